This is an optimization exercise on Yosys and OpenROAD, whose aim is small area and a short achievable clock period, not a production implementation.
Only simulation tests tie the RTL to the original design; equivalence was not proved.
Runs are listed by start time; runs that overlapped did not see each other's results, and the first one shown may already differ from the original design.
Not every run is shown, and edits may drop behaviour that the tests do not exercise.
Power and IR drop assume default switching activity.

===== flow/design.v =====
module Decoder (
input  wire [1:0] IN ,
output reg  [3:0] OUT
);
always @(*)
  begin
  OUT = 4'b0000 ;
    case (IN)
     2'b00 : OUT = 4'b0001 ;
     2'b01 : OUT = 4'b0010 ;          
     2'b10 : OUT = 4'b0100 ;     
     2'b11 : OUT = 4'b1000 ;     
   endcase
 end 
 endmodule
module ARITHMATIC_UNIT
  #(parameter IN_DATA_WIDTH= 16,
              OUT_DATA_WIDTH=16
  )
  (
  input wire      [IN_DATA_WIDTH-1:0]        A,
  input wire      [IN_DATA_WIDTH-1:0]        B,
  input wire      [1:0]                      ALU_FUN,
  input wire                                 Clk,
  input wire                                 RST,
  input wire                                 Arithmaitc_Enable,
  output reg     [OUT_DATA_WIDTH-1:0]       Arith_out,
  output reg                                Arith_Flag,
  output reg                                Carry_out
  );
   reg     [OUT_DATA_WIDTH-1:0]       Arith_out_signal;
   reg     [1:0]                      Arith_Flag_signal;
   wire                              Carry_out_signal;
always@(posedge Clk or negedge RST)
begin
  if(!RST)
    begin
      Arith_out<=0;
      Arith_Flag<=0;
      Carry_out<=0;
    end
  else 
    begin
     Arith_out<=Arith_out_signal;
     Arith_Flag<=Arith_Flag_signal;
     Carry_out<=Carry_out_signal;
    end
end
always@(*)
begin
  Arith_out_signal=16'b0;
  Arith_Flag_signal=1'b0;
  if(Arithmaitc_Enable)
    begin
      case(ALU_FUN)
        2'b00:begin
          Arith_out_signal=A+B;
            Arith_Flag_signal=1'b1;
        end
        2'b01:begin
          Arith_out_signal=A-B;
            Arith_Flag_signal=1'b1;
        end
        2'b10:begin
          Arith_out_signal=A*B;
            Arith_Flag_signal=1'b1;
        end
        2'b11:begin
          Arith_out_signal=(B==0)?32'h0000FFFF:A/B;
            Arith_Flag_signal=1'b1;
        end   
    endcase
    end
    else
      begin
        Arith_out_signal=16'b0;
        Arith_Flag_signal=1'b0;
      end
end
assign  Carry_out_signal= Arith_out_signal[IN_DATA_WIDTH];
endmodule
module LOGIC_UNIT
   #(parameter IN_DATA_WIDTH= 16,
              OUT_DATA_WIDTH=16
  )
  (
  input wire      [IN_DATA_WIDTH-1:0]        A,
  input wire      [IN_DATA_WIDTH-1:0]        B,
  input wire      [1:0]                      ALU_FUN,
  input wire                                 Clk,
  input wire                                 RST,
  input wire                                 LOGIC_Enable,
  output reg     [OUT_DATA_WIDTH-1:0]        LOGICAL_out,
  output reg                                 LOGICAL_Flag
  );
  reg [OUT_DATA_WIDTH-1:0]        LOGICAL_out_signal;
  reg                             LOGICAL_Flag_siganl;
  always@(posedge Clk or negedge RST)
  begin
    if(!RST)
      begin
      LOGICAL_out<=16'b0;
      LOGICAL_Flag<=1'b0;
      end
    else
      begin
      LOGICAL_out<=LOGICAL_out_signal;
      LOGICAL_Flag<=LOGICAL_Flag_siganl;
      end
  end
  always@(*)
  begin
    LOGICAL_Flag_siganl=1'b0;
    LOGICAL_out_signal=16'b0;
    if(LOGIC_Enable)
      begin
        case(ALU_FUN)
           2'b00 : begin
              LOGICAL_out_signal = A & B ;
              LOGICAL_Flag_siganl = 1'b1 ;              
		      end
          2'b01 : begin
              LOGICAL_out_signal = A | B ;
              LOGICAL_Flag_siganl = 1'b1 ;           
		      end
         2'b10 : begin
              LOGICAL_out_signal = ~(A & B) ;
              LOGICAL_Flag_siganl = 1'b1 ;           
		      end
         2'b11 : begin
              LOGICAL_out_signal = ~(A | B) ;
              LOGICAL_Flag_siganl = 1'b1 ;           
		      end
		    endcase
		   end
		   else
		     begin
		        LOGICAL_Flag_siganl=1'b0;
            LOGICAL_out_signal=16'b0;
		       end
		end
		endmodule
module SHIFT_UNIT  
   #(parameter IN_DATA_WIDTH= 16,
              OUT_DATA_WIDTH=16
  )
  (
  input wire      [IN_DATA_WIDTH-1:0]        A,
  input wire      [IN_DATA_WIDTH-1:0]        B,
  input wire      [1:0]                      ALU_FUN,
  input wire                                 Clk,
  input wire                                 RST,
  input wire                                 SHIFT_Enable,
  output reg     [OUT_DATA_WIDTH-1:0]        SHIFT_OUT,
  output reg                                 SHIFT_FLAG
  );
  reg [OUT_DATA_WIDTH-1:0]        SHIFT_OUT_SIGNAL;
  reg                             SHIFT_FLAG_SIGNAL;
  always@(posedge Clk or negedge RST)
  begin
    if(!RST)
      begin
        SHIFT_OUT<=16'b0;
        SHIFT_FLAG<=1'b0;
      end
    else
      begin
      SHIFT_OUT<=SHIFT_OUT_SIGNAL;
      SHIFT_FLAG<=SHIFT_FLAG_SIGNAL;
      end
  end
  always@(*)
  begin 
    SHIFT_OUT_SIGNAL = 1'b0 ;
    SHIFT_FLAG_SIGNAL = 1'b0 ;
	if(SHIFT_Enable)
      case (ALU_FUN)
      2'b00 : begin
              SHIFT_OUT_SIGNAL = A >> 1  ;
              SHIFT_FLAG_SIGNAL = 1'b1 ;              
		      end
      2'b01 : begin
              SHIFT_OUT_SIGNAL = A << 1 ;
              SHIFT_FLAG_SIGNAL = 1'b1 ;           
		      end
      2'b10 : begin
              SHIFT_OUT_SIGNAL = B >> 1 ;
              SHIFT_FLAG_SIGNAL = 1'b1 ;           
		      end
      2'b11 : begin
              SHIFT_OUT_SIGNAL = B << 1 ;
              SHIFT_FLAG_SIGNAL = 1'b1 ;           
		      end
      endcase
	else
	 begin
      SHIFT_OUT_SIGNAL = 1'b0 ;
      SHIFT_FLAG_SIGNAL = 1'b0 ;
     end
 end
 endmodule
module CMP_UNIT 
  #(parameter IN_DATA_WIDTH= 16,
              OUT_DATA_WIDTH=16
  )
    (
  input wire      [IN_DATA_WIDTH-1:0]        A,
  input wire      [IN_DATA_WIDTH-1:0]        B,
  input wire      [1:0]                      ALU_FUN,
  input wire                                 Clk,
  input wire                                 RST,
  input wire                                 CMP_Enable,
  output reg     [OUT_DATA_WIDTH-1:0]        CMP_out,
  output reg                                 CMP_Flag
  );
  reg [OUT_DATA_WIDTH-1:0]        CMP_out_signal;
  reg                             CMP_Flag_siganl;
  always@(posedge Clk or negedge RST)
  begin
    if(!RST)
      begin
        CMP_out<=16'b0;
        CMP_Flag<=1'b0; 
      end
    else
      begin
      CMP_out<=CMP_out_signal;
      CMP_Flag<=CMP_Flag_siganl;
      end
  end
  always@(*)
  begin
    CMP_Flag_siganl=1'b0;
    CMP_out_signal=16'b0;
    if(CMP_Enable)
      begin
        case(ALU_FUN)
           2'b00 : begin
              CMP_out_signal = 16'b0  ;
              CMP_Flag_siganl = 1'b1 ;              
		               end
           2'b01 : begin
              CMP_Flag_siganl = 1'b1 ;  
              if (A==B)
                CMP_out_signal = 16'b1;
              else
                CMP_out_signal = 16'b0;			  
		               end
          2'b10 : begin
              CMP_Flag_siganl = 1'b1 ;  
              if (A>B)
                CMP_out_signal = 16'b10;
              else
                CMP_out_signal = 16'b0;			  
		              end
          2'b11 : begin
              CMP_Flag_siganl = 1'b1 ; 
              if (A<B)
                CMP_out_signal = 16'b11;
              else
                CMP_out_signal = 16'b0;			  
		              end
		         endcase
		     end
		   else
		     begin
		        CMP_Flag_siganl=1'b0;
            CMP_out_signal=16'b0;
		       end
		end
		endmodule
module ALU_TOP 
  #(parameter INDATA_WIDTH=16,
              Arithmatic_width=INDATA_WIDTH+INDATA_WIDTH,
              Logic_Width= INDATA_WIDTH,
              Shift_Width=INDATA_WIDTH,
              CMP_Width=3
  )
(
input wire [INDATA_WIDTH-1:0]           A,
input wire [INDATA_WIDTH-1:0]           B,
input wire [3:0]                        ALU_FUN,
input wire                              CLK,
input wire                              RST,
output wire [Arithmatic_width-1:0]      Arith_OUT,
output wire [Logic_Width-1:0]           Logic_OUT,
output wire [Shift_Width-1:0]           Shift_OUT,
output wire [CMP_Width-1:0]             CMP_OUT,
output wire                             Arith_FLAG,
output wire                             Carry_OUT,
output wire                             Logic_FLAG,
output wire                             Shift_FLAG,
output wire                             CMP_FLAG
);
wire                  Arith_enable ;
wire                  Logic_enable ;
wire                  Shift_enable ;
wire                  CMP_enable ;
Decoder mapping_Decoder(
.IN(ALU_FUN[3:2]),
.OUT({Shift_enable,CMP_enable,Logic_enable,Arith_enable})
);
ARITHMATIC_UNIT #(.IN_DATA_WIDTH(INDATA_WIDTH),.OUT_DATA_WIDTH(Arithmatic_width))mapping_Arith
(
.A(A),
.B(B),
.ALU_FUN(ALU_FUN[1:0]),
.Clk(CLK),
.RST(RST),
.Arithmaitc_Enable(Arith_enable),
.Arith_out(Arith_OUT),
.Arith_Flag(Arith_FLAG),
.Carry_out(Carry_OUT)
);
LOGIC_UNIT #(.IN_DATA_WIDTH(INDATA_WIDTH),.OUT_DATA_WIDTH(Logic_Width))mapping_Logic
(
.A(A),
.B(B),
.ALU_FUN(ALU_FUN[1:0]),
.Clk(CLK),
.RST(RST),
.LOGIC_Enable(Logic_enable),
.LOGICAL_out(Logic_OUT),
.LOGICAL_Flag(Logic_FLAG)
);
SHIFT_UNIT  #(.IN_DATA_WIDTH(INDATA_WIDTH),.OUT_DATA_WIDTH(Shift_Width))mapping_Shift
(
.A(A),
.B(B),
.ALU_FUN(ALU_FUN[1:0]),
.Clk(CLK),
.RST(RST),
.SHIFT_Enable(Shift_enable),
.SHIFT_OUT(Shift_OUT),
.SHIFT_FLAG(Shift_FLAG)
);
CMP_UNIT #(.IN_DATA_WIDTH(INDATA_WIDTH),.OUT_DATA_WIDTH(CMP_Width))mapping_Cmp
(
.A(A),
.B(B),
.ALU_FUN(ALU_FUN[1:0]),
.Clk(CLK),
.RST(RST),
.CMP_Enable(CMP_enable),
.CMP_out(CMP_OUT),
.CMP_Flag(CMP_FLAG)
);
endmodule

===== flow/run.sh =====
#!/bin/bash
# synth_recipe.tcl (not shown) runs the flow's synth.tcl, then flattens the netlist and writes it again
# the make line also repeats each setting of config.mk as NAME=value (left out here)
make -C /OpenROAD-flow-scripts/flow DESIGN_CONFIG=/design/flow/config.mk WORK_HOME=/design/flow/orfs CLKGATE_MAP_FILE= SYNTH_SCRIPT=/design/flow/synth_recipe.tcl finish

===== flow/config.mk =====
export PLATFORM = sky130hd
export DESIGN_NAME = ALU_TOP
export DESIGN_NICKNAME = ALU_TOP
export VERILOG_FILES = /design/flow/design.v
export SDC_FILE = /design/flow/constraint.sdc
export NUM_CORES = 4
export LEC_CHECK = 0
export CAP_MARGIN = 20
export CORE_MARGIN = 2
export CORE_UTILIZATION = 40
export SLEW_MARGIN = 20

===== flow/constraint.sdc =====
create_clock -name core_clock -period 110.0 [get_ports {CLK}]
set_input_delay 22.0000 -clock core_clock [delete_from_list [all_inputs] [get_ports {CLK}]]
set_output_delay 22.0000 -clock core_clock [all_outputs]
set_load 0.01 [all_outputs]

==> results of run 1 <==
==> area by class of cell <==
| class | count | share of cell area (%) |
|---|---|---|
| flip-flops and latches | 70 | 4.304 |
| inverters | 342 | 3.163 |
| clock inverters | 7 | 0.2521 |
| multi-input cells | 4031 | 79.02 |
| well taps | 1144 | 3.517 |
| clock buffers | 9 | 0.5534 |
| repair buffers | 434 | 9.173 |
| diodes | 2 | 0.01230 |
==> per-layer routing <==
layer  track usage [%]  vias to the layer above  part of all wire (%)
met3             2.952                      191                   6.5
met1             38.10                    17110                    45
met2             44.30                     1176                    45
met5                 0                        -                 0.010
met4             8.303                        2                   3.1
li1                  -                    17070                     -
==> through the flow <==
stage | hold WS (ns) | utilization (%) | setup slack (ns)
finish | 21.48 | 47.58 | 4.456
floorplan | 21.70 | - | 0.03515
global route | 21.50 | 47.57 | -0.4583
CTS | 21.48 | 45.51 | 0.03809
global placement | 21.89 | 45.03 | -0.02941
detailed placement | 21.89 | 45.03 | -1.692
==> flip-flops by register name, indices dropped and copies added (netlist names) <==
name and flops:
mapping_Arith.Arith_out 32, mapping_Logic.LOGICAL_out 16, mapping_Shift.SHIFT_OUT 16, mapping_Cmp.CMP_out 2, mapping_Arith.Arith_Flag 1, mapping_Cmp.CMP_Flag 1, mapping_Logic.LOGICAL_Flag 1, mapping_Shift.SHIFT_FLAG 1
==> cells in the final DEF, fill, tap and decap left out, types with 17 or more instances in the layout <==
cell             Yosys  final
nor2_1             478    453
xnor2_1            177    177
a211oi_1            34     28
o211ai_1            46     46
nor2_2               1     20
clkdlybuf4s50_1      0    100
nor2b_1             42     40
buf_4                6    306
mux2i_1             26     24
and2_1              58     56
fa_1               196    196
o21bai_1            42     41
a21oi_2              4     32
a21o_1              84     83
o22ai_1             19     19
and3_1              40     36
nor3_1             217    207
conb_1               1     17
o31ai_1             76     68
o21ai_0            156    136
mux2_2              82     80
nand3_1             65     61
nand2_1            441    429
o21ai_1             33     42
ha_1               546    531
nand4_1             33     33
nor4_1              28     21
or3_1               47     44
or2_2               76     76
dfrtp_1             70     70
nand2b_1            36     34
a21oi_1            331    299
o21a_1             204    202
inv_1              336    329
a31oi_1             36     29
xor2_1              68     68
==> cells by family after synthesis <==
kind of cell	Yosys count	synth area share (%)
adders and majority gates	742	31.03
xor gates and xnor gates	249	6.379
other	1	0.01082
and+or+nand+nor	1634	22.52
AOI/OAI and AO/OA	1263	24.82
DFF	70	5.054
muxes	124	4.368
buffers and inverters	513	5.809
==> synth_stat cells (22+ instances only) <==
cell / number / area (um2)
o31ai_1: 76 / 570.6
mux2i_1: 26 / 260.3
a31oi_1: 36 / 225.2
nor2b_1: 42 / 262.8
buf_2: 22 / 110.1
nor3_1: 217 / 1086
and2_1: 58 / 362.9
o21bai_1: 42 / 315.3
a21oi_1: 331 / 1657
a211oi_1: 34 / 255.2
inv_1: 336 / 1261
o21ai_0: 156 / 780.8
o21ai_1: 33 / 165.2
mux2_2: 82 / 923.4
dfrtp_1: 70 / 1752
nand4_1: 33 / 206.5
a21o_1: 84 / 630.6
fa_1: 196 / 3924
xor2_1: 68 / 595.6
clkbuf_1: 122 / 457.9
or3_1: 47 / 294.0
nor4_1: 28 / 175.2
nand3_1: 65 / 325.3
xnor2_1: 177 / 1550
o211ai_1: 46 / 345.3
nand2b_1: 36 / 225.2
o21a_1: 204 / 1531
and3_1: 40 / 250.2
nand2_1: 441 / 1655
ha_1: 546 / 6832
nor2_1: 478 / 1794
or2_2: 76 / 475.5
==> what timing repair did <==
action	in CTS	in global routing
setup endpoints to repair	1	2
hold buffers	0	0
gates cloned	1	8
setup buffers	1	72
pin swaps	1	76
gates resized for setup	15	235
==> worst paths after layout <==
| path | start | end | slack [ns] | cells past startpoint |
|---|---|---|---|---|
| max in group asynchronous | RST | mapping_Arith.Arith_out[0] | 87.47 | 2 |
| min in group core_clock | ALU_FUN[1] | mapping_Logic.LOGICAL_out[9] | 22.20 | 3 |
| min | RST | mapping_Arith.Arith_out[20] | 21.48 | 1 |
| max | B[13] | mapping_Arith.Arith_out[0] | 4.46 | 435 |
==> metrics.cfg, run 1 <==
[run_status]
status = complete, no violations

[yosys]
ys_warn_count = 5
synth_seq_area_share_pct = 5.054
syn_area_per_cell_um2 = 7.541
synthCells = 4596
synth_area_um2 = 34660
synth_seq_cells = 70
async_flop_share_pct = 100.0
synth_cell_types = 119
synth_ff_type = dfrtp_1
synth-edff-count = 0

[clock_network]
h-tree-depth = 3
cts_root_buffer = clkbuf_16
cts_tree = yes
cts_sinks = 70
path_clk_slew_ns = 0.06
cts_max_path_buffers = 2
cts_buffers = 9

[finish]
syn2layout_area_growth_pct = 17.43
fillCellCount = 8465
ff_latch_area_um2 = 1752
multiInputGateArea_um2 = 32160
final_area_um2 = 40700
drive_gt1_share_pct = 16.06
instances_no_fill = 6039
layout.nets = 5668

[global_route]
grt_usage_pct = 27.32
grt_overflow = 0
grt_pass1_wl_mm = 193.3
grt_max_degree = 56
grt_pass1_vias = 33480
antenna_found_initial = 3

[drt]
finalWirelength_mm = 126.2
antenna_left = 0
drtIter0Drc = 2742
drc = 0
via_per_inst = 5.886
dr.pass1.iters = 6
wl_per_cell_um = 20.90
vias = 35550

[critical_path]
critPathMaxFanout = 16
end_kind = flip-flop
path_class = in2reg
crit_family = compound AO/OA/AOI/OAI gates
crit_arrival_ns = 105.79
slowest_stage = clkdlybuf4s50_1
critPathMaxStageDelay_ns = 0.62
crit_path_frequent_cell = o21a_1
start_kind = input port
required_ns = 110.25
cp.buffers_inverters = 20

[floorplan]
dieWidth_um = 298.4
coreArea_um2 = 85550
die_h_um = 298.4
start_util_pct = 40.51
core.rowCount = 107
die_area_um2 = 89020
io-pin-count = 110

[timing]
max_freq_mhz = 9.475
max_slew_margin_pct = 18.31
worst_pin_slew_ns = 1.224
finalSetupTns_ns = 0
hold_violations = 0
finalSetupViolCount = 0
min_period_over_period_pct = 95.95
fin_crit_ns = 105.54
slew_viol_final = 0

[placed_design]
io_buffers = 108
gp_congestion = 0.9717
place_hpwl_mm = 97.69
placed_cells = 5939
dpl_cell_area_um2 = 38530

[job]
drv_cap = 0

[worst_hold_path]
hold_class = in2async

Power of run 1 is left out: the tool's default activity adds up to more than one toggle a clock period on the data nets, which glitch-free logic cannot reach.
==> run 2: changes to the inputs <==
==> flow/design.v (replaced) <==
module ALU_TOP (
  input  wire [15:0] A,
  input  wire [15:0] B,
  input  wire [3:0]  ALU_FUN,
  input  wire        CLK,
  input  wire        RST,
  output wire [31:0] Arith_OUT,
  output wire [15:0] Logic_OUT,
  output wire [15:0] Shift_OUT,
  output wire [2:0]  CMP_OUT,
  output wire        Arith_FLAG,
  output wire        Carry_OUT,
  output wire        Logic_FLAG,
  output wire        Shift_FLAG,
  output wire        CMP_FLAG
);
  wire [0:0] s1x15 = A[15];
  wire [1:0] s1d15 = {1'b0, s1x15} - {1'b0, B[0:0]};
  wire q15 = ~|B[15:1] & ~s1d15[1];
  wire [0:0] s1r15 = q15 ? s1d15[0:0] : s1x15;
  wire [1:0] s1x14 = {s1r15, A[14]};
  wire [2:0] s1d14 = {1'b0, s1x14} - {1'b0, B[1:0]};
  wire q14 = ~|B[15:2] & ~s1d14[2];
  wire [1:0] s1r14 = q14 ? s1d14[1:0] : s1x14;
  wire [2:0] s1x13 = {s1r14, A[13]};
  wire [3:0] s1d13 = {1'b0, s1x13} - {1'b0, B[2:0]};
  wire q13 = ~|B[15:3] & ~s1d13[3];
  wire [2:0] s1r13 = q13 ? s1d13[2:0] : s1x13;
  wire [3:0] s1x12 = {s1r13, A[12]};
  wire [4:0] s1d12 = {1'b0, s1x12} - {1'b0, B[3:0]};
  wire q12 = ~|B[15:4] & ~s1d12[4];
  wire [3:0] s1r12 = q12 ? s1d12[3:0] : s1x12;
  wire [4:0] s1x11 = {s1r12, A[11]};
  wire [5:0] s1d11 = {1'b0, s1x11} - {1'b0, B[4:0]};
  wire q11 = ~|B[15:5] & ~s1d11[5];
  wire [4:0] s1r11 = q11 ? s1d11[4:0] : s1x11;
  wire [5:0] s1x10 = {s1r11, A[10]};
  wire [6:0] s1d10 = {1'b0, s1x10} - {1'b0, B[5:0]};
  wire q10 = ~|B[15:6] & ~s1d10[6];
  wire [5:0] s1r10 = q10 ? s1d10[5:0] : s1x10;
  wire [6:0] s1x9 = {s1r10, A[9]};
  wire [7:0] s1d9 = {1'b0, s1x9} - {1'b0, B[6:0]};
  wire q9 = ~|B[15:7] & ~s1d9[7];
  wire [6:0] s1r9 = q9 ? s1d9[6:0] : s1x9;
  wire [7:0] s1x8 = {s1r9, A[8]};
  wire [8:0] s1d8 = {1'b0, s1x8} - {1'b0, B[7:0]};
  wire q8 = ~|B[15:8] & ~s1d8[8];
  wire [7:0] s1r8 = q8 ? s1d8[7:0] : s1x8;
  wire [8:0] s1x7 = {s1r8, A[7]};
  wire [9:0] s1d7 = {1'b0, s1x7} - {1'b0, B[8:0]};
  wire q7 = ~|B[15:9] & ~s1d7[9];
  wire [8:0] s1r7 = q7 ? s1d7[8:0] : s1x7;
  reg [15:0] a_r, b_r;
  reg [3:0] f_r;
  reg v_r;
  reg [8:0] rem_r;
  reg [15:7] qh_r;
  always @(posedge CLK or negedge RST)
    if (!RST) v_r <= 1'b0; else v_r <= 1'b1;
  always @(posedge CLK) begin
    a_r <= A; b_r <= B; f_r <= ALU_FUN;
    rem_r <= s1r7;
    qh_r <= {q15, q14, q13, q12, q11, q10, q9, q8, q7};
  end
  wire [9:0] s2x6 = {rem_r, a_r[6]};
  wire [10:0] s2d6 = {1'b0, s2x6} - {1'b0, b_r[9:0]};
  wire q6 = ~|b_r[15:10] & ~s2d6[10];
  wire [9:0] s2r6 = q6 ? s2d6[9:0] : s2x6;
  wire [10:0] s2x5 = {s2r6, a_r[5]};
  wire [11:0] s2d5 = {1'b0, s2x5} - {1'b0, b_r[10:0]};
  wire q5 = ~|b_r[15:11] & ~s2d5[11];
  wire [10:0] s2r5 = q5 ? s2d5[10:0] : s2x5;
  wire [11:0] s2x4 = {s2r5, a_r[4]};
  wire [12:0] s2d4 = {1'b0, s2x4} - {1'b0, b_r[11:0]};
  wire q4 = ~|b_r[15:12] & ~s2d4[12];
  wire [11:0] s2r4 = q4 ? s2d4[11:0] : s2x4;
  wire [12:0] s2x3 = {s2r4, a_r[3]};
  wire [13:0] s2d3 = {1'b0, s2x3} - {1'b0, b_r[12:0]};
  wire q3 = ~|b_r[15:13] & ~s2d3[13];
  wire [12:0] s2r3 = q3 ? s2d3[12:0] : s2x3;
  wire [13:0] s2x2 = {s2r3, a_r[2]};
  wire [14:0] s2d2 = {1'b0, s2x2} - {1'b0, b_r[13:0]};
  wire q2 = ~|b_r[15:14] & ~s2d2[14];
  wire [13:0] s2r2 = q2 ? s2d2[13:0] : s2x2;
  wire [14:0] s2x1 = {s2r2, a_r[1]};
  wire [15:0] s2d1 = {1'b0, s2x1} - {1'b0, b_r[14:0]};
  wire q1 = ~|b_r[15:15] & ~s2d1[15];
  wire [14:0] s2r1 = q1 ? s2d1[14:0] : s2x1;
  wire [15:0] s2x0 = {s2r1, a_r[0]};
  wire [16:0] s2d0 = {1'b0, s2x0} - {1'b0, b_r[15:0]};
  wire q0 = 1'b1 & ~s2d0[16];
  wire [15:0] quo = {qh_r, q6, q5, q4, q3, q2, q1, q0};
  wire en_a = v_r & (f_r[3:2] == 2'b00);
  wire en_l = v_r & (f_r[3:2] == 2'b01);
  wire en_c = v_r & (f_r[3:2] == 2'b10);
  wire en_s = v_r & (f_r[3:2] == 2'b11);
  wire [16:0] sum  = {1'b0, a_r} + {1'b0, b_r};
  wire [16:0] dif  = {1'b0, a_r} - {1'b0, b_r};
  wire [31:0] prod = a_r * b_r;
  reg  [31:0] ar;
  always @(*)
    case (f_r[1:0])
      2'b00: ar = {15'b0, sum};
      2'b01: ar = {{15{dif[16]}}, dif};
      2'b10: ar = prod;
      default: ar = {16'b0, quo};
    endcase
  assign Arith_OUT  = en_a ? ar : 32'b0;
  assign Carry_OUT  = Arith_OUT[16];
  assign Arith_FLAG = en_a;
  reg [15:0] lo;
  always @(*)
    case (f_r[1:0])
      2'b00: lo = a_r & b_r;
      2'b01: lo = a_r | b_r;
      2'b10: lo = ~(a_r & b_r);
      default: lo = ~(a_r | b_r);
    endcase
  assign Logic_OUT  = en_l ? lo : 16'b0;
  assign Logic_FLAG = en_l;
  wire [15:0] sx = f_r[1] ? b_r : a_r;
  wire [15:0] sh = f_r[0] ? {sx[14:0], 1'b0} : {1'b0, sx[15:1]};
  assign Shift_OUT  = en_s ? sh : 16'b0;
  assign Shift_FLAG = en_s;
  wire eq = (a_r == b_r);
  wire lt = dif[16];
  wire gt = ~lt & ~eq;
  assign CMP_OUT[2] = 1'b0;
  assign CMP_OUT[1] = en_c & f_r[1] & (f_r[0] ? lt : gt);
  assign CMP_OUT[0] = en_c & f_r[0] & (f_r[1] ? lt : eq);
  assign CMP_FLAG   = en_c;
endmodule
==> run 2 against run 1 <==
Still clean on timing, DRC and antenna. First-iteration DRC count down 63%. Via count down 53%. Largest cell class unchanged. Sequential share of layout area up 1.0 points.
==> metrics.cfg, run 2 <==
[yosys]
ys_warn_count = 1  ; was 5
synth_area_um2 = 18830  ; was 34660 um2
synth_cell_types = 88  ; was 119
synthTopCellsByCount = inv_1, ha_1, nand2_1  ; was ha_1, nor2_1, nand2_1
async_flop_share_pct = 1.818  ; was 100.0%
syn_area_per_cell_um2 = 8.240  ; was 7.541 um2
synth_compound_gate_area_share_pct = 14.39  ; was 24.82%
synthAdderAreaFrac_pct = 41.73  ; was 31.03%
synthMuxAreaShare_pct = 7.981  ; was 4.368%
synthTopCellsByArea = fa_1, ha_1, inv_1  ; was ha_1, fa_1, nor2_1
synth-simple-area-share_pct = 15.36  ; was 22.52%
synth-edff-count = 0  ; unchanged
synth_seq_cells = 55  ; was 70
yosysTopAreaCell = fa_1  ; was ha_1
synth_top_family_by_area = adder cells  ; unchanged
synth_xor_area_share_pct = 6.094  ; was 6.379%
synth_seq_area_share_pct = 5.875  ; was 5.054%
synthCells = 2285  ; was 4596
synth_ff_type = dfxtp_1  ; was dfrtp_1
synth.most_common_cell = inv_1  ; was ha_1
synthDominantCellAreaShare_pct = 22.33  ; was 19.71%

[clock_network]
post_cts_buffers = 0  ; was 1
h-tree-depth = 2  ; was 3
holdBufCountCts = 0  ; unchanged
cts_root_buffer = clkbuf_16  ; unchanged
cts_sinks = 55  ; was 70
cts_tree = yes  ; unchanged
cts_resized = 0  ; was 15
cts_buffers = 5  ; was 9
path_clk_slew_ns = 0.08  ; was 0.06 ns
cts_max_path_buffers = 2  ; unchanged

[finish]
antenna_cells = 0  ; was 2
final_util_pct = 44.79  ; was 47.58%
syn2layout_area_growth_pct = 10.53  ; was 17.43%
layout.nets = 2905  ; was 5668
fillCellCount = 4637  ; was 8465
largestRegisters = a_r (16), b_r (16)  ; was mapping_Arith.Arith_out (32), mapping_Logic.LOGICAL_out (16), mapping_Shift.SHIFT_OUT (16)
drive_gt1_share_pct = 7.185  ; was 16.06%
final_common_cell = inv_1  ; was ha_1
layout_common_cells = inv_1, ha_1, nand2_1, nor2_1, fa_1  ; was ha_1, nor2_1, nand2_1, inv_1, buf_4

[timing]
setup_slack_ns = 69.87  ; was 4.456 ns
finalSetupTns_ns = 0  ; unchanged
rsz0062_at_grt = no
worst_pin_slew_ns = 1.043  ; was 1.224 ns
finalSetupViolCount = 0  ; unchanged
min_period_over_period_pct = 36.48  ; was 95.95%
slew_viol_final = 0  ; unchanged
max_slew_margin_pct = 29.38  ; was 18.31%
fin_crit_ns = 40.13  ; was 105.54 ns
hold_violations = 0  ; unchanged
max_freq_mhz = 24.92  ; was 9.475 MHz
whs_ns = 21.82  ; was 21.48 ns

[global_route]
grt_overflow = 0  ; unchanged
grt_usage_pct = 24.66  ; was 27.32%
antenna_found_initial = 1  ; was 3
grt_max_degree = 67  ; was 56
grt_pass1_wl_mm = 94.89  ; was 193.3 mm
grt_pass1_vias = 16700  ; was 33480

[drt]
drc = 0  ; unchanged
drtIter0Drc = 1010  ; was 2742
wl_per_cell_um = 20.45  ; was 20.90 um
dr.pass1.iters = 6  ; unchanged
via_per_inst = 5.598  ; was 5.886
finalWirelength_mm = 60.81  ; was 126.2 mm
vias = 16640  ; was 35550
antenna_left = 0  ; unchanged

[critical_path]
crit_path_frequent_cell = ha_1  ; was o21a_1
start_kind = flip-flop  ; was input port
end_kind = output pin  ; was flip-flop
path_class = reg2out  ; was in2reg
slowest_stage = dfxtp_1  ; was clkdlybuf4s50_1
crit_start = b_r[1]  ; was B[13]
critPathMaxFanout = 22  ; was 16
crit_arrival_ns = 18.13  ; was 105.79 ns
required_ns = 88.00  ; was 110.25 ns
critPathMaxStageDelay_ns = 0.94  ; was 0.62 ns

[power_and_ir_drop]
power_density_nw_per_um2 = 20.73
p_total_uw = 431.3
vdd_drop_max_v = 0.00004051
p_leak_uw = 0.009943

[floorplan]
coreArea_um2 = 46460  ; was 85550 um2
dieWidth_um = 221.0  ; was 298.4 um
core.rowCount = 79  ; was 107
start_util_pct = 40.53  ; was 40.51%
die_h_um = 221.0  ; was 298.4 um
io-pin-count = 110  ; unchanged
die_area_um2 = 48820  ; was 89020 um2

[placed_design]
preCtsSetupSlack_ns = 69.99  ; was -1.692 ns
io_buffers = 108  ; unchanged
place_hpwl_mm = 48.27  ; was 97.69 mm
gp_congestion = 0.9486  ; was 0.9717

[worst_hold_path]
hold_class = in2async  ; unchanged

[job]
drv_cap = 0  ; unchanged

[run_status]
status = complete, no violations  ; unchanged

[run 2: cell types whose count changed after synthesis, moves of 69 or more]
| cell | delta |
|---|---|
| nor2_1 | -266 |
| or2_2 | -71 |
| nand2_1 | -197 |
| o21a_1 | -175 |
| dfrtp_1 | -69 |
| nor3_1 | -188 |
| ha_1 | -254 |
| a21oi_1 | -206 |
| xnor2_1 | -85 |
[run 2: worst paths after layout]
path / endpoint / cells after the start
min in group core_clock: f_r[1] / 1
worst min-delay path: v_r / 1
worst max-delay path: Arith_OUT[0] / 67
max in group asynchronous: v_r / 1
[run 2: worst max-delay path, delay by kind of cell (launching register included)]
kind                     cells  cell delay (ns)
AND/OR/NAND/NOR             13             1.61
flip-flops                   1             0.94
buffers and inverters        8             2.58
adder cells (fa/ha/maj)      7             2.55
multiplexers                 4             1.49
AO/OA/AOI/OAI               35             8.64
[run 2: final cells by class]
type                       count  area [um2]  area share, %
multi-input combinational   1811       16130          77.51
timing repair buffer         143        1344          6.457
inverter                     349        1310          6.295
sequential                    55        1109          5.327
tap                          607       759.5          3.650
clock buffer                   6       138.9         0.6674
clock inverter                 2       20.02        0.09620
[run 2: cell families (layout without fill, tap and decap cells)]
kind of cell | Yosys count | in the layout
AO/OA/AOI/OAI | 418 | 418
XOR/XNOR | 131 | 131
adder cells (fa/ha/maj) | 502 | 502
buffers and inverters | 419 | 500
flip-flops | 55 | 55
multiplexers | 120 | 120
other | 2 | 2
AND/OR/NAND/NOR | 638 | 638
[run 2: report_power, final]
| part | internal, uW | switching (uW) | total [uW] | leakage (uW) |
|---|---|---|---|---|
| clock | 9.35 | 9.56 | 18.9 | 0.0000790 |
| sequential | 20.8 | 2.01 | 22.8 | 0.000464 |
| combinational | 165 | 224 | 390 | 0.00940 |
| total | 195 | 236 | 431 | 0.00994 |
[run 2: routing by layer]
metal,GRT usage (%),vias up,routed length (um)
li1,-,7767,-
met5,0,-,0
met4,7.794,0,2046
met2,39.92,624,27440
met1,33.99,8137,26990
met3,3.426,116,4331
[run 2: metrics by stage]
stage          area (um2)  std cells
3_3_place_gp        20640       2965
4_1_cts             20800       2973
5_1_grt             20810       2973
2_1_floorplan       18830       2285
3_5_place_dp        20640       2965
6_report            20810       2973
==> run 3: changes to the inputs <==
==> flow/design.v (replaced) <==
module mul16 (input wire [15:0] a, input wire [15:0] b, output wire [31:0] p);
  wire m1 = ~(a[0] & b[0]);
  wire m2 = ~(a[0] & b[1]);
  wire m3 = ~(a[0] & b[2]);
  wire m4 = ~(a[0] & b[3]);
  wire m5 = ~(a[0] & b[4]);
  wire m6 = ~(a[0] & b[5]);
  wire m7 = ~(a[0] & b[6]);
  wire m8 = ~(a[0] & b[7]);
  wire m9 = ~(a[0] & b[8]);
  wire m10 = ~(a[0] & b[9]);
  wire m11 = ~(a[0] & b[10]);
  wire m12 = ~(a[0] & b[11]);
  wire m13 = ~(a[0] & b[12]);
  wire m14 = ~(a[0] & b[13]);
  wire m15 = ~(a[0] & b[14]);
  wire m16 = ~(a[0] & b[15]);
  wire m17 = ~(a[1] & b[0]);
  wire m18 = ~(a[1] & b[1]);
  wire m19 = ~(a[1] & b[2]);
  wire m20 = ~(a[1] & b[3]);
  wire m21 = ~(a[1] & b[4]);
  wire m22 = ~(a[1] & b[5]);
  wire m23 = ~(a[1] & b[6]);
  wire m24 = ~(a[1] & b[7]);
  wire m25 = ~(a[1] & b[8]);
  wire m26 = ~(a[1] & b[9]);
  wire m27 = ~(a[1] & b[10]);
  wire m28 = ~(a[1] & b[11]);
  wire m29 = ~(a[1] & b[12]);
  wire m30 = ~(a[1] & b[13]);
  wire m31 = ~(a[1] & b[14]);
  wire m32 = ~(a[1] & b[15]);
  wire m33 = ~(a[2] & b[0]);
  wire m34 = ~(a[2] & b[1]);
  wire m35 = ~(a[2] & b[2]);
  wire m36 = ~(a[2] & b[3]);
  wire m37 = ~(a[2] & b[4]);
  wire m38 = ~(a[2] & b[5]);
  wire m39 = ~(a[2] & b[6]);
  wire m40 = ~(a[2] & b[7]);
  wire m41 = ~(a[2] & b[8]);
  wire m42 = ~(a[2] & b[9]);
  wire m43 = ~(a[2] & b[10]);
  wire m44 = ~(a[2] & b[11]);
  wire m45 = ~(a[2] & b[12]);
  wire m46 = ~(a[2] & b[13]);
  wire m47 = ~(a[2] & b[14]);
  wire m48 = ~(a[2] & b[15]);
  wire m49 = ~(a[3] & b[0]);
  wire m50 = ~(a[3] & b[1]);
  wire m51 = ~(a[3] & b[2]);
  wire m52 = ~(a[3] & b[3]);
  wire m53 = ~(a[3] & b[4]);
  wire m54 = ~(a[3] & b[5]);
  wire m55 = ~(a[3] & b[6]);
  wire m56 = ~(a[3] & b[7]);
  wire m57 = ~(a[3] & b[8]);
  wire m58 = ~(a[3] & b[9]);
  wire m59 = ~(a[3] & b[10]);
  wire m60 = ~(a[3] & b[11]);
  wire m61 = ~(a[3] & b[12]);
  wire m62 = ~(a[3] & b[13]);
  wire m63 = ~(a[3] & b[14]);
  wire m64 = ~(a[3] & b[15]);
  wire m65 = ~(a[4] & b[0]);
  wire m66 = ~(a[4] & b[1]);
  wire m67 = ~(a[4] & b[2]);
  wire m68 = ~(a[4] & b[3]);
  wire m69 = ~(a[4] & b[4]);
  wire m70 = ~(a[4] & b[5]);
  wire m71 = ~(a[4] & b[6]);
  wire m72 = ~(a[4] & b[7]);
  wire m73 = ~(a[4] & b[8]);
  wire m74 = ~(a[4] & b[9]);
  wire m75 = ~(a[4] & b[10]);
  wire m76 = ~(a[4] & b[11]);
  wire m77 = ~(a[4] & b[12]);
  wire m78 = ~(a[4] & b[13]);
  wire m79 = ~(a[4] & b[14]);
  wire m80 = ~(a[4] & b[15]);
  wire m81 = ~(a[5] & b[0]);
  wire m82 = ~(a[5] & b[1]);
  wire m83 = ~(a[5] & b[2]);
  wire m84 = ~(a[5] & b[3]);
  wire m85 = ~(a[5] & b[4]);
  wire m86 = ~(a[5] & b[5]);
  wire m87 = ~(a[5] & b[6]);
  wire m88 = ~(a[5] & b[7]);
  wire m89 = ~(a[5] & b[8]);
  wire m90 = ~(a[5] & b[9]);
  wire m91 = ~(a[5] & b[10]);
  wire m92 = ~(a[5] & b[11]);
  wire m93 = ~(a[5] & b[12]);
  wire m94 = ~(a[5] & b[13]);
  wire m95 = ~(a[5] & b[14]);
  wire m96 = ~(a[5] & b[15]);
  wire m97 = ~(a[6] & b[0]);
  wire m98 = ~(a[6] & b[1]);
  wire m99 = ~(a[6] & b[2]);
  wire m100 = ~(a[6] & b[3]);
  wire m101 = ~(a[6] & b[4]);
  wire m102 = ~(a[6] & b[5]);
  wire m103 = ~(a[6] & b[6]);
  wire m104 = ~(a[6] & b[7]);
  wire m105 = ~(a[6] & b[8]);
  wire m106 = ~(a[6] & b[9]);
  wire m107 = ~(a[6] & b[10]);
  wire m108 = ~(a[6] & b[11]);
  wire m109 = ~(a[6] & b[12]);
  wire m110 = ~(a[6] & b[13]);
  wire m111 = ~(a[6] & b[14]);
  wire m112 = ~(a[6] & b[15]);
  wire m113 = ~(a[7] & b[0]);
  wire m114 = ~(a[7] & b[1]);
  wire m115 = ~(a[7] & b[2]);
  wire m116 = ~(a[7] & b[3]);
  wire m117 = ~(a[7] & b[4]);
  wire m118 = ~(a[7] & b[5]);
  wire m119 = ~(a[7] & b[6]);
  wire m120 = ~(a[7] & b[7]);
  wire m121 = ~(a[7] & b[8]);
  wire m122 = ~(a[7] & b[9]);
  wire m123 = ~(a[7] & b[10]);
  wire m124 = ~(a[7] & b[11]);
  wire m125 = ~(a[7] & b[12]);
  wire m126 = ~(a[7] & b[13]);
  wire m127 = ~(a[7] & b[14]);
  wire m128 = ~(a[7] & b[15]);
  wire m129 = ~(a[8] & b[0]);
  wire m130 = ~(a[8] & b[1]);
  wire m131 = ~(a[8] & b[2]);
  wire m132 = ~(a[8] & b[3]);
  wire m133 = ~(a[8] & b[4]);
  wire m134 = ~(a[8] & b[5]);
  wire m135 = ~(a[8] & b[6]);
  wire m136 = ~(a[8] & b[7]);
  wire m137 = ~(a[8] & b[8]);
  wire m138 = ~(a[8] & b[9]);
  wire m139 = ~(a[8] & b[10]);
  wire m140 = ~(a[8] & b[11]);
  wire m141 = ~(a[8] & b[12]);
  wire m142 = ~(a[8] & b[13]);
  wire m143 = ~(a[8] & b[14]);
  wire m144 = ~(a[8] & b[15]);
  wire m145 = ~(a[9] & b[0]);
  wire m146 = ~(a[9] & b[1]);
  wire m147 = ~(a[9] & b[2]);
  wire m148 = ~(a[9] & b[3]);
  wire m149 = ~(a[9] & b[4]);
  wire m150 = ~(a[9] & b[5]);
  wire m151 = ~(a[9] & b[6]);
  wire m152 = ~(a[9] & b[7]);
  wire m153 = ~(a[9] & b[8]);
  wire m154 = ~(a[9] & b[9]);
  wire m155 = ~(a[9] & b[10]);
  wire m156 = ~(a[9] & b[11]);
  wire m157 = ~(a[9] & b[12]);
  wire m158 = ~(a[9] & b[13]);
  wire m159 = ~(a[9] & b[14]);
  wire m160 = ~(a[9] & b[15]);
  wire m161 = ~(a[10] & b[0]);
  wire m162 = ~(a[10] & b[1]);
  wire m163 = ~(a[10] & b[2]);
  wire m164 = ~(a[10] & b[3]);
  wire m165 = ~(a[10] & b[4]);
  wire m166 = ~(a[10] & b[5]);
  wire m167 = ~(a[10] & b[6]);
  wire m168 = ~(a[10] & b[7]);
  wire m169 = ~(a[10] & b[8]);
  wire m170 = ~(a[10] & b[9]);
  wire m171 = ~(a[10] & b[10]);
  wire m172 = ~(a[10] & b[11]);
  wire m173 = ~(a[10] & b[12]);
  wire m174 = ~(a[10] & b[13]);
  wire m175 = ~(a[10] & b[14]);
  wire m176 = ~(a[10] & b[15]);
  wire m177 = ~(a[11] & b[0]);
  wire m178 = ~(a[11] & b[1]);
  wire m179 = ~(a[11] & b[2]);
  wire m180 = ~(a[11] & b[3]);
  wire m181 = ~(a[11] & b[4]);
  wire m182 = ~(a[11] & b[5]);
  wire m183 = ~(a[11] & b[6]);
  wire m184 = ~(a[11] & b[7]);
  wire m185 = ~(a[11] & b[8]);
  wire m186 = ~(a[11] & b[9]);
  wire m187 = ~(a[11] & b[10]);
  wire m188 = ~(a[11] & b[11]);
  wire m189 = ~(a[11] & b[12]);
  wire m190 = ~(a[11] & b[13]);
  wire m191 = ~(a[11] & b[14]);
  wire m192 = ~(a[11] & b[15]);
  wire m193 = ~(a[12] & b[0]);
  wire m194 = ~(a[12] & b[1]);
  wire m195 = ~(a[12] & b[2]);
  wire m196 = ~(a[12] & b[3]);
  wire m197 = ~(a[12] & b[4]);
  wire m198 = ~(a[12] & b[5]);
  wire m199 = ~(a[12] & b[6]);
  wire m200 = ~(a[12] & b[7]);
  wire m201 = ~(a[12] & b[8]);
  wire m202 = ~(a[12] & b[9]);
  wire m203 = ~(a[12] & b[10]);
  wire m204 = ~(a[12] & b[11]);
  wire m205 = ~(a[12] & b[12]);
  wire m206 = ~(a[12] & b[13]);
  wire m207 = ~(a[12] & b[14]);
  wire m208 = ~(a[12] & b[15]);
  wire m209 = ~(a[13] & b[0]);
  wire m210 = ~(a[13] & b[1]);
  wire m211 = ~(a[13] & b[2]);
  wire m212 = ~(a[13] & b[3]);
  wire m213 = ~(a[13] & b[4]);
  wire m214 = ~(a[13] & b[5]);
  wire m215 = ~(a[13] & b[6]);
  wire m216 = ~(a[13] & b[7]);
  wire m217 = ~(a[13] & b[8]);
  wire m218 = ~(a[13] & b[9]);
  wire m219 = ~(a[13] & b[10]);
  wire m220 = ~(a[13] & b[11]);
  wire m221 = ~(a[13] & b[12]);
  wire m222 = ~(a[13] & b[13]);
  wire m223 = ~(a[13] & b[14]);
  wire m224 = ~(a[13] & b[15]);
  wire m225 = ~(a[14] & b[0]);
  wire m226 = ~(a[14] & b[1]);
  wire m227 = ~(a[14] & b[2]);
  wire m228 = ~(a[14] & b[3]);
  wire m229 = ~(a[14] & b[4]);
  wire m230 = ~(a[14] & b[5]);
  wire m231 = ~(a[14] & b[6]);
  wire m232 = ~(a[14] & b[7]);
  wire m233 = ~(a[14] & b[8]);
  wire m234 = ~(a[14] & b[9]);
  wire m235 = ~(a[14] & b[10]);
  wire m236 = ~(a[14] & b[11]);
  wire m237 = ~(a[14] & b[12]);
  wire m238 = ~(a[14] & b[13]);
  wire m239 = ~(a[14] & b[14]);
  wire m240 = ~(a[14] & b[15]);
  wire m241 = ~(a[15] & b[0]);
  wire m242 = ~(a[15] & b[1]);
  wire m243 = ~(a[15] & b[2]);
  wire m244 = ~(a[15] & b[3]);
  wire m245 = ~(a[15] & b[4]);
  wire m246 = ~(a[15] & b[5]);
  wire m247 = ~(a[15] & b[6]);
  wire m248 = ~(a[15] & b[7]);
  wire m249 = ~(a[15] & b[8]);
  wire m250 = ~(a[15] & b[9]);
  wire m251 = ~(a[15] & b[10]);
  wire m252 = ~(a[15] & b[11]);
  wire m253 = ~(a[15] & b[12]);
  wire m254 = ~(a[15] & b[13]);
  wire m255 = ~(a[15] & b[14]);
  wire m256 = ~(a[15] & b[15]);
  wire m257 = ~(m14 ^ m29);
  wire m258 = m14 | m29;
  wire m259, m260;
  FA um259 (m15, m30, m45, m259, m260);
  wire m261 = ~(m60 ^ m75);
  wire m262 = m60 | m75;
  wire m263, m264;
  FA um263 (m16, m31, m46, m263, m264);
  wire m265, m266;
  FA um265 (m61, m76, m91, m265, m266);
  wire m267 = ~(m106 ^ m121);
  wire m268 = m106 | m121;
  wire m269, m270;
  FA um269 (m32, m47, m62, m269, m270);
  wire m271, m272;
  FA um271 (m77, m92, m107, m271, m272);
  wire m273 = ~(m122 ^ m137);
  wire m274 = m122 | m137;
  wire m275, m276;
  FA um275 (m48, m63, m78, m275, m276);
  wire m277, m278;
  FA um277 (m93, m108, m123, m277, m278);
  wire m279, m280;
  FA um279 (m64, m79, m94, m279, m280);
  wire m281 = ~(m10 ^ m25);
  wire m282 = m10 | m25;
  wire m283, m284;
  FA um283 (m11, m26, m41, m283, m284);
  wire m285 = ~(m56 ^ m71);
  wire m286 = m56 | m71;
  wire m287, m288;
  FA um287 (m12, m27, m42, m287, m288);
  wire m289, m290;
  FA um289 (m57, m72, m87, m289, m290);
  wire m291 = ~(m102 ^ m117);
  wire m292 = m102 | m117;
  wire m293, m294;
  FA um293 (m13, m28, m43, m293, m294);
  wire m295, m296;
  FA um295 (m58, m73, m88, m295, m296);
  wire m297, m298;
  FA um297 (m103, m118, m133, m297, m298);
  wire m299 = ~(m148 ^ m163);
  wire m300 = m148 | m163;
  wire m301, m302;
  FA um301 (m44, m59, m74, m301, m302);
  wire m303, m304;
  FA um303 (m89, m104, m119, m303, m304);
  wire m305, m306;
  FA um305 (m134, m149, m164, m305, m306);
  wire m307, m308;
  FA um307 (m179, m194, m209, m307, m308);
  wire m309, m310;
  FA um309 (m90, m105, m120, m309, m310);
  wire m311, m312;
  FA um311 (m135, m150, m165, m311, m312);
  wire m313, m314;
  FA um313 (m180, m195, m210, m313, m314);
  wire m315, m316;
  FA um315 (m225, m258, m259, m315, m316);
  wire m317, m318;
  FA um317 (m136, m151, m166, m317, m318);
  wire m319, m320;
  FA um319 (m181, m196, m211, m319, m320);
  wire m321, m322;
  FA um321 (m226, m241, m260, m321, m322);
  wire m323, m324;
  FA um323 (m262, m263, m265, m323, m324);
  wire m325, m326;
  FA um325 (m152, m167, m182, m325, m326);
  wire m327, m328;
  FA um327 (m197, m212, m227, m327, m328);
  wire m329, m330;
  FA um329 (m242, m264, m266, m329, m330);
  wire m331, m332;
  FA um331 (m268, m269, m271, m331, m332);
  wire m333, m334;
  FA um333 (m138, m153, m168, m333, m334);
  wire m335, m336;
  FA um335 (m183, m198, m213, m335, m336);
  wire m337, m338;
  FA um337 (m228, m243, m270, m337, m338);
  wire m339, m340;
  FA um339 (m272, m274, m275, m339, m340);
  wire m341, m342;
  FA um341 (m109, m124, m139, m341, m342);
  wire m343, m344;
  FA um343 (m154, m169, m184, m343, m344);
  wire m345, m346;
  FA um345 (m199, m214, m229, m345, m346);
  wire m347, m348;
  FA um347 (m244, m276, m278, m347, m348);
  wire m349, m350;
  FA um349 (m80, m95, m110, m349, m350);
  wire m351, m352;
  FA um351 (m125, m140, m155, m351, m352);
  wire m353, m354;
  FA um353 (m170, m185, m200, m353, m354);
  wire m355, m356;
  FA um355 (m215, m230, m245, m355, m356);
  wire m357, m358;
  FA um357 (m96, m111, m126, m357, m358);
  wire m359, m360;
  FA um359 (m141, m156, m171, m359, m360);
  wire m361, m362;
  FA um361 (m186, m201, m216, m361, m362);
  wire m363, m364;
  FA um363 (m112, m127, m142, m363, m364);
  wire m365, m366;
  FA um365 (m157, m172, m187, m365, m366);
  wire m367, m368;
  FA um367 (m128, m143, m158, m367, m368);
  wire m369 = ~(m7 ^ m22);
  wire m370 = m7 | m22;
  wire m371, m372;
  FA um371 (m8, m23, m38, m371, m372);
  wire m373 = ~(m53 ^ m68);
  wire m374 = m53 | m68;
  wire m375, m376;
  FA um375 (m9, m24, m39, m375, m376);
  wire m377, m378;
  FA um377 (m54, m69, m84, m377, m378);
  wire m379 = ~(m99 ^ m114);
  wire m380 = m99 | m114;
  wire m381, m382;
  FA um381 (m40, m55, m70, m381, m382);
  wire m383, m384;
  FA um383 (m85, m100, m115, m383, m384);
  wire m385, m386;
  FA um385 (m130, m145, m281, m385, m386);
  wire m387, m388;
  FA um387 (m86, m101, m116, m387, m388);
  wire m389, m390;
  FA um389 (m131, m146, m161, m389, m390);
  wire m391, m392;
  FA um391 (m282, m283, m285, m391, m392);
  wire m393, m394;
  FA um393 (m132, m147, m162, m393, m394);
  wire m395, m396;
  FA um395 (m177, m284, m286, m395, m396);
  wire m397, m398;
  FA um397 (m287, m289, m291, m397, m398);
  wire m399, m400;
  FA um399 (m178, m193, m288, m399, m400);
  wire m401, m402;
  FA um401 (m290, m292, m293, m401, m402);
  wire m403, m404;
  FA um403 (m295, m297, m299, m403, m404);
  wire m405, m406;
  FA um405 (m257, m294, m296, m405, m406);
  wire m407, m408;
  FA um407 (m298, m300, m301, m407, m408);
  wire m409, m410;
  FA um409 (m303, m305, m307, m409, m410);
  wire m411, m412;
  FA um411 (m261, m302, m304, m411, m412);
  wire m413, m414;
  FA um413 (m306, m308, m309, m413, m414);
  wire m415, m416;
  FA um415 (m311, m313, m315, m415, m416);
  wire m417, m418;
  FA um417 (m267, m310, m312, m417, m418);
  wire m419, m420;
  FA um419 (m314, m316, m317, m419, m420);
  wire m421, m422;
  FA um421 (m319, m321, m323, m421, m422);
  wire m423, m424;
  FA um423 (m273, m318, m320, m423, m424);
  wire m425, m426;
  FA um425 (m322, m324, m325, m425, m426);
  wire m427, m428;
  FA um427 (m327, m329, m331, m427, m428);
  wire m429, m430;
  FA um429 (m277, m326, m328, m429, m430);
  wire m431, m432;
  FA um431 (m330, m332, m333, m431, m432);
  wire m433, m434;
  FA um433 (m335, m337, m339, m433, m434);
  wire m435, m436;
  FA um435 (m279, m334, m336, m435, m436);
  wire m437, m438;
  FA um437 (m338, m340, m341, m437, m438);
  wire m439, m440;
  FA um439 (m343, m345, m347, m439, m440);
  wire m441, m442;
  FA um441 (m280, m342, m344, m441, m442);
  wire m443, m444;
  FA um443 (m346, m348, m349, m443, m444);
  wire m445, m446;
  FA um445 (m351, m353, m355, m445, m446);
  wire m447, m448;
  FA um447 (m231, m246, m350, m447, m448);
  wire m449, m450;
  FA um449 (m352, m354, m356, m449, m450);
  wire m451, m452;
  FA um451 (m357, m359, m361, m451, m452);
  wire m453, m454;
  FA um453 (m202, m217, m232, m453, m454);
  wire m455, m456;
  FA um455 (m247, m358, m360, m455, m456);
  wire m457, m458;
  FA um457 (m362, m363, m365, m457, m458);
  wire m459, m460;
  FA um459 (m173, m188, m203, m459, m460);
  wire m461, m462;
  FA um461 (m218, m233, m248, m461, m462);
  wire m463, m464;
  FA um463 (m364, m366, m367, m463, m464);
  wire m465, m466;
  FA um465 (m144, m159, m174, m465, m466);
  wire m467, m468;
  FA um467 (m189, m204, m219, m467, m468);
  wire m469, m470;
  FA um469 (m234, m249, m368, m469, m470);
  wire m471, m472;
  FA um471 (m160, m175, m190, m471, m472);
  wire m473, m474;
  FA um473 (m205, m220, m235, m473, m474);
  wire m475, m476;
  FA um475 (m176, m191, m206, m475, m476);
  wire m477 = ~(m5 ^ m20);
  wire m478 = m5 | m20;
  wire m479, m480;
  FA um479 (m6, m21, m36, m479, m480);
  wire m481 = ~(m51 ^ m66);
  wire m482 = m51 | m66;
  wire m483, m484;
  FA um483 (m37, m52, m67, m483, m484);
  wire m485, m486;
  FA um485 (m82, m97, m369, m485, m486);
  wire m487, m488;
  FA um487 (m83, m98, m113, m487, m488);
  wire m489, m490;
  FA um489 (m370, m371, m373, m489, m490);
  wire m491, m492;
  FA um491 (m129, m372, m374, m491, m492);
  wire m493, m494;
  FA um493 (m375, m377, m379, m493, m494);
  wire m495, m496;
  FA um495 (m376, m378, m380, m495, m496);
  wire m497, m498;
  FA um497 (m381, m383, m385, m497, m498);
  wire m499, m500;
  FA um499 (m382, m384, m386, m499, m500);
  wire m501, m502;
  FA um501 (m387, m389, m391, m501, m502);
  wire m503, m504;
  FA um503 (m388, m390, m392, m503, m504);
  wire m505, m506;
  FA um505 (m393, m395, m397, m505, m506);
  wire m507, m508;
  FA um507 (m394, m396, m398, m507, m508);
  wire m509, m510;
  FA um509 (m399, m401, m403, m509, m510);
  wire m511, m512;
  FA um511 (m400, m402, m404, m511, m512);
  wire m513, m514;
  FA um513 (m405, m407, m409, m513, m514);
  wire m515, m516;
  FA um515 (m406, m408, m410, m515, m516);
  wire m517, m518;
  FA um517 (m411, m413, m415, m517, m518);
  wire m519, m520;
  FA um519 (m412, m414, m416, m519, m520);
  wire m521, m522;
  FA um521 (m417, m419, m421, m521, m522);
  wire m523, m524;
  FA um523 (m418, m420, m422, m523, m524);
  wire m525, m526;
  FA um525 (m423, m425, m427, m525, m526);
  wire m527, m528;
  FA um527 (m424, m426, m428, m527, m528);
  wire m529, m530;
  FA um529 (m429, m431, m433, m529, m530);
  wire m531, m532;
  FA um531 (m430, m432, m434, m531, m532);
  wire m533, m534;
  FA um533 (m435, m437, m439, m533, m534);
  wire m535, m536;
  FA um535 (m436, m438, m440, m535, m536);
  wire m537, m538;
  FA um537 (m441, m443, m445, m537, m538);
  wire m539, m540;
  FA um539 (m442, m444, m446, m539, m540);
  wire m541, m542;
  FA um541 (m447, m449, m451, m541, m542);
  wire m543, m544;
  FA um543 (m448, m450, m452, m543, m544);
  wire m545, m546;
  FA um545 (m453, m455, m457, m545, m546);
  wire m547, m548;
  FA um547 (m454, m456, m458, m547, m548);
  wire m549, m550;
  FA um549 (m459, m461, m463, m549, m550);
  wire m551, m552;
  FA um551 (m460, m462, m464, m551, m552);
  wire m553, m554;
  FA um553 (m465, m467, m469, m553, m554);
  wire m555, m556;
  FA um555 (m250, m466, m468, m555, m556);
  wire m557, m558;
  FA um557 (m470, m471, m473, m557, m558);
  wire m559, m560;
  FA um559 (m221, m236, m251, m559, m560);
  wire m561, m562;
  FA um561 (m472, m474, m475, m561, m562);
  wire m563, m564;
  FA um563 (m192, m207, m222, m563, m564);
  wire m565, m566;
  FA um565 (m237, m252, m476, m565, m566);
  wire m567, m568;
  FA um567 (m208, m223, m238, m567, m568);
  wire m569 = ~(m4 ^ m19);
  wire m570 = m4 | m19;
  wire m571, m572;
  FA um571 (m35, m50, m65, m571, m572);
  wire m573, m574;
  FA um573 (m81, m478, m479, m573, m574);
  wire m575, m576;
  FA um575 (m480, m482, m483, m575, m576);
  wire m577, m578;
  FA um577 (m484, m486, m487, m577, m578);
  wire m579, m580;
  FA um579 (m488, m490, m491, m579, m580);
  wire m581, m582;
  FA um581 (m492, m494, m495, m581, m582);
  wire m583, m584;
  FA um583 (m496, m498, m499, m583, m584);
  wire m585, m586;
  FA um585 (m500, m502, m503, m585, m586);
  wire m587, m588;
  FA um587 (m504, m506, m507, m587, m588);
  wire m589, m590;
  FA um589 (m508, m510, m511, m589, m590);
  wire m591, m592;
  FA um591 (m512, m514, m515, m591, m592);
  wire m593, m594;
  FA um593 (m516, m518, m519, m593, m594);
  wire m595, m596;
  FA um595 (m520, m522, m523, m595, m596);
  wire m597, m598;
  FA um597 (m524, m526, m527, m597, m598);
  wire m599, m600;
  FA um599 (m528, m530, m531, m599, m600);
  wire m601, m602;
  FA um601 (m532, m534, m535, m601, m602);
  wire m603, m604;
  FA um603 (m536, m538, m539, m603, m604);
  wire m605, m606;
  FA um605 (m540, m542, m543, m605, m606);
  wire m607, m608;
  FA um607 (m544, m546, m547, m607, m608);
  wire m609, m610;
  FA um609 (m548, m550, m551, m609, m610);
  wire m611, m612;
  FA um611 (m552, m554, m555, m611, m612);
  wire m613, m614;
  FA um613 (m556, m558, m559, m613, m614);
  wire m615, m616;
  FA um615 (m560, m562, m563, m615, m616);
  wire m617, m618;
  FA um617 (m253, m564, m566, m617, m618);
  wire m619, m620;
  FA um619 (m224, m239, m254, m619, m620);
  wire m621 = ~(m3 ^ m18);
  wire m622 = m3 | m18;
  wire m623, m624;
  FA um623 (m34, m49, m569, m623, m624);
  wire m625, m626;
  FA um625 (m477, m570, m571, m625, m626);
  wire m627, m628;
  FA um627 (m481, m572, m573, m627, m628);
  wire m629, m630;
  FA um629 (m485, m574, m575, m629, m630);
  wire m631, m632;
  FA um631 (m489, m576, m577, m631, m632);
  wire m633, m634;
  FA um633 (m493, m578, m579, m633, m634);
  wire m635, m636;
  FA um635 (m497, m580, m581, m635, m636);
  wire m637, m638;
  FA um637 (m501, m582, m583, m637, m638);
  wire m639, m640;
  FA um639 (m505, m584, m585, m639, m640);
  wire m641, m642;
  FA um641 (m509, m586, m587, m641, m642);
  wire m643, m644;
  FA um643 (m513, m588, m589, m643, m644);
  wire m645, m646;
  FA um645 (m517, m590, m591, m645, m646);
  wire m647, m648;
  FA um647 (m521, m592, m593, m647, m648);
  wire m649, m650;
  FA um649 (m525, m594, m595, m649, m650);
  wire m651, m652;
  FA um651 (m529, m596, m597, m651, m652);
  wire m653, m654;
  FA um653 (m533, m598, m599, m653, m654);
  wire m655, m656;
  FA um655 (m537, m600, m601, m655, m656);
  wire m657, m658;
  FA um657 (m541, m602, m603, m657, m658);
  wire m659, m660;
  FA um659 (m545, m604, m605, m659, m660);
  wire m661, m662;
  FA um661 (m549, m606, m607, m661, m662);
  wire m663, m664;
  FA um663 (m553, m608, m609, m663, m664);
  wire m665, m666;
  FA um665 (m557, m610, m611, m665, m666);
  wire m667, m668;
  FA um667 (m561, m612, m613, m667, m668);
  wire m669, m670;
  FA um669 (m565, m614, m615, m669, m670);
  wire m671, m672;
  FA um671 (m567, m616, m617, m671, m672);
  wire m673, m674;
  FA um673 (m568, m618, m619, m673, m674);
  wire m675, m676;
  FA um675 (m240, m255, m620, m675, m676);
  wire m677 = ~(m2 ^ m17);
  wire m678 = m2 | m17;
  wire m679, m680;
  FA um679 (m33, m621, m678, m679, m680);
  wire m681, m682;
  FA um681 (m622, m623, m680, m681, m682);
  wire m683, m684;
  FA um683 (m624, m625, m682, m683, m684);
  wire m685, m686;
  FA um685 (m626, m627, m684, m685, m686);
  wire m687, m688;
  FA um687 (m628, m629, m686, m687, m688);
  wire m689, m690;
  FA um689 (m630, m631, m688, m689, m690);
  wire m691, m692;
  FA um691 (m632, m633, m690, m691, m692);
  wire m693, m694;
  FA um693 (m634, m635, m692, m693, m694);
  wire m695, m696;
  FA um695 (m636, m637, m694, m695, m696);
  wire m697, m698;
  FA um697 (m638, m639, m696, m697, m698);
  wire m699, m700;
  FA um699 (m640, m641, m698, m699, m700);
  wire m701, m702;
  FA um701 (m642, m643, m700, m701, m702);
  wire m703, m704;
  FA um703 (m644, m645, 1'b1, m703, m704);
  wire m705, m706;
  FA um705 (m646, m647, m704, m705, m706);
  wire m707, m708;
  FA um707 (m648, m649, m706, m707, m708);
  wire m709, m710;
  FA um709 (m650, m651, m708, m709, m710);
  wire m711, m712;
  FA um711 (m652, m653, m710, m711, m712);
  wire m713, m714;
  FA um713 (m654, m655, m712, m713, m714);
  wire m715, m716;
  FA um715 (m644, m645, 1'b0, m715, m716);
  wire m717, m718;
  FA um717 (m646, m647, m716, m717, m718);
  wire m719, m720;
  FA um719 (m648, m649, m718, m719, m720);
  wire m721, m722;
  FA um721 (m650, m651, m720, m721, m722);
  wire m723, m724;
  FA um723 (m652, m653, m722, m723, m724);
  wire m725, m726;
  FA um725 (m654, m655, m724, m725, m726);
  wire m727 = m702 ? m703 : m715;
  wire m728 = m702 ? m705 : m717;
  wire m729 = m702 ? m707 : m719;
  wire m730 = m702 ? m709 : m721;
  wire m731 = m702 ? m711 : m723;
  wire m732 = m702 ? m713 : m725;
  wire m733 = m702 ? m714 : m726;
  wire m734, m735;
  FA um734 (m656, m657, 1'b1, m734, m735);
  wire m736, m737;
  FA um736 (m658, m659, m735, m736, m737);
  wire m738, m739;
  FA um738 (m660, m661, m737, m738, m739);
  wire m740, m741;
  FA um740 (m662, m663, m739, m740, m741);
  wire m742, m743;
  FA um742 (m664, m665, m741, m742, m743);
  wire m744, m745;
  FA um744 (m666, m667, m743, m744, m745);
  wire m746, m747;
  FA um746 (m656, m657, 1'b0, m746, m747);
  wire m748, m749;
  FA um748 (m658, m659, m747, m748, m749);
  wire m750, m751;
  FA um750 (m660, m661, m749, m750, m751);
  wire m752, m753;
  FA um752 (m662, m663, m751, m752, m753);
  wire m754, m755;
  FA um754 (m664, m665, m753, m754, m755);
  wire m756, m757;
  FA um756 (m666, m667, m755, m756, m757);
  wire m758 = m733 ? m734 : m746;
  wire m759 = m733 ? m736 : m748;
  wire m760 = m733 ? m738 : m750;
  wire m761 = m733 ? m740 : m752;
  wire m762 = m733 ? m742 : m754;
  wire m763 = m733 ? m744 : m756;
  wire m764 = m733 ? m745 : m757;
  wire m765, m766;
  FA um765 (m668, m669, 1'b1, m765, m766);
  wire m767, m768;
  FA um767 (m670, m671, m766, m767, m768);
  wire m769, m770;
  FA um769 (m672, m673, m768, m769, m770);
  wire m771, m772;
  FA um771 (m674, m675, m770, m771, m772);
  wire m773, m774;
  FA um773 (m256, m676, m772, m773, m774);
  wire m775, m776;
  FA um775 (m668, m669, 1'b0, m775, m776);
  wire m777, m778;
  FA um777 (m670, m671, m776, m777, m778);
  wire m779, m780;
  FA um779 (m672, m673, m778, m779, m780);
  wire m781, m782;
  FA um781 (m674, m675, m780, m781, m782);
  wire m783, m784;
  FA um783 (m256, m676, m782, m783, m784);
  wire m785 = m764 ? m765 : m775;
  wire m786 = m764 ? m767 : m777;
  wire m787 = m764 ? m769 : m779;
  wire m788 = m764 ? m771 : m781;
  wire m789 = m764 ? m773 : m783;
  wire m790 = m764 ? m774 : m784;
  assign p[0] = ~m1;
  assign p[1] = ~m677;
  assign p[2] = ~m679;
  assign p[3] = ~m681;
  assign p[4] = ~m683;
  assign p[5] = ~m685;
  assign p[6] = ~m687;
  assign p[7] = ~m689;
  assign p[8] = ~m691;
  assign p[9] = ~m693;
  assign p[10] = ~m695;
  assign p[11] = ~m697;
  assign p[12] = ~m699;
  assign p[13] = ~m701;
  assign p[14] = ~m727;
  assign p[15] = ~m728;
  assign p[16] = ~m729;
  assign p[17] = ~m730;
  assign p[18] = ~m731;
  assign p[19] = ~m732;
  assign p[20] = ~m758;
  assign p[21] = ~m759;
  assign p[22] = ~m760;
  assign p[23] = ~m761;
  assign p[24] = ~m762;
  assign p[25] = ~m763;
  assign p[26] = ~m785;
  assign p[27] = ~m786;
  assign p[28] = ~m787;
  assign p[29] = ~m788;
  assign p[30] = ~m789;
  assign p[31] = ~m790;
endmodule
module FA (input wire a, input wire b, input wire c, output wire s, output wire co);
  assign s = a ^ b ^ c;
  assign co = (a & b) | (a & c) | (b & c);
endmodule
module ALU_TOP (
  input  wire [15:0] A,
  input  wire [15:0] B,
  input  wire [3:0]  ALU_FUN,
  input  wire        CLK,
  input  wire        RST,
  output wire [31:0] Arith_OUT,
  output wire [15:0] Logic_OUT,
  output wire [15:0] Shift_OUT,
  output wire [2:0]  CMP_OUT,
  output wire        Arith_FLAG,
  output wire        Carry_OUT,
  output wire        Logic_FLAG,
  output wire        Shift_FLAG,
  output wire        CMP_FLAG
);
  wire [0:0] s1x15 = A[15];
  wire s115_P0 = ~(s1x15[0] ^ B[0]);
  wire s115_G0 = s1x15[0] | ~B[0];
  wire [0:0] s1d15;
  assign s1d15[0] = ~s115_P0;
  wire q15 = ~|B[15:1] & s115_G0;
  wire [0:0] s1r15 = q15 ? s1d15 : s1x15;
  wire [1:0] s1x14 = {s1r15, A[14]};
  wire s114_P0 = ~(s1x14[0] ^ B[0]);
  wire s114_G0 = s1x14[0] | ~B[0];
  wire s114_P1 = ~(s1x14[1] ^ B[1]);
  wire s114_G1 = s1x14[1] & ~B[1];
  wire s114_g1_1 = s114_G1 | (s114_P1 & s114_G0);
  wire s114_p1_1 = s114_P1 & s114_P0;
  wire [1:0] s1d14;
  assign s1d14[0] = ~s114_P0;
  assign s1d14[1] = s114_P1 ^ s114_G0;
  wire q14 = ~|B[15:2] & s114_g1_1;
  wire [1:0] s1r14 = q14 ? s1d14 : s1x14;
  wire [2:0] s1x13 = {s1r14, A[13]};
  wire s113_P0 = ~(s1x13[0] ^ B[0]);
  wire s113_G0 = s1x13[0] | ~B[0];
  wire s113_P1 = ~(s1x13[1] ^ B[1]);
  wire s113_G1 = s1x13[1] & ~B[1];
  wire s113_P2 = ~(s1x13[2] ^ B[2]);
  wire s113_G2 = s1x13[2] & ~B[2];
  wire s113_g1_1 = s113_G1 | (s113_P1 & s113_G0);
  wire s113_p1_1 = s113_P1 & s113_P0;
  wire s113_g2_2 = s113_G2 | (s113_P2 & s113_g1_1);
  wire s113_p2_2 = s113_P2 & s113_p1_1;
  wire [2:0] s1d13;
  assign s1d13[0] = ~s113_P0;
  assign s1d13[1] = s113_P1 ^ s113_G0;
  assign s1d13[2] = s113_P2 ^ s113_g1_1;
  wire q13 = ~|B[15:3] & s113_g2_2;
  wire [2:0] s1r13 = q13 ? s1d13 : s1x13;
  wire [3:0] s1x12 = {s1r13, A[12]};
  wire s112_P0 = ~(s1x12[0] ^ B[0]);
  wire s112_G0 = s1x12[0] | ~B[0];
  wire s112_P1 = ~(s1x12[1] ^ B[1]);
  wire s112_G1 = s1x12[1] & ~B[1];
  wire s112_P2 = ~(s1x12[2] ^ B[2]);
  wire s112_G2 = s1x12[2] & ~B[2];
  wire s112_P3 = ~(s1x12[3] ^ B[3]);
  wire s112_G3 = s1x12[3] & ~B[3];
  wire s112_g1_1 = s112_G1 | (s112_P1 & s112_G0);
  wire s112_p1_1 = s112_P1 & s112_P0;
  wire s112_g1_3 = s112_G3 | (s112_P3 & s112_G2);
  wire s112_p1_3 = s112_P3 & s112_P2;
  wire s112_g2_2 = s112_G2 | (s112_P2 & s112_g1_1);
  wire s112_p2_2 = s112_P2 & s112_p1_1;
  wire s112_g2_3 = s112_g1_3 | (s112_p1_3 & s112_g1_1);
  wire s112_p2_3 = s112_p1_3 & s112_p1_1;
  wire [3:0] s1d12;
  assign s1d12[0] = ~s112_P0;
  assign s1d12[1] = s112_P1 ^ s112_G0;
  assign s1d12[2] = s112_P2 ^ s112_g1_1;
  assign s1d12[3] = s112_P3 ^ s112_g2_2;
  wire q12 = ~|B[15:4] & s112_g2_3;
  wire [3:0] s1r12 = q12 ? s1d12 : s1x12;
  wire [4:0] s1x11 = {s1r12, A[11]};
  wire s111_P0 = ~(s1x11[0] ^ B[0]);
  wire s111_G0 = s1x11[0] | ~B[0];
  wire s111_P1 = ~(s1x11[1] ^ B[1]);
  wire s111_G1 = s1x11[1] & ~B[1];
  wire s111_P2 = ~(s1x11[2] ^ B[2]);
  wire s111_G2 = s1x11[2] & ~B[2];
  wire s111_P3 = ~(s1x11[3] ^ B[3]);
  wire s111_G3 = s1x11[3] & ~B[3];
  wire s111_P4 = ~(s1x11[4] ^ B[4]);
  wire s111_G4 = s1x11[4] & ~B[4];
  wire s111_g1_1 = s111_G1 | (s111_P1 & s111_G0);
  wire s111_p1_1 = s111_P1 & s111_P0;
  wire s111_g1_3 = s111_G3 | (s111_P3 & s111_G2);
  wire s111_p1_3 = s111_P3 & s111_P2;
  wire s111_g2_2 = s111_G2 | (s111_P2 & s111_g1_1);
  wire s111_p2_2 = s111_P2 & s111_p1_1;
  wire s111_g2_3 = s111_g1_3 | (s111_p1_3 & s111_g1_1);
  wire s111_p2_3 = s111_p1_3 & s111_p1_1;
  wire s111_g4_4 = s111_G4 | (s111_P4 & s111_g2_3);
  wire s111_p4_4 = s111_P4 & s111_p2_3;
  wire [4:0] s1d11;
  assign s1d11[0] = ~s111_P0;
  assign s1d11[1] = s111_P1 ^ s111_G0;
  assign s1d11[2] = s111_P2 ^ s111_g1_1;
  assign s1d11[3] = s111_P3 ^ s111_g2_2;
  assign s1d11[4] = s111_P4 ^ s111_g2_3;
  wire q11 = ~|B[15:5] & s111_g4_4;
  wire [4:0] s1r11 = q11 ? s1d11 : s1x11;
  wire [5:0] s1x10 = {s1r11, A[10]};
  wire s110_P0 = ~(s1x10[0] ^ B[0]);
  wire s110_G0 = s1x10[0] | ~B[0];
  wire s110_P1 = ~(s1x10[1] ^ B[1]);
  wire s110_G1 = s1x10[1] & ~B[1];
  wire s110_P2 = ~(s1x10[2] ^ B[2]);
  wire s110_G2 = s1x10[2] & ~B[2];
  wire s110_P3 = ~(s1x10[3] ^ B[3]);
  wire s110_G3 = s1x10[3] & ~B[3];
  wire s110_P4 = ~(s1x10[4] ^ B[4]);
  wire s110_G4 = s1x10[4] & ~B[4];
  wire s110_P5 = ~(s1x10[5] ^ B[5]);
  wire s110_G5 = s1x10[5] & ~B[5];
  wire s110_g1_1 = s110_G1 | (s110_P1 & s110_G0);
  wire s110_p1_1 = s110_P1 & s110_P0;
  wire s110_g1_3 = s110_G3 | (s110_P3 & s110_G2);
  wire s110_p1_3 = s110_P3 & s110_P2;
  wire s110_g1_5 = s110_G5 | (s110_P5 & s110_G4);
  wire s110_p1_5 = s110_P5 & s110_P4;
  wire s110_g2_2 = s110_G2 | (s110_P2 & s110_g1_1);
  wire s110_p2_2 = s110_P2 & s110_p1_1;
  wire s110_g2_3 = s110_g1_3 | (s110_p1_3 & s110_g1_1);
  wire s110_p2_3 = s110_p1_3 & s110_p1_1;
  wire s110_g4_4 = s110_G4 | (s110_P4 & s110_g2_3);
  wire s110_p4_4 = s110_P4 & s110_p2_3;
  wire s110_g4_5 = s110_g1_5 | (s110_p1_5 & s110_g2_3);
  wire s110_p4_5 = s110_p1_5 & s110_p2_3;
  wire [5:0] s1d10;
  assign s1d10[0] = ~s110_P0;
  assign s1d10[1] = s110_P1 ^ s110_G0;
  assign s1d10[2] = s110_P2 ^ s110_g1_1;
  assign s1d10[3] = s110_P3 ^ s110_g2_2;
  assign s1d10[4] = s110_P4 ^ s110_g2_3;
  assign s1d10[5] = s110_P5 ^ s110_g4_4;
  wire q10 = ~|B[15:6] & s110_g4_5;
  wire [5:0] s1r10 = q10 ? s1d10 : s1x10;
  wire [6:0] s1x9 = {s1r10, A[9]};
  wire s19_P0 = ~(s1x9[0] ^ B[0]);
  wire s19_G0 = s1x9[0] | ~B[0];
  wire s19_P1 = ~(s1x9[1] ^ B[1]);
  wire s19_G1 = s1x9[1] & ~B[1];
  wire s19_P2 = ~(s1x9[2] ^ B[2]);
  wire s19_G2 = s1x9[2] & ~B[2];
  wire s19_P3 = ~(s1x9[3] ^ B[3]);
  wire s19_G3 = s1x9[3] & ~B[3];
  wire s19_P4 = ~(s1x9[4] ^ B[4]);
  wire s19_G4 = s1x9[4] & ~B[4];
  wire s19_P5 = ~(s1x9[5] ^ B[5]);
  wire s19_G5 = s1x9[5] & ~B[5];
  wire s19_P6 = ~(s1x9[6] ^ B[6]);
  wire s19_G6 = s1x9[6] & ~B[6];
  wire s19_g1_1 = s19_G1 | (s19_P1 & s19_G0);
  wire s19_p1_1 = s19_P1 & s19_P0;
  wire s19_g1_3 = s19_G3 | (s19_P3 & s19_G2);
  wire s19_p1_3 = s19_P3 & s19_P2;
  wire s19_g1_5 = s19_G5 | (s19_P5 & s19_G4);
  wire s19_p1_5 = s19_P5 & s19_P4;
  wire s19_g2_2 = s19_G2 | (s19_P2 & s19_g1_1);
  wire s19_p2_2 = s19_P2 & s19_p1_1;
  wire s19_g2_3 = s19_g1_3 | (s19_p1_3 & s19_g1_1);
  wire s19_p2_3 = s19_p1_3 & s19_p1_1;
  wire s19_g2_6 = s19_G6 | (s19_P6 & s19_g1_5);
  wire s19_p2_6 = s19_P6 & s19_p1_5;
  wire s19_g4_4 = s19_G4 | (s19_P4 & s19_g2_3);
  wire s19_p4_4 = s19_P4 & s19_p2_3;
  wire s19_g4_5 = s19_g1_5 | (s19_p1_5 & s19_g2_3);
  wire s19_p4_5 = s19_p1_5 & s19_p2_3;
  wire s19_g4_6 = s19_g2_6 | (s19_p2_6 & s19_g2_3);
  wire s19_p4_6 = s19_p2_6 & s19_p2_3;
  wire [6:0] s1d9;
  assign s1d9[0] = ~s19_P0;
  assign s1d9[1] = s19_P1 ^ s19_G0;
  assign s1d9[2] = s19_P2 ^ s19_g1_1;
  assign s1d9[3] = s19_P3 ^ s19_g2_2;
  assign s1d9[4] = s19_P4 ^ s19_g2_3;
  assign s1d9[5] = s19_P5 ^ s19_g4_4;
  assign s1d9[6] = s19_P6 ^ s19_g4_5;
  wire q9 = ~|B[15:7] & s19_g4_6;
  wire [6:0] s1r9 = q9 ? s1d9 : s1x9;
  wire [7:0] s1x8 = {s1r9, A[8]};
  wire s18_P0 = ~(s1x8[0] ^ B[0]);
  wire s18_G0 = s1x8[0] | ~B[0];
  wire s18_P1 = ~(s1x8[1] ^ B[1]);
  wire s18_G1 = s1x8[1] & ~B[1];
  wire s18_P2 = ~(s1x8[2] ^ B[2]);
  wire s18_G2 = s1x8[2] & ~B[2];
  wire s18_P3 = ~(s1x8[3] ^ B[3]);
  wire s18_G3 = s1x8[3] & ~B[3];
  wire s18_P4 = ~(s1x8[4] ^ B[4]);
  wire s18_G4 = s1x8[4] & ~B[4];
  wire s18_P5 = ~(s1x8[5] ^ B[5]);
  wire s18_G5 = s1x8[5] & ~B[5];
  wire s18_P6 = ~(s1x8[6] ^ B[6]);
  wire s18_G6 = s1x8[6] & ~B[6];
  wire s18_P7 = ~(s1x8[7] ^ B[7]);
  wire s18_G7 = s1x8[7] & ~B[7];
  wire s18_g1_1 = s18_G1 | (s18_P1 & s18_G0);
  wire s18_p1_1 = s18_P1 & s18_P0;
  wire s18_g1_3 = s18_G3 | (s18_P3 & s18_G2);
  wire s18_p1_3 = s18_P3 & s18_P2;
  wire s18_g1_5 = s18_G5 | (s18_P5 & s18_G4);
  wire s18_p1_5 = s18_P5 & s18_P4;
  wire s18_g1_7 = s18_G7 | (s18_P7 & s18_G6);
  wire s18_p1_7 = s18_P7 & s18_P6;
  wire s18_g2_2 = s18_G2 | (s18_P2 & s18_g1_1);
  wire s18_p2_2 = s18_P2 & s18_p1_1;
  wire s18_g2_3 = s18_g1_3 | (s18_p1_3 & s18_g1_1);
  wire s18_p2_3 = s18_p1_3 & s18_p1_1;
  wire s18_g2_6 = s18_G6 | (s18_P6 & s18_g1_5);
  wire s18_p2_6 = s18_P6 & s18_p1_5;
  wire s18_g2_7 = s18_g1_7 | (s18_p1_7 & s18_g1_5);
  wire s18_p2_7 = s18_p1_7 & s18_p1_5;
  wire s18_g4_4 = s18_G4 | (s18_P4 & s18_g2_3);
  wire s18_p4_4 = s18_P4 & s18_p2_3;
  wire s18_g4_5 = s18_g1_5 | (s18_p1_5 & s18_g2_3);
  wire s18_p4_5 = s18_p1_5 & s18_p2_3;
  wire s18_g4_6 = s18_g2_6 | (s18_p2_6 & s18_g2_3);
  wire s18_p4_6 = s18_p2_6 & s18_p2_3;
  wire s18_g4_7 = s18_g2_7 | (s18_p2_7 & s18_g2_3);
  wire s18_p4_7 = s18_p2_7 & s18_p2_3;
  wire [7:0] s1d8;
  assign s1d8[0] = ~s18_P0;
  assign s1d8[1] = s18_P1 ^ s18_G0;
  assign s1d8[2] = s18_P2 ^ s18_g1_1;
  assign s1d8[3] = s18_P3 ^ s18_g2_2;
  assign s1d8[4] = s18_P4 ^ s18_g2_3;
  assign s1d8[5] = s18_P5 ^ s18_g4_4;
  assign s1d8[6] = s18_P6 ^ s18_g4_5;
  assign s1d8[7] = s18_P7 ^ s18_g4_6;
  wire q8 = ~|B[15:8] & s18_g4_7;
  wire [7:0] s1r8 = q8 ? s1d8 : s1x8;
  wire [8:0] s1x7 = {s1r8, A[7]};
  wire s17_P0 = ~(s1x7[0] ^ B[0]);
  wire s17_G0 = s1x7[0] | ~B[0];
  wire s17_P1 = ~(s1x7[1] ^ B[1]);
  wire s17_G1 = s1x7[1] & ~B[1];
  wire s17_P2 = ~(s1x7[2] ^ B[2]);
  wire s17_G2 = s1x7[2] & ~B[2];
  wire s17_P3 = ~(s1x7[3] ^ B[3]);
  wire s17_G3 = s1x7[3] & ~B[3];
  wire s17_P4 = ~(s1x7[4] ^ B[4]);
  wire s17_G4 = s1x7[4] & ~B[4];
  wire s17_P5 = ~(s1x7[5] ^ B[5]);
  wire s17_G5 = s1x7[5] & ~B[5];
  wire s17_P6 = ~(s1x7[6] ^ B[6]);
  wire s17_G6 = s1x7[6] & ~B[6];
  wire s17_P7 = ~(s1x7[7] ^ B[7]);
  wire s17_G7 = s1x7[7] & ~B[7];
  wire s17_P8 = ~(s1x7[8] ^ B[8]);
  wire s17_G8 = s1x7[8] & ~B[8];
  wire s17_g1_1 = s17_G1 | (s17_P1 & s17_G0);
  wire s17_p1_1 = s17_P1 & s17_P0;
  wire s17_g1_3 = s17_G3 | (s17_P3 & s17_G2);
  wire s17_p1_3 = s17_P3 & s17_P2;
  wire s17_g1_5 = s17_G5 | (s17_P5 & s17_G4);
  wire s17_p1_5 = s17_P5 & s17_P4;
  wire s17_g1_7 = s17_G7 | (s17_P7 & s17_G6);
  wire s17_p1_7 = s17_P7 & s17_P6;
  wire s17_g2_2 = s17_G2 | (s17_P2 & s17_g1_1);
  wire s17_p2_2 = s17_P2 & s17_p1_1;
  wire s17_g2_3 = s17_g1_3 | (s17_p1_3 & s17_g1_1);
  wire s17_p2_3 = s17_p1_3 & s17_p1_1;
  wire s17_g2_6 = s17_G6 | (s17_P6 & s17_g1_5);
  wire s17_p2_6 = s17_P6 & s17_p1_5;
  wire s17_g2_7 = s17_g1_7 | (s17_p1_7 & s17_g1_5);
  wire s17_p2_7 = s17_p1_7 & s17_p1_5;
  wire s17_g4_4 = s17_G4 | (s17_P4 & s17_g2_3);
  wire s17_p4_4 = s17_P4 & s17_p2_3;
  wire s17_g4_5 = s17_g1_5 | (s17_p1_5 & s17_g2_3);
  wire s17_p4_5 = s17_p1_5 & s17_p2_3;
  wire s17_g4_6 = s17_g2_6 | (s17_p2_6 & s17_g2_3);
  wire s17_p4_6 = s17_p2_6 & s17_p2_3;
  wire s17_g4_7 = s17_g2_7 | (s17_p2_7 & s17_g2_3);
  wire s17_p4_7 = s17_p2_7 & s17_p2_3;
  wire s17_g8_8 = s17_G8 | (s17_P8 & s17_g4_7);
  wire s17_p8_8 = s17_P8 & s17_p4_7;
  wire [8:0] s1d7;
  assign s1d7[0] = ~s17_P0;
  assign s1d7[1] = s17_P1 ^ s17_G0;
  assign s1d7[2] = s17_P2 ^ s17_g1_1;
  assign s1d7[3] = s17_P3 ^ s17_g2_2;
  assign s1d7[4] = s17_P4 ^ s17_g2_3;
  assign s1d7[5] = s17_P5 ^ s17_g4_4;
  assign s1d7[6] = s17_P6 ^ s17_g4_5;
  assign s1d7[7] = s17_P7 ^ s17_g4_6;
  assign s1d7[8] = s17_P8 ^ s17_g4_7;
  wire q7 = ~|B[15:9] & s17_g8_8;
  wire [8:0] s1r7 = q7 ? s1d7 : s1x7;
  reg [15:0] a_r, b_r;
  reg [3:0]  f_r;
  reg        v_r;
  reg [8:0] rem_r;
  reg [15:7] qh_r;
  always @(posedge CLK or negedge RST)
    if (!RST) v_r <= 1'b0; else v_r <= 1'b1;
  always @(posedge CLK) begin
    a_r <= A; b_r <= B; f_r <= ALU_FUN;
    rem_r <= s1r7;
    qh_r <= {q15, q14, q13, q12, q11, q10, q9, q8, q7};
  end
  wire [9:0] s2x6 = {rem_r, a_r[6]};
  wire s26_P0 = ~(s2x6[0] ^ b_r[0]);
  wire s26_G0 = s2x6[0] | ~b_r[0];
  wire s26_P1 = ~(s2x6[1] ^ b_r[1]);
  wire s26_G1 = s2x6[1] & ~b_r[1];
  wire s26_P2 = ~(s2x6[2] ^ b_r[2]);
  wire s26_G2 = s2x6[2] & ~b_r[2];
  wire s26_P3 = ~(s2x6[3] ^ b_r[3]);
  wire s26_G3 = s2x6[3] & ~b_r[3];
  wire s26_P4 = ~(s2x6[4] ^ b_r[4]);
  wire s26_G4 = s2x6[4] & ~b_r[4];
  wire s26_P5 = ~(s2x6[5] ^ b_r[5]);
  wire s26_G5 = s2x6[5] & ~b_r[5];
  wire s26_P6 = ~(s2x6[6] ^ b_r[6]);
  wire s26_G6 = s2x6[6] & ~b_r[6];
  wire s26_P7 = ~(s2x6[7] ^ b_r[7]);
  wire s26_G7 = s2x6[7] & ~b_r[7];
  wire s26_P8 = ~(s2x6[8] ^ b_r[8]);
  wire s26_G8 = s2x6[8] & ~b_r[8];
  wire s26_P9 = ~(s2x6[9] ^ b_r[9]);
  wire s26_G9 = s2x6[9] & ~b_r[9];
  wire s26_g1_1 = s26_G1 | (s26_P1 & s26_G0);
  wire s26_p1_1 = s26_P1 & s26_P0;
  wire s26_g1_3 = s26_G3 | (s26_P3 & s26_G2);
  wire s26_p1_3 = s26_P3 & s26_P2;
  wire s26_g1_5 = s26_G5 | (s26_P5 & s26_G4);
  wire s26_p1_5 = s26_P5 & s26_P4;
  wire s26_g1_7 = s26_G7 | (s26_P7 & s26_G6);
  wire s26_p1_7 = s26_P7 & s26_P6;
  wire s26_g1_9 = s26_G9 | (s26_P9 & s26_G8);
  wire s26_p1_9 = s26_P9 & s26_P8;
  wire s26_g2_2 = s26_G2 | (s26_P2 & s26_g1_1);
  wire s26_p2_2 = s26_P2 & s26_p1_1;
  wire s26_g2_3 = s26_g1_3 | (s26_p1_3 & s26_g1_1);
  wire s26_p2_3 = s26_p1_3 & s26_p1_1;
  wire s26_g2_6 = s26_G6 | (s26_P6 & s26_g1_5);
  wire s26_p2_6 = s26_P6 & s26_p1_5;
  wire s26_g2_7 = s26_g1_7 | (s26_p1_7 & s26_g1_5);
  wire s26_p2_7 = s26_p1_7 & s26_p1_5;
  wire s26_g4_4 = s26_G4 | (s26_P4 & s26_g2_3);
  wire s26_p4_4 = s26_P4 & s26_p2_3;
  wire s26_g4_5 = s26_g1_5 | (s26_p1_5 & s26_g2_3);
  wire s26_p4_5 = s26_p1_5 & s26_p2_3;
  wire s26_g4_6 = s26_g2_6 | (s26_p2_6 & s26_g2_3);
  wire s26_p4_6 = s26_p2_6 & s26_p2_3;
  wire s26_g4_7 = s26_g2_7 | (s26_p2_7 & s26_g2_3);
  wire s26_p4_7 = s26_p2_7 & s26_p2_3;
  wire s26_g8_8 = s26_G8 | (s26_P8 & s26_g4_7);
  wire s26_p8_8 = s26_P8 & s26_p4_7;
  wire s26_g8_9 = s26_g1_9 | (s26_p1_9 & s26_g4_7);
  wire s26_p8_9 = s26_p1_9 & s26_p4_7;
  wire [9:0] s2d6;
  assign s2d6[0] = ~s26_P0;
  assign s2d6[1] = s26_P1 ^ s26_G0;
  assign s2d6[2] = s26_P2 ^ s26_g1_1;
  assign s2d6[3] = s26_P3 ^ s26_g2_2;
  assign s2d6[4] = s26_P4 ^ s26_g2_3;
  assign s2d6[5] = s26_P5 ^ s26_g4_4;
  assign s2d6[6] = s26_P6 ^ s26_g4_5;
  assign s2d6[7] = s26_P7 ^ s26_g4_6;
  assign s2d6[8] = s26_P8 ^ s26_g4_7;
  assign s2d6[9] = s26_P9 ^ s26_g8_8;
  wire q6 = ~|b_r[15:10] & s26_g8_9;
  wire [9:0] s2r6 = q6 ? s2d6 : s2x6;
  wire [10:0] s2x5 = {s2r6, a_r[5]};
  wire s25_P0 = ~(s2x5[0] ^ b_r[0]);
  wire s25_G0 = s2x5[0] | ~b_r[0];
  wire s25_P1 = ~(s2x5[1] ^ b_r[1]);
  wire s25_G1 = s2x5[1] & ~b_r[1];
  wire s25_P2 = ~(s2x5[2] ^ b_r[2]);
  wire s25_G2 = s2x5[2] & ~b_r[2];
  wire s25_P3 = ~(s2x5[3] ^ b_r[3]);
  wire s25_G3 = s2x5[3] & ~b_r[3];
  wire s25_P4 = ~(s2x5[4] ^ b_r[4]);
  wire s25_G4 = s2x5[4] & ~b_r[4];
  wire s25_P5 = ~(s2x5[5] ^ b_r[5]);
  wire s25_G5 = s2x5[5] & ~b_r[5];
  wire s25_P6 = ~(s2x5[6] ^ b_r[6]);
  wire s25_G6 = s2x5[6] & ~b_r[6];
  wire s25_P7 = ~(s2x5[7] ^ b_r[7]);
  wire s25_G7 = s2x5[7] & ~b_r[7];
  wire s25_P8 = ~(s2x5[8] ^ b_r[8]);
  wire s25_G8 = s2x5[8] & ~b_r[8];
  wire s25_P9 = ~(s2x5[9] ^ b_r[9]);
  wire s25_G9 = s2x5[9] & ~b_r[9];
  wire s25_P10 = ~(s2x5[10] ^ b_r[10]);
  wire s25_G10 = s2x5[10] & ~b_r[10];
  wire s25_g1_1 = s25_G1 | (s25_P1 & s25_G0);
  wire s25_p1_1 = s25_P1 & s25_P0;
  wire s25_g1_3 = s25_G3 | (s25_P3 & s25_G2);
  wire s25_p1_3 = s25_P3 & s25_P2;
  wire s25_g1_5 = s25_G5 | (s25_P5 & s25_G4);
  wire s25_p1_5 = s25_P5 & s25_P4;
  wire s25_g1_7 = s25_G7 | (s25_P7 & s25_G6);
  wire s25_p1_7 = s25_P7 & s25_P6;
  wire s25_g1_9 = s25_G9 | (s25_P9 & s25_G8);
  wire s25_p1_9 = s25_P9 & s25_P8;
  wire s25_g2_2 = s25_G2 | (s25_P2 & s25_g1_1);
  wire s25_p2_2 = s25_P2 & s25_p1_1;
  wire s25_g2_3 = s25_g1_3 | (s25_p1_3 & s25_g1_1);
  wire s25_p2_3 = s25_p1_3 & s25_p1_1;
  wire s25_g2_6 = s25_G6 | (s25_P6 & s25_g1_5);
  wire s25_p2_6 = s25_P6 & s25_p1_5;
  wire s25_g2_7 = s25_g1_7 | (s25_p1_7 & s25_g1_5);
  wire s25_p2_7 = s25_p1_7 & s25_p1_5;
  wire s25_g2_10 = s25_G10 | (s25_P10 & s25_g1_9);
  wire s25_p2_10 = s25_P10 & s25_p1_9;
  wire s25_g4_4 = s25_G4 | (s25_P4 & s25_g2_3);
  wire s25_p4_4 = s25_P4 & s25_p2_3;
  wire s25_g4_5 = s25_g1_5 | (s25_p1_5 & s25_g2_3);
  wire s25_p4_5 = s25_p1_5 & s25_p2_3;
  wire s25_g4_6 = s25_g2_6 | (s25_p2_6 & s25_g2_3);
  wire s25_p4_6 = s25_p2_6 & s25_p2_3;
  wire s25_g4_7 = s25_g2_7 | (s25_p2_7 & s25_g2_3);
  wire s25_p4_7 = s25_p2_7 & s25_p2_3;
  wire s25_g8_8 = s25_G8 | (s25_P8 & s25_g4_7);
  wire s25_p8_8 = s25_P8 & s25_p4_7;
  wire s25_g8_9 = s25_g1_9 | (s25_p1_9 & s25_g4_7);
  wire s25_p8_9 = s25_p1_9 & s25_p4_7;
  wire s25_g8_10 = s25_g2_10 | (s25_p2_10 & s25_g4_7);
  wire s25_p8_10 = s25_p2_10 & s25_p4_7;
  wire [10:0] s2d5;
  assign s2d5[0] = ~s25_P0;
  assign s2d5[1] = s25_P1 ^ s25_G0;
  assign s2d5[2] = s25_P2 ^ s25_g1_1;
  assign s2d5[3] = s25_P3 ^ s25_g2_2;
  assign s2d5[4] = s25_P4 ^ s25_g2_3;
  assign s2d5[5] = s25_P5 ^ s25_g4_4;
  assign s2d5[6] = s25_P6 ^ s25_g4_5;
  assign s2d5[7] = s25_P7 ^ s25_g4_6;
  assign s2d5[8] = s25_P8 ^ s25_g4_7;
  assign s2d5[9] = s25_P9 ^ s25_g8_8;
  assign s2d5[10] = s25_P10 ^ s25_g8_9;
  wire q5 = ~|b_r[15:11] & s25_g8_10;
  wire [10:0] s2r5 = q5 ? s2d5 : s2x5;
  wire [11:0] s2x4 = {s2r5, a_r[4]};
  wire s24_P0 = ~(s2x4[0] ^ b_r[0]);
  wire s24_G0 = s2x4[0] | ~b_r[0];
  wire s24_P1 = ~(s2x4[1] ^ b_r[1]);
  wire s24_G1 = s2x4[1] & ~b_r[1];
  wire s24_P2 = ~(s2x4[2] ^ b_r[2]);
  wire s24_G2 = s2x4[2] & ~b_r[2];
  wire s24_P3 = ~(s2x4[3] ^ b_r[3]);
  wire s24_G3 = s2x4[3] & ~b_r[3];
  wire s24_P4 = ~(s2x4[4] ^ b_r[4]);
  wire s24_G4 = s2x4[4] & ~b_r[4];
  wire s24_P5 = ~(s2x4[5] ^ b_r[5]);
  wire s24_G5 = s2x4[5] & ~b_r[5];
  wire s24_P6 = ~(s2x4[6] ^ b_r[6]);
  wire s24_G6 = s2x4[6] & ~b_r[6];
  wire s24_P7 = ~(s2x4[7] ^ b_r[7]);
  wire s24_G7 = s2x4[7] & ~b_r[7];
  wire s24_P8 = ~(s2x4[8] ^ b_r[8]);
  wire s24_G8 = s2x4[8] & ~b_r[8];
  wire s24_P9 = ~(s2x4[9] ^ b_r[9]);
  wire s24_G9 = s2x4[9] & ~b_r[9];
  wire s24_P10 = ~(s2x4[10] ^ b_r[10]);
  wire s24_G10 = s2x4[10] & ~b_r[10];
  wire s24_P11 = ~(s2x4[11] ^ b_r[11]);
  wire s24_G11 = s2x4[11] & ~b_r[11];
  wire s24_g1_1 = s24_G1 | (s24_P1 & s24_G0);
  wire s24_p1_1 = s24_P1 & s24_P0;
  wire s24_g1_3 = s24_G3 | (s24_P3 & s24_G2);
  wire s24_p1_3 = s24_P3 & s24_P2;
  wire s24_g1_5 = s24_G5 | (s24_P5 & s24_G4);
  wire s24_p1_5 = s24_P5 & s24_P4;
  wire s24_g1_7 = s24_G7 | (s24_P7 & s24_G6);
  wire s24_p1_7 = s24_P7 & s24_P6;
  wire s24_g1_9 = s24_G9 | (s24_P9 & s24_G8);
  wire s24_p1_9 = s24_P9 & s24_P8;
  wire s24_g1_11 = s24_G11 | (s24_P11 & s24_G10);
  wire s24_p1_11 = s24_P11 & s24_P10;
  wire s24_g2_2 = s24_G2 | (s24_P2 & s24_g1_1);
  wire s24_p2_2 = s24_P2 & s24_p1_1;
  wire s24_g2_3 = s24_g1_3 | (s24_p1_3 & s24_g1_1);
  wire s24_p2_3 = s24_p1_3 & s24_p1_1;
  wire s24_g2_6 = s24_G6 | (s24_P6 & s24_g1_5);
  wire s24_p2_6 = s24_P6 & s24_p1_5;
  wire s24_g2_7 = s24_g1_7 | (s24_p1_7 & s24_g1_5);
  wire s24_p2_7 = s24_p1_7 & s24_p1_5;
  wire s24_g2_10 = s24_G10 | (s24_P10 & s24_g1_9);
  wire s24_p2_10 = s24_P10 & s24_p1_9;
  wire s24_g2_11 = s24_g1_11 | (s24_p1_11 & s24_g1_9);
  wire s24_p2_11 = s24_p1_11 & s24_p1_9;
  wire s24_g4_4 = s24_G4 | (s24_P4 & s24_g2_3);
  wire s24_p4_4 = s24_P4 & s24_p2_3;
  wire s24_g4_5 = s24_g1_5 | (s24_p1_5 & s24_g2_3);
  wire s24_p4_5 = s24_p1_5 & s24_p2_3;
  wire s24_g4_6 = s24_g2_6 | (s24_p2_6 & s24_g2_3);
  wire s24_p4_6 = s24_p2_6 & s24_p2_3;
  wire s24_g4_7 = s24_g2_7 | (s24_p2_7 & s24_g2_3);
  wire s24_p4_7 = s24_p2_7 & s24_p2_3;
  wire s24_g8_8 = s24_G8 | (s24_P8 & s24_g4_7);
  wire s24_p8_8 = s24_P8 & s24_p4_7;
  wire s24_g8_9 = s24_g1_9 | (s24_p1_9 & s24_g4_7);
  wire s24_p8_9 = s24_p1_9 & s24_p4_7;
  wire s24_g8_10 = s24_g2_10 | (s24_p2_10 & s24_g4_7);
  wire s24_p8_10 = s24_p2_10 & s24_p4_7;
  wire s24_g8_11 = s24_g2_11 | (s24_p2_11 & s24_g4_7);
  wire s24_p8_11 = s24_p2_11 & s24_p4_7;
  wire [11:0] s2d4;
  assign s2d4[0] = ~s24_P0;
  assign s2d4[1] = s24_P1 ^ s24_G0;
  assign s2d4[2] = s24_P2 ^ s24_g1_1;
  assign s2d4[3] = s24_P3 ^ s24_g2_2;
  assign s2d4[4] = s24_P4 ^ s24_g2_3;
  assign s2d4[5] = s24_P5 ^ s24_g4_4;
  assign s2d4[6] = s24_P6 ^ s24_g4_5;
  assign s2d4[7] = s24_P7 ^ s24_g4_6;
  assign s2d4[8] = s24_P8 ^ s24_g4_7;
  assign s2d4[9] = s24_P9 ^ s24_g8_8;
  assign s2d4[10] = s24_P10 ^ s24_g8_9;
  assign s2d4[11] = s24_P11 ^ s24_g8_10;
  wire q4 = ~|b_r[15:12] & s24_g8_11;
  wire [11:0] s2r4 = q4 ? s2d4 : s2x4;
  wire [12:0] s2x3 = {s2r4, a_r[3]};
  wire s23_P0 = ~(s2x3[0] ^ b_r[0]);
  wire s23_G0 = s2x3[0] | ~b_r[0];
  wire s23_P1 = ~(s2x3[1] ^ b_r[1]);
  wire s23_G1 = s2x3[1] & ~b_r[1];
  wire s23_P2 = ~(s2x3[2] ^ b_r[2]);
  wire s23_G2 = s2x3[2] & ~b_r[2];
  wire s23_P3 = ~(s2x3[3] ^ b_r[3]);
  wire s23_G3 = s2x3[3] & ~b_r[3];
  wire s23_P4 = ~(s2x3[4] ^ b_r[4]);
  wire s23_G4 = s2x3[4] & ~b_r[4];
  wire s23_P5 = ~(s2x3[5] ^ b_r[5]);
  wire s23_G5 = s2x3[5] & ~b_r[5];
  wire s23_P6 = ~(s2x3[6] ^ b_r[6]);
  wire s23_G6 = s2x3[6] & ~b_r[6];
  wire s23_P7 = ~(s2x3[7] ^ b_r[7]);
  wire s23_G7 = s2x3[7] & ~b_r[7];
  wire s23_P8 = ~(s2x3[8] ^ b_r[8]);
  wire s23_G8 = s2x3[8] & ~b_r[8];
  wire s23_P9 = ~(s2x3[9] ^ b_r[9]);
  wire s23_G9 = s2x3[9] & ~b_r[9];
  wire s23_P10 = ~(s2x3[10] ^ b_r[10]);
  wire s23_G10 = s2x3[10] & ~b_r[10];
  wire s23_P11 = ~(s2x3[11] ^ b_r[11]);
  wire s23_G11 = s2x3[11] & ~b_r[11];
  wire s23_P12 = ~(s2x3[12] ^ b_r[12]);
  wire s23_G12 = s2x3[12] & ~b_r[12];
  wire s23_g1_1 = s23_G1 | (s23_P1 & s23_G0);
  wire s23_p1_1 = s23_P1 & s23_P0;
  wire s23_g1_3 = s23_G3 | (s23_P3 & s23_G2);
  wire s23_p1_3 = s23_P3 & s23_P2;
  wire s23_g1_5 = s23_G5 | (s23_P5 & s23_G4);
  wire s23_p1_5 = s23_P5 & s23_P4;
  wire s23_g1_7 = s23_G7 | (s23_P7 & s23_G6);
  wire s23_p1_7 = s23_P7 & s23_P6;
  wire s23_g1_9 = s23_G9 | (s23_P9 & s23_G8);
  wire s23_p1_9 = s23_P9 & s23_P8;
  wire s23_g1_11 = s23_G11 | (s23_P11 & s23_G10);
  wire s23_p1_11 = s23_P11 & s23_P10;
  wire s23_g2_2 = s23_G2 | (s23_P2 & s23_g1_1);
  wire s23_p2_2 = s23_P2 & s23_p1_1;
  wire s23_g2_3 = s23_g1_3 | (s23_p1_3 & s23_g1_1);
  wire s23_p2_3 = s23_p1_3 & s23_p1_1;
  wire s23_g2_6 = s23_G6 | (s23_P6 & s23_g1_5);
  wire s23_p2_6 = s23_P6 & s23_p1_5;
  wire s23_g2_7 = s23_g1_7 | (s23_p1_7 & s23_g1_5);
  wire s23_p2_7 = s23_p1_7 & s23_p1_5;
  wire s23_g2_10 = s23_G10 | (s23_P10 & s23_g1_9);
  wire s23_p2_10 = s23_P10 & s23_p1_9;
  wire s23_g2_11 = s23_g1_11 | (s23_p1_11 & s23_g1_9);
  wire s23_p2_11 = s23_p1_11 & s23_p1_9;
  wire s23_g4_4 = s23_G4 | (s23_P4 & s23_g2_3);
  wire s23_p4_4 = s23_P4 & s23_p2_3;
  wire s23_g4_5 = s23_g1_5 | (s23_p1_5 & s23_g2_3);
  wire s23_p4_5 = s23_p1_5 & s23_p2_3;
  wire s23_g4_6 = s23_g2_6 | (s23_p2_6 & s23_g2_3);
  wire s23_p4_6 = s23_p2_6 & s23_p2_3;
  wire s23_g4_7 = s23_g2_7 | (s23_p2_7 & s23_g2_3);
  wire s23_p4_7 = s23_p2_7 & s23_p2_3;
  wire s23_g4_12 = s23_G12 | (s23_P12 & s23_g2_11);
  wire s23_p4_12 = s23_P12 & s23_p2_11;
  wire s23_g8_8 = s23_G8 | (s23_P8 & s23_g4_7);
  wire s23_p8_8 = s23_P8 & s23_p4_7;
  wire s23_g8_9 = s23_g1_9 | (s23_p1_9 & s23_g4_7);
  wire s23_p8_9 = s23_p1_9 & s23_p4_7;
  wire s23_g8_10 = s23_g2_10 | (s23_p2_10 & s23_g4_7);
  wire s23_p8_10 = s23_p2_10 & s23_p4_7;
  wire s23_g8_11 = s23_g2_11 | (s23_p2_11 & s23_g4_7);
  wire s23_p8_11 = s23_p2_11 & s23_p4_7;
  wire s23_g8_12 = s23_g4_12 | (s23_p4_12 & s23_g4_7);
  wire s23_p8_12 = s23_p4_12 & s23_p4_7;
  wire [12:0] s2d3;
  assign s2d3[0] = ~s23_P0;
  assign s2d3[1] = s23_P1 ^ s23_G0;
  assign s2d3[2] = s23_P2 ^ s23_g1_1;
  assign s2d3[3] = s23_P3 ^ s23_g2_2;
  assign s2d3[4] = s23_P4 ^ s23_g2_3;
  assign s2d3[5] = s23_P5 ^ s23_g4_4;
  assign s2d3[6] = s23_P6 ^ s23_g4_5;
  assign s2d3[7] = s23_P7 ^ s23_g4_6;
  assign s2d3[8] = s23_P8 ^ s23_g4_7;
  assign s2d3[9] = s23_P9 ^ s23_g8_8;
  assign s2d3[10] = s23_P10 ^ s23_g8_9;
  assign s2d3[11] = s23_P11 ^ s23_g8_10;
  assign s2d3[12] = s23_P12 ^ s23_g8_11;
  wire q3 = ~|b_r[15:13] & s23_g8_12;
  wire [12:0] s2r3 = q3 ? s2d3 : s2x3;
  wire [13:0] s2x2 = {s2r3, a_r[2]};
  wire s22_P0 = ~(s2x2[0] ^ b_r[0]);
  wire s22_G0 = s2x2[0] | ~b_r[0];
  wire s22_P1 = ~(s2x2[1] ^ b_r[1]);
  wire s22_G1 = s2x2[1] & ~b_r[1];
  wire s22_P2 = ~(s2x2[2] ^ b_r[2]);
  wire s22_G2 = s2x2[2] & ~b_r[2];
  wire s22_P3 = ~(s2x2[3] ^ b_r[3]);
  wire s22_G3 = s2x2[3] & ~b_r[3];
  wire s22_P4 = ~(s2x2[4] ^ b_r[4]);
  wire s22_G4 = s2x2[4] & ~b_r[4];
  wire s22_P5 = ~(s2x2[5] ^ b_r[5]);
  wire s22_G5 = s2x2[5] & ~b_r[5];
  wire s22_P6 = ~(s2x2[6] ^ b_r[6]);
  wire s22_G6 = s2x2[6] & ~b_r[6];
  wire s22_P7 = ~(s2x2[7] ^ b_r[7]);
  wire s22_G7 = s2x2[7] & ~b_r[7];
  wire s22_P8 = ~(s2x2[8] ^ b_r[8]);
  wire s22_G8 = s2x2[8] & ~b_r[8];
  wire s22_P9 = ~(s2x2[9] ^ b_r[9]);
  wire s22_G9 = s2x2[9] & ~b_r[9];
  wire s22_P10 = ~(s2x2[10] ^ b_r[10]);
  wire s22_G10 = s2x2[10] & ~b_r[10];
  wire s22_P11 = ~(s2x2[11] ^ b_r[11]);
  wire s22_G11 = s2x2[11] & ~b_r[11];
  wire s22_P12 = ~(s2x2[12] ^ b_r[12]);
  wire s22_G12 = s2x2[12] & ~b_r[12];
  wire s22_P13 = ~(s2x2[13] ^ b_r[13]);
  wire s22_G13 = s2x2[13] & ~b_r[13];
  wire s22_g1_1 = s22_G1 | (s22_P1 & s22_G0);
  wire s22_p1_1 = s22_P1 & s22_P0;
  wire s22_g1_3 = s22_G3 | (s22_P3 & s22_G2);
  wire s22_p1_3 = s22_P3 & s22_P2;
  wire s22_g1_5 = s22_G5 | (s22_P5 & s22_G4);
  wire s22_p1_5 = s22_P5 & s22_P4;
  wire s22_g1_7 = s22_G7 | (s22_P7 & s22_G6);
  wire s22_p1_7 = s22_P7 & s22_P6;
  wire s22_g1_9 = s22_G9 | (s22_P9 & s22_G8);
  wire s22_p1_9 = s22_P9 & s22_P8;
  wire s22_g1_11 = s22_G11 | (s22_P11 & s22_G10);
  wire s22_p1_11 = s22_P11 & s22_P10;
  wire s22_g1_13 = s22_G13 | (s22_P13 & s22_G12);
  wire s22_p1_13 = s22_P13 & s22_P12;
  wire s22_g2_2 = s22_G2 | (s22_P2 & s22_g1_1);
  wire s22_p2_2 = s22_P2 & s22_p1_1;
  wire s22_g2_3 = s22_g1_3 | (s22_p1_3 & s22_g1_1);
  wire s22_p2_3 = s22_p1_3 & s22_p1_1;
  wire s22_g2_6 = s22_G6 | (s22_P6 & s22_g1_5);
  wire s22_p2_6 = s22_P6 & s22_p1_5;
  wire s22_g2_7 = s22_g1_7 | (s22_p1_7 & s22_g1_5);
  wire s22_p2_7 = s22_p1_7 & s22_p1_5;
  wire s22_g2_10 = s22_G10 | (s22_P10 & s22_g1_9);
  wire s22_p2_10 = s22_P10 & s22_p1_9;
  wire s22_g2_11 = s22_g1_11 | (s22_p1_11 & s22_g1_9);
  wire s22_p2_11 = s22_p1_11 & s22_p1_9;
  wire s22_g4_4 = s22_G4 | (s22_P4 & s22_g2_3);
  wire s22_p4_4 = s22_P4 & s22_p2_3;
  wire s22_g4_5 = s22_g1_5 | (s22_p1_5 & s22_g2_3);
  wire s22_p4_5 = s22_p1_5 & s22_p2_3;
  wire s22_g4_6 = s22_g2_6 | (s22_p2_6 & s22_g2_3);
  wire s22_p4_6 = s22_p2_6 & s22_p2_3;
  wire s22_g4_7 = s22_g2_7 | (s22_p2_7 & s22_g2_3);
  wire s22_p4_7 = s22_p2_7 & s22_p2_3;
  wire s22_g4_12 = s22_G12 | (s22_P12 & s22_g2_11);
  wire s22_p4_12 = s22_P12 & s22_p2_11;
  wire s22_g4_13 = s22_g1_13 | (s22_p1_13 & s22_g2_11);
  wire s22_p4_13 = s22_p1_13 & s22_p2_11;
  wire s22_g8_8 = s22_G8 | (s22_P8 & s22_g4_7);
  wire s22_p8_8 = s22_P8 & s22_p4_7;
  wire s22_g8_9 = s22_g1_9 | (s22_p1_9 & s22_g4_7);
  wire s22_p8_9 = s22_p1_9 & s22_p4_7;
  wire s22_g8_10 = s22_g2_10 | (s22_p2_10 & s22_g4_7);
  wire s22_p8_10 = s22_p2_10 & s22_p4_7;
  wire s22_g8_11 = s22_g2_11 | (s22_p2_11 & s22_g4_7);
  wire s22_p8_11 = s22_p2_11 & s22_p4_7;
  wire s22_g8_12 = s22_g4_12 | (s22_p4_12 & s22_g4_7);
  wire s22_p8_12 = s22_p4_12 & s22_p4_7;
  wire s22_g8_13 = s22_g4_13 | (s22_p4_13 & s22_g4_7);
  wire s22_p8_13 = s22_p4_13 & s22_p4_7;
  wire [13:0] s2d2;
  assign s2d2[0] = ~s22_P0;
  assign s2d2[1] = s22_P1 ^ s22_G0;
  assign s2d2[2] = s22_P2 ^ s22_g1_1;
  assign s2d2[3] = s22_P3 ^ s22_g2_2;
  assign s2d2[4] = s22_P4 ^ s22_g2_3;
  assign s2d2[5] = s22_P5 ^ s22_g4_4;
  assign s2d2[6] = s22_P6 ^ s22_g4_5;
  assign s2d2[7] = s22_P7 ^ s22_g4_6;
  assign s2d2[8] = s22_P8 ^ s22_g4_7;
  assign s2d2[9] = s22_P9 ^ s22_g8_8;
  assign s2d2[10] = s22_P10 ^ s22_g8_9;
  assign s2d2[11] = s22_P11 ^ s22_g8_10;
  assign s2d2[12] = s22_P12 ^ s22_g8_11;
  assign s2d2[13] = s22_P13 ^ s22_g8_12;
  wire q2 = ~|b_r[15:14] & s22_g8_13;
  wire [13:0] s2r2 = q2 ? s2d2 : s2x2;
  wire [14:0] s2x1 = {s2r2, a_r[1]};
  wire s21_P0 = ~(s2x1[0] ^ b_r[0]);
  wire s21_G0 = s2x1[0] | ~b_r[0];
  wire s21_P1 = ~(s2x1[1] ^ b_r[1]);
  wire s21_G1 = s2x1[1] & ~b_r[1];
  wire s21_P2 = ~(s2x1[2] ^ b_r[2]);
  wire s21_G2 = s2x1[2] & ~b_r[2];
  wire s21_P3 = ~(s2x1[3] ^ b_r[3]);
  wire s21_G3 = s2x1[3] & ~b_r[3];
  wire s21_P4 = ~(s2x1[4] ^ b_r[4]);
  wire s21_G4 = s2x1[4] & ~b_r[4];
  wire s21_P5 = ~(s2x1[5] ^ b_r[5]);
  wire s21_G5 = s2x1[5] & ~b_r[5];
  wire s21_P6 = ~(s2x1[6] ^ b_r[6]);
  wire s21_G6 = s2x1[6] & ~b_r[6];
  wire s21_P7 = ~(s2x1[7] ^ b_r[7]);
  wire s21_G7 = s2x1[7] & ~b_r[7];
  wire s21_P8 = ~(s2x1[8] ^ b_r[8]);
  wire s21_G8 = s2x1[8] & ~b_r[8];
  wire s21_P9 = ~(s2x1[9] ^ b_r[9]);
  wire s21_G9 = s2x1[9] & ~b_r[9];
  wire s21_P10 = ~(s2x1[10] ^ b_r[10]);
  wire s21_G10 = s2x1[10] & ~b_r[10];
  wire s21_P11 = ~(s2x1[11] ^ b_r[11]);
  wire s21_G11 = s2x1[11] & ~b_r[11];
  wire s21_P12 = ~(s2x1[12] ^ b_r[12]);
  wire s21_G12 = s2x1[12] & ~b_r[12];
  wire s21_P13 = ~(s2x1[13] ^ b_r[13]);
  wire s21_G13 = s2x1[13] & ~b_r[13];
  wire s21_P14 = ~(s2x1[14] ^ b_r[14]);
  wire s21_G14 = s2x1[14] & ~b_r[14];
  wire s21_g1_1 = s21_G1 | (s21_P1 & s21_G0);
  wire s21_p1_1 = s21_P1 & s21_P0;
  wire s21_g1_3 = s21_G3 | (s21_P3 & s21_G2);
  wire s21_p1_3 = s21_P3 & s21_P2;
  wire s21_g1_5 = s21_G5 | (s21_P5 & s21_G4);
  wire s21_p1_5 = s21_P5 & s21_P4;
  wire s21_g1_7 = s21_G7 | (s21_P7 & s21_G6);
  wire s21_p1_7 = s21_P7 & s21_P6;
  wire s21_g1_9 = s21_G9 | (s21_P9 & s21_G8);
  wire s21_p1_9 = s21_P9 & s21_P8;
  wire s21_g1_11 = s21_G11 | (s21_P11 & s21_G10);
  wire s21_p1_11 = s21_P11 & s21_P10;
  wire s21_g1_13 = s21_G13 | (s21_P13 & s21_G12);
  wire s21_p1_13 = s21_P13 & s21_P12;
  wire s21_g2_2 = s21_G2 | (s21_P2 & s21_g1_1);
  wire s21_p2_2 = s21_P2 & s21_p1_1;
  wire s21_g2_3 = s21_g1_3 | (s21_p1_3 & s21_g1_1);
  wire s21_p2_3 = s21_p1_3 & s21_p1_1;
  wire s21_g2_6 = s21_G6 | (s21_P6 & s21_g1_5);
  wire s21_p2_6 = s21_P6 & s21_p1_5;
  wire s21_g2_7 = s21_g1_7 | (s21_p1_7 & s21_g1_5);
  wire s21_p2_7 = s21_p1_7 & s21_p1_5;
  wire s21_g2_10 = s21_G10 | (s21_P10 & s21_g1_9);
  wire s21_p2_10 = s21_P10 & s21_p1_9;
  wire s21_g2_11 = s21_g1_11 | (s21_p1_11 & s21_g1_9);
  wire s21_p2_11 = s21_p1_11 & s21_p1_9;
  wire s21_g2_14 = s21_G14 | (s21_P14 & s21_g1_13);
  wire s21_p2_14 = s21_P14 & s21_p1_13;
  wire s21_g4_4 = s21_G4 | (s21_P4 & s21_g2_3);
  wire s21_p4_4 = s21_P4 & s21_p2_3;
  wire s21_g4_5 = s21_g1_5 | (s21_p1_5 & s21_g2_3);
  wire s21_p4_5 = s21_p1_5 & s21_p2_3;
  wire s21_g4_6 = s21_g2_6 | (s21_p2_6 & s21_g2_3);
  wire s21_p4_6 = s21_p2_6 & s21_p2_3;
  wire s21_g4_7 = s21_g2_7 | (s21_p2_7 & s21_g2_3);
  wire s21_p4_7 = s21_p2_7 & s21_p2_3;
  wire s21_g4_12 = s21_G12 | (s21_P12 & s21_g2_11);
  wire s21_p4_12 = s21_P12 & s21_p2_11;
  wire s21_g4_13 = s21_g1_13 | (s21_p1_13 & s21_g2_11);
  wire s21_p4_13 = s21_p1_13 & s21_p2_11;
  wire s21_g4_14 = s21_g2_14 | (s21_p2_14 & s21_g2_11);
  wire s21_p4_14 = s21_p2_14 & s21_p2_11;
  wire s21_g8_8 = s21_G8 | (s21_P8 & s21_g4_7);
  wire s21_p8_8 = s21_P8 & s21_p4_7;
  wire s21_g8_9 = s21_g1_9 | (s21_p1_9 & s21_g4_7);
  wire s21_p8_9 = s21_p1_9 & s21_p4_7;
  wire s21_g8_10 = s21_g2_10 | (s21_p2_10 & s21_g4_7);
  wire s21_p8_10 = s21_p2_10 & s21_p4_7;
  wire s21_g8_11 = s21_g2_11 | (s21_p2_11 & s21_g4_7);
  wire s21_p8_11 = s21_p2_11 & s21_p4_7;
  wire s21_g8_12 = s21_g4_12 | (s21_p4_12 & s21_g4_7);
  wire s21_p8_12 = s21_p4_12 & s21_p4_7;
  wire s21_g8_13 = s21_g4_13 | (s21_p4_13 & s21_g4_7);
  wire s21_p8_13 = s21_p4_13 & s21_p4_7;
  wire s21_g8_14 = s21_g4_14 | (s21_p4_14 & s21_g4_7);
  wire s21_p8_14 = s21_p4_14 & s21_p4_7;
  wire [14:0] s2d1;
  assign s2d1[0] = ~s21_P0;
  assign s2d1[1] = s21_P1 ^ s21_G0;
  assign s2d1[2] = s21_P2 ^ s21_g1_1;
  assign s2d1[3] = s21_P3 ^ s21_g2_2;
  assign s2d1[4] = s21_P4 ^ s21_g2_3;
  assign s2d1[5] = s21_P5 ^ s21_g4_4;
  assign s2d1[6] = s21_P6 ^ s21_g4_5;
  assign s2d1[7] = s21_P7 ^ s21_g4_6;
  assign s2d1[8] = s21_P8 ^ s21_g4_7;
  assign s2d1[9] = s21_P9 ^ s21_g8_8;
  assign s2d1[10] = s21_P10 ^ s21_g8_9;
  assign s2d1[11] = s21_P11 ^ s21_g8_10;
  assign s2d1[12] = s21_P12 ^ s21_g8_11;
  assign s2d1[13] = s21_P13 ^ s21_g8_12;
  assign s2d1[14] = s21_P14 ^ s21_g8_13;
  wire q1 = ~|b_r[15:15] & s21_g8_14;
  wire [14:0] s2r1 = q1 ? s2d1 : s2x1;
  wire [15:0] s2x0 = {s2r1, a_r[0]};
  wire s20_P0 = ~(s2x0[0] ^ b_r[0]);
  wire s20_G0 = s2x0[0] | ~b_r[0];
  wire s20_P1 = ~(s2x0[1] ^ b_r[1]);
  wire s20_G1 = s2x0[1] & ~b_r[1];
  wire s20_P2 = ~(s2x0[2] ^ b_r[2]);
  wire s20_G2 = s2x0[2] & ~b_r[2];
  wire s20_P3 = ~(s2x0[3] ^ b_r[3]);
  wire s20_G3 = s2x0[3] & ~b_r[3];
  wire s20_P4 = ~(s2x0[4] ^ b_r[4]);
  wire s20_G4 = s2x0[4] & ~b_r[4];
  wire s20_P5 = ~(s2x0[5] ^ b_r[5]);
  wire s20_G5 = s2x0[5] & ~b_r[5];
  wire s20_P6 = ~(s2x0[6] ^ b_r[6]);
  wire s20_G6 = s2x0[6] & ~b_r[6];
  wire s20_P7 = ~(s2x0[7] ^ b_r[7]);
  wire s20_G7 = s2x0[7] & ~b_r[7];
  wire s20_P8 = ~(s2x0[8] ^ b_r[8]);
  wire s20_G8 = s2x0[8] & ~b_r[8];
  wire s20_P9 = ~(s2x0[9] ^ b_r[9]);
  wire s20_G9 = s2x0[9] & ~b_r[9];
  wire s20_P10 = ~(s2x0[10] ^ b_r[10]);
  wire s20_G10 = s2x0[10] & ~b_r[10];
  wire s20_P11 = ~(s2x0[11] ^ b_r[11]);
  wire s20_G11 = s2x0[11] & ~b_r[11];
  wire s20_P12 = ~(s2x0[12] ^ b_r[12]);
  wire s20_G12 = s2x0[12] & ~b_r[12];
  wire s20_P13 = ~(s2x0[13] ^ b_r[13]);
  wire s20_G13 = s2x0[13] & ~b_r[13];
  wire s20_P14 = ~(s2x0[14] ^ b_r[14]);
  wire s20_G14 = s2x0[14] & ~b_r[14];
  wire s20_P15 = ~(s2x0[15] ^ b_r[15]);
  wire s20_G15 = s2x0[15] & ~b_r[15];
  wire s20_g1_1 = s20_G1 | (s20_P1 & s20_G0);
  wire s20_p1_1 = s20_P1 & s20_P0;
  wire s20_g1_3 = s20_G3 | (s20_P3 & s20_G2);
  wire s20_p1_3 = s20_P3 & s20_P2;
  wire s20_g1_5 = s20_G5 | (s20_P5 & s20_G4);
  wire s20_p1_5 = s20_P5 & s20_P4;
  wire s20_g1_7 = s20_G7 | (s20_P7 & s20_G6);
  wire s20_p1_7 = s20_P7 & s20_P6;
  wire s20_g1_9 = s20_G9 | (s20_P9 & s20_G8);
  wire s20_p1_9 = s20_P9 & s20_P8;
  wire s20_g1_11 = s20_G11 | (s20_P11 & s20_G10);
  wire s20_p1_11 = s20_P11 & s20_P10;
  wire s20_g1_13 = s20_G13 | (s20_P13 & s20_G12);
  wire s20_p1_13 = s20_P13 & s20_P12;
  wire s20_g1_15 = s20_G15 | (s20_P15 & s20_G14);
  wire s20_p1_15 = s20_P15 & s20_P14;
  wire s20_g2_2 = s20_G2 | (s20_P2 & s20_g1_1);
  wire s20_p2_2 = s20_P2 & s20_p1_1;
  wire s20_g2_3 = s20_g1_3 | (s20_p1_3 & s20_g1_1);
  wire s20_p2_3 = s20_p1_3 & s20_p1_1;
  wire s20_g2_6 = s20_G6 | (s20_P6 & s20_g1_5);
  wire s20_p2_6 = s20_P6 & s20_p1_5;
  wire s20_g2_7 = s20_g1_7 | (s20_p1_7 & s20_g1_5);
  wire s20_p2_7 = s20_p1_7 & s20_p1_5;
  wire s20_g2_10 = s20_G10 | (s20_P10 & s20_g1_9);
  wire s20_p2_10 = s20_P10 & s20_p1_9;
  wire s20_g2_11 = s20_g1_11 | (s20_p1_11 & s20_g1_9);
  wire s20_p2_11 = s20_p1_11 & s20_p1_9;
  wire s20_g2_14 = s20_G14 | (s20_P14 & s20_g1_13);
  wire s20_p2_14 = s20_P14 & s20_p1_13;
  wire s20_g2_15 = s20_g1_15 | (s20_p1_15 & s20_g1_13);
  wire s20_p2_15 = s20_p1_15 & s20_p1_13;
  wire s20_g4_4 = s20_G4 | (s20_P4 & s20_g2_3);
  wire s20_p4_4 = s20_P4 & s20_p2_3;
  wire s20_g4_5 = s20_g1_5 | (s20_p1_5 & s20_g2_3);
  wire s20_p4_5 = s20_p1_5 & s20_p2_3;
  wire s20_g4_6 = s20_g2_6 | (s20_p2_6 & s20_g2_3);
  wire s20_p4_6 = s20_p2_6 & s20_p2_3;
  wire s20_g4_7 = s20_g2_7 | (s20_p2_7 & s20_g2_3);
  wire s20_p4_7 = s20_p2_7 & s20_p2_3;
  wire s20_g4_12 = s20_G12 | (s20_P12 & s20_g2_11);
  wire s20_p4_12 = s20_P12 & s20_p2_11;
  wire s20_g4_13 = s20_g1_13 | (s20_p1_13 & s20_g2_11);
  wire s20_p4_13 = s20_p1_13 & s20_p2_11;
  wire s20_g4_14 = s20_g2_14 | (s20_p2_14 & s20_g2_11);
  wire s20_p4_14 = s20_p2_14 & s20_p2_11;
  wire s20_g4_15 = s20_g2_15 | (s20_p2_15 & s20_g2_11);
  wire s20_p4_15 = s20_p2_15 & s20_p2_11;
  wire s20_g8_8 = s20_G8 | (s20_P8 & s20_g4_7);
  wire s20_p8_8 = s20_P8 & s20_p4_7;
  wire s20_g8_9 = s20_g1_9 | (s20_p1_9 & s20_g4_7);
  wire s20_p8_9 = s20_p1_9 & s20_p4_7;
  wire s20_g8_10 = s20_g2_10 | (s20_p2_10 & s20_g4_7);
  wire s20_p8_10 = s20_p2_10 & s20_p4_7;
  wire s20_g8_11 = s20_g2_11 | (s20_p2_11 & s20_g4_7);
  wire s20_p8_11 = s20_p2_11 & s20_p4_7;
  wire s20_g8_12 = s20_g4_12 | (s20_p4_12 & s20_g4_7);
  wire s20_p8_12 = s20_p4_12 & s20_p4_7;
  wire s20_g8_13 = s20_g4_13 | (s20_p4_13 & s20_g4_7);
  wire s20_p8_13 = s20_p4_13 & s20_p4_7;
  wire s20_g8_14 = s20_g4_14 | (s20_p4_14 & s20_g4_7);
  wire s20_p8_14 = s20_p4_14 & s20_p4_7;
  wire s20_g8_15 = s20_g4_15 | (s20_p4_15 & s20_g4_7);
  wire s20_p8_15 = s20_p4_15 & s20_p4_7;
  wire [15:0] s2d0;
  assign s2d0[0] = ~s20_P0;
  assign s2d0[1] = s20_P1 ^ s20_G0;
  assign s2d0[2] = s20_P2 ^ s20_g1_1;
  assign s2d0[3] = s20_P3 ^ s20_g2_2;
  assign s2d0[4] = s20_P4 ^ s20_g2_3;
  assign s2d0[5] = s20_P5 ^ s20_g4_4;
  assign s2d0[6] = s20_P6 ^ s20_g4_5;
  assign s2d0[7] = s20_P7 ^ s20_g4_6;
  assign s2d0[8] = s20_P8 ^ s20_g4_7;
  assign s2d0[9] = s20_P9 ^ s20_g8_8;
  assign s2d0[10] = s20_P10 ^ s20_g8_9;
  assign s2d0[11] = s20_P11 ^ s20_g8_10;
  assign s2d0[12] = s20_P12 ^ s20_g8_11;
  assign s2d0[13] = s20_P13 ^ s20_g8_12;
  assign s2d0[14] = s20_P14 ^ s20_g8_13;
  assign s2d0[15] = s20_P15 ^ s20_g8_14;
  wire q0 = 1'b1 & s20_g8_15;
  wire [15:0] quo = {qh_r, q6, q5, q4, q3, q2, q1, q0};
  wire [31:0] prod;
  mul16 u_mul (.a(a_r), .b(b_r), .p(prod));
  wire en_a = v_r & ~f_r[3] & ~f_r[2];
  wire en_l = v_r & ~f_r[3] &  f_r[2];
  wire en_c = v_r &  f_r[3] & ~f_r[2];
  wire en_s = v_r &  f_r[3] &  f_r[2];
  wire sb = f_r[0] | f_r[3];
  wire [16:0] ac;
  wire [15:0] as;
  assign ac[0] = sb;
  FA u_as0 (a_r[0], b_r[0] ^ sb, ac[0], as[0], ac[1]);
  FA u_as1 (a_r[1], b_r[1] ^ sb, ac[1], as[1], ac[2]);
  FA u_as2 (a_r[2], b_r[2] ^ sb, ac[2], as[2], ac[3]);
  FA u_as3 (a_r[3], b_r[3] ^ sb, ac[3], as[3], ac[4]);
  FA u_as4 (a_r[4], b_r[4] ^ sb, ac[4], as[4], ac[5]);
  FA u_as5 (a_r[5], b_r[5] ^ sb, ac[5], as[5], ac[6]);
  FA u_as6 (a_r[6], b_r[6] ^ sb, ac[6], as[6], ac[7]);
  FA u_as7 (a_r[7], b_r[7] ^ sb, ac[7], as[7], ac[8]);
  FA u_as8 (a_r[8], b_r[8] ^ sb, ac[8], as[8], ac[9]);
  FA u_as9 (a_r[9], b_r[9] ^ sb, ac[9], as[9], ac[10]);
  FA u_as10 (a_r[10], b_r[10] ^ sb, ac[10], as[10], ac[11]);
  FA u_as11 (a_r[11], b_r[11] ^ sb, ac[11], as[11], ac[12]);
  FA u_as12 (a_r[12], b_r[12] ^ sb, ac[12], as[12], ac[13]);
  FA u_as13 (a_r[13], b_r[13] ^ sb, ac[13], as[13], ac[14]);
  FA u_as14 (a_r[14], b_r[14] ^ sb, ac[14], as[14], ac[15]);
  FA u_as15 (a_r[15], b_r[15] ^ sb, ac[15], as[15], ac[16]);
  wire en_as  = en_a & ~f_r[1];
  wire en_sub = en_a & ~f_r[1] & f_r[0];
  wire en_mul = en_a & f_r[1] & ~f_r[0];
  wire en_div = en_a & f_r[1] & f_r[0];
  assign Arith_OUT[15:0] = ({16{en_as}} & as) | ({16{en_mul}} & prod[15:0]) | ({16{en_div}} & quo);
  assign Arith_OUT[16] = (en_as & (ac[16] ^ f_r[0])) | (en_mul & prod[16]);
  assign Arith_OUT[31:17] = ({15{en_sub & ~ac[16]}}) | ({15{en_mul}} & prod[31:17]);
  assign Carry_OUT  = Arith_OUT[16];
  assign Arith_FLAG = en_a;
  wire l_and  = en_l & ~f_r[1] & ~f_r[0];
  wire l_or   = en_l & ~f_r[1] &  f_r[0];
  wire l_nand = en_l &  f_r[1] & ~f_r[0];
  wire l_nor  = en_l &  f_r[1] &  f_r[0];
  assign Logic_OUT = ({16{l_and}} & (a_r & b_r)) | ({16{l_or}} & (a_r | b_r)) |
                     ({16{l_nand}} & ~(a_r & b_r)) | ({16{l_nor}} & ~(a_r | b_r));
  assign Logic_FLAG = en_l;
  wire s_ar = en_s & ~f_r[1] & ~f_r[0];
  wire s_al = en_s & ~f_r[1] &  f_r[0];
  wire s_br = en_s &  f_r[1] & ~f_r[0];
  wire s_bl = en_s &  f_r[1] &  f_r[0];
  assign Shift_OUT = ({16{s_ar}} & {1'b0, a_r[15:1]}) | ({16{s_al}} & {a_r[14:0], 1'b0}) |
                     ({16{s_br}} & {1'b0, b_r[15:1]}) | ({16{s_bl}} & {b_r[14:0], 1'b0});
  assign Shift_FLAG = en_s;
  wire eq = ~|as;
  wire lt = ~ac[16];
  wire gt = ac[16] & ~eq;
  assign CMP_OUT[2] = 1'b0;
  assign CMP_OUT[1] = en_c & f_r[1] & (f_r[0] ? lt : gt);
  assign CMP_OUT[0] = en_c & f_r[0] & (f_r[1] ? lt : eq);
  assign CMP_FLAG   = en_c;
endmodule
--- a/flow/config.mk
+++ b/flow/config.mk
@@ -5,7 +5,10 @@
 export SDC_FILE = /design/flow/constraint.sdc
 export NUM_CORES = 4
 export LEC_CHECK = 0
+export ABC_AREA = 1
 export CAP_MARGIN = 20
 export CORE_MARGIN = 2
 export CORE_UTILIZATION = 40
 export SLEW_MARGIN = 20
+export SYNTH_HIERARCHICAL = 1
+export SYNTH_MINIMUM_KEEP_SIZE = 0
==> run 3 against run 2 <==
Fmax increased by 5.8%. Largest power group unchanged. Via count decreased by 13%. Critical endpoint unchanged. Critical path type unchanged. Highest routed layer unchanged. Still clean. Worst hold slack got worse by 0.0088 ns.
==> metrics.cfg, run 3 <==
[finish]
antenna_cells = 0  ; unchanged
instances_no_fill = 2686  ; was 2973
fillCellCount = 4114  ; was 4637
layout.nets = 2627  ; was 2905
largestRegisters = a_r (16), b_r (16)  ; unchanged
layout_common_cells = nand2_1, fa_1, inv_1, nand3_1, ha_1  ; was inv_1, ha_1, nand2_1, nor2_1, fa_1
final_common_cell = nand2_1  ; was inv_1
drive_gt1_share_pct = 7.335  ; was 7.185%
syn2layout_area_growth_pct = 10.34  ; was 10.53%

[power_and_ir_drop]
power_density_nw_per_um2 = 18.82  ; was 20.73 nW/um2
p_total_uw = 342.1  ; was 431.3 uW
vdd_drop_max_v = 0.00003532  ; was 0.00004051 V
p_leak_uw = 0.008422  ; was 0.009943 uW

[clock_network]
holdBufCountCts = 0  ; unchanged
cts_resized = 0  ; unchanged
cts_buffers = 5  ; unchanged
cts_sinks = 55  ; unchanged
cts_max_path_buffers = 2  ; unchanged
post_cts_buffers = 0  ; unchanged
cts_root_buffer = clkbuf_16  ; unchanged
cts_tree = yes  ; unchanged
h-tree-depth = 2  ; unchanged
path_clk_slew_ns = 0.08  ; about the same

[floorplan]
dieWidth_um = 207.0  ; was 221.0 um
die_area_um2 = 42830  ; was 48820 um2
start_util_pct = 40.44  ; was 40.53%
core.rowCount = 74  ; was 79
die_h_um = 207.0  ; was 221.0 um
coreArea_um2 = 40740  ; was 46460 um2
io-pin-count = 110  ; unchanged

[drt]
drtIter0Drc = 1018  ; was 1010
finalWirelength_mm = 53.50  ; was 60.81 mm
dr.pass1.iters = 6  ; unchanged
via_per_inst = 5.375  ; was 5.598
wl_per_cell_um = 19.92  ; was 20.45 um
vias = 14440  ; was 16640
antenna_left = 0  ; unchanged
drc = 0  ; unchanged

[placed_design]
placed_cells = 2678  ; was 2965
gp_congestion = 0.9154  ; was 0.9486
preCtsSetupSlack_ns = 72.41  ; was 69.99 ns
io_buffers = 108  ; unchanged
place_hpwl_mm = 41.96  ; was 48.27 mm

[critical_path]
required_ns = 88.00  ; about the same
start_kind = flip-flop  ; unchanged
crit_path_frequent_cell = nand2_1  ; was ha_1
path_class = reg2out  ; unchanged
crit_arrival_ns = 15.92  ; was 18.13 ns
critPathMaxFanout = 22  ; unchanged
critPathMaxStageDelay_ns = 0.95  ; was 0.94 ns
slowest_stage = dfxtp_1  ; unchanged
end_kind = output pin  ; unchanged

[global_route]
grt_usage_pct = 25.98  ; was 24.66%
grt_overflow = 0  ; unchanged
grt_max_degree = 33  ; was 67
grt_pass1_vias = 15150  ; was 16700
grt_pass1_wl_mm = 84.26  ; was 94.89 mm
antenna_found_initial = 1  ; unchanged

[yosys]
synth_top_family_by_area = adder cells  ; unchanged
ys_warn_count = 7  ; was 1
synth_xor_area_share_pct = 3.030  ; was 6.094%
synthCells = 2098  ; was 2285
synthAdderAreaFrac_pct = 47.05  ; was 41.73%
synth.most_common_cell = nand2_1  ; was inv_1
syn_area_per_cell_um2 = 7.853  ; was 8.240 um2
synth_area_um2 = 16480  ; was 18830 um2
synthDominantCellAreaShare_pct = 36.70  ; was 22.33%
synthTopCellsByCount = nand2_1, fa_1, inv_1  ; was inv_1, ha_1, nand2_1
synth_cell_types = 60  ; was 88
async_flop_share_pct = 1.818  ; unchanged
synth_seq_cells = 55  ; unchanged
synth_ff_type = dfxtp_1  ; unchanged
synthMuxAreaShare_pct = 0.3645  ; was 7.981%
synthTopCellsByArea = fa_1, nand2_1, ha_1  ; was fa_1, ha_1, inv_1
synth_compound_gate_area_share_pct = 8.088  ; was 14.39%
synth-simple-area-share_pct = 25.22  ; was 15.36%
synth_seq_area_share_pct = 6.713  ; was 5.875%
yosysTopAreaCell = fa_1  ; unchanged
synth-edff-count = 0  ; unchanged

[job]
drv_cap = 0  ; unchanged

[timing]
hold_violations = 0  ; unchanged
max_freq_mhz = 26.37  ; was 24.92 MHz
worst_pin_slew_ns = 1.131  ; was 1.043 ns
slew_viol_final = 0  ; unchanged
finalSetupViolCount = 0  ; unchanged
max_slew_margin_pct = 24.49  ; was 29.38%
finalSetupTns_ns = 0  ; unchanged
setup_slack_ns = 72.08  ; was 69.87 ns
rsz0062_at_grt = no  ; unchanged
fin_crit_ns = 37.92  ; was 40.13 ns
whs_ns = 21.81  ; was 21.82 ns
min_period_over_period_pct = 34.47  ; was 36.48%

[worst_hold_path]
hold_class = in2async  ; unchanged

[run_status]
status = complete, no violations  ; unchanged

==> run 3: cell count changes in the layout (fill, tap and decap cells not counted), moves of 66 or more <==
| cell | before | now |
|---|---|---|
| nor2_1 | 212 | 44 |
| nand3_1 | 29 | 138 |
| inv_1 | 338 | 260 |
| mux2_2 | 66 | 0 |
| xnor2_1 | 92 | 18 |
| fa_1 | 210 | 302 |
| nand2_1 | 244 | 616 |
| a21oi_1 | 125 | 58 |
| ha_1 | 292 | 134 |
==> run 3: final timing paths <==
| kind | startpoint | end | slack (ns) | depth (start not counted) |
|---|---|---|---|---|
| max | b_r[3] | Arith_OUT[0] | 72.08 | 81 |
| min | RST | v_r | 21.81 | 1 |
| max in group asynchronous | RST | v_r | 88.09 | 1 |
| min in group core_clock | A[2] | a_r[2] | 22.10 | 1 |
==> run 3: final cells by class <==
class | count | area, um2 | share of cell area [%]
clock inverter | 3 | 33.78 | 0.1858
timing repair buffer | 144 | 1351 | 7.433
inverter | 281 | 1062 | 5.843
tap | 532 | 665.6 | 3.662
multi-input combinational | 1666 | 13830 | 76.10
clock buffer | 5 | 125.1 | 0.6883
sequential | 55 | 1106 | 6.084
==> run 3: critical path, delay by kind of cell (launching register included) <==
family	cells	cell delay (ns)
compound gates	18	2.92
fa+ha+maj	7	2.70
simple gates	47	6.12
buf+inv	9	2.84
flops	1	0.95
==> run 3: per-module statistics from Yosys (local to each module, per instance) <==
| module | copies in the design | area (um2) |
|---|---|---|
| mul16 | 1 | 2157 |
| FA | 257 | 20.02 |
| ALU_TOP | 1 | 9174 |
==> run 3: kinds of logic after synthesis <==
logic type,count (synthesis)
flops,55
buf+inv,381
mux,6
other cells,4
fa+ha+maj,439
compound gates,223
simple gates,933
xor+xnor,57
==> run 3: power by group <==
part	total (uW)	internal (uW)	switching, uW	leakage [uW]
clock	18.6	8.83	9.76	0.0000772
sequential	22.6	20.8	1.76	0.000464
combinational	301	127	174	0.00788
==> run 3: through the flow <==
stage / utilization [%] / cell area, um2
after floorplan: - / 16490
after global routing: 44.62 / 18180
after detailed placement: 44.23 / 18020
final: 44.62 / 18180
after CTS: 44.62 / 18180
after global placement: 44.23 / 18020
==> run 3: per-layer routing <==
| metal | share of wire, % | track usage (%) | up-vias | wire, um |
|---|---|---|---|---|
| li1 | - | - | 6647 | - |
| met1 | 41 | 32.75 | 7066 | 21810 |
| met2 | 48 | 44.30 | 562 | 25720 |
| met3 | 6.7 | 4.129 | 162 | 3563 |
| met4 | 4.5 | 10.92 | 0 | 2402 |
| met5 | 0 | 0 | - | 0 |
==> run 4: changes to the inputs <==
==> flow/flow/run.sh (new file) <==
#!/bin/bash
set -euo pipefail
bash standard.sh SETUP_SLACK_MARGIN=76 finish > standard.log 2>&1
==> flow/standard.sh (new file) <==
#!/bin/bash
# synth_recipe.tcl (not shown) runs the flow's synth.tcl, then flattens the netlist and writes it again
# the make line also repeats each setting of config.mk as NAME=value (left out here)
make -C /OpenROAD-flow-scripts/flow DESIGN_CONFIG=/design/flow/config.mk WORK_HOME=/design/flow/orfs CLKGATE_MAP_FILE= SYNTH_SCRIPT=/design/flow/synth_recipe.tcl "${@:-finish}"
removed: flow/run.sh
==> run 4 against run 3 <==
Still clean. Cell area rose by 9.3%. Count of clock-buffer cells in the layout did not move. Sequential share of layout area fell by 0.40 points. Via count rose by 4.3%. Routed wire length rose by 7.0%. Non-clock buffer count rose by 94. Synthesized cell count did not move. Core utilization rose by 4.1 points. Setup slack improved by 4.3 ns. Fmax rose by 13%. Critical endpoint is now rem_r[5]. Largest power group unchanged.
==> metrics.cfg, run 4 <==
[run_status]
status = complete, no violations  ; unchanged

[timing]
finalSetupTns_ns = 0  ; unchanged
worst_pin_slew_ns = 1.129  ; was 1.131 ns
min_period_over_period_pct = 30.57  ; was 34.47%
max_slew_margin_pct = 24.62  ; was 24.49%
finalSetupViolCount = 0  ; unchanged
max_freq_mhz = 29.74  ; was 26.37 MHz
rsz0062_at_grt = no  ; unchanged
slew_viol_final = 0  ; unchanged
hold_violations = 0  ; unchanged
fin_crit_ns = 33.62  ; was 37.92 ns

[critical_path]
end_kind = flip-flop  ; was output pin
required_ns = 110.26  ; was 88.00 ns
slowest_stage = clkdlybuf4s50_1  ; was dfxtp_1
crit_family = simple AND/OR/NAND/NOR gates  ; unchanged
cp.buffers_inverters = 8  ; was 9
critPathMaxFanout = 10  ; was 22
crit_cells = 74  ; was 81
start_kind = input port  ; was flip-flop
critPathMaxStageDelay_ns = 0.49  ; was 0.95 ns
crit_arrival_ns = 33.88  ; was 15.92 ns
path_class = in2reg  ; was reg2out

[drt]
drc = 0  ; unchanged
vias = 15060  ; was 14440
finalWirelength_mm = 57.25  ; was 53.50 mm
via_per_inst = 5.409  ; was 5.375
dr.pass1.iters = 5  ; was 6
antenna_left = 0  ; unchanged
wl_per_cell_um = 20.57  ; was 19.92 um
drtIter0Drc = 1216  ; was 1018

[global_route]
grt_pass1_wl_mm = 87.04  ; was 84.26 mm
grt_max_degree = 33  ; unchanged
grt_overflow = 0  ; unchanged
grt_pass1_vias = 15520  ; was 15150
grt_usage_pct = 26.84  ; was 25.98%
antenna_found_initial = 1  ; unchanged

[finish]
syn2layout_area_growth_pct = 20.56  ; was 10.34%
final_common_cell = nand2_1  ; unchanged
layout.nets = 2725  ; was 2627
layout_common_cells = nand2_1, fa_1, inv_1, nand3_1, ha_1  ; unchanged
largestRegisters = a_r (16), b_r (16)  ; unchanged
drive_gt1_share_pct = 17.90  ; was 7.335%
antenna_cells = 0  ; unchanged
instances_no_fill = 2784  ; was 2686
final_util_pct = 48.76  ; was 44.62%

[yosys]
synthCells = 2098  ; unchanged
synth.most_common_cell = nand2_1  ; unchanged
synthTopCellsByCount = nand2_1, fa_1, inv_1  ; unchanged
synth_area_um2 = 16480  ; unchanged
synth-edff-count = 0  ; unchanged
syn_area_per_cell_um2 = 7.853  ; unchanged
synth_seq_cells = 55  ; unchanged
synthTopCellsByArea = fa_1, nand2_1, ha_1  ; unchanged
synth_cell_types = 60  ; unchanged
synth_seq_area_share_pct = 6.713  ; unchanged
synthDominantCellAreaShare_pct = 36.70  ; unchanged
synth_ff_type = dfxtp_1  ; unchanged
ys_warn_count = 7  ; unchanged
yosysTopAreaCell = fa_1  ; unchanged
async_flop_share_pct = 1.818  ; unchanged

[clock_network]
cts_tree = yes  ; unchanged
cts_root_buffer = clkbuf_16  ; unchanged
cts_buffers = 5  ; unchanged
cts_sinks = 55  ; unchanged
cts_max_path_buffers = 2  ; unchanged
h-tree-depth = 2  ; unchanged
path_clk_slew_ns = 0.08  ; about the same

[power_and_ir_drop]
vdd_drop_max_v = 0.00003514  ; was 0.00003532 V
p_total_uw = 352.8  ; was 342.1 uW
p_leak_uw = 0.009013  ; was 0.008422 uW
power_density_nw_per_um2 = 17.76  ; was 18.82 nW/um2

[job]
drv_cap = 0  ; unchanged

[floorplan]
die_area_um2 = 42830  ; unchanged
io-pin-count = 110  ; unchanged
core.rowCount = 74  ; unchanged
coreArea_um2 = 40740  ; unchanged
dieWidth_um = 207.0  ; unchanged
start_util_pct = 40.44  ; unchanged
die_h_um = 207.0  ; unchanged

[placed_design]
placed_cells = 2678  ; unchanged
gp_congestion = 0.9154  ; unchanged
place_hpwl_mm = 41.96  ; unchanged
io_buffers = 108  ; unchanged

[worst_hold_path]
hold_class = in2async  ; unchanged

[run 4: cell counts after synthesis]
Identical to the previous run, type by type.
[run 4: layout make-up]
class	count	area, um2
tap	532	665.6
timing repair buffer	238	2242
inverter	281	1139
clock inverter	3	33.78
clock buffer	5	125.1
sequential	55	1129
multi-input combinational	1669	14520
timing repair inverter	1	8.758
fill	3973	20880
[run 4: repair_timing]
item                                    CTS  global route
gates resized for setup                 104           134
hold endpoints to repair                  0             0
pin swaps                                21            64
hold buffers                              0             0
setup buffers                            43            47
endpoints found under the setup margin   13            11
cloned                                    3             5
[run 4: how the worst max path moves through the flow]
stage	end	startpoint	slack, ns
floorplan	rem_r[0]	B[4]	76.44
global placement	Arith_OUT[0]	b_r[3]	72.37
detailed placement	Arith_OUT[0]	b_r[3]	72.41
CTS	Arith_OUT[0]	b_r[1]	76.01
global route	rem_r[8]	B[2]	75.74
finish	rem_r[5]	B[10]	76.38
[run 4: Yosys stat by module (local to each module, per instance)]
module,copies in the design,flip-flops and latches
mul16,1,0
ALU_TOP,1,55
FA,257,0
[run 4: through the flow]
step           hold WS, ns  area, um2  setup WS (ns)
3_3_place_gp         22.15      18020          72.37
6_report             21.81      19860          76.38
2_1_floorplan        21.70      16490          76.44
4_1_cts              21.81      18890          76.01
5_1_grt              21.80      19860          75.74
3_5_place_dp         22.15      18020          72.41
[run 4: per-layer routing]
metal / track usage, % / vias to the layer above / share of wire, %
met3: 4.239 / 166 / 6.9
met2: 45.70 / 614 / 49
met5: 0 / - / 0
met4: 11.78 / 0 / 4.8
li1: - / 6852 / -
met1: 33.72 / 7428 / 40
[run 4: cells by family after synthesis]
logic type | Yosys count | share of synthesized area (%)
other | 4 | 0.09110
buffers and inverters | 381 | 9.439
flip-flops | 55 | 6.713
AO/OA/AOI/OAI | 223 | 8.088
multiplexers | 6 | 0.3645
XOR/XNOR | 57 | 3.030
AND/OR/NAND/NOR | 933 | 25.22
adder cells (fa/ha/maj) | 439 | 47.05
[run 4: power by group]
| group | switching [uW] | internal (uW) | total, uW |
|---|---|---|---|
| Clock | 9.70 | 8.83 | 18.5 |
| Combinational | 178 | 133 | 312 |
| Sequential | 1.79 | 20.8 | 22.6 |
==> run 5: changes to the inputs <==
==> flow/flow/run.sh (replaced) <==
#!/bin/bash
set -euo pipefail
bash standard.sh SETUP_SLACK_MARGIN=79 finish > standard.log 2>&1
==> run 5 against run 4 <==
Still clean on timing, DRC and antenna. Global-route usage increased by 1.2 points. Cell area increased by 8.9%. Non-clock buffer count increased by 98. Synthesized cell count unchanged. Setup slack improved by 0.48 ns. Critical path type is now reg2out.
==> metrics.cfg, run 5 <==
[clock_network]
cts_root_buffer = clkbuf_16  ; unchanged
cts_max_path_buffers = 2  ; unchanged
path_clk_slew_ns = 0.08  ; about the same
holdBufCountCts = 0  ; unchanged
cts_buffers = 5  ; unchanged
cts_tree = yes  ; unchanged
h-tree-depth = 2  ; unchanged
cts_sinks = 55  ; unchanged

[drt]
vias = 15810  ; was 15060
antenna_left = 0  ; unchanged
via_per_inst = 5.477  ; was 5.409
drc = 0  ; unchanged
wl_per_cell_um = 20.85  ; was 20.57 um
drtIter0Drc = 1356  ; was 1216
finalWirelength_mm = 60.19  ; was 57.25 mm
dr.pass1.iters = 7  ; was 5

[finish]
final_area_um2 = 21640  ; was 19860 um2
layout_common_cells = nand2_1, fa_1, inv_1, buf_4, nand3_1  ; was nand2_1, fa_1, inv_1, nand3_1, ha_1
layout.nets = 2828  ; was 2725
drive_gt1_share_pct = 28.03  ; was 17.90%
final_common_cell = nand2_1  ; unchanged
fillCellCount = 3748  ; was 3973
instances_no_fill = 2887  ; was 2784
largestRegisters = a_r (16), b_r (16)  ; unchanged
syn2layout_area_growth_pct = 31.33  ; was 20.56%
antenna_cells = 0  ; unchanged

[yosys]
synth_cell_types = 60  ; unchanged
yosysTopAreaCell = fa_1  ; unchanged
ys_warn_count = 7  ; unchanged
synth-edff-count = 0  ; unchanged
synth_compound_gate_area_share_pct = 8.088  ; unchanged
synthMuxAreaShare_pct = 0.3645  ; unchanged
synth_seq_cells = 55  ; unchanged
synthTopCellsByCount = nand2_1, fa_1, inv_1  ; unchanged
synth.most_common_cell = nand2_1  ; unchanged
synthTopCellsByArea = fa_1, nand2_1, ha_1  ; unchanged
syn_area_per_cell_um2 = 7.853  ; unchanged
synthCells = 2098  ; unchanged
synth_xor_area_share_pct = 3.030  ; unchanged
synthAdderAreaFrac_pct = 47.05  ; unchanged
async_flop_share_pct = 1.818  ; unchanged
synth_seq_area_share_pct = 6.713  ; unchanged
synthDominantCellAreaShare_pct = 36.70  ; unchanged
synth-simple-area-share_pct = 25.22  ; unchanged
synth_top_family_by_area = adder cells  ; unchanged
synth_area_um2 = 16480  ; unchanged
synth_ff_type = dfxtp_1  ; unchanged

[worst_hold_path]
hold_class = in2reg  ; was in2async
hp-start = A[15]
min_path_cells = 1
holdPathEnd = a_r[15]

[critical_path]
crit_arrival_ns = 11.15  ; was 33.88 ns
path_class = reg2out  ; was in2reg
slowest_stage = fa_1  ; was clkdlybuf4s50_1
crit_path_frequent_cell = nand2_2
critPathMaxFanout = 7  ; was 10
required_ns = 88.00  ; was 110.26 ns
end_kind = output pin  ; was flip-flop
critPathMaxStageDelay_ns = 0.45  ; was 0.49 ns
start_kind = flip-flop  ; was input port

[timing]
rsz0062_at_grt = yes  ; was no
min_period_over_period_pct = 30.13  ; was 30.57%
finalSetupTns_ns = 0  ; unchanged
whs_ns = 21.79  ; was 21.81 ns
finalSetupViolCount = 0  ; unchanged
worst_pin_slew_ns = 1.047  ; was 1.129 ns
max_slew_margin_pct = 30.07  ; was 24.62%
slew_viol_final = 0  ; unchanged
max_freq_mhz = 30.17  ; was 29.74 MHz
fin_crit_ns = 33.15  ; was 33.62 ns
hold_violations = 0  ; unchanged

[placed_design]
placed_cells = 2677  ; was 2678
dpl_cell_area_um2 = 18430  ; was 18020 um2
io_buffers = 108  ; unchanged
gp_congestion = 0.9087  ; was 0.9154
place_hpwl_mm = 42.05  ; was 41.96 mm

[global_route]
grt_usage_pct = 28.02  ; was 26.84%
antenna_found_initial = 0  ; was 1
grt_overflow = 0  ; unchanged
grt_pass1_wl_mm = 90.56  ; was 87.04 mm
grt_pass1_vias = 16110  ; was 15520
grt_max_degree = 33  ; unchanged

[job]
drv_cap = 0  ; unchanged

[floorplan]
core.rowCount = 74  ; unchanged
dieWidth_um = 207.0  ; unchanged
die_area_um2 = 42830  ; unchanged
start_util_pct = 40.44  ; unchanged
die_h_um = 207.0  ; unchanged
io-pin-count = 110  ; unchanged
coreArea_um2 = 40740  ; unchanged

[power_and_ir_drop]
vdd_drop_max_v = 0.00003258  ; was 0.00003514 V
power_density_nw_per_um2 = 16.80  ; was 17.76 nW/um2
p_leak_uw = 0.009729  ; was 0.009013 uW

[run_status]
status = complete, no violations  ; unchanged

==> run 5: critical path, delay by kind of cell (launching register included) <==
| kind | cells | cell delay (ns) |
|---|---|---|
| fa+ha+maj | 11 | 3.28 |
| simple gates | 36 | 3.89 |
| xor+xnor | 1 | 0.16 |
| buf+inv | 13 | 1.14 |
| compound gates | 13 | 1.94 |
| flops | 1 | 0.36 |
==> run 5: cell type report <==
class | count | area [um2] | area share, %
clock buffer | 5 | 125.1 | 0.5782
clock inverter | 3 | 33.78 | 0.1561
inverter | 281 | 1171 | 5.412
multi-input combinational | 1673 | 15530 | 71.75
sequential | 55 | 1137 | 5.256
tap | 532 | 665.6 | 3.076
timing repair buffer | 336 | 2965 | 13.70
timing repair inverter | 2 | 13.76 | 0.06361
==> run 5: worst max path at each step <==
stage | startpoint | slack (ns) | endpoint
floorplan | B[3] | 77.52 | rem_r[0]
global placement | b_r[5] | 74.42 | Arith_OUT[0]
detailed placement | b_r[5] | 74.04 | Arith_OUT[0]
CTS | a_r[6] | 76.92 | Arith_OUT[0]
global route | a_r[6] | 76.30 | Arith_OUT[0]
finish | a_r[6] | 76.85 | Arith_OUT[0]
==> run 5: where the power goes <==
group | internal (uW) | switching [uW]
Sequential | 20.8 | 1.05
Combinational | 139 | 184
Clock | 8.82 | 9.50
Total | 168 | 195
==> run 5: kinds of logic (layout without fill, tap and decap cells) <==
logic type      Yosys count  after routing
flops                    55             55
compound gates          223            223
other cells               4              8
buf+inv                 381            627
xor+xnor                 57             57
simple gates            933            940
fa+ha+maj               439            439
mux                       6              6
==> run 5: repair_timing <==
| item | in CTS | in global routing |
|---|---|---|
| pin swaps | 99 | 116 |
| gates cloned | 9 | 2 |
| resized for setup | 282 | 150 |
| setup endpoints to repair | 33 | 33 |
| setup buffers | 126 | 65 |
==> run 5: metrics by stage <==
| step | utilization (%) | worst slack, ns | total power [uW] |
|---|---|---|---|
| 2_1_floorplan | - | 77.52 | 261.8 |
| 3_3_place_gp | 45.24 | 74.42 | 320.5 |
| 3_5_place_dp | 45.24 | 74.04 | 327.4 |
| 4_1_cts | 50.18 | 76.92 | 358.1 |
| 5_1_grt | 53.11 | 76.30 | 411.6 |
| 6_report | 53.11 | 76.85 | 363.5 |
==> run 5: modules after synthesis (local to each module, per instance) <==
module,cells,cell area (um2),flops+latches,times used
FA,1,20.02,0,257
mul16,484,2157,0,1
ALU_TOP,1357,9174,55,1
==> run 5: layer usage <==
metal / part of all wire [%] / track usage, % / vias up / routed length, um
li1: - / - / 7066 / -
met1: 39 / 35.59 / 7838 / 23220
met2: 49 / 47.11 / 719 / 29200
met3: 7.3 / 4.019 / 188 / 4416
met4: 5.6 / 13.17 / 0 / 3356
met5: 0 / 0 / - / 0
==> run 6: changes to the inputs <==
==> flow/run.sh (new file) <==
#!/bin/bash
# synth_recipe.tcl (not shown) runs the flow's synth.tcl, then flattens the netlist and writes it again
# the make line also repeats each setting of config.mk as NAME=value (left out here)
make -C /OpenROAD-flow-scripts/flow DESIGN_CONFIG=/design/flow/config.mk WORK_HOME=/design/flow/orfs CLKGATE_MAP_FILE= SYNTH_SCRIPT=/design/flow/synth_recipe.tcl finish
--- a/flow/config.mk
+++ b/flow/config.mk
@@ -6,9 +6,9 @@
 export NUM_CORES = 4
 export LEC_CHECK = 0
 export ABC_AREA = 1
-export CAP_MARGIN = 20
+export CAP_MARGIN = 80
 export CORE_MARGIN = 2
 export CORE_UTILIZATION = 40
-export SLEW_MARGIN = 20
+export SLEW_MARGIN = 80
 export SYNTH_HIERARCHICAL = 1
 export SYNTH_MINIMUM_KEEP_SIZE = 0
removed: flow/flow/run.sh
removed: flow/standard.sh
==> run 6 against run 5 <==
Combinational power down 4%. Sequential share of layout area increased by 0.76 points. Cell count is 6.0% lower. Global-route usage fell by 1.9 points. Clock power hardly changed. Flip-flop and latch count stayed put. Total power down 3.9%. Count of clock-buffer cells in the layout stayed put. Synthesized area did not move. Synthesized cell count is the same. Critical endpoint unchanged. Highest routed layer unchanged.
==> metrics.cfg, run 6 <==
[drt]
vias = 14670  ; was 15810
drtIter0Drc = 1039  ; was 1356
via_per_inst = 5.404  ; was 5.477
dr.pass1.iters = 6  ; was 7
antenna_left = 0  ; unchanged
finalWirelength_mm = 53.79  ; was 60.19 mm
drc = 0  ; unchanged
wl_per_cell_um = 19.82  ; was 20.85 um

[worst_hold_path]
hold_class = in2async  ; was in2reg

[placed_design]
gp_congestion = 0.9154  ; was 0.9087
place_hpwl_mm = 42.47  ; was 42.05 mm
dpl_cell_area_um2 = 18570  ; was 18430 um2
io_buffers = 108  ; unchanged
preCtsSetupSlack_ns = 74.84  ; was 74.04 ns

[clock_network]
cts_sinks = 55  ; unchanged
cts_buffers = 5  ; unchanged
post_cts_buffers = 0  ; was 126
holdBufCountCts = 0  ; unchanged
cts_max_path_buffers = 2  ; unchanged
cts_resized = 0  ; was 282
cts_root_buffer = clkbuf_16  ; unchanged
h-tree-depth = 2  ; unchanged
path_clk_slew_ns = 0.09  ; was 0.08 ns
cts_tree = yes  ; unchanged

[floorplan]
dieWidth_um = 207.0  ; unchanged
start_util_pct = 40.44  ; unchanged
io-pin-count = 110  ; unchanged
coreArea_um2 = 40740  ; unchanged
core.rowCount = 74  ; unchanged
die_h_um = 207.0  ; unchanged
die_area_um2 = 42830  ; unchanged

[critical_path]
path_class = reg2out  ; unchanged
crit_path_frequent_cell = nand2_1  ; was nand2_2
required_ns = 88.00  ; about the same
critPathMaxStageDelay_ns = 0.49  ; was 0.45 ns
slowest_stage = clkdlybuf4s50_1  ; was fa_1
end_kind = output pin  ; unchanged
crit_arrival_ns = 13.39  ; was 11.15 ns
critPathMaxFanout = 22  ; was 7
cp.buffers_inverters = 11  ; was 13
crit_family = simple AND/OR/NAND/NOR gates  ; unchanged
start_kind = flip-flop  ; unchanged

[yosys]
synthTopCellsByArea = fa_1, nand2_1, ha_1  ; unchanged
synth_ff_type = dfxtp_1  ; unchanged
synthCells = 2098  ; unchanged
yosysTopAreaCell = fa_1  ; unchanged
ys_warn_count = 7  ; unchanged
synthDominantCellAreaShare_pct = 36.70  ; unchanged
syn_area_per_cell_um2 = 7.853  ; unchanged
synth_seq_area_share_pct = 6.713  ; unchanged
synth-edff-count = 0  ; unchanged
synth_cell_types = 60  ; unchanged
synthTopCellsByCount = nand2_1, fa_1, inv_1  ; unchanged
synth.most_common_cell = nand2_1  ; unchanged
synth_seq_cells = 55  ; unchanged
synth_area_um2 = 16480  ; unchanged
async_flop_share_pct = 1.818  ; unchanged

[power_and_ir_drop]
p_comb_share_pct = 88.5  ; was 89.0%
pwr-share-seq_pct = 6.3  ; was 6.0%
p_total_uw = 349.3  ; was 363.5 uW
p_sw_share_pct = 53.50  ; was 53.65%
p_int_uw = 162.4  ; was 168.5 uW
vdd_drop_max_v = 0.00003310  ; was 0.00003258 V
p_leak_uw = 0.008696  ; was 0.009729 uW
p_switching_uw = 186.8  ; was 195.0 uW
clock_power_share_pct = 5.3  ; was 5.0%
power_density_nw_per_um2 = 18.47  ; was 16.80 nW/um2

[global_route]
grt_max_degree = 33  ; unchanged
grt_pass1_vias = 15360  ; was 16110
grt_usage_pct = 26.14  ; was 28.02%
antenna_found_initial = 2  ; was 0
grt_overflow = 0  ; unchanged
grt_pass1_wl_mm = 84.71  ; was 90.56 mm

[timing]
finalSetupViolCount = 0  ; unchanged
fin_crit_ns = 35.39  ; was 33.15 ns
slew_viol_final = 0  ; unchanged
max_freq_mhz = 28.26  ; was 30.17 MHz
rsz0062_at_grt = no  ; was yes
finalSetupTns_ns = 0  ; unchanged
hold_violations = 0  ; unchanged
min_period_over_period_pct = 32.17  ; was 30.13%
setup_slack_ns = 74.61  ; was 76.85 ns

[finish]
largestRegisters = a_r (16), b_r (16)  ; unchanged
layout.nets = 2653  ; was 2828
final_area_um2 = 18910  ; was 21640 um2
layout_common_cells = nand2_1, fa_1, inv_1, nand3_1, ha_1  ; was nand2_1, fa_1, inv_1, buf_4, nand3_1
drive_gt1_share_pct = 12.29  ; was 28.03%
syn2layout_area_growth_pct = 14.80  ; was 31.33%
final_common_cell = nand2_1  ; unchanged

[run_status]
status = complete, no violations  ; unchanged

[job]
drv_cap = 0  ; unchanged

-- run 6: cell counts after synthesis --
Identical to the previous run, type by type.
-- run 6: power by group through the flow --
stage | Combinational, uW | Clock (uW) | Sequential (uW)
floorplan | 237 | 0 | 22.3
global placement | 296 | 0 | 23.0
detailed placement | 312 | 0 | 22.6
CTS | 314 | 18.9 | 22.1
global route | 354 | 19.3 | 22.0
finish | 309 | 18.3 | 21.9
-- run 6: worst max-delay path by stage --
stage,from,to,cells after the start
6_report,a_r[6],Arith_OUT[0],84
5_1_grt,a_r[6],Arith_OUT[0],84
2_1_floorplan,B[4],rem_r[0],69
4_1_cts,b_r[1],Arith_OUT[0],85
3_3_place_gp,b_r[3],Arith_OUT[0],77
3_5_place_dp,B[6],rem_r[6],73
-- run 6: area by class of cell --
type / instances / area (um2)
fill: 4065 / 21820
clock buffer: 5 / 125.1
antenna: 2 / 5.005
inverter: 281 / 1091
clock inverter: 3 / 33.78
tap: 532 / 665.6
timing repair buffer: 170 / 1695
multi-input combinational: 1666 / 14160
sequential: 55 / 1137
-- run 6: cells by family (layout without fill, tap and decap cells) --
| logic type | count (synthesis) | after routing | synth area share [%] |
|---|---|---|---|
| buf+inv | 381 | 459 | 9.439 |
| other cells | 4 | 10 | 0.09110 |
| simple gates | 933 | 933 | 25.22 |
| flops | 55 | 55 | 6.713 |
| compound gates | 223 | 223 | 8.088 |
| mux | 6 | 6 | 0.3645 |
| xor+xnor | 57 | 57 | 3.030 |
| fa+ha+maj | 439 | 439 | 47.05 |
-- run 6: modules after synthesis, one instance, submodules excluded --
module | copies in the design | cell area [um2] | cells inside
mul16 | 1 | 2157 | 484
FA | 257 | 20.02 | 1
ALU_TOP | 1 | 9174 | 1357
-- run 6: per-layer routing --
layer / share of wire [%] / global-route usage (%)
met5: 0 / 0
met4: 4.8 / 11.80
met3: 7.1 / 4.254
met2: 48 / 44.35
met1: 40 / 32.76
-- run 6: metrics by stage --
stage	hold WS, ns	instances	util, %
floorplan	21.70	2102	-
global placement	22.15	2678	44.23
detailed placement	22.15	2695	45.58
CTS	21.81	2703	45.97
global route	21.80	2712	46.42
finish	21.81	2714	46.43
==> run 7: changes to the inputs <==
==> flow/flow/run.sh (new file) <==
#!/bin/bash
set -euo pipefail
bash standard.sh "BUFFER_PORTS_ARGS=-buffer_cell sky130_fd_sc_hd__buf_1" finish > standard.log 2>&1
==> flow/standard.sh (new file) <==
#!/bin/bash
# synth_recipe.tcl (not shown) runs the flow's synth.tcl, then flattens the netlist and writes it again
# the make line also repeats each setting of config.mk as NAME=value (left out here)
make -C /OpenROAD-flow-scripts/flow DESIGN_CONFIG=/design/flow/config.mk WORK_HOME=/design/flow/orfs CLKGATE_MAP_FILE= SYNTH_SCRIPT=/design/flow/synth_recipe.tcl "${@:-finish}"
removed: flow/run.sh
==> run 7 against run 6 <==
Die area unchanged. Critical path depth increased by 2. Combinational power about the same. Count of clock-buffer cells in the layout unchanged. Flip-flop and latch count unchanged. Critical path type unchanged. Critical endpoint unchanged. Highest routed layer unchanged.
==> metrics.cfg, run 7 <==
[critical_path]
crit_family = simple AND/OR/NAND/NOR gates  ; unchanged
start_kind = flip-flop  ; unchanged
required_ns = 88.00  ; about the same
end_kind = output pin  ; unchanged
critPathMaxStageDelay_ns = 0.47  ; was 0.49 ns
path_class = reg2out  ; unchanged
crit_path_frequent_cell = nand2_1  ; unchanged
slowest_stage = fa_1  ; was clkdlybuf4s50_1
crit_arrival_ns = 13.03  ; was 13.39 ns
critPathMaxFanout = 22  ; unchanged
cp.buffers_inverters = 11  ; unchanged

[clock_network]
cts_root_buffer = clkbuf_16  ; unchanged
post_cts_buffers = 0  ; unchanged
h-tree-depth = 2  ; unchanged
holdBufCountCts = 0  ; unchanged
cts_max_path_buffers = 2  ; unchanged
cts_buffers = 5  ; unchanged
cts_sinks = 55  ; unchanged
cts_tree = yes  ; unchanged
path_clk_slew_ns = 0.09  ; about the same
cts_resized = 0  ; unchanged

[power_and_ir_drop]
p_leak_uw = 0.008423  ; was 0.008696 uW
power_density_nw_per_um2 = 19.03  ; was 18.47 nW/um2
vdd_drop_max_v = 0.00003730  ; was 0.00003310 V

[finish]
layout.nets = 2646  ; was 2653
final_util_pct = 44.69  ; was 46.43%
final_common_cell = nand2_1  ; unchanged
drive_gt1_share_pct = 12.47  ; was 12.29%
syn2layout_area_growth_pct = 10.50  ; was 14.80%
antenna_cells = 0  ; was 2
largestRegisters = a_r (16), b_r (16)  ; unchanged
layout_common_cells = nand2_1, fa_1, inv_1, nand3_1, ha_1  ; unchanged
instances_no_fill = 2705  ; was 2714

[yosys]
synth_seq_area_share_pct = 6.713  ; unchanged
synthCells = 2098  ; unchanged
synth_area_um2 = 16480  ; unchanged
synth_ff_type = dfxtp_1  ; unchanged
synth_top_family_by_area = adder cells  ; unchanged
synth_xor_area_share_pct = 3.030  ; unchanged
synth.most_common_cell = nand2_1  ; unchanged
synth_cell_types = 60  ; unchanged
synthMuxAreaShare_pct = 0.3645  ; unchanged
async_flop_share_pct = 1.818  ; unchanged
yosysTopAreaCell = fa_1  ; unchanged
synthDominantCellAreaShare_pct = 36.70  ; unchanged
synth-edff-count = 0  ; unchanged
synth-simple-area-share_pct = 25.22  ; unchanged
synth_compound_gate_area_share_pct = 8.088  ; unchanged
syn_area_per_cell_um2 = 7.853  ; unchanged
synthTopCellsByArea = fa_1, nand2_1, ha_1  ; unchanged
synth_seq_cells = 55  ; unchanged
ys_warn_count = 7  ; unchanged
synthTopCellsByCount = nand2_1, fa_1, inv_1  ; unchanged
synthAdderAreaFrac_pct = 47.05  ; unchanged

[global_route]
antenna_found_initial = 1  ; was 2
grt_overflow = 0  ; unchanged
grt_pass1_wl_mm = 82.34  ; was 84.71 mm
grt_pass1_vias = 15050  ; was 15360
grt_max_degree = 33  ; unchanged
grt_usage_pct = 25.31  ; was 26.14%

[worst_hold_path]
hold_class = in2async  ; unchanged

[floorplan]
dieWidth_um = 207.0  ; unchanged
die_h_um = 207.0  ; unchanged
start_util_pct = 40.44  ; unchanged
coreArea_um2 = 40740  ; unchanged
io-pin-count = 110  ; unchanged
die_area_um2 = 42830  ; unchanged
core.rowCount = 74  ; unchanged

[drt]
wl_per_cell_um = 19.33  ; was 19.82 um
drc = 0  ; unchanged
vias = 14420  ; was 14670
antenna_left = 0  ; unchanged
dr.pass1.iters = 5  ; was 6
drtIter0Drc = 890  ; was 1039
via_per_inst = 5.329  ; was 5.404
finalWirelength_mm = 52.30  ; was 53.79 mm

[timing]
rsz0062_at_grt = no  ; unchanged
hold_violations = 0  ; unchanged
finalSetupViolCount = 0  ; unchanged
fin_crit_ns = 35.03  ; was 35.39 ns
max_freq_mhz = 28.55  ; was 28.26 MHz
finalSetupTns_ns = 0  ; unchanged
min_period_over_period_pct = 31.85  ; was 32.17%
slew_viol_final = 0  ; unchanged

[placed_design]
gp_congestion = 0.9039  ; was 0.9154
placed_cells = 2692  ; was 2695
io_buffers = 108  ; unchanged
place_hpwl_mm = 41.74  ; was 42.47 mm

[job]
drv_cap = 0  ; unchanged

[run_status]
status = complete, no violations  ; unchanged

-- run 7: final timing paths --
check | startpoint | endpoint | cells past startpoint | slack (ns)
min | RST | v_r | 1 | 21.43
max in group asynchronous | RST | v_r | 1 | 88.46
max | a_r[6] | Arith_OUT[0] | 86 | 74.97
min in group core_clock | A[3] | a_r[3] | 1 | 21.76
-- run 7: per-module statistics from Yosys (local to each module, per instance) --
module	flip-flops and latches	times used
ALU_TOP	55	1
FA	0	257
mul16	0	1
-- run 7: report_power, final --
part | switching (uW) | internal [uW] | total, uW
logic | 177 | 129 | 306
clock network | 9.58 | 8.83 | 18.4
registers | 1.51 | 20.7 | 22.2
total | 188 | 159 | 346
-- run 7: layout make-up --
cell class                 count  area (um2)
clock buffer                   5       125.1
clock inverter                 3       33.78
fill                        4098       22530
inverter                     281        1091
multi-input combinational   1666       14180
sequential                    55        1149
tap                          532       665.6
timing repair buffer         163       965.9
-- run 7: per-layer routing --
metal | vias to the layer above | track usage [%] | wire, um
met5 | - | 0 | 0
met4 | 0 | 12.16 | 2671
met3 | 139 | 4.835 | 3904
met2 | 565 | 42.65 | 24720
met1 | 7027 | 31.21 | 21010
li1 | 6684 | - | -
-- run 7: logic make-up after synthesis --
family / after synthesis
AND/OR/NAND/NOR: 933
adder cells (fa/ha/maj): 439
buffers and inverters: 381
AO/OA/AOI/OAI: 223
XOR/XNOR: 57
flip-flops: 55
multiplexers: 6
other: 4
-- run 7: through the flow --
step	power (uW)	cell area, um2	setup WS, ns	hold slack (ns)
3_5_place_dp	330.1	17900	75.01	21.77
3_3_place_gp	314.5	17330	72.78	21.77
4_1_cts	350.8	18050	74.64	21.43
5_1_grt	391.8	18210	73.65	21.43
6_report	346.4	18210	74.97	21.43
2_1_floorplan	259.5	16490	76.44	21.70
==> run 8: changes to the inputs <==
--- a/flow/design.v
+++ b/flow/design.v
@@ -1,4 +1,4 @@
-module mul16 (input wire [15:0] a, input wire [15:0] b, output wire [31:0] p);
+module mul16 (input wire [15:0] a, input wire [15:0] b, output wire [31:0] pn);
   wire m1 = ~(a[0] & b[0]);
   wire m2 = ~(a[0] & b[1]);
   wire m3 = ~(a[0] & b[2]);
@@ -702,7 +702,7 @@
   wire m701, m702;
   FA um701 (m642, m643, m700, m701, m702);
   wire m703, m704;
-  FA um703 (m644, m645, 1'b1, m703, m704);
+  FA um703 (m644, m645, m702, m703, m704);
   wire m705, m706;
   FA um705 (m646, m647, m704, m705, m706);
   wire m707, m708;
@@ -714,113 +714,93 @@
   wire m713, m714;
   FA um713 (m654, m655, m712, m713, m714);
   wire m715, m716;
-  FA um715 (m644, m645, 1'b0, m715, m716);
+  FA um715 (m656, m657, 1'b1, m715, m716);
   wire m717, m718;
-  FA um717 (m646, m647, m716, m717, m718);
+  FA um717 (m658, m659, m716, m717, m718);
   wire m719, m720;
-  FA um719 (m648, m649, m718, m719, m720);
+  FA um719 (m660, m661, m718, m719, m720);
   wire m721, m722;
-  FA um721 (m650, m651, m720, m721, m722);
+  FA um721 (m662, m663, m720, m721, m722);
   wire m723, m724;
-  FA um723 (m652, m653, m722, m723, m724);
+  FA um723 (m664, m665, m722, m723, m724);
   wire m725, m726;
-  FA um725 (m654, m655, m724, m725, m726);
-  wire m727 = m702 ? m703 : m715;
-  wire m728 = m702 ? m705 : m717;
-  wire m729 = m702 ? m707 : m719;
-  wire m730 = m702 ? m709 : m721;
-  wire m731 = m702 ? m711 : m723;
-  wire m732 = m702 ? m713 : m725;
-  wire m733 = m702 ? m714 : m726;
-  wire m734, m735;
-  FA um734 (m656, m657, 1'b1, m734, m735);
-  wire m736, m737;
-  FA um736 (m658, m659, m735, m736, m737);
-  wire m738, m739;
-  FA um738 (m660, m661, m737, m738, m739);
-  wire m740, m741;
-  FA um740 (m662, m663, m739, m740, m741);
-  wire m742, m743;
-  FA um742 (m664, m665, m741, m742, m743);
-  wire m744, m745;
-  FA um744 (m666, m667, m743, m744, m745);
-  wire m746, m747;
-  FA um746 (m656, m657, 1'b0, m746, m747);
-  wire m748, m749;
-  FA um748 (m658, m659, m747, m748, m749);
-  wire m750, m751;
-  FA um750 (m660, m661, m749, m750, m751);
-  wire m752, m753;
-  FA um752 (m662, m663, m751, m752, m753);
-  wire m754, m755;
-  FA um754 (m664, m665, m753, m754, m755);
-  wire m756, m757;
-  FA um756 (m666, m667, m755, m756, m757);
-  wire m758 = m733 ? m734 : m746;
-  wire m759 = m733 ? m736 : m748;
-  wire m760 = m733 ? m738 : m750;
-  wire m761 = m733 ? m740 : m752;
-  wire m762 = m733 ? m742 : m754;
-  wire m763 = m733 ? m744 : m756;
-  wire m764 = m733 ? m745 : m757;
-  wire m765, m766;
-  FA um765 (m668, m669, 1'b1, m765, m766);
-  wire m767, m768;
-  FA um767 (m670, m671, m766, m767, m768);
-  wire m769, m770;
-  FA um769 (m672, m673, m768, m769, m770);
-  wire m771, m772;
-  FA um771 (m674, m675, m770, m771, m772);
-  wire m773, m774;
-  FA um773 (m256, m676, m772, m773, m774);
-  wire m775, m776;
-  FA um775 (m668, m669, 1'b0, m775, m776);
-  wire m777, m778;
-  FA um777 (m670, m671, m776, m777, m778);
-  wire m779, m780;
-  FA um779 (m672, m673, m778, m779, m780);
-  wire m781, m782;
-  FA um781 (m674, m675, m780, m781, m782);
-  wire m783, m784;
-  FA um783 (m256, m676, m782, m783, m784);
-  wire m785 = m764 ? m765 : m775;
-  wire m786 = m764 ? m767 : m777;
-  wire m787 = m764 ? m769 : m779;
-  wire m788 = m764 ? m771 : m781;
-  wire m789 = m764 ? m773 : m783;
-  wire m790 = m764 ? m774 : m784;
-  assign p[0] = ~m1;
-  assign p[1] = ~m677;
-  assign p[2] = ~m679;
-  assign p[3] = ~m681;
-  assign p[4] = ~m683;
-  assign p[5] = ~m685;
-  assign p[6] = ~m687;
-  assign p[7] = ~m689;
-  assign p[8] = ~m691;
-  assign p[9] = ~m693;
-  assign p[10] = ~m695;
-  assign p[11] = ~m697;
-  assign p[12] = ~m699;
-  assign p[13] = ~m701;
-  assign p[14] = ~m727;
-  assign p[15] = ~m728;
-  assign p[16] = ~m729;
-  assign p[17] = ~m730;
-  assign p[18] = ~m731;
-  assign p[19] = ~m732;
-  assign p[20] = ~m758;
-  assign p[21] = ~m759;
-  assign p[22] = ~m760;
-  assign p[23] = ~m761;
-  assign p[24] = ~m762;
-  assign p[25] = ~m763;
-  assign p[26] = ~m785;
-  assign p[27] = ~m786;
-  assign p[28] = ~m787;
-  assign p[29] = ~m788;
-  assign p[30] = ~m789;
-  assign p[31] = ~m790;
+  FA um725 (m666, m667, m724, m725, m726);
+  wire m727, m728;
+  FA um727 (m668, m669, m726, m727, m728);
+  wire m729, m730;
+  FA um729 (m670, m671, m728, m729, m730);
+  wire m731, m732;
+  FA um731 (m672, m673, m730, m731, m732);
+  wire m733, m734;
+  FA um733 (m674, m675, m732, m733, m734);
+  wire m735, m736;
+  FA um735 (m256, m676, m734, m735, m736);
+  wire m737, m738;
+  FA um737 (m656, m657, 1'b0, m737, m738);
+  wire m739, m740;
+  FA um739 (m658, m659, m738, m739, m740);
+  wire m741, m742;
+  FA um741 (m660, m661, m740, m741, m742);
+  wire m743, m744;
+  FA um743 (m662, m663, m742, m743, m744);
+  wire m745, m746;
+  FA um745 (m664, m665, m744, m745, m746);
+  wire m747, m748;
+  FA um747 (m666, m667, m746, m747, m748);
+  wire m749, m750;
+  FA um749 (m668, m669, m748, m749, m750);
+  wire m751, m752;
+  FA um751 (m670, m671, m750, m751, m752);
+  wire m753, m754;
+  FA um753 (m672, m673, m752, m753, m754);
+  wire m755, m756;
+  FA um755 (m674, m675, m754, m755, m756);
+  wire m757, m758;
+  FA um757 (m256, m676, m756, m757, m758);
+  wire m759 = m714 ? m715 : m737;
+  wire m760 = m714 ? m717 : m739;
+  wire m761 = m714 ? m719 : m741;
+  wire m762 = m714 ? m721 : m743;
+  wire m763 = m714 ? m723 : m745;
+  wire m764 = m714 ? m725 : m747;
+  wire m765 = m714 ? m727 : m749;
+  wire m766 = m714 ? m729 : m751;
+  wire m767 = m714 ? m731 : m753;
+  wire m768 = m714 ? m733 : m755;
+  wire m769 = m714 ? m735 : m757;
+  wire m770 = m714 ? m736 : m758;
+  assign pn[0] = m1;
+  assign pn[1] = m677;
+  assign pn[2] = m679;
+  assign pn[3] = m681;
+  assign pn[4] = m683;
+  assign pn[5] = m685;
+  assign pn[6] = m687;
+  assign pn[7] = m689;
+  assign pn[8] = m691;
+  assign pn[9] = m693;
+  assign pn[10] = m695;
+  assign pn[11] = m697;
+  assign pn[12] = m699;
+  assign pn[13] = m701;
+  assign pn[14] = m703;
+  assign pn[15] = m705;
+  assign pn[16] = m707;
+  assign pn[17] = m709;
+  assign pn[18] = m711;
+  assign pn[19] = m713;
+  assign pn[20] = m759;
+  assign pn[21] = m760;
+  assign pn[22] = m761;
+  assign pn[23] = m762;
+  assign pn[24] = m763;
+  assign pn[25] = m764;
+  assign pn[26] = m765;
+  assign pn[27] = m766;
+  assign pn[28] = m767;
+  assign pn[29] = m768;
+  assign pn[30] = m769;
+  assign pn[31] = m770;
 endmodule
 module FA (input wire a, input wire b, input wire c, output wire s, output wire co);
   assign s = a ^ b ^ c;
@@ -1750,8 +1730,9 @@
   assign s2d0[15] = s20_P15 ^ s20_g8_14;
   wire q0 = 1'b1 & s20_g8_15;
   wire [15:0] quo = {qh_r, q6, q5, q4, q3, q2, q1, q0};
-  wire [31:0] prod;
-  mul16 u_mul (.a(a_r), .b(b_r), .p(prod));
+  wire [31:0] prodn;   
+  mul16 u_mul (.a(a_r), .b(b_r), .pn(prodn));
+  wire [31:0] prod = ~prodn;
   wire en_a = v_r & ~f_r[3] & ~f_r[2];
   wire en_l = v_r & ~f_r[3] &  f_r[2];
   wire en_c = v_r &  f_r[3] & ~f_r[2];
==> run 8 against run 7 <==
First-iteration DRC count grew 16%. Fmax grew 0.42%. Sequential share of layout area is essentially flat. Sequential power shrank 2%. Cell count shrank 2.3%. Total power shrank 21%. Combinational power shrank 25%. Cell area shrank 1.8%. Count of clock-buffer cells in the layout grew 1. Critical path depth shrank 7. Worst hold slack lost 0.024 ns. Critical endpoint unchanged.
==> metrics.cfg, run 8 <==
[global_route]
grt_overflow = 0  ; unchanged
grt_pass1_vias = 14770  ; was 15050
grt_pass1_wl_mm = 82.10  ; was 82.34 mm
grt_usage_pct = 24.30  ; was 25.31%
grt_max_degree = 33  ; unchanged
antenna_found_initial = 1  ; unchanged

[timing]
hold_violations = 0  ; unchanged
rsz0062_at_grt = no  ; unchanged
max_freq_mhz = 28.67  ; was 28.55 MHz
whs_ns = 21.41  ; was 21.43 ns
fin_crit_ns = 34.88  ; was 35.03 ns
min_period_over_period_pct = 31.71  ; was 31.85%
finalSetupViolCount = 0  ; unchanged
slew_viol_final = 0  ; unchanged
finalSetupTns_ns = 0  ; unchanged

[yosys]
synth_seq_area_share_pct = 6.703  ; was 6.713%
synthCells = 2058  ; was 2098
ys_warn_count = 7  ; unchanged
synth-edff-count = 0  ; unchanged
synth_area_um2 = 16500  ; was 16480 um2
synth.most_common_cell = nand2_1  ; unchanged
synth_cell_types = 59  ; was 60
syn_area_per_cell_um2 = 8.019  ; was 7.853 um2
synth_ff_type = dfxtp_1  ; unchanged
yosysTopAreaCell = fa_1  ; unchanged
synthDominantCellAreaShare_pct = 35.91  ; was 36.70%
synthTopCellsByArea = fa_1, nand2_1, ha_1  ; unchanged
synth_seq_cells = 55  ; unchanged
synthTopCellsByCount = nand2_1, fa_1, inv_1  ; unchanged
async_flop_share_pct = 1.818  ; unchanged

[drt]
drtIter0Drc = 1029  ; was 890
wl_per_cell_um = 19.36  ; was 19.33 um
antenna_left = 0  ; unchanged
drc = 0  ; unchanged
vias = 14150  ; was 14420
finalWirelength_mm = 51.15  ; was 52.30 mm
via_per_inst = 5.357  ; was 5.329
dr.pass1.iters = 6  ; was 5

[critical_path]
end_kind = output pin  ; unchanged
crit_arrival_ns = 12.88  ; was 13.03 ns
slowest_stage = fa_1  ; unchanged
start_kind = flip-flop  ; unchanged
critPathMaxStageDelay_ns = 0.47  ; about the same
path_class = reg2out  ; unchanged
crit_path_frequent_cell = nand2_1  ; unchanged
crit_start = a_r[6]  ; unchanged
required_ns = 88.00  ; about the same
critPathMaxFanout = 21  ; was 22

[floorplan]
io-pin-count = 110  ; unchanged
core.rowCount = 74  ; unchanged
dieWidth_um = 207.1  ; was 207.0 um
die_area_um2 = 42900  ; was 42830 um2
die_h_um = 207.1  ; was 207.0 um
coreArea_um2 = 40740  ; unchanged
start_util_pct = 40.51  ; was 40.44%

[power_and_ir_drop]
p_comb_share_pct = 84.7  ; was 88.3%
vdd_drop_max_v = 0.00001732  ; was 0.00003730 V
p_switching_uw = 144.4  ; was 187.7 uW
p_int_uw = 128.5  ; was 158.7 uW
pwr-share-seq_pct = 8.0  ; was 6.4%
power_density_nw_per_um2 = 15.27  ; was 19.03 nW/um2
p_leak_uw = 0.008034  ; was 0.008423 uW
p_sw_share_pct = 52.91  ; was 54.19%
clock_power_share_pct = 7.3  ; was 5.3%

[finish]
drive_gt1_share_pct = 12.99  ; was 12.47%
layout.nets = 2576  ; was 2646
layout_common_cells = nand2_1, fa_1, inv_1, ha_1, buf_1  ; was nand2_1, fa_1, inv_1, nand3_1, ha_1
fillCellCount = 4060  ; was 4098
largestRegisters = a_r (16), b_r (16)  ; unchanged
syn2layout_area_growth_pct = 8.310  ; was 10.50%
final_common_cell = nand2_1  ; unchanged

[placed_design]
place_hpwl_mm = 40.40  ; was 41.74 mm
gp_congestion = 0.9272  ; was 0.9039
io_buffers = 108  ; unchanged

[clock_network]
path_clk_slew_ns = 0.10  ; was 0.09 ns
cts_buffers = 5  ; unchanged
post_cts_buffers = 0  ; unchanged
cts_root_buffer = clkbuf_16  ; unchanged
holdBufCountCts = 0  ; unchanged
cts_max_path_buffers = 2  ; unchanged
cts_sinks = 55  ; unchanged
cts_tree = yes  ; unchanged
cts_resized = 0  ; unchanged
h-tree-depth = 2  ; unchanged

[run_status]
status = complete, no violations  ; unchanged

[worst_hold_path]
hold_class = in2async  ; unchanged

[job]
drv_cap = 0  ; unchanged

## run 8: changes by cell type in the layout (fill, tap and decap cells not counted), sizes merged, moves of 3 or more
| cell | change |
|---|---|
| conb | -4 |
| buf | +7 |
| fa | -6 |
| o21ai | -7 |
| o2111ai | +4 |
| inv | -34 |
| mux2i | -6 |
| a21oi | -5 |
| nand3 | -12 |
| maj3 | +3 |
| o211ai | +9 |
| a22oi | -10 |
## run 8: area by class of cell
type                    instances  area (um2)  area share [%]
flip-flops and latches         55        1131           6.328
clock inverters                 2       25.02          0.1400
repair buffers                171       974.7           5.453
inverters                     246       960.9           5.376
diodes                          1       2.502         0.01400
well taps                     532       665.6           3.724
multi-input cells            1629       13960           78.12
clock buffers                   6       150.1          0.8400
## run 8: worst max path at each step
stage                              end  cells after the start
final                     Arith_OUT[0]                     79
after global routing      Arith_OUT[0]                     87
after CTS                 Arith_OUT[0]                     79
after detailed placement      rem_r[7]                     74
after global placement    Arith_OUT[0]                     77
after floorplan               rem_r[0]                     69
## run 8: through the flow
step | instances | setup slack, ns | area [um2] | utilization [%] | power [uW]
after floorplan | 2058 | 76.42 | 16500 | - | 251.9
after global placement | 2604 | 73.91 | 16970 | 41.64 | 243.8
after detailed placement | 2627 | 75.39 | 17510 | 42.99 | 250.6
after CTS | 2635 | 75.14 | 17690 | 43.42 | 274.0
after global routing | 2641 | 73.73 | 17870 | 43.87 | 310.7
final | 2642 | 75.12 | 17870 | 43.87 | 272.9
## run 8: critical path, delay by kind of cell (launching register included)
| family | cells | cell delay [ns] |
|---|---|---|
| fa+ha+maj | 9 | 3.16 |
| simple gates | 40 | 4.60 |
| buf+inv | 11 | 1.40 |
| compound gates | 19 | 2.98 |
| flops | 1 | 0.33 |
## run 8: modules after synthesis, one instance, submodules excluded
module | copies in the design | flip-flops and latches | cells inside | area (um2)
FA | 251 | 0 | 1 | 20.02
ALU_TOP | 1 | 55 | 1334 | 9239
mul16 | 1 | 0 | 473 | 2238
## run 8: layer usage
| layer | vias to the layer above | routed length, um | share of wire (%) | GRT usage [%] |
|---|---|---|---|---|
| met4 | 2 | 2091 | 4.1 | 10.37 |
| li1 | 6527 | - | - | - |
| met2 | 580 | 24600 | 48 | 40.74 |
| met3 | 122 | 3504 | 6.9 | 3.441 |
| met5 | - | 7 | 0.014 | 0 |
| met1 | 6921 | 20950 | 41 | 31.39 |
## run 8: kinds of logic (layout without fill, tap and decap cells)
kind of cell,after synthesis,after routing,share of synthesized area (%)
simple gates,918,918,25.16
other cells,4,5,0.09096
buf+inv,374,425,10.87
xor+xnor,56,56,2.972
compound gates,215,215,7.772
fa+ha+maj,436,436,46.43
flops,55,55,6.703
## run 8: power groups by stage
stage	clock, uW	combinational (uW)	sequential, uW
global route	21.0	268	21.9
detailed placement	0	228	22.6
global placement	0	221	22.6
finish	19.9	231	21.8
CTS	20.2	232	22.2
floorplan	0	230	22.4

[what the ideal ports hide]
Ports are ideal in the flow. The routed layouts listed here were re-timed in OpenROAD.
Step 1 sets driving cells, clkbuf_16 on the clock port and buf_2 on the other inputs (assumed; they add their load-dependent delay and slew).
Step 2 moves the port delays by t, midway between the first and last clock arrival at a register: inputs arrive t later, outputs are due t later. That takes back most of the time a late clock gives input paths.
Three values: ideal ports, drivers, drivers and shift; two values: the first two.
run	shift t [ns]	slack for setup (ns)	worst setup path after step 2	latest minus earliest clock arrival (ns)
run 1	0.430	4.456 / 4.472 / 4.042	input to register	0.016 / 0.016
run 2	0.374	69.868 / 69.821 / 70.195	register to output	0.032 / 0.032
run 3	0.369	72.082 / 72.038 / 72.407	register to output	0.014 / 0.013
run 4	0.370	76.377 / 76.397 / 76.027	input to register	0.011 / 0.011
run 5	0.370	76.853 / 76.804 / 76.738	input to register	0.005 / 0.004
run 6	0.366	74.615 / 74.569 / 74.812	input to register	0.013 / 0.013
run 7	0.366	74.970 / 74.922 / 75.120	input to register	0.008 / 0.009
run 8	0.367	75.117 / 75.072 / 75.341	input to register	0.019 / 0.020
After both steps every run listed still meets setup and hold. The setup slack of run 1, which loses most, moves by +0.016 ns with the drivers and by -0.414 ns with both steps.
